This design comes from an exercise in tuning for a short achievable clock period and few clock cycles per item on the open sky130 flow, not from production work. RTL that was checked went through simulation tests only; none was proved equivalent to the original. The runs stand in the order in which they began. Some may have run side by side, so a run need not build on the results above it, and the first need not be the original design. Not every run is shown, and edits may drop behaviour that the tests do not exercise. Only the layout flow was run in runs 1 and 6; the RTL was not checked for function there. The flow treats the clock pin as an ideal source, which a real chip does not have. Power figures rest on the tool's default switching activity, not on a simulated workload.

File: run.sh
#!/bin/bash
# synth_recipe.tcl (not shown) runs the flow's synth.tcl, then flattens the netlist and writes it again
# the make line also repeats each setting of config.mk as NAME=value (left out here)
make -C /OpenROAD-flow-scripts/flow DESIGN_CONFIG=/design/flow/config.mk WORK_HOME=/design/flow/orfs CLKGATE_MAP_FILE= SYNTH_SCRIPT=/design/flow/synth_recipe.tcl finish
File: config.mk
export PLATFORM = sky130hd
export DESIGN_NAME = se15
export DESIGN_NICKNAME = se15
export VERILOG_FILES = /design/flow/design.v
export SDC_FILE = /design/flow/constraint.sdc
export NUM_CORES = 8
export LEC_CHECK = 0
export CAP_MARGIN = 20
export CORE_MARGIN = 2
export CORE_UTILIZATION = 40
export SLEW_MARGIN = 20
File: constraint.sdc
create_clock -name core_clock -period 5.5 [get_ports {clk}]
set_input_delay 1.1000 -clock core_clock [delete_from_list [all_inputs] [get_ports {clk}]]
set_output_delay 1.1000 -clock core_clock [all_outputs]
set_load 0.01 [all_outputs]
File: design.v
module primary_lfsr_0 #(
parameter POLY_WIDTH = 96,
parameter NUM_OF_STEPS = 15
) 
(
input                       clk,
input                       rst,
input                       enable,
input                       write,
input                [11:0] addr,
input                [31:0] lfsrdin,
output              [9:0] bits_stream,
output   [(POLY_WIDTH-1):0] dout  
);
wire                    lfsr_ld_c;
wire              [9:0] bits_stream_c;
wire [(POLY_WIDTH-1):0] lfsr_ld_data_c;      
wire [(POLY_WIDTH-1):0] lfsr_reg_c;         
wire [(POLY_WIDTH-1):0] temp_c[(NUM_OF_STEPS-1):0],shift;  
reg  [(POLY_WIDTH-1):0] lfsr_reg;            
reg                     enable_d;            
wire load_wrd_0 ,load_wrd_1 ,load_wrd_2;
assign shift = (enable | enable_d) ? lfsr_reg : 'h00000000000;
assign dout = lfsr_reg;
assign load_wrd_0 =  (addr == 12'h6a) & write;
assign load_wrd_1 =  (addr == 12'h6b) & write;
assign load_wrd_2 =  (addr == 12'h6c) & write;
assign lfsr_ld_data_c[   31:0] =  ( load_wrd_0  ) ? lfsrdin : lfsr_reg[   31:0];           
assign lfsr_ld_data_c[  63:32] =  ( load_wrd_1  ) ? lfsrdin : lfsr_reg[  63:32];           
assign lfsr_ld_data_c[  95:64] =  ( load_wrd_2  ) ? lfsrdin : lfsr_reg[  95:64];           
assign bits_stream = {lfsr_reg[86], lfsr_reg[87], lfsr_reg[88], lfsr_reg[89], lfsr_reg[90], 
                                   lfsr_reg[91], lfsr_reg[92], lfsr_reg[93], lfsr_reg[94], lfsr_reg[95]};  
assign lfsr_ld_c = ((load_wrd_0  | load_wrd_1 | load_wrd_2));   
assign temp_c[0] = {shift[(POLY_WIDTH-2):81],
                    shift[(POLY_WIDTH-1)]^shift[80],
                    shift[79:17],
                    shift[(POLY_WIDTH-1)]^shift[16],
                    shift[15],
                    shift[(POLY_WIDTH-1)]^shift[14],
                    shift[13:0],
                    shift[(POLY_WIDTH-1)]};
assign lfsr_reg_c = (enable) ? temp_c[(NUM_OF_STEPS-1)] : (lfsr_ld_c) ? lfsr_ld_data_c : lfsr_reg;
genvar i;
generate
  for (i=1; i<=(NUM_OF_STEPS-1); i=i+1) begin:shifter
   assign temp_c[i] = {temp_c[i-1][(POLY_WIDTH-2):81],
                       temp_c[i-1][(POLY_WIDTH-1)]^temp_c[i-1][80],
                       temp_c[i-1][79:17],
                       temp_c[i-1][(POLY_WIDTH-1)]^temp_c[i-1][16],
                       temp_c[i-1][15],
                       temp_c[i-1][(POLY_WIDTH-1)]^temp_c[i-1][14],
                       temp_c[i-1][13:0],
                       temp_c[i-1][(POLY_WIDTH-1)]};
  end
endgenerate
always @ ( posedge clk or posedge rst )
begin
  if (rst) 
  begin
    lfsr_reg     <= 'h0000000000;
    enable_d     <= 1'b0;
  end
  else
  begin
    enable_d     <= enable;
    lfsr_reg     <= lfsr_reg_c;
  end
end
endmodule
module primary_lfsr_1 #(
parameter POLY_WIDTH = 301,
parameter NUM_OF_STEPS = 15
) 
(
input           clk,
input           rst,
input           enable,
input           write,
input    [11:0] addr,
input    [31:0] lfsrdin,
output   [(POLY_WIDTH-1):0] dout  
);
wire [(POLY_WIDTH-1):0] lfsr_ld_data_c;
wire         lfsr_ld_c;
wire [(POLY_WIDTH-1):0] lfsr_reg_c;   
wire [(POLY_WIDTH-1):0] temp_c[(NUM_OF_STEPS-1):0],shift;
reg  [(POLY_WIDTH-1):0] lfsr_reg;           
reg          enable_d;           
wire load_wrd_0 ,load_wrd_1 ,load_wrd_2 ,load_wrd_3 ,load_wrd_4 ,load_wrd_5 , load_wrd_6 , load_wrd_7 , load_wrd_8 , load_wrd_9;
assign shift = (enable | enable_d) ? lfsr_reg : 'h00000000000;
assign dout = lfsr_reg;
assign load_wrd_0 =  (addr == 12'h071) & write;
assign load_wrd_1 =  (addr == 12'h072) & write;
assign load_wrd_2 =  (addr == 12'h073) & write;
assign load_wrd_3 =  (addr == 12'h074) & write;
assign load_wrd_4 =  (addr == 12'h075) & write;
assign load_wrd_5 =  (addr == 12'h076) & write;
assign load_wrd_6 =  (addr == 12'h077) & write;
assign load_wrd_7 =  (addr == 12'h078) & write;
assign load_wrd_8 =  (addr == 12'h079) & write;
assign load_wrd_9 =  (addr == 12'h07a) & write;
assign lfsr_ld_data_c[              31:0] =  ( load_wrd_0  ) ? lfsrdin : lfsr_reg[   31:0];           
assign lfsr_ld_data_c[             63:32] =  ( load_wrd_1  ) ? lfsrdin : lfsr_reg[  63:32];           
assign lfsr_ld_data_c[             95:64] =  ( load_wrd_2  ) ? lfsrdin : lfsr_reg[  95:64];           
assign lfsr_ld_data_c[            127:96] =  ( load_wrd_3  ) ? lfsrdin : lfsr_reg[ 127:96];           
assign lfsr_ld_data_c[           159:128] =  ( load_wrd_4  ) ? lfsrdin : lfsr_reg[159:128];           
assign lfsr_ld_data_c[           191:160] =  ( load_wrd_5  ) ? lfsrdin : lfsr_reg[191:160];           
assign lfsr_ld_data_c[           223:192] =  ( load_wrd_6  ) ? lfsrdin : lfsr_reg[223:192];           
assign lfsr_ld_data_c[           255:224] =  ( load_wrd_7  ) ? lfsrdin : lfsr_reg[255:224];           
assign lfsr_ld_data_c[           287:256] =  ( load_wrd_8  ) ? lfsrdin : lfsr_reg[287:256];           
assign lfsr_ld_data_c[(POLY_WIDTH-1):288] =  ( load_wrd_9  ) ? lfsrdin : lfsr_reg[(POLY_WIDTH-1):288];           
assign lfsr_ld_c = ((load_wrd_0  | load_wrd_1 | load_wrd_2)
                  | (load_wrd_3  | load_wrd_4  |  load_wrd_5)
                  | (load_wrd_6  | load_wrd_7  |  load_wrd_8 | load_wrd_9 ));
assign temp_c[0] = {shift[(POLY_WIDTH-2):215],
                    shift[(POLY_WIDTH-1)]^shift[214],
                    shift[213:209],
                    shift[(POLY_WIDTH-1)]^shift[208],
                    shift[207:181],
                    shift[(POLY_WIDTH-1)]^shift[180],
                    shift[179:0],
                    shift[(POLY_WIDTH-1)]};
assign lfsr_reg_c = (enable) ? temp_c[(NUM_OF_STEPS-1)] : (lfsr_ld_c) ? lfsr_ld_data_c : lfsr_reg;
genvar i;
generate
  for (i=1; i<=(NUM_OF_STEPS-1); i=i+1) begin:shifter
   assign temp_c[i] = {temp_c[i-1][(POLY_WIDTH-2):215],
                    temp_c[i-1][(POLY_WIDTH-1)]^temp_c[i-1][214],
                    temp_c[i-1][213:209],
                    temp_c[i-1][(POLY_WIDTH-1)]^temp_c[i-1][208],
                    temp_c[i-1][207:181],
                    temp_c[i-1][(POLY_WIDTH-1)]^temp_c[i-1][180],
                    temp_c[i-1][179:0],
                    temp_c[i-1][(POLY_WIDTH-1)]};
  end
endgenerate
always @ ( posedge clk or posedge rst )
begin
  if (rst) 
  begin
    lfsr_reg     <= 'h0000000000;
    enable_d     <= 1'b0;
  end
  else
  begin
    enable_d <= enable;
    lfsr_reg <= lfsr_reg_c;
  end
end
endmodule
module primary_lfsr_2 #(
parameter POLY_WIDTH = 285,
parameter NUM_OF_STEPS = 11
) 
(
input           clk,
input           rst,
input           enable,
input           write,
input    [11:0] addr,
input    [31:0] lfsrdin,
output   [(POLY_WIDTH-1):0] dout  
);
wire [(POLY_WIDTH-1):0] lfsr_ld_data_c; 
wire         lfsr_ld_c;
wire [(POLY_WIDTH-1):0] lfsr_reg_c;    
wire [(POLY_WIDTH-1):0] temp_c[(NUM_OF_STEPS-1):0],shift;  
reg  [(POLY_WIDTH-1):0] lfsr_reg;          
reg          enable_d;           
wire load_wrd_0 ,load_wrd_1 ,load_wrd_2 ,load_wrd_3 ,load_wrd_4 ,load_wrd_5 , load_wrd_6 , load_wrd_7 , load_wrd_8;
assign shift = (enable | enable_d) ? lfsr_reg : 'h00000000000;
assign dout = lfsr_reg;
assign load_wrd_0 =  (addr == 12'h081) & write;
assign load_wrd_1 =  (addr == 12'h082) & write;
assign load_wrd_2 =  (addr == 12'h083) & write;
assign load_wrd_3 =  (addr == 12'h084) & write;
assign load_wrd_4 =  (addr == 12'h085) & write;
assign load_wrd_5 =  (addr == 12'h086) & write;
assign load_wrd_6 =  (addr == 12'h087) & write;
assign load_wrd_7 =  (addr == 12'h088) & write;
assign load_wrd_8 =  (addr == 12'h089) & write;
assign lfsr_ld_data_c[              31:0] =  ( load_wrd_0  ) ? lfsrdin : lfsr_reg[   31:0];           
assign lfsr_ld_data_c[             63:32] =  ( load_wrd_1  ) ? lfsrdin : lfsr_reg[  63:32];           
assign lfsr_ld_data_c[             95:64] =  ( load_wrd_2  ) ? lfsrdin : lfsr_reg[  95:64];           
assign lfsr_ld_data_c[            127:96] =  ( load_wrd_3  ) ? lfsrdin : lfsr_reg[ 127:96];           
assign lfsr_ld_data_c[           159:128] =  ( load_wrd_4  ) ? lfsrdin : lfsr_reg[159:128];           
assign lfsr_ld_data_c[           191:160] =  ( load_wrd_5  ) ? lfsrdin : lfsr_reg[191:160];           
assign lfsr_ld_data_c[           223:192] =  ( load_wrd_6  ) ? lfsrdin : lfsr_reg[223:192];           
assign lfsr_ld_data_c[           255:224] =  ( load_wrd_7  ) ? lfsrdin : lfsr_reg[255:224];           
assign lfsr_ld_data_c[(POLY_WIDTH-1):256] =  ( load_wrd_8  ) ? lfsrdin : lfsr_reg[(POLY_WIDTH-1):256];           
assign lfsr_ld_c = ((load_wrd_0  | load_wrd_1 | load_wrd_2)
                  | (load_wrd_3  | load_wrd_4  |  load_wrd_5)
                  | (load_wrd_6  | load_wrd_7  |  load_wrd_8));
assign temp_c[0] = {shift[(POLY_WIDTH-2):269],
                    shift[(POLY_WIDTH-1)]^shift[268],
                    shift[267:255],
                    shift[(POLY_WIDTH-1)]^shift[254],
                    shift[253:222],
                    shift[(POLY_WIDTH-1)]^shift[221],
                    shift[220:188],
                    shift[(POLY_WIDTH-1)]^shift[187],
                    shift[186:129],
                    shift[(POLY_WIDTH-1)]^shift[128],
                    shift[127:0],
                    shift[(POLY_WIDTH-1)]};
assign lfsr_reg_c = (enable) ? temp_c[(NUM_OF_STEPS-1)] : (lfsr_ld_c) ? lfsr_ld_data_c : lfsr_reg;
genvar i;
generate
  for (i=1; i<=(NUM_OF_STEPS-1); i=i+1) begin:shifter
   assign temp_c[i] = {temp_c[i-1][(POLY_WIDTH-2):269],
                    temp_c[i-1][(POLY_WIDTH-1)]^temp_c[i-1][268],
                    temp_c[i-1][267:255],
                    temp_c[i-1][(POLY_WIDTH-1)]^temp_c[i-1][254],
                    temp_c[i-1][253:222],
                    temp_c[i-1][(POLY_WIDTH-1)]^temp_c[i-1][221],
                    temp_c[i-1][220:188],
                    temp_c[i-1][(POLY_WIDTH-1)]^temp_c[i-1][187],
                    temp_c[i-1][186:129],
                    temp_c[i-1][(POLY_WIDTH-1)]^temp_c[i-1][128],
                    temp_c[i-1][127:0],
                    temp_c[i-1][(POLY_WIDTH-1)]};
  end
endgenerate
always @ ( posedge clk or posedge rst )
begin
  if (rst) 
  begin
    lfsr_reg     <= 'h0000000000;
    enable_d     <= 1'b0;
  end
  else
  begin
    enable_d <= enable;
    lfsr_reg <= lfsr_reg_c;
  end
end
endmodule
module primary_lfsr_3 #(
parameter POLY_WIDTH = 347,
parameter NUM_OF_STEPS = 13
) 
(
input           clk,
input           rst,
input           enable,
input           write,
input    [11:0] addr,
input    [31:0] lfsrdin,
output   [(POLY_WIDTH-1):0] dout  
);
wire [(POLY_WIDTH-1):0] lfsr_ld_data_c; 
wire         lfsr_ld_c;
wire [(POLY_WIDTH-1):0] lfsr_reg_c;    
wire [(POLY_WIDTH-1):0] temp_c[(NUM_OF_STEPS-1):0],shift; 
reg  [(POLY_WIDTH-1):0] lfsr_reg;         
reg          enable_d;          
wire load_wrd_0 ,load_wrd_1 ,load_wrd_2 ,load_wrd_3 ,load_wrd_4 ,load_wrd_5 , load_wrd_6 , load_wrd_7 , load_wrd_8 , load_wrd_9 , load_wrd_10;
assign shift = (enable | enable_d) ? lfsr_reg : 'h00000000000;
assign dout = lfsr_reg;
assign load_wrd_0  =  (addr == 12'h091) & write;
assign load_wrd_1  =  (addr == 12'h092) & write;
assign load_wrd_2  =  (addr == 12'h093) & write;
assign load_wrd_3  =  (addr == 12'h094) & write;
assign load_wrd_4  =  (addr == 12'h095) & write;
assign load_wrd_5  =  (addr == 12'h096) & write;
assign load_wrd_6  =  (addr == 12'h097) & write;
assign load_wrd_7  =  (addr == 12'h098) & write;
assign load_wrd_8  =  (addr == 12'h099) & write;
assign load_wrd_9  =  (addr == 12'h09a) & write;
assign load_wrd_10 =  (addr == 12'h09b) & write;
assign lfsr_ld_data_c[              31:0] =  ( load_wrd_0   ) ? lfsrdin : lfsr_reg[   31:0];           
assign lfsr_ld_data_c[             63:32] =  ( load_wrd_1   ) ? lfsrdin : lfsr_reg[  63:32];           
assign lfsr_ld_data_c[             95:64] =  ( load_wrd_2   ) ? lfsrdin : lfsr_reg[  95:64];           
assign lfsr_ld_data_c[            127:96] =  ( load_wrd_3   ) ? lfsrdin : lfsr_reg[ 127:96];           
assign lfsr_ld_data_c[           159:128] =  ( load_wrd_4   ) ? lfsrdin : lfsr_reg[159:128];           
assign lfsr_ld_data_c[           191:160] =  ( load_wrd_5   ) ? lfsrdin : lfsr_reg[191:160];           
assign lfsr_ld_data_c[           223:192] =  ( load_wrd_6   ) ? lfsrdin : lfsr_reg[223:192];           
assign lfsr_ld_data_c[           255:224] =  ( load_wrd_7   ) ? lfsrdin : lfsr_reg[255:224];           
assign lfsr_ld_data_c[           287:256] =  ( load_wrd_8   ) ? lfsrdin : lfsr_reg[287:256];           
assign lfsr_ld_data_c[           319:288] =  ( load_wrd_9   ) ? lfsrdin : lfsr_reg[319:288];           
assign lfsr_ld_data_c[(POLY_WIDTH-1):320] =  ( load_wrd_10  ) ? lfsrdin : lfsr_reg[(POLY_WIDTH-1):320];           
assign lfsr_ld_c = ((load_wrd_0  | load_wrd_1 | load_wrd_2)
                  | (load_wrd_3  | load_wrd_4  |  load_wrd_5)
                  | (load_wrd_6  | load_wrd_7  |  load_wrd_8)
                  | (load_wrd_9  | load_wrd_10));
assign temp_c[0] = {shift[(POLY_WIDTH-2):236],
                    shift[(POLY_WIDTH-1)]^shift[235],
                    shift[234:209],
                    shift[(POLY_WIDTH-1)]^shift[208],
                    shift[207:162],
                    shift[(POLY_WIDTH-1)]^shift[161],
                    shift[160:64],
                    shift[(POLY_WIDTH-1)]^shift[63],
                    shift[62:31],
                    shift[(POLY_WIDTH-1)]^shift[30],
                    shift[29:0],
                    shift[(POLY_WIDTH-1)]};
assign lfsr_reg_c = (enable) ? temp_c[(NUM_OF_STEPS-1)] : (lfsr_ld_c) ? lfsr_ld_data_c : lfsr_reg;
genvar i;
generate
  for (i=1; i<=(NUM_OF_STEPS-1); i=i+1) begin:shifter
   assign temp_c[i] = {temp_c[i-1][(POLY_WIDTH-2):236],
                    temp_c[i-1][(POLY_WIDTH-1)]^temp_c[i-1][235],
                    temp_c[i-1][234:209],
                    temp_c[i-1][(POLY_WIDTH-1)]^temp_c[i-1][208],
                    temp_c[i-1][207:162],
                    temp_c[i-1][(POLY_WIDTH-1)]^temp_c[i-1][161],
                    temp_c[i-1][160:64],
                    temp_c[i-1][(POLY_WIDTH-1)]^temp_c[i-1][63],
                    temp_c[i-1][62:31],
                    temp_c[i-1][(POLY_WIDTH-1)]^temp_c[i-1][30],
                    temp_c[i-1][29:0],
                    temp_c[i-1][(POLY_WIDTH-1)]};
  end
endgenerate
always @ ( posedge clk or posedge rst )
begin
  if (rst) 
  begin
    lfsr_reg     <= 'h0000000000;
    enable_d     <= 1'b0;
  end
  else
  begin
    enable_d <= enable;
    lfsr_reg <= lfsr_reg_c;
  end
end
endmodule
module primary_lfsr_4 #(
parameter POLY_WIDTH = 34,
parameter NUM_OF_STEPS = 18
) 
(
input           clk,
input           rst,
input           enable,
input           write,
input    [11:0] addr,
input    [31:0] lfsrdin,
output   [(POLY_WIDTH-1):0] dout  
);
wire [(POLY_WIDTH-1):0] lfsr_ld_data_c;      
wire         lfsr_ld_c;
wire [(POLY_WIDTH-1):0] lfsr_reg_c;            
wire [(POLY_WIDTH-1):0] temp_c[(NUM_OF_STEPS-1):0],shift;  
reg  [(POLY_WIDTH-1):0] lfsr_reg;            
reg          enable_d;            
wire load_wrd_0 ,load_wrd_1;
assign shift = (enable | enable_d) ? lfsr_reg : 'h00000000000;
assign dout = lfsr_reg;
assign load_wrd_0  =  (addr == 12'h0a1 ) & write;
assign load_wrd_1  =  (addr == 12'h0a2 ) & write;
assign lfsr_ld_data_c[              31:0] =  ( load_wrd_0   ) ? lfsrdin : lfsr_reg[   31:0];           
assign lfsr_ld_data_c[ (POLY_WIDTH-1):32] =  ( load_wrd_1   ) ? lfsrdin : lfsr_reg[(POLY_WIDTH-1):32];           
assign lfsr_ld_c = ((load_wrd_0  | load_wrd_1 ));
assign temp_c[0] = {shift[(POLY_WIDTH-2):17],
                    shift[(POLY_WIDTH-1)]^shift[16],
                    shift[15:12],
                    shift[(POLY_WIDTH-1)]^shift[11],
                    shift[10:8],
                    shift[(POLY_WIDTH-1)]^shift[7],
                    shift[6:0],
                    shift[(POLY_WIDTH-1)]};
assign lfsr_reg_c = (enable) ? temp_c[(NUM_OF_STEPS-1)] : (lfsr_ld_c) ? lfsr_ld_data_c : lfsr_reg;
genvar i;
generate
  for (i=1; i<=(NUM_OF_STEPS-1); i=i+1) begin:shifter
   assign temp_c[i] = {temp_c[i-1][(POLY_WIDTH-2):17],
                       temp_c[i-1][(POLY_WIDTH-1)]^temp_c[i-1][16],
                       temp_c[i-1][15:12],
                       temp_c[i-1][(POLY_WIDTH-1)]^temp_c[i-1][11],
                       temp_c[i-1][10:8],
                       temp_c[i-1][(POLY_WIDTH-1)]^temp_c[i-1][7],
                       temp_c[i-1][6:0],
                       temp_c[i-1][(POLY_WIDTH-1)]};
  end
endgenerate
always @ ( posedge clk or posedge rst )
begin
  if (rst) 
  begin
    lfsr_reg     <= 'h0000000000;
    enable_d     <= 1'b0;
  end
  else
  begin
    enable_d <= enable;
    lfsr_reg <= lfsr_reg_c;
  end
end
endmodule
module primary_lfsr_5 #(
parameter POLY_WIDTH = 43,
parameter NUM_OF_STEPS = 15
) 
(
input           clk,
input           rst,
input           enable,
input           write,
input    [11:0] addr,
input    [31:0] lfsrdin,
output   [(POLY_WIDTH-1):0] dout  
);
wire [(POLY_WIDTH-1):0] lfsr_ld_data_c;      
wire         lfsr_ld_c;
wire [(POLY_WIDTH-1):0] lfsr_reg_c;            
wire [(POLY_WIDTH-1):0] temp_c[(NUM_OF_STEPS-1):0],shift;  
reg  [(POLY_WIDTH-1):0] lfsr_reg;            
reg          enable_d;            
wire load_wrd_0 ,load_wrd_1;
assign shift = (enable | enable_d) ? lfsr_reg : 'h00000000000;
assign dout = lfsr_reg;
assign load_wrd_0 =  (addr == 12'h0a4) & write;  
assign load_wrd_1 =  (addr == 12'h0a5) & write;
assign lfsr_ld_data_c[   31:0] =  ( load_wrd_0  ) ? lfsrdin : lfsr_reg[   31:0];           
assign lfsr_ld_data_c[(POLY_WIDTH-1):32] =  ( load_wrd_1  ) ? lfsrdin : lfsr_reg[(POLY_WIDTH-1):32];           
assign lfsr_ld_c = ((load_wrd_0  | load_wrd_1 ));   
assign temp_c[0] = {shift[41:35],
                    shift[(POLY_WIDTH-1)]^shift[34],
                    shift[33:32],
                    shift[(POLY_WIDTH-1)]^shift[31],
                    shift[30],
                    shift[(POLY_WIDTH-1)]^shift[29],
                    shift[28:25],
                    shift[(POLY_WIDTH-1)]^shift[24],
                    shift[23:8],
                    shift[(POLY_WIDTH-1)]^shift[7],
                    shift[6:0],
                    shift[(POLY_WIDTH-1)]};
assign lfsr_reg_c = (enable) ? temp_c[14] : (lfsr_ld_c) ? lfsr_ld_data_c : lfsr_reg; 
genvar i;
generate
  for (i=1; i<=(NUM_OF_STEPS-1); i=i+1) begin:shifter
   assign temp_c[i] = {temp_c[i-1][41:35],
                       temp_c[i-1][(POLY_WIDTH-1)]^temp_c[i-1][34],
                       temp_c[i-1][33:32],
                       temp_c[i-1][(POLY_WIDTH-1)]^temp_c[i-1][31],
                       temp_c[i-1][30],
                       temp_c[i-1][(POLY_WIDTH-1)]^temp_c[i-1][29],
                       temp_c[i-1][28:25],
                       temp_c[i-1][(POLY_WIDTH-1)]^temp_c[i-1][24],
                       temp_c[i-1][23:8],
                       temp_c[i-1][(POLY_WIDTH-1)]^temp_c[i-1][7],
                       temp_c[i-1][6:0],
                       temp_c[i-1][(POLY_WIDTH-1)]};
  end
endgenerate
always @ ( posedge clk or posedge rst )
begin
  if (rst) 
  begin
    lfsr_reg     <= 43'h0000000000; 
    enable_d     <= 1'b0;
  end
  else
  begin
    enable_d <= enable;
    lfsr_reg <= lfsr_reg_c;
  end
end
endmodule
module primary_lfsr_6 #(
parameter POLY_WIDTH = 84,
parameter NUM_OF_STEPS = 14
) 
(
input                       clk,
input                       rst,
input                       enable,
input                       write,
input                [11:0] addr,
input                [31:0] lfsrdin,
output   [(POLY_WIDTH-1):0] dout 
);
wire                    lfsr_ld_c;
wire [(POLY_WIDTH-1):0] lfsr_ld_data_c;      
wire [(POLY_WIDTH-1):0] lfsr_reg_c;            
wire [(POLY_WIDTH-1):0] temp_c[(NUM_OF_STEPS-1):0],shift;  
reg  [(POLY_WIDTH-1):0] lfsr_reg;            
reg                      enable_d;            
wire load_wrd_0 ,load_wrd_1 ,load_wrd_2;
assign shift = (enable | enable_d) ? lfsr_reg : 'h00000000000;
assign dout = lfsr_reg;
assign load_wrd_0 =  (addr == 12'h0a9) & write;
assign load_wrd_1 =  (addr == 12'h0aa) & write;
assign load_wrd_2 =  (addr == 12'h0ab) & write;
assign lfsr_ld_data_c[             31:0] =  ( load_wrd_0  ) ? lfsrdin : lfsr_reg[             31:0];           
assign lfsr_ld_data_c[            63:32] =  ( load_wrd_1  ) ? lfsrdin : lfsr_reg[            63:32];           
assign lfsr_ld_data_c[(POLY_WIDTH-1):64] =  ( load_wrd_2  ) ? lfsrdin : lfsr_reg[(POLY_WIDTH-1):64];           
assign lfsr_ld_c = ((load_wrd_0  | load_wrd_1 | load_wrd_2));   
assign temp_c[0] = {shift[(POLY_WIDTH-2):82],
                    shift[(POLY_WIDTH-1)]^shift[81],
                    shift[80:62],
                    shift[(POLY_WIDTH-1)]^shift[61],
                    shift[60:49],
                    shift[(POLY_WIDTH-1)]^shift[48],
                    shift[47:30],
                    shift[(POLY_WIDTH-1)]^shift[29],
                    shift[28:15],
                    shift[(POLY_WIDTH-1)]^shift[14],
                    shift[13:0],
                    shift[(POLY_WIDTH-1)]};
assign lfsr_reg_c = (enable) ? temp_c[(NUM_OF_STEPS-1)] : (lfsr_ld_c) ? lfsr_ld_data_c : lfsr_reg;
genvar i;
generate
  for (i=1; i<=(NUM_OF_STEPS-1); i=i+1) begin:shifter
   assign temp_c[i] = {temp_c[i-1][(POLY_WIDTH-2):82],
                       temp_c[i-1][(POLY_WIDTH-1)]^temp_c[i-1][81],
                       temp_c[i-1][80:62],
                       temp_c[i-1][(POLY_WIDTH-1)]^temp_c[i-1][61],
                       temp_c[i-1][60:49],
                       temp_c[i-1][(POLY_WIDTH-1)]^temp_c[i-1][48],
                       temp_c[i-1][47:30],
                       temp_c[i-1][(POLY_WIDTH-1)]^temp_c[i-1][29],
                       temp_c[i-1][28:15],
                       temp_c[i-1][(POLY_WIDTH-1)]^temp_c[i-1][14],
                       temp_c[i-1][13:0],
                       temp_c[i-1][(POLY_WIDTH-1)]};
  end
endgenerate
always @ ( posedge clk or posedge rst )
begin
  if (rst) 
  begin
    lfsr_reg     <= 'h0000000000;
    enable_d     <= 1'b0;
  end
  else
  begin
    enable_d <= enable;
    lfsr_reg <= lfsr_reg_c;
  end
end
endmodule
module primary_lfsr_7 #(
parameter POLY_WIDTH = 342,
parameter NUM_OF_STEPS = 16
) 
(
input           clk,
input           rst,
input           enable,
input           write,
input    [11:0] addr,
input    [31:0] lfsrdin,
output   [(POLY_WIDTH-1):0] dout  
);
wire [(POLY_WIDTH-1):0] lfsr_ld_data_c;      
wire         lfsr_ld_c;
wire [(POLY_WIDTH-1):0] lfsr_reg_c;            
wire [(POLY_WIDTH-1):0] temp_c[(NUM_OF_STEPS-1):0],shift;  
reg  [(POLY_WIDTH-1):0] lfsr_reg;            
reg          enable_d;            
wire load_wrd_0 ,load_wrd_1 ,load_wrd_2 ,load_wrd_3 ,load_wrd_4 ,load_wrd_5 , load_wrd_6 , load_wrd_7 , load_wrd_8 , load_wrd_9 , load_wrd_10;
assign shift = (enable | enable_d) ? lfsr_reg : 'h00000000000;
assign dout = lfsr_reg;
assign load_wrd_0  =  (addr == 12'h0ac) & write;
assign load_wrd_1  =  (addr == 12'h0ad) & write;
assign load_wrd_2  =  (addr == 12'h0ae) & write;
assign load_wrd_3  =  (addr == 12'h0af) & write;
assign load_wrd_4  =  (addr == 12'h0b0) & write;
assign load_wrd_5  =  (addr == 12'h0b1) & write;
assign load_wrd_6  =  (addr == 12'h0b2) & write;
assign load_wrd_7  =  (addr == 12'h0b3) & write;
assign load_wrd_8  =  (addr == 12'h0b4) & write;
assign load_wrd_9  =  (addr == 12'h0b5) & write;
assign load_wrd_10 =  (addr == 12'h0b6) & write;
assign lfsr_ld_data_c[              31:0] =  ( load_wrd_0   ) ? lfsrdin : lfsr_reg[   31:0];           
assign lfsr_ld_data_c[             63:32] =  ( load_wrd_1   ) ? lfsrdin : lfsr_reg[  63:32];           
assign lfsr_ld_data_c[             95:64] =  ( load_wrd_2   ) ? lfsrdin : lfsr_reg[  95:64];           
assign lfsr_ld_data_c[            127:96] =  ( load_wrd_3   ) ? lfsrdin : lfsr_reg[ 127:96];           
assign lfsr_ld_data_c[           159:128] =  ( load_wrd_4   ) ? lfsrdin : lfsr_reg[159:128];           
assign lfsr_ld_data_c[           191:160] =  ( load_wrd_5   ) ? lfsrdin : lfsr_reg[191:160];           
assign lfsr_ld_data_c[           223:192] =  ( load_wrd_6   ) ? lfsrdin : lfsr_reg[223:192];           
assign lfsr_ld_data_c[           255:224] =  ( load_wrd_7   ) ? lfsrdin : lfsr_reg[255:224];           
assign lfsr_ld_data_c[           287:256] =  ( load_wrd_8   ) ? lfsrdin : lfsr_reg[287:256];           
assign lfsr_ld_data_c[           319:288] =  ( load_wrd_9   ) ? lfsrdin : lfsr_reg[319:288];           
assign lfsr_ld_data_c[(POLY_WIDTH-1):320] =  ( load_wrd_10  ) ? lfsrdin : lfsr_reg[(POLY_WIDTH-1):320];           
assign lfsr_ld_c = ((load_wrd_0  | load_wrd_1 | load_wrd_2)
                  | (load_wrd_3  | load_wrd_4  |  load_wrd_5)
                  | (load_wrd_6  | load_wrd_7  |  load_wrd_8)
                  | (load_wrd_9  | load_wrd_10));
assign temp_c[0] = {shift[(POLY_WIDTH-2):316],
                    shift[(POLY_WIDTH-1)]^shift[315],
                    shift[314:310],
                    shift[(POLY_WIDTH-1)]^shift[309],
                    shift[308:281],
                    shift[(POLY_WIDTH-1)]^shift[280],
                    shift[279:273],
                    shift[(POLY_WIDTH-1)]^shift[272],
                    shift[271:240],
                    shift[(POLY_WIDTH-1)]^shift[239],
                    shift[238:0],
                    shift[(POLY_WIDTH-1)]};
assign lfsr_reg_c = (enable) ? temp_c[(NUM_OF_STEPS-1)] : (lfsr_ld_c) ? lfsr_ld_data_c : lfsr_reg;
genvar i;
generate
  for (i=1; i<=(NUM_OF_STEPS-1); i=i+1) begin:shifter
   assign temp_c[i] = {temp_c[i-1][(POLY_WIDTH-2):316],
                       temp_c[i-1][(POLY_WIDTH-1)]^temp_c[i-1][315],
                       temp_c[i-1][314:310],
                       temp_c[i-1][(POLY_WIDTH-1)]^temp_c[i-1][309],
                       temp_c[i-1][308:281],
                       temp_c[i-1][(POLY_WIDTH-1)]^temp_c[i-1][280],
                       temp_c[i-1][279:273],
                       temp_c[i-1][(POLY_WIDTH-1)]^temp_c[i-1][272],
                       temp_c[i-1][271:240],
                       temp_c[i-1][(POLY_WIDTH-1)]^temp_c[i-1][239],
                       temp_c[i-1][238:0],
                       temp_c[i-1][(POLY_WIDTH-1)]};
  end
endgenerate
always @ ( posedge clk or posedge rst )
begin
  if (rst) 
  begin
    lfsr_reg     <= 'h0000000000;
    enable_d     <= 1'b0;
  end
  else
  begin
    enable_d <= enable;
    lfsr_reg <= lfsr_reg_c;
  end
end
endmodule
module primary_lfsr_8 #(
parameter POLY_WIDTH = 528,
parameter NUM_OF_STEPS = 17
) 
(
input           clk,
input           rst,
input           enable,
input           write,
input    [11:0] addr,
input    [31:0] lfsrdin,
output   [(POLY_WIDTH-1):0] dout  
);
wire [(POLY_WIDTH-1):0] lfsr_ld_data_c;   
wire         lfsr_ld_c;
wire [(POLY_WIDTH-1):0] lfsr_reg_c;            
wire [(POLY_WIDTH-1):0] temp_c[(NUM_OF_STEPS-1):0],shift;  
reg  [(POLY_WIDTH-1):0] lfsr_reg;           
reg          enable_d;            
wire load_wrd_0 ;
wire load_wrd_1 ;
wire load_wrd_2 ;
wire load_wrd_3 ;
wire load_wrd_4 ;
wire load_wrd_5 ;
wire load_wrd_6 ;
wire load_wrd_7 ;
wire load_wrd_8 ;
wire load_wrd_9 ;
wire load_wrd_10;
wire load_wrd_11;
wire load_wrd_12;
wire load_wrd_13;
wire load_wrd_14;
wire load_wrd_15;
wire load_wrd_16;
assign shift = (enable | enable_d) ? lfsr_reg : 0;
assign dout = lfsr_reg;
assign load_wrd_0 =  (addr == 12'h0ba) & write;  
assign load_wrd_1 =  (addr == 12'h0bb) & write;
assign load_wrd_2 =  (addr == 12'h0bc) & write;  
assign load_wrd_3 =  (addr == 12'h0bd) & write;
assign load_wrd_4 =  (addr == 12'h0be) & write;  
assign load_wrd_5 =  (addr == 12'h0bf) & write;
assign load_wrd_6 =  (addr == 12'h0c0) & write;  
assign load_wrd_7 =  (addr == 12'h0c1) & write;
assign load_wrd_8 =  (addr == 12'h0c2) & write;  
assign load_wrd_9 =  (addr == 12'h0c3) & write;
assign load_wrd_10 =  (addr == 12'h0c4) & write;  
assign load_wrd_11 =  (addr == 12'h0c5) & write;
assign load_wrd_12 =  (addr == 12'h0c6) & write;  
assign load_wrd_13 =  (addr == 12'h0c7) & write;
assign load_wrd_14 =  (addr == 12'h0c8) & write;  
assign load_wrd_15 =  (addr == 12'h0c9) & write;
assign load_wrd_16 =  (addr == 12'h0ca) & write;  
assign lfsr_ld_data_c[31:0] =  ( load_wrd_0  ) ? lfsrdin : lfsr_reg[31:0];
assign lfsr_ld_data_c[63:32] =  ( load_wrd_1 ) ? lfsrdin : lfsr_reg[63:32];
assign lfsr_ld_data_c[95:64] =  ( load_wrd_2 ) ? lfsrdin : lfsr_reg[95:64];
assign lfsr_ld_data_c[127:96] =  ( load_wrd_3 ) ? lfsrdin : lfsr_reg[127:96];
assign lfsr_ld_data_c[159:128] =  ( load_wrd_4 ) ? lfsrdin : lfsr_reg[159:128];
assign lfsr_ld_data_c[191:160] =  ( load_wrd_5 ) ? lfsrdin : lfsr_reg[191:160];
assign lfsr_ld_data_c[223:192] =  ( load_wrd_6 ) ? lfsrdin : lfsr_reg[223:192];
assign lfsr_ld_data_c[255:224] =  ( load_wrd_7 ) ? lfsrdin : lfsr_reg[255:224];
assign lfsr_ld_data_c[287:256] =  ( load_wrd_8 ) ? lfsrdin : lfsr_reg[287:256];
assign lfsr_ld_data_c[319:288] =  ( load_wrd_9 ) ? lfsrdin : lfsr_reg[319:288];
assign lfsr_ld_data_c[351:320] =  ( load_wrd_10 ) ? lfsrdin : lfsr_reg[351:320];
assign lfsr_ld_data_c[383:352] =  ( load_wrd_11 ) ? lfsrdin : lfsr_reg[383:352];
assign lfsr_ld_data_c[415:384] =  ( load_wrd_12 ) ? lfsrdin : lfsr_reg[415:384];
assign lfsr_ld_data_c[447:416] =  ( load_wrd_13 ) ? lfsrdin : lfsr_reg[447:416];
assign lfsr_ld_data_c[479:448] =  ( load_wrd_14 ) ? lfsrdin : lfsr_reg[479:448];
assign lfsr_ld_data_c[511:480] =  ( load_wrd_15 ) ? lfsrdin : lfsr_reg[511:480];
assign lfsr_ld_data_c[(POLY_WIDTH-1):512] =  ( load_wrd_16  ) ? lfsrdin : lfsr_reg[(POLY_WIDTH-1):512];           
assign lfsr_ld_c = (load_wrd_0  | load_wrd_1 |
                    load_wrd_2  | load_wrd_3 |
                    load_wrd_4  | load_wrd_5 |
                    load_wrd_6  | load_wrd_7 |
                    load_wrd_8  | load_wrd_9 |
                    load_wrd_10  | load_wrd_11 | 
                    load_wrd_12  | load_wrd_13 |
                    load_wrd_14  | load_wrd_15 |
                    load_wrd_16);
assign temp_c[0] = {shift[526:401],
                    shift[(POLY_WIDTH-1)]^shift[400],
                    shift[399:283],
                    shift[(POLY_WIDTH-1)]^shift[282],
                    shift[281:169],
                    shift[(POLY_WIDTH-1)]^shift[168],
                    shift[167:0],
                    shift[(POLY_WIDTH-1)]};
assign lfsr_reg_c = (enable) ? temp_c[16] : (lfsr_ld_c) ? lfsr_ld_data_c : lfsr_reg; 
genvar i;
generate
  for (i=1; i<=(NUM_OF_STEPS-1); i=i+1) begin:shifter
   assign temp_c[i] = {temp_c[i-1][526:401],
                       temp_c[i-1][(POLY_WIDTH-1)]^temp_c[i-1][400],
                       temp_c[i-1][399:283],
                       temp_c[i-1][(POLY_WIDTH-1)]^temp_c[i-1][282],
                       temp_c[i-1][281:169],
                       temp_c[i-1][(POLY_WIDTH-1)]^temp_c[i-1][168],
                       temp_c[i-1][167:0],
                       temp_c[i-1][(POLY_WIDTH-1)]};
  end
endgenerate
always @ ( posedge clk or posedge rst )
begin
  if (rst) 
  begin
    lfsr_reg     <= 1'b0; 
    enable_d     <= 1'b0;
  end
  else
  begin
    enable_d <= enable;
    lfsr_reg <= lfsr_reg_c;
  end
end
endmodule
module primary_lfsr_9 #(
parameter POLY_WIDTH = 127,
parameter NUM_OF_STEPS = 16
) 
(
input           clk,
input           rst,
input           enable,
input           write,
input    [11:0] addr,
input    [31:0] lfsrdin,
output   [(POLY_WIDTH-1):0] dout  
);
wire [(POLY_WIDTH-1):0] lfsr_ld_data_c;      
wire         lfsr_ld_c;
wire [(POLY_WIDTH-1):0] lfsr_reg_c;          
wire [(POLY_WIDTH-1):0] temp_c[(NUM_OF_STEPS-1):0],shift; 
reg  [(POLY_WIDTH-1):0] lfsr_reg;            
reg          enable_d;            
wire        load_wrd_0;
wire        load_wrd_1;
wire        load_wrd_2;
wire        load_wrd_3;
assign shift = (enable | enable_d) ? lfsr_reg : 0;
assign dout = lfsr_reg;
assign load_wrd_0 =  (addr == 12'h0cc) & write;  
assign load_wrd_1 =  (addr == 12'h0cd) & write;
assign load_wrd_2 =  (addr == 12'h0ce) & write;  
assign load_wrd_3 =  (addr == 12'h0cf) & write;
assign lfsr_ld_data_c[31:0] =  ( load_wrd_0  ) ? lfsrdin : lfsr_reg[31:0];
assign lfsr_ld_data_c[63:32] =  ( load_wrd_1 ) ? lfsrdin : lfsr_reg[63:32];
assign lfsr_ld_data_c[95:64] =  ( load_wrd_2 ) ? lfsrdin : lfsr_reg[95:64];
assign lfsr_ld_data_c[(POLY_WIDTH-1):96] =  ( load_wrd_3  ) ? lfsrdin : lfsr_reg[(POLY_WIDTH-1):96];           
assign lfsr_ld_c = (load_wrd_0  | load_wrd_1 |
                    load_wrd_2  | load_wrd_3 );
assign temp_c[0] = {shift[125:54],
                    shift[(POLY_WIDTH-1)]^shift[53],
                    shift[52:45],
                    shift[(POLY_WIDTH-1)]^shift[44],
                    shift[43:13],
                    shift[(POLY_WIDTH-1)]^shift[12],
                    shift[11:0],
                    shift[(POLY_WIDTH-1)]};
assign lfsr_reg_c = (enable) ? temp_c[15] : (lfsr_ld_c) ? lfsr_ld_data_c : lfsr_reg; 
genvar i;
generate
  for (i=1; i<=(NUM_OF_STEPS-1); i=i+1) begin:shifter
   assign temp_c[i] = {temp_c[i-1][125:54],
                       temp_c[i-1][(POLY_WIDTH-1)]^temp_c[i-1][53],
                       temp_c[i-1][52:45],
                       temp_c[i-1][(POLY_WIDTH-1)]^temp_c[i-1][44],
                       temp_c[i-1][43:13],
                       temp_c[i-1][(POLY_WIDTH-1)]^temp_c[i-1][12],
                       temp_c[i-1][11:0],
                       temp_c[i-1][(POLY_WIDTH-1)]};
  end
endgenerate
always @ ( posedge clk or posedge rst )
begin
  if (rst) 
  begin
    lfsr_reg     <= 1'b0; 
    enable_d     <= 1'b0;
  end
  else
  begin
    enable_d <= enable;
    lfsr_reg <= lfsr_reg_c;
  end
end
endmodule
module primary_lfsr_10 #(
parameter POLY_WIDTH = 86,
parameter NUM_OF_STEPS = 14
) 
(
input           clk,
input           rst,
input           enable,
input           write,
input    [11:0] addr,
input    [31:0] lfsrdin,
output   [(POLY_WIDTH-1):0] dout  
);
wire [(POLY_WIDTH-1):0] lfsr_ld_data_c;   
wire         lfsr_ld_c;
wire [(POLY_WIDTH-1):0] lfsr_reg_c;            
wire [(POLY_WIDTH-1):0] temp_c[(NUM_OF_STEPS-1):0],shift;  
reg  [(POLY_WIDTH-1):0] lfsr_reg;           
reg          enable_d;            
wire        load_wrd_0;
wire        load_wrd_1;
wire        load_wrd_2;
assign shift = (enable | enable_d) ? lfsr_reg : 0;
assign dout = lfsr_reg;
assign load_wrd_0 =  (addr == 12'h0d4) & write;  
assign load_wrd_1 =  (addr == 12'h0d5) & write;
assign load_wrd_2 =  (addr == 12'h0d6) & write;  
assign lfsr_ld_data_c[31:0] =  ( load_wrd_0  ) ? lfsrdin : lfsr_reg[31:0];
assign lfsr_ld_data_c[63:32] =  ( load_wrd_1 ) ? lfsrdin : lfsr_reg[63:32];
assign lfsr_ld_data_c[(POLY_WIDTH-1):64] =  ( load_wrd_2  ) ? lfsrdin : lfsr_reg[(POLY_WIDTH-1):64];           
assign lfsr_ld_c = (load_wrd_0  | load_wrd_1 |
                    load_wrd_2 );
assign temp_c[0] = {shift[84:78],
                    shift[(POLY_WIDTH-1)]^shift[77],
                    shift[76:65],
                    shift[(POLY_WIDTH-1)]^shift[64],
                    shift[63:56],
                    shift[(POLY_WIDTH-1)]^shift[55],
                    shift[54:47],
                    shift[(POLY_WIDTH-1)]^shift[46],
                    shift[45:32],
                    shift[(POLY_WIDTH-1)]^shift[31],
                    shift[30:0],
                    shift[(POLY_WIDTH-1)]};
assign lfsr_reg_c = (enable) ? temp_c[13] : (lfsr_ld_c) ? lfsr_ld_data_c : lfsr_reg; 
genvar i;
generate
  for (i=1; i<=(NUM_OF_STEPS-1); i=i+1) begin:shifter
   assign temp_c[i] = {temp_c[i-1][84:78],
                       temp_c[i-1][(POLY_WIDTH-1)]^temp_c[i-1][77],
                       temp_c[i-1][76:65],
                       temp_c[i-1][(POLY_WIDTH-1)]^temp_c[i-1][64],
                       temp_c[i-1][63:56],
                       temp_c[i-1][(POLY_WIDTH-1)]^temp_c[i-1][55],
                       temp_c[i-1][54:47],
                       temp_c[i-1][(POLY_WIDTH-1)]^temp_c[i-1][46],
                       temp_c[i-1][45:32],
                       temp_c[i-1][(POLY_WIDTH-1)]^temp_c[i-1][31],
                       temp_c[i-1][30:0],
                       temp_c[i-1][(POLY_WIDTH-1)]};
  end
endgenerate
always @ ( posedge clk or posedge rst )
begin
  if (rst) 
  begin
    lfsr_reg     <= 1'b0; 
    enable_d     <= 1'b0;
  end
  else
  begin
    enable_d <= enable;
    lfsr_reg <= lfsr_reg_c;
  end
end
endmodule
module primary_lfsr_11 #(
parameter POLY_WIDTH = 73,
parameter NUM_OF_STEPS = 16
) 
(
input           clk,
input           rst,
input           enable,
input           write,
input    [11:0] addr,
input    [31:0] lfsrdin,
output   [(POLY_WIDTH-1):0] dout  
);
wire [(POLY_WIDTH-1):0] lfsr_ld_data_c;   
wire         lfsr_ld_c;
wire [(POLY_WIDTH-1):0] lfsr_reg_c;            
wire [(POLY_WIDTH-1):0] temp_c[(NUM_OF_STEPS-1):0],shift;  
reg  [(POLY_WIDTH-1):0] lfsr_reg;           
reg          enable_d;            
wire        load_wrd_0;
wire        load_wrd_1;
wire        load_wrd_2;
assign shift = (enable | enable_d) ? lfsr_reg : 0;
assign dout = lfsr_reg;
assign load_wrd_0 =  (addr == 12'h0d7) & write;  
assign load_wrd_1 =  (addr == 12'h0d8) & write;
assign load_wrd_2 =  (addr == 12'h0d9) & write;  
assign lfsr_ld_data_c[31:0] =  ( load_wrd_0  ) ? lfsrdin : lfsr_reg[31:0];
assign lfsr_ld_data_c[63:32] =  ( load_wrd_1 ) ? lfsrdin : lfsr_reg[63:32];
assign lfsr_ld_data_c[(POLY_WIDTH-1):64] =  ( load_wrd_2  ) ? lfsrdin : lfsr_reg[(POLY_WIDTH-1):64];           
assign lfsr_ld_c = (load_wrd_0  | load_wrd_1 |
                    load_wrd_2);
assign temp_c[0] = {shift[71:58],
                    shift[(POLY_WIDTH-1)]^shift[57],
                    shift[56:50],
                    shift[(POLY_WIDTH-1)]^shift[49],
                    shift[48:11],
                    shift[(POLY_WIDTH-1)]^shift[10],
                    shift[9:0],
                    shift[(POLY_WIDTH-1)]};
assign lfsr_reg_c = (enable) ? temp_c[15] : (lfsr_ld_c) ? lfsr_ld_data_c : lfsr_reg; 
genvar i;
generate
  for (i=1; i<=(NUM_OF_STEPS-1); i=i+1) begin:shifter
   assign temp_c[i] = {temp_c[i-1][71:58],
                       temp_c[i-1][(POLY_WIDTH-1)]^temp_c[i-1][57],
                       temp_c[i-1][56:50],
                       temp_c[i-1][(POLY_WIDTH-1)]^temp_c[i-1][49],
                       temp_c[i-1][48:11],
                       temp_c[i-1][(POLY_WIDTH-1)]^temp_c[i-1][10],
                       temp_c[i-1][9:0],
                       temp_c[i-1][(POLY_WIDTH-1)]};
  end
endgenerate
always @ ( posedge clk or posedge rst )
begin
  if (rst) 
  begin
    lfsr_reg     <= 1'b0; 
    enable_d     <= 1'b0;
  end
  else
  begin
    enable_d <= enable;
    lfsr_reg <= lfsr_reg_c;
  end
end
endmodule
module primary_lfsr_12 #(
parameter POLY_WIDTH = 212,
parameter NUM_OF_STEPS = 12
) 
(
input           clk,
input           rst,
input           enable,
input           write,
input    [11:0] addr,
input    [31:0] lfsrdin,
output   [(POLY_WIDTH-1):0] dout  
);
wire [(POLY_WIDTH-1):0] lfsr_ld_data_c;   
wire         lfsr_ld_c;
wire [(POLY_WIDTH-1):0] lfsr_reg_c;            
wire [(POLY_WIDTH-1):0] temp_c[(NUM_OF_STEPS-1):0],shift;  
reg  [(POLY_WIDTH-1):0] lfsr_reg;           
reg          enable_d;            
wire        load_wrd_0;
wire        load_wrd_1;
wire        load_wrd_2;
wire        load_wrd_3;
wire        load_wrd_4;
wire        load_wrd_5;
wire        load_wrd_6;
assign shift = (enable | enable_d) ? lfsr_reg : 0;
assign dout = lfsr_reg;
assign load_wrd_0 =  (addr == 12'h0de) & write;  
assign load_wrd_1 =  (addr == 12'h0df) & write;
assign load_wrd_2 =  (addr == 12'h0e0) & write;  
assign load_wrd_3 =  (addr == 12'h0e1) & write;
assign load_wrd_4 =  (addr == 12'h0e2) & write;  
assign load_wrd_5 =  (addr == 12'h0e3) & write;
assign load_wrd_6 =  (addr == 12'h0e4) & write;
assign lfsr_ld_data_c[31:0] =  ( load_wrd_0  ) ? lfsrdin : lfsr_reg[31:0];
assign lfsr_ld_data_c[63:32] =  ( load_wrd_1 ) ? lfsrdin : lfsr_reg[63:32];
assign lfsr_ld_data_c[95:64] =  ( load_wrd_2 ) ? lfsrdin : lfsr_reg[95:64];
assign lfsr_ld_data_c[127:96] =  ( load_wrd_3 ) ? lfsrdin : lfsr_reg[127:96];
assign lfsr_ld_data_c[159:128] =  ( load_wrd_4 ) ? lfsrdin : lfsr_reg[159:128];
assign lfsr_ld_data_c[191:160] =  ( load_wrd_5 ) ? lfsrdin : lfsr_reg[191:160];
assign lfsr_ld_data_c[(POLY_WIDTH-1):192] =  ( load_wrd_6  ) ? lfsrdin : lfsr_reg[(POLY_WIDTH-1):192];           
assign lfsr_ld_c = (load_wrd_0  | load_wrd_1 |
                    load_wrd_2  | load_wrd_3 |
                    load_wrd_4  | load_wrd_5 |
                    load_wrd_6 );
assign temp_c[0] = {shift[210:181],
                    shift[(POLY_WIDTH-1)]^shift[180],
                    shift[179:158],
                    shift[(POLY_WIDTH-1)]^shift[157],
                    shift[156:127],
                    shift[(POLY_WIDTH-1)]^shift[126],
                    shift[125:92],
                    shift[(POLY_WIDTH-1)]^shift[91],
                    shift[90:83],
                    shift[(POLY_WIDTH-1)]^shift[82],
                    shift[81:0],                    
                    shift[(POLY_WIDTH-1)]};
assign lfsr_reg_c = (enable) ? temp_c[11] : (lfsr_ld_c) ? lfsr_ld_data_c : lfsr_reg; 
genvar i;
generate
  for (i=1; i<=(NUM_OF_STEPS-1); i=i+1) begin:shifter
   assign temp_c[i] = {temp_c[i-1][210:181],
                       temp_c[i-1][(POLY_WIDTH-1)]^temp_c[i-1][180],
                       temp_c[i-1][179:158],
                       temp_c[i-1][(POLY_WIDTH-1)]^temp_c[i-1][157],
                       temp_c[i-1][156:127],
                       temp_c[i-1][(POLY_WIDTH-1)]^temp_c[i-1][126],
                       temp_c[i-1][125:92],
                       temp_c[i-1][(POLY_WIDTH-1)]^temp_c[i-1][91],
                       temp_c[i-1][90:83],
                       temp_c[i-1][(POLY_WIDTH-1)]^temp_c[i-1][82],
                       temp_c[i-1][81:0],
                       temp_c[i-1][(POLY_WIDTH-1)]};
  end
endgenerate
always @ ( posedge clk or posedge rst )
begin
  if (rst) 
  begin
    lfsr_reg     <= 1'b0; 
    enable_d     <= 1'b0;
  end
  else
  begin
    enable_d <= enable;
    lfsr_reg <= lfsr_reg_c;
  end
end
endmodule
module primary_lfsr_13 #(
parameter POLY_WIDTH = 195,
parameter NUM_OF_STEPS = 10
) 
(
input           clk,
input           rst,
input           enable,
input           write,
input    [11:0] addr,
input    [31:0] lfsrdin,
output   [(POLY_WIDTH-1):0] dout  
);
wire [(POLY_WIDTH-1):0] lfsr_ld_data_c;   
wire         lfsr_ld_c;
wire [(POLY_WIDTH-1):0] lfsr_reg_c;            
wire [(POLY_WIDTH-1):0] temp_c[(NUM_OF_STEPS-1):0],shift;  
reg  [(POLY_WIDTH-1):0] lfsr_reg;           
reg          enable_d;            
wire        load_wrd_0;
wire        load_wrd_1;
wire        load_wrd_2;
wire        load_wrd_3;
wire        load_wrd_4;
wire        load_wrd_5;
wire        load_wrd_6;
assign shift = (enable | enable_d) ? lfsr_reg : 0;
assign dout = lfsr_reg;
assign load_wrd_0 =  (addr == 12'h0e8) & write;  
assign load_wrd_1 =  (addr == 12'h0e9) & write;
assign load_wrd_2 =  (addr == 12'h0ea) & write;  
assign load_wrd_3 =  (addr == 12'h0eb) & write;
assign load_wrd_4 =  (addr == 12'h0ec) & write;  
assign load_wrd_5 =  (addr == 12'h0ed) & write;
assign load_wrd_6 =  (addr == 12'h0ee) & write;
assign lfsr_ld_data_c[31:0] =  ( load_wrd_0  ) ? lfsrdin : lfsr_reg[31:0];
assign lfsr_ld_data_c[63:32] =  ( load_wrd_1 ) ? lfsrdin : lfsr_reg[63:32];
assign lfsr_ld_data_c[95:64] =  ( load_wrd_2 ) ? lfsrdin : lfsr_reg[95:64];
assign lfsr_ld_data_c[127:96] =  ( load_wrd_3 ) ? lfsrdin : lfsr_reg[127:96];
assign lfsr_ld_data_c[159:128] =  ( load_wrd_4 ) ? lfsrdin : lfsr_reg[159:128];
assign lfsr_ld_data_c[191:160] =  ( load_wrd_5 ) ? lfsrdin : lfsr_reg[191:160];
assign lfsr_ld_data_c[(POLY_WIDTH-1):192] =  ( load_wrd_6  ) ? lfsrdin : lfsr_reg[(POLY_WIDTH-1):192];           
assign lfsr_ld_c = (load_wrd_0  | load_wrd_1 |
                    load_wrd_2  | load_wrd_3 |
                    load_wrd_4  | load_wrd_5 |
                    load_wrd_6 );
assign temp_c[0] = {shift[193:68],
                    shift[(POLY_WIDTH-1)]^shift[67],
                    shift[66:41],
                    shift[(POLY_WIDTH-1)]^shift[40],
                    shift[39:28],
                    shift[(POLY_WIDTH-1)]^shift[27],
                    shift[26:0],
                    shift[(POLY_WIDTH-1)]};
assign lfsr_reg_c = (enable) ? temp_c[9] : (lfsr_ld_c) ? lfsr_ld_data_c : lfsr_reg; 
genvar i;
generate
  for (i=1; i<=(NUM_OF_STEPS-1); i=i+1) begin:shifter
   assign temp_c[i] = {temp_c[i-1][193:68],
                       temp_c[i-1][(POLY_WIDTH-1)]^temp_c[i-1][67],
                       temp_c[i-1][66:41],
                       temp_c[i-1][(POLY_WIDTH-1)]^temp_c[i-1][40],
                       temp_c[i-1][39:28],
                       temp_c[i-1][(POLY_WIDTH-1)]^temp_c[i-1][27],
                       temp_c[i-1][26:0],
                       temp_c[i-1][(POLY_WIDTH-1)]};
  end
endgenerate
always @ ( posedge clk or posedge rst )
begin
  if (rst) 
  begin
    lfsr_reg     <= 1'b0; 
    enable_d     <= 1'b0;
  end
  else
  begin
    enable_d <= enable;
    lfsr_reg <= lfsr_reg_c;
  end
end
endmodule
module primary_lfsr_14 #(
parameter POLY_WIDTH = 147,
parameter NUM_OF_STEPS = 12
) 
(
input           clk,
input           rst,
input           enable,
input           write,
input    [11:0] addr,
input    [31:0] lfsrdin,
output   [(POLY_WIDTH-1):0] dout  
);
wire [(POLY_WIDTH-1):0] lfsr_ld_data_c;   
wire         lfsr_ld_c;
wire [(POLY_WIDTH-1):0] lfsr_reg_c;            
wire [(POLY_WIDTH-1):0] temp_c[(NUM_OF_STEPS-1):0],shift;  
reg  [(POLY_WIDTH-1):0] lfsr_reg;           
reg          enable_d;            
wire        load_wrd_0;
wire        load_wrd_1;
wire        load_wrd_2;
wire        load_wrd_3;
wire        load_wrd_4;
assign shift = (enable | enable_d) ? lfsr_reg : 0;
assign dout = lfsr_reg;
assign load_wrd_0 =  (addr == 12'h0f0) & write;  
assign load_wrd_1 =  (addr == 12'h0f1) & write;
assign load_wrd_2 =  (addr == 12'h0f2) & write;  
assign load_wrd_3 =  (addr == 12'h0f3) & write;
assign load_wrd_4 =  (addr == 12'h0f4) & write;  
assign lfsr_ld_data_c[31:0] =  ( load_wrd_0  ) ? lfsrdin : lfsr_reg[31:0];
assign lfsr_ld_data_c[63:32] =  ( load_wrd_1 ) ? lfsrdin : lfsr_reg[63:32];
assign lfsr_ld_data_c[95:64] =  ( load_wrd_2 ) ? lfsrdin : lfsr_reg[95:64];
assign lfsr_ld_data_c[127:96] =  ( load_wrd_3 ) ? lfsrdin : lfsr_reg[127:96];
assign lfsr_ld_data_c[(POLY_WIDTH-1):128] =  ( load_wrd_4  ) ? lfsrdin : lfsr_reg[(POLY_WIDTH-1):128];           
assign lfsr_ld_c = (load_wrd_0  | load_wrd_1 |
                    load_wrd_2  | load_wrd_3 |
                    load_wrd_4);
assign temp_c[0] = {shift[145:110],
                    shift[(POLY_WIDTH-1)]^shift[109],
                    shift[108:89],
                    shift[(POLY_WIDTH-1)]^shift[88],
                    shift[87:43],
                    shift[(POLY_WIDTH-1)]^shift[42],
                    shift[41:0],                    
                    shift[(POLY_WIDTH-1)]};
assign lfsr_reg_c = (enable) ? temp_c[11] : (lfsr_ld_c) ? lfsr_ld_data_c : lfsr_reg; 
genvar i;
generate
  for (i=1; i<=(NUM_OF_STEPS-1); i=i+1) begin:shifter
   assign temp_c[i] = {temp_c[i-1][145:110],
                       temp_c[i-1][(POLY_WIDTH-1)]^temp_c[i-1][109],
                       temp_c[i-1][108:89],
                       temp_c[i-1][(POLY_WIDTH-1)]^temp_c[i-1][88],
                       temp_c[i-1][87:43],
                       temp_c[i-1][(POLY_WIDTH-1)]^temp_c[i-1][42],
                       temp_c[i-1][41:0],
                       temp_c[i-1][(POLY_WIDTH-1)]};
  end
endgenerate
always @ ( posedge clk or posedge rst )
begin
  if (rst) 
  begin
    lfsr_reg     <= 1'b0; 
    enable_d     <= 1'b0;
  end
  else
  begin
    enable_d <= enable;
    lfsr_reg <= lfsr_reg_c;
  end
end
endmodule
module primary_lfsr_15 #(
parameter POLY_WIDTH = 64,
parameter NUM_OF_STEPS = 14
) 
(
input           clk,
input           rst,
input           enable,
input           write,
input    [11:0] addr,
input    [31:0] lfsrdin,
output   [(POLY_WIDTH-1):0] dout  
);
wire [(POLY_WIDTH-1):0] lfsr_ld_data_c;   
wire         lfsr_ld_c;
wire [(POLY_WIDTH-1):0] lfsr_reg_c;            
wire [(POLY_WIDTH-1):0] temp_c[(NUM_OF_STEPS-1):0],shift;  
reg  [(POLY_WIDTH-1):0] lfsr_reg;           
reg          enable_d;            
wire        load_wrd_0;
wire        load_wrd_1;
assign shift = (enable | enable_d) ? lfsr_reg : 0;
assign dout = lfsr_reg;
assign load_wrd_0 =  (addr == 12'h0f6) & write;  
assign load_wrd_1 =  (addr == 12'h0f7) & write;
assign lfsr_ld_data_c[31:0] =  ( load_wrd_0  ) ? lfsrdin : lfsr_reg[31:0];
assign lfsr_ld_data_c[(POLY_WIDTH-1):32] =  ( load_wrd_1  ) ? lfsrdin : lfsr_reg[(POLY_WIDTH-1):32];           
assign lfsr_ld_c = (load_wrd_0  | load_wrd_1 );
assign temp_c[0] = {shift[62:61],
                    shift[(POLY_WIDTH-1)]^shift[60],
                    shift[59:34],
                    shift[(POLY_WIDTH-1)]^shift[33],
                    shift[32:9],
                    shift[(POLY_WIDTH-1)]^shift[8],
                    shift[7:0],
                    shift[(POLY_WIDTH-1)]};
assign lfsr_reg_c = (enable) ? temp_c[13] : (lfsr_ld_c) ? lfsr_ld_data_c : lfsr_reg; 
genvar i;
generate
  for (i=1; i<=(NUM_OF_STEPS-1); i=i+1) begin:shifter
   assign temp_c[i] = {temp_c[i-1][62:61],
                       temp_c[i-1][(POLY_WIDTH-1)]^temp_c[i-1][60],
                       temp_c[i-1][59:34],
                       temp_c[i-1][(POLY_WIDTH-1)]^temp_c[i-1][33],
                       temp_c[i-1][32:9],
                       temp_c[i-1][(POLY_WIDTH-1)]^temp_c[i-1][8],
                       temp_c[i-1][7:0],
                       temp_c[i-1][(POLY_WIDTH-1)]};
  end
endgenerate
always @ ( posedge clk or posedge rst )
begin
  if (rst) 
  begin
    lfsr_reg     <= 1'b0; 
    enable_d     <= 1'b0;
  end
  else
  begin
    enable_d <= enable;
    lfsr_reg <= lfsr_reg_c;
  end
end
endmodule
module data_selector(
input           clk,
input           rst,
input           enable,
input           write,
input    [11:0] addr,
input    [31:0] lfsrdin,
input     [9:0] bits_stream,
output   [63:0] dout
);
wire [63:0] lfsr_ld_data_c;
wire         lfsr_ld_c;
wire [63:0] lfsr_reg_c;             
wire [63:0] temp_c[9:0],shift;   
reg  [63:0] lfsr_reg;             
reg          enable_d;             
assign shift = (enable | enable_d) ? lfsr_reg : 64'h00000000;
assign dout = lfsr_reg;
assign load_wrd_0 =  (addr == 12'h068) & write;
assign load_wrd_1 =  (addr == 12'h069) & write;
assign lfsr_ld_data_c[   31:0] =  ( load_wrd_0  ) ? lfsrdin : lfsr_reg[   31:0];           
assign lfsr_ld_data_c[  63:32] =  ( load_wrd_1  ) ? lfsrdin : lfsr_reg[  63:32];           
assign lfsr_ld_c = ((load_wrd_0  | load_wrd_1));
assign temp_c[0] = {shift[62],
                    shift[63]^shift[61],
                    shift[60:57],
                    shift[63]^shift[56],
                    shift[55],
                    shift[63]^shift[54],
                    shift[63]^shift[53],
                    shift[63]^shift[52],
                    shift[63]^shift[51],
                    shift[50:47],
                    shift[63]^shift[46],
                    shift[63]^shift[45],
                    shift[63]^shift[44],
                    shift[43:40],
                    shift[63]^shift[39],
                    shift[63]^shift[38],
                    shift[63]^shift[37],
                    shift[63]^shift[36],
                    shift[35],
                    shift[63]^shift[34],
                    shift[33],
                    shift[63]^shift[32],
                    shift[63]^shift[31],
                    shift[63]^shift[30],
                    shift[29],
                    shift[63]^shift[28],
                    shift[27],
                    shift[63]^shift[26],
                    shift[25:24],
                    shift[63]^shift[23],
                    shift[63]^shift[22],
                    shift[63]^shift[21],
                    shift[63]^shift[20],
                    shift[19],
                    shift[63]^shift[18],
                    shift[17],
                    shift[63]^shift[16],
                    shift[15:13],
                    shift[63]^shift[12],
                    shift[63]^shift[11],
                    shift[10],
                    shift[63]^shift[9],
                    shift[63]^shift[8],
                    shift[7],
                    shift[63]^shift[6],
                    shift[5:4],
                    shift[63]^shift[3],
                    shift[2:1],
                    shift[63]^shift[0],
                    shift[63]^bits_stream[0]};
assign lfsr_reg_c = (enable) ? temp_c[9] : (lfsr_ld_c) ? lfsr_ld_data_c : lfsr_reg;
genvar i;
generate
  for (i=1; i<=9; i=i+1) begin:shifter
   assign temp_c[i] = {temp_c[i-1][62],
                        temp_c[i-1][63]^temp_c[i-1][61],
                        temp_c[i-1][60:57],
                        temp_c[i-1][63]^temp_c[i-1][56],
                        temp_c[i-1][55],
                        temp_c[i-1][63]^temp_c[i-1][54],
                        temp_c[i-1][63]^temp_c[i-1][53],
                        temp_c[i-1][63]^temp_c[i-1][52],
                        temp_c[i-1][63]^temp_c[i-1][51],
                        temp_c[i-1][50:47],
                        temp_c[i-1][63]^temp_c[i-1][46],
                        temp_c[i-1][63]^temp_c[i-1][45],
                        temp_c[i-1][63]^temp_c[i-1][44],
                        temp_c[i-1][43:40],
                        temp_c[i-1][63]^temp_c[i-1][39],
                        temp_c[i-1][63]^temp_c[i-1][38],
                        temp_c[i-1][63]^temp_c[i-1][37],
                        temp_c[i-1][63]^temp_c[i-1][36],
                        temp_c[i-1][35],
                        temp_c[i-1][63]^temp_c[i-1][34],
                        temp_c[i-1][33],
                        temp_c[i-1][63]^temp_c[i-1][32],
                        temp_c[i-1][63]^temp_c[i-1][31],
                        temp_c[i-1][63]^temp_c[i-1][30],
                        temp_c[i-1][29],
                        temp_c[i-1][63]^temp_c[i-1][28],
                        temp_c[i-1][27],
                        temp_c[i-1][63]^temp_c[i-1][26],
                        temp_c[i-1][25:24],
                        temp_c[i-1][63]^temp_c[i-1][23],
                        temp_c[i-1][63]^temp_c[i-1][22],
                        temp_c[i-1][63]^temp_c[i-1][21],
                        temp_c[i-1][63]^temp_c[i-1][20],
                        temp_c[i-1][19],
                        temp_c[i-1][63]^temp_c[i-1][18],
                        temp_c[i-1][17],
                        temp_c[i-1][63]^temp_c[i-1][16],
                        temp_c[i-1][15:13],
                        temp_c[i-1][63]^temp_c[i-1][12],
                        temp_c[i-1][63]^temp_c[i-1][11],
                        temp_c[i-1][10],
                        temp_c[i-1][63]^temp_c[i-1][9],
                        temp_c[i-1][63]^temp_c[i-1][8],
                        temp_c[i-1][7],
                        temp_c[i-1][63]^temp_c[i-1][6],
                        temp_c[i-1][5:4],
                        temp_c[i-1][63]^temp_c[i-1][3],
                        temp_c[i-1][2:1],
                        temp_c[i-1][63]^temp_c[i-1][0],
                        temp_c[i-1][63]^bits_stream[i]};
  end
endgenerate
always @ ( posedge clk or posedge rst )
begin
  if (rst)
  begin
    lfsr_reg     <= 63'h0000000000;
    enable_d     <= 1'b0;
  end
  else
  begin
    enable_d     <= enable;
    lfsr_reg     <= lfsr_reg_c;
  end
end
endmodule
module poly_select_mux(
input   [95:0] p0,
input  [300:0] p1,
input  [284:0] p2,
input  [346:0] p3,
input   [33:0] p4,
input   [42:0] p5,
input   [83:0] p6,
input  [341:0] p7,
input  [527:0] p8,
input  [126:0] p9,
input   [85:0] p10,
input   [72:0] p11,
input  [211:0] p12,
input  [194:0] p13,
input  [146:0] p14,
input   [63:0] p15,
input   [63:0] data_sel_to_poly_mux,
output  [15:0] data_out
);
wire  [4:0] slction_code;
reg  [15:0] poly_sel;
assign slction_code = { data_sel_to_poly_mux[19],
                        data_sel_to_poly_mux[59],
                        data_sel_to_poly_mux[13],
                        data_sel_to_poly_mux[24],
                        data_sel_to_poly_mux[49] };
assign data_out = poly_sel;
always @ (*)
begin
 case (slction_code)
  0 : poly_sel = {p8[0],p2[36],p4[16],p11[13],p5[8],p1[200],p10[58],p3[61],p13[51],p14[96],p9[111],p7[101],p15[12],p6[71],p12[122],p0[58]};
  1 : poly_sel = {p11[61],p6[82],p3[87],p0[14],p5[30],p1[3],p4[20],p13[171],p7[93],p9[15],p8[148],p12[12],p14[75],p2[178],p10[57],p15[38]};
  2 : poly_sel = {p6[36],p5[9],p14[93],p0[48],p4[5],p2[107],p7[118],p1[146],p11[51],p15[30],p10[26],p3[184],p12[182],p13[29],p8[461],p9[92]};
  3 : poly_sel = {p8[456],p13[92],p2[37],p1[88],p12[35],p9[27],p10[17],p15[51],p0[16],p7[121],p5[22],p6[60],p3[239],p14[145],p4[23],p11[27]};
  4 : poly_sel = {p4[26],p9[77],p11[16],p0[65],p5[17],p12[63],p7[298],p8[62],p10[7],p2[184],p14[35],p3[13],p1[252],p6[46],p15[60],p13[145]};
  5 : poly_sel = {p7[9],p2[269],p4[4],p14[64],p1[61],p9[14],p8[375],p15[45],p0[7],p6[30],p10[20],p3[110],p5[26],p11[26],p13[113],p12[16]};
  6 : poly_sel = {p13[67],p10[51],p0[74],p9[1],p5[3],p11[59],p1[147],p12[211],p14[47],p4[17],p3[20],p6[3],p2[202],p15[32],p8[495],p7[274]};
  7 : poly_sel = {p2[95],p9[6],p11[49],p10[40],p4[10],p5[29],p14[95],p0[63],p1[16],p8[319],p15[33],p12[198],p6[83],p7[256],p13[8],p3[66]};
  8 : poly_sel = {p10[31],p1[239],p15[7],p7[56],p12[206],p2[222],p5[41],p9[49],p8[31],p4[21],p6[48],p3[117],p14[74],p11[53],p13[188],p0[50]};
  9 : poly_sel = {p2[231],p15[50],p6[44],p3[55],p7[164],p13[46],p0[44],p14[6],p8[106],p12[104],p11[22],p4[3],p10[9],p9[48],p1[167],p5[10]};
  10: poly_sel = {p9[107],p12[164],p4[12],p0[94],p6[9],p15[54],p14[113],p3[219],p5[11],p1[170],p2[129],p8[76],p7[52],p11[24],p13[87],p10[68]};
  11: poly_sel = {p10[35],p0[82],p2[128],p4[6],p9[31],p11[32],p1[199],p8[513],p12[105],p15[49],p14[126],p3[253],p6[5],p7[193],p13[43],p5[36]};
  12: poly_sel = {p14[25],p15[46],p8[358],p4[28],p1[130],p6[41],p5[18],p13[186],p0[33],p12[201],p9[9],p11[28],p10[30],p7[334],p3[275],p2[116]};
  13: poly_sel = {p7[8],p4[13],p13[70],p1[185],p3[212],p0[54],p6[47],p11[43],p15[19],p8[80],p9[36],p14[73],p10[59],p12[36],p2[181],p5[2]};
  14: poly_sel = {p3[272],p11[52],p10[0],p14[85],p5[1],p12[183],p15[16],p1[194],p2[40],p7[74],p6[37],p8[341],p0[91],p4[11],p9[33],p13[105]};
  15: poly_sel = {p6[14],p14[84],p13[175],p1[293],p3[102],p7[322],p4[15],p9[24],p5[13],p11[47],p12[94],p8[489],p10[70],p2[67],p15[44],p0[51]};
  16: poly_sel = {p5[6],p13[47],p10[66],p3[7],p6[31],p14[140],p7[191],p11[8],p0[40],p15[35],p4[32],p9[53],p1[122],p2[194],p12[24],p8[500]};
  17: poly_sel = {p1[255],p11[10],p13[54],p9[20],p6[16],p2[16],p3[271],p8[175],p7[168],p12[98],p14[112],p0[86],p4[1],p15[29],p10[3],p5[42]};
  18: poly_sel = {p4[25],p9[99],p8[139],p2[0],p15[24],p11[0],p3[151],p5[0],p6[54],p10[65],p1[219],p14[101],p12[142],p0[42],p13[63],p7[126]};
  19: poly_sel = {p3[18],p2[19],p14[9],p1[183],p15[28],p11[9],p6[51],p13[97],p5[14],p4[2],p12[93],p8[301],p9[68],p0[83],p7[317],p10[15]};
  20: poly_sel = {p8[277],p6[0],p13[39],p15[11],p2[154],p12[185],p4[30],p10[82],p0[10],p3[105],p1[139],p11[57],p14[133],p9[79],p5[35],p7[21]};
  21: poly_sel = {p6[53],p11[54],p13[28],p1[220],p15[1],p0[88],p5[37],p3[277],p14[15],p12[0],p10[69],p7[303],p8[369],p2[104],p9[61],p4[31]};
  22: poly_sel = {p3[285],p11[46],p8[120],p10[8],p2[47],p4[27],p15[40],p5[38],p0[90],p9[30],p6[29],p13[5],p12[178],p1[73],p7[100],p14[16]};
  23: poly_sel = {p7[231],p2[244],p4[8],p15[25],p0[34],p1[263],p5[25],p11[31],p12[168],p9[45],p3[335],p8[210],p6[62],p14[12],p10[83],p13[149]};
  24: poly_sel = {p8[110],p9[110],p5[21],p0[57],p1[291],p15[23],p2[103],p13[96],p10[67],p11[3],p6[35],p3[278],p14[8],p12[167],p7[297],p4[14]};
  25: poly_sel = {p3[257],p13[122],p8[131],p2[234],p14[60],p10[4],p1[94],p9[26],p15[61],p5[34],p6[2],p4[33],p0[81],p12[174],p7[300],p11[33]};
  26: poly_sel = {p5[5],p6[58],p13[34],p11[14],p4[18],p9[80],p14[51],p8[404],p12[121],p1[85],p15[0],p3[127],p10[76],p2[199],p7[229],p0[52]};
  27: poly_sel = {p13[111],p12[106],p8[458],p0[66],p1[300],p15[63],p2[211],p11[30],p6[56],p7[210],p4[19],p14[0],p10[53],p3[162],p5[24],p9[104]};
  28: poly_sel = {p0[6],p7[299],p8[484],p11[69],p1[22],p15[53],p12[146],p14[103],p4[7],p13[89],p2[180],p5[28],p9[43],p6[7],p3[136],p10[22]};
  29: poly_sel = {p7[160],p8[520],p3[143],p10[12],p11[67],p9[91],p12[64],p4[0],p13[187],p2[52],p15[13],p6[23],p1[251],p14[131],p0[3],p5[40]};
  30: poly_sel = {p12[43],p9[112],p10[73],p15[34],p0[5],p8[22],p5[31],p14[78],p3[317],p11[19],p4[24],p2[263],p7[166],p13[74],p1[210],p6[13]};
  31: poly_sel = {p6[15],p2[100],p13[117],p11[55],p12[4],p14[118],p9[120],p10[56],p7[331],p4[22],p15[6],p8[256],p5[12],p3[224],p1[187],p0[38]};
 endcase
end
endmodule
module intial_scrmbl_mux(
input [7:0]   data,
input [31:0]  entrophy,
input  [63:0] data_sel_i,
output [31:0] data_pls_entr_o
);
wire  [4:0] slction_code;
reg  [31:0] data_pls_entr;
wire [31:0] e;
assign slction_code = { data_sel_i[55],
                        data_sel_i[33],
                        data_sel_i[54],
                        data_sel_i[35],
                        data_sel_i[45] };
assign e = entrophy;
assign data_pls_entr_o = data_pls_entr;
always @ (*)
begin
 case (slction_code)
  0  : data_pls_entr = {e[17],e[13],e[21],e[26],data[2],e[14],e[11],e[20],e[27],e[25],e[19],e[28],e[1],data[1],e[7],e[18],data[4],data[3],e[22],e[29],e[30],e[15],data[0],e[16],e[3],e[23],data[5],e[31],data[6],e[12],data[7],e[8]};
  1  : data_pls_entr = {e[3],e[1],e[26],e[17],data[4],e[8],data[5],e[14],data[3],e[20],e[27],data[1],data[0],e[12],data[2],e[0],e[18],e[13],e[23],e[4],e[9],e[6],data[6],e[16],e[7],e[15],data[7],e[28],e[22],e[24],e[5],e[31]};
  2  : data_pls_entr = {e[13],e[10],e[11],data[3],data[2],e[23],e[18],e[17],e[15],e[6],data[4],data[6],e[19],e[20],e[5],e[4],e[30],e[28],data[5],e[22],e[9],e[7],e[25],e[2],e[31],data[7],e[24],data[1],data[0],e[8],e[21],e[29]};
  3  : data_pls_entr = {e[23],e[19],e[26],e[16],e[18],e[12],data[6],e[5],data[2],e[29],e[24],data[5],e[3],e[20],e[30],e[28],e[0],e[21],e[9],e[27],data[0],data[3],data[1],data[7],e[14],data[4],e[6],e[22],e[15],e[10],e[11],e[2]};
  4  : data_pls_entr = {e[11],e[20],data[4],e[15],e[0],data[0],e[8],e[7],e[23],data[6],e[17],data[7],data[2],e[24],e[28],e[3],data[5],e[16],e[25],e[21],e[22],e[1],data[1],e[4],e[30],data[3],e[19],e[10],e[26],e[27],e[31],e[6]};
  5  : data_pls_entr = {data[4],data[3],data[0],data[2],e[12],e[5],e[1],e[10],data[6],e[3],e[23],e[18],e[22],e[0],data[1],e[21],e[2],data[7],e[25],e[8],e[24],e[30],e[6],e[27],e[9],e[7],data[5],e[20],e[26],e[11],e[15],e[16]};
  6  : data_pls_entr = {e[15],data[6],data[4],e[4],e[1],e[3],e[30],data[5],data[3],e[7],e[19],e[27],e[16],data[0],data[7],e[25],e[28],e[24],e[26],e[6],e[11],data[2],e[20],e[5],e[17],e[0],e[18],e[31],data[1],e[23],e[14],e[8]};
  7  : data_pls_entr = {e[7],e[28],e[19],e[8],e[29],e[6],e[11],e[21],e[15],e[27],e[2],data[3],e[9],e[16],data[4],e[26],e[17],data[1],data[7],data[6],data[2],e[10],data[5],e[12],e[24],e[14],e[5],e[23],e[3],e[30],data[0],e[25]};
  8  : data_pls_entr = {e[4],e[22],e[15],e[31],e[25],e[27],e[18],e[1],data[7],e[13],data[6],e[21],e[11],data[2],e[0],e[2],e[19],e[12],e[17],e[28],data[0],data[1],e[9],e[24],data[4],e[30],e[26],data[3],e[3],data[5],e[23],e[8]};
  9  : data_pls_entr = {e[7],e[19],data[1],e[14],e[15],e[24],data[0],data[6],data[2],e[9],e[16],e[27],data[5],data[7],e[10],e[20],e[17],e[2],e[12],e[25],e[28],e[13],e[8],e[21],e[31],data[4],e[1],e[6],e[18],data[3],e[3],e[30]};
  10 : data_pls_entr = {e[4],data[0],e[31],e[10],e[24],e[15],data[4],e[0],data[6],e[23],e[11],data[7],e[22],e[9],e[20],e[28],e[21],data[1],data[2],e[12],e[19],data[5],e[5],data[3],e[2],e[1],e[7],e[30],e[3],e[26],e[17],e[14]};
  11 : data_pls_entr = {e[11],e[18],e[0],e[9],data[6],e[6],data[3],data[4],e[5],e[26],e[12],e[17],e[1],e[20],e[22],e[4],e[21],e[7],e[28],data[7],e[31],e[15],data[2],e[8],e[10],e[30],data[1],data[0],data[5],e[27],e[16],e[2]};
  12 : data_pls_entr = {e[18],e[19],data[3],e[12],e[1],e[13],e[8],e[10],e[30],e[5],e[9],data[4],e[6],e[4],e[0],e[31],e[11],data[1],e[24],data[2],e[27],data[7],e[20],e[29],data[6],e[3],data[5],e[21],e[15],data[0],e[28],e[17]};
  13 : data_pls_entr = {e[25],e[9],e[26],data[5],data[6],e[5],e[16],e[24],e[1],e[31],e[8],e[15],data[7],data[0],e[14],e[13],e[10],e[29],e[17],data[2],e[20],e[2],data[4],e[18],data[1],e[11],data[3],e[12],e[28],e[21],e[7],e[19]};
  14 : data_pls_entr = {e[28],e[1],e[19],e[14],data[6],e[24],data[1],e[3],e[11],e[6],e[22],e[10],e[18],data[0],e[16],e[31],e[25],e[9],e[20],e[8],data[2],e[12],data[5],e[29],e[21],e[15],data[7],data[3],e[27],e[26],data[4],e[30]};
  15 : data_pls_entr = {e[2],e[16],e[31],e[8],e[25],e[23],data[1],e[19],data[3],data[6],e[5],e[28],e[7],e[12],e[17],e[10],data[7],e[9],e[24],data[5],e[1],e[30],e[13],e[21],data[2],e[22],data[4],e[26],e[11],data[0],e[6],e[20]};
  16 : data_pls_entr = {data[7],e[15],e[19],e[31],e[12],data[0],e[23],e[17],e[29],e[26],e[20],e[1],e[10],data[1],e[14],e[8],data[6],data[4],e[18],e[22],e[13],data[2],e[3],e[4],e[11],e[27],data[5],data[3],e[9],e[30],e[2],e[5]};
  17 : data_pls_entr = {e[14],e[10],e[13],e[8],e[7],e[27],e[16],e[25],e[3],data[0],data[2],e[1],e[11],e[20],e[24],data[6],e[19],e[28],e[5],data[4],data[7],e[12],e[15],e[4],data[1],e[31],e[30],data[3],e[17],e[22],data[5],e[18]};
  18 : data_pls_entr = {e[30],e[9],data[5],data[7],e[12],e[1],e[22],data[1],e[20],e[3],e[29],data[4],data[6],e[2],data[2],e[10],e[15],data[0],e[25],e[7],e[14],e[18],e[17],e[11],e[6],data[3],e[31],e[24],e[13],e[26],e[27],e[16]};
  19 : data_pls_entr = {data[6],e[22],e[7],data[0],e[11],data[4],data[5],data[7],data[2],e[2],e[21],e[17],e[26],e[19],e[18],e[8],e[0],e[4],e[28],e[14],e[12],data[3],e[24],e[15],e[27],data[1],e[30],e[25],e[1],e[31],e[5],e[20]};
  20 : data_pls_entr = {e[2],e[17],e[27],e[14],data[6],data[7],e[12],e[21],data[2],e[13],e[29],e[10],e[4],e[5],e[7],e[22],e[3],e[24],e[9],e[11],data[0],data[3],data[5],e[8],e[25],data[1],e[28],data[4],e[19],e[1],e[16],e[26]};
  21 : data_pls_entr = {e[28],e[21],data[2],e[10],e[3],e[27],e[17],data[0],e[0],data[3],e[7],data[1],e[5],e[18],data[7],e[31],e[6],e[29],e[24],e[16],data[6],e[22],e[26],e[19],data[5],data[4],e[14],e[12],e[25],e[1],e[15],e[8]};
  22 : data_pls_entr = {e[23],e[22],e[2],data[3],e[13],e[12],e[19],e[15],e[4],e[7],e[27],e[16],data[7],e[24],e[0],e[1],e[5],e[20],e[31],data[4],e[6],data[1],e[21],data[5],data[6],e[25],data[0],e[3],data[2],e[28],e[10],e[29]};
  23 : data_pls_entr = {e[21],e[13],data[3],e[6],data[2],e[26],e[4],e[7],e[19],e[8],data[5],e[14],e[20],e[2],data[1],e[27],e[12],e[3],data[4],e[25],data[7],data[0],e[15],e[10],e[30],e[24],data[6],e[5],e[22],e[17],e[18],e[11]};
  24 : data_pls_entr = {e[19],e[25],e[6],e[3],e[26],e[21],data[6],e[17],e[30],data[5],e[7],e[11],e[8],data[7],e[23],data[2],data[4],e[5],e[24],e[29],e[31],e[4],e[22],data[1],e[14],e[12],e[2],e[13],data[0],e[28],e[1],data[3]};
  25 : data_pls_entr = {data[4],e[7],e[19],data[3],data[2],e[14],e[22],e[12],e[30],e[23],e[3],e[15],e[18],e[8],e[29],e[2],e[6],e[20],data[6],e[11],e[0],data[1],e[5],e[26],data[5],e[25],data[0],e[27],e[31],e[16],e[9],data[7]};
  26 : data_pls_entr = {data[1],e[23],e[24],e[19],data[7],e[18],e[3],e[4],e[15],data[3],e[1],e[13],e[31],e[6],e[11],e[20],e[5],data[0],data[2],e[22],e[25],data[6],e[14],e[16],data[5],e[28],e[26],e[10],e[21],e[30],data[4],e[2]};
  27 : data_pls_entr = {e[8],e[5],data[1],data[7],e[21],e[19],e[25],e[10],e[15],data[0],data[5],e[31],e[4],e[17],e[24],e[6],e[30],e[12],data[3],data[2],e[7],data[6],e[14],e[11],e[0],data[4],e[13],e[29],e[28],e[9],e[22],e[3]};
  28 : data_pls_entr = {e[14],e[20],e[28],e[26],data[3],e[27],e[19],e[9],e[25],e[17],e[12],data[0],e[0],e[8],e[13],e[2],data[6],data[1],e[31],e[5],e[16],e[22],e[3],e[18],data[4],data[5],data[2],data[7],e[21],e[29],e[1],e[30]};
  29 : data_pls_entr = {e[24],e[9],e[1],e[26],data[5],data[3],e[29],e[5],e[6],e[31],e[30],data[1],e[28],e[3],e[11],e[21],data[7],e[0],e[20],e[4],e[27],data[0],e[22],e[7],e[25],data[6],e[15],data[2],e[8],e[2],e[18],data[4]};
  30 : data_pls_entr = {e[22],e[4],e[12],e[17],data[0],e[20],data[2],e[13],e[11],e[7],e[5],e[18],e[3],data[1],e[16],data[6],data[4],e[25],data[3],e[2],data[7],e[28],e[24],e[15],e[26],e[19],data[5],e[1],e[27],e[10],e[8],e[29]};
  31 : data_pls_entr = {e[30],e[3],e[24],e[0],e[8],e[6],e[4],e[1],data[4],e[5],e[7],e[11],e[31],data[2],e[22],e[10],e[28],e[9],e[25],e[26],e[23],data[7],data[3],e[29],data[5],e[2],data[0],data[6],data[1],e[18],e[13],e[27] };
endcase
end
endmodule
module scrambler(
input           clk,
input           rst,
input           enable,
input    [31:0] data_plus_entr,    
input    [15:0] pad_key,
output   [31:0] dout,
output          pushout
);
wire [31:0] lfsr_reg_c;             
wire [31:0] temp_c[15:0],shift;   
reg  [31:0] lfsr_reg;             
reg          enable_d;             
reg          enable_dd;             
assign shift = (enable) ? data_plus_entr : 32'h00000000;
assign dout = lfsr_reg;
assign pushout = enable_d;
assign temp_c[0] = {shift[31]^shift[30],
                    shift[29:25],
                    shift[31]^shift[24],
                    shift[23],
                    shift[31]^shift[22],
                    shift[31]^shift[21],
                    shift[31]^shift[20],
                    shift[31]^shift[19],
                    shift[18],
                    shift[31]^shift[17],
                    shift[31]^shift[16],
                    shift[15:13],
                    shift[31]^shift[12],
                    shift[31]^shift[11],
                    shift[31]^shift[10],
                    shift[9],
                    shift[31]^shift[8],
                    shift[31]^shift[7],
                    shift[6],
                    shift[31]^shift[5],
                    shift[31]^shift[4],
                    shift[31]^shift[3],
                    shift[31]^shift[2],
                    shift[1:0],
                    pad_key[0]};
assign lfsr_reg_c = (enable) ? temp_c[15] : lfsr_reg;
genvar i;
generate
  for (i=1; i<=15; i=i+1) begin:shifter
   assign temp_c[i] = {temp_c[i-1][31]^temp_c[i-1][30],
                    temp_c[i-1][29:25],
                    temp_c[i-1][31]^temp_c[i-1][24],
                    temp_c[i-1][23],
                    temp_c[i-1][31]^temp_c[i-1][22],
                    temp_c[i-1][31]^temp_c[i-1][21],
                    temp_c[i-1][31]^temp_c[i-1][20],
                    temp_c[i-1][31]^temp_c[i-1][19],
                    temp_c[i-1][18],
                    temp_c[i-1][31]^temp_c[i-1][17],
                    temp_c[i-1][31]^temp_c[i-1][16],
                    temp_c[i-1][15:13],
                    temp_c[i-1][31]^temp_c[i-1][12],
                    temp_c[i-1][31]^temp_c[i-1][11],
                    temp_c[i-1][31]^temp_c[i-1][10],
                    temp_c[i-1][9],
                    temp_c[i-1][31]^temp_c[i-1][8],
                    temp_c[i-1][31]^temp_c[i-1][7],
                    temp_c[i-1][6],
                    temp_c[i-1][31]^temp_c[i-1][5],
                    temp_c[i-1][31]^temp_c[i-1][4],
                    temp_c[i-1][31]^temp_c[i-1][3],
                    temp_c[i-1][31]^temp_c[i-1][2],
                    temp_c[i-1][1:0],
                    pad_key[i]};
  end
endgenerate
always @ ( posedge clk or posedge rst )
begin
  if (rst)
  begin
    lfsr_reg     <= 'h00000000;
    enable_d     <= 1'b0;
    enable_dd    <= 1'b0;
  end
  else
  begin
    enable_d  <= enable;
    enable_dd <= enable;
    lfsr_reg  <= lfsr_reg_c;
  end
end
endmodule
module se15(
input           clk,
input           rst,
input           write,
input    [11:0] addr,
input    [31:0] lfsrdin,
input           pushin,
input     [7:0] datain,
input    [31:0] entrophy,
output          pushout,
output   [31:0] dataout
);
wire [95:0]  dout0;
wire [300:0] dout1;
wire [284:0] dout2;
wire [346:0] dout3;
wire [33:0]  dout4;
wire [42:0]  dout5;
wire [83:0]  dout6;
wire [341:0] dout7;
wire [527:0] dout8;
wire [126:0] dout9;
wire [85:0]  dout10;
wire [72:0]  dout11;
wire [211:0] dout12;
wire [194:0] dout13;
wire [146:0] dout14;
wire [63:0]  dout15;
wire [63:0]  dout_data_selector;
wire   [9:0] pad_bits_for_data_selector;
wire  [15:0] pad_bits_for_scrambler;
wire  [31:0] data_plus_entr;
primary_lfsr_0 primary_lfsr_0_dut ( .clk(clk),
                                    .rst(rst),
                                    .enable(pushin),
                                    .write(write),
                                    .lfsrdin(lfsrdin),
                                    .addr(addr),
                                    .bits_stream(pad_bits_for_data_selector),
                                    .dout(dout0) );
primary_lfsr_1 primary_lfsr_1_dut ( .clk(clk),
                                    .rst(rst),
                                    .enable(pushin),
                                    .write(write),
                                    .lfsrdin(lfsrdin),
                                    .addr(addr),
                                    .dout(dout1) );
primary_lfsr_2 primary_lfsr_2_dut ( .clk(clk),
                                    .rst(rst),
                                    .enable(pushin),
                                    .write(write),
                                    .lfsrdin(lfsrdin),
                                    .addr(addr),
                                    .dout(dout2) );
primary_lfsr_3 primary_lfsr_3_dut ( .clk(clk),
                                    .rst(rst),
                                    .enable(pushin),
                                    .write(write),
                                    .lfsrdin(lfsrdin),
                                    .addr(addr),
                                    .dout(dout3) );
primary_lfsr_4 primary_lfsr_4_dut ( .clk(clk),
                                    .rst(rst),
                                    .enable(pushin),
                                    .write(write),
                                    .lfsrdin(lfsrdin),
                                    .addr(addr),
                                    .dout(dout4) );
primary_lfsr_5 primary_lfsr_5_dut ( .clk(clk),
                                    .rst(rst),
                                    .enable(pushin),
                                    .write(write),
                                    .lfsrdin(lfsrdin),
                                    .addr(addr),
                                    .dout(dout5) );
primary_lfsr_6 primary_lfsr_6_dut ( .clk(clk),
                                    .rst(rst),
                                    .enable(pushin),
                                    .write(write),
                                    .lfsrdin(lfsrdin),
                                    .addr(addr),
                                    .dout(dout6) );
primary_lfsr_7 primary_lfsr_7_dut ( .clk(clk),
                                    .rst(rst),
                                    .enable(pushin),
                                    .write(write),
                                    .lfsrdin(lfsrdin),
                                    .addr(addr),
                                    .dout(dout7) );
primary_lfsr_8 primary_lfsr_8_dut ( .clk(clk),
                                    .rst(rst),
                                    .enable(pushin),
                                    .write(write),
                                    .lfsrdin(lfsrdin),
                                    .addr(addr),
                                    .dout(dout8) );
primary_lfsr_9 primary_lfsr_9_dut ( .clk(clk),
                                    .rst(rst),
                                    .enable(pushin),
                                    .write(write),
                                    .lfsrdin(lfsrdin),
                                    .addr(addr),
                                    .dout(dout9) );
primary_lfsr_10 primary_lfsr_10_dut ( .clk(clk),
                                      .rst(rst),
                                      .enable(pushin),
                                      .write(write),
                                      .lfsrdin(lfsrdin),
                                      .addr(addr),
                                      .dout(dout10) );
primary_lfsr_11 primary_lfsr_11_dut ( .clk(clk),
                                      .rst(rst),
                                      .enable(pushin),
                                      .write(write),
                                      .lfsrdin(lfsrdin),
                                      .addr(addr),
                                      .dout(dout11) );
primary_lfsr_12 primary_lfsr_12_dut ( .clk(clk),
                                      .rst(rst),
                                      .enable(pushin),
                                      .write(write),
                                      .lfsrdin(lfsrdin),
                                      .addr(addr),
                                      .dout(dout12) );
primary_lfsr_13 primary_lfsr_13_dut ( .clk(clk),
                                      .rst(rst),
                                      .enable(pushin),
                                      .write(write),
                                      .lfsrdin(lfsrdin),
                                      .addr(addr),
                                      .dout(dout13) );
primary_lfsr_14 primary_lfsr_14_dut ( .clk(clk),
                                      .rst(rst),
                                      .enable(pushin),
                                      .write(write),
                                      .lfsrdin(lfsrdin),
                                      .addr(addr),
                                      .dout(dout14) );
primary_lfsr_15 primary_lfsr_15_dut ( .clk(clk),
                                      .rst(rst),
                                      .enable(pushin),
                                      .write(write),
                                      .lfsrdin(lfsrdin),
                                      .addr(addr),
                                      .dout(dout15) );
data_selector data_selector_dut ( .clk(clk),
                                  .rst(rst),
                                  .enable(pushin),
                                  .write(write),
                                  .lfsrdin(lfsrdin),
                                  .bits_stream(pad_bits_for_data_selector),
                                  .addr(addr),
                                  .dout(dout_data_selector) );
poly_select_mux poly_select_mux_1( .p0  ( dout0),
                                   .p1  ( dout1),
                                   .p2  ( dout2),
                                   .p3  ( dout3),
                                   .p4  ( dout4),
                                   .p5  ( dout5),
                                   .p6  ( dout6),
                                   .p7  ( dout7),
                                   .p8  ( dout8),
                                   .p9  ( dout9),
                                   .p10 (dout10),
                                   .p11 (dout11),
                                   .p12 (dout12),
                                   .p13 (dout13),
                                   .p14 (dout14),
                                   .p15 (dout15),
                                   .data_sel_to_poly_mux(dout_data_selector),
                                   .data_out(pad_bits_for_scrambler));
intial_scrmbl_mux intial_scrmbl_mux_1(.data(datain),
                                      .entrophy(entrophy),
                                      .data_sel_i(dout_data_selector),
                                      .data_pls_entr_o(data_plus_entr));
scrambler scrambler_dut(.clk(clk),
                        .rst(rst),
                        .enable(pushin),
                        .data_plus_entr(data_plus_entr), 
                        .pad_key(pad_bits_for_scrambler),
                        .dout(dataout),
                        .pushout(pushout));
endmodule
==> results.yml, run 1 <==
worst_setup_path:
  max_stage_delay_ns: 1.03
  cp-end-kind: "flop"
  setup_slack_on_the_worst_flop_to_flop_path_ns: 0.21
  critPathKind: "flop to flop"
  start_kind: "flop"
  timing.critical_path.mode_cell: "buf_4"
  worstPathMaxFanout: 32
  worstPathArrival_ns: 6.13
  worstPathCellList: "buf_12 -> nand2b_1 -> nor3_1 -> buf_4 -> a2111oi_1 -> buf_4 -> nand4_1 -> o22a_1 -> xnor2_1 -> xnor2_2 -> buf_4 -> nand2_1 -> xor2_1 -> xnor3_1 -> xnor2_1 -> mux2_2"
  worst_path_max_delay_cell: "a2111oi_1"
  timing.critical_path.required_ns: 6.34
routing:
  ant_nets: 0
  route.detailed.vias_per_inst: 6.22
  drt-pass1-iter-count: 7
  routed-wl-met3_um: 71600
  met1_length_um: 272000
  detail_route.iter0.violations: 18245
  met2RoutedLength_um: 283000
  top_layer: "met5"
  number_of_vias_in_the_routed_layout: 130072
  wire_length_reported_by_the_detailed_router_um: 676000
  wire_per_inst_um: 32.3
  drc_errors: 0
power_and_ir_drop:
  part_of_the_power_in_registers_pct: 31.1
  pwr-share-clk_pct: 24.1
  power.switching_fraction_pct: 38.0
  power_density_nw_per_um2: 584
  share_comb_of_total_power_pct: 44.8
  leakage_nw: 71.3
  netSwitchingPower_mw: 37.7
  p_int_mw: 61.5
  ir_worst_vdd_v: 0.00151
  power.total_mw: 99.2
global_routing:
  global_route.overflow_total: 0
  largest_net_degree_at_the_start_of_global_routing: 138
  grt_use_total_pct: 35.5
  antenna_found_initial: 63
  grt_first_pass_wirelength_um: 953000
  first_global_vias: 120727
sta:
  layout_worst_path_cycle_share_pct: 96.2
  worst_clock_skew_ns: 0.0782
  hold_viol_final: 0
  slew_violations: 0
  setup_viol_count_final: 0
  worst-slew-pin-transition_ns: 1.35
  achievable-frequency_mhz: 189
  worst_hold_slack_after_final_layout_ns: 0.472
  grt_setup_unrepaired: "no"
  slew_headroom_pct: 9.72
  tns_ns: 0
  period_minus_slack_ns: 5.29
layout:
  finish.cell_count_without_fillers: 20920
  num-fill-cells: 34882
  syn2layout_area_growth_pct: 15.1
  drive_above_1_share_pct: 10.9
  largest_reg_flops: 528
  final_nets: 15856
placed_design:
  dp.cells: 20257
  place_congestion: 1.09
  dp.final_hpwl_um: 435000
  port_buffers: 120
floorplan:
  die_x_um: 611
  initial_utilization_pct: 40.1
  die_area_um2: 374000
  rows: 223
  chipHeight_um: 611
  design.core.area_um2: 368000
  top_level_ports: 121
logic_synthesis:
  synth-seq-area-share_pct: 51.9
  synth_edf_count: 0
  syn-cell-area_um2: 148000
  synth.yosys.warnings: 22
  postSynthCellCount: 16126
  yosys_register_bits: 3061
  syn-num-nets: 16214
  synth-async-reset-ratio_pct: 100
  avgSynthCellArea_um2: 9.15
  synth_flop_cell: "dfrtp_1"
  synth.lib_cells_used.distinct: 113
clocking:
  cts_num_sinks: 3061
  cts_buffers: 336
  tritoncts: "done"
  cts_max_level: 5
  cts.root.buffer_cell: "clkbuf_16"
  cts.hold.buffers_added: 0
  cts.path.max_buffers: 4
  post_cts_resized: 0
  cts_post_setup_buffers_inserted: 0
  clock_insertion_delay_worst_skew_ns: 0.98
  clk_pin_slew_ns: 0.06
status:
  run_status: "no timing/DRC/antenna violations"
min_path:
  min-delay-path-class: "flop to flop"
flow_run:
  maxCapViolations: 0
==> final timing paths <==
| check | start | endpoint | cells past startpoint |
|---|---|---|---|
| setup / recovery | data_selector_dut.lfsr_reg[45] | scrambler_dut.lfsr_reg[14] | 16 |
| hold / removal | primary_lfsr_6_dut.lfsr_reg[70] | primary_lfsr_6_dut.lfsr_reg[70] | 1 |
| setup reg to reg | data_selector_dut.lfsr_reg[45] | scrambler_dut.lfsr_reg[14] | 16 |
| hold reg to reg | primary_lfsr_6_dut.lfsr_reg[70] | primary_lfsr_6_dut.lfsr_reg[70] | 1 |
| max in group asynchronous | rst | primary_lfsr_8_dut.lfsr_reg[378] | 4 |
| min in group asynchronous | rst | primary_lfsr_12_dut.lfsr_reg[54] | 2 |
==> stage by stage <==
stage / util [%] / setup WS [ns] / cell area (µm²)
after floorplan: - / -38.20 / 148000
after global routing: 46.1 / 0.0669 / 170000
final: 46.2 / 0.207 / 170000
after detailed placement: 42.9 / -0.178 / 158000
after global placement: 42.9 / -0.277 / 158000
after CTS: 46.1 / 0.299 / 170000
==> worst max-delay path: cells and delay by family (launching register included) <==
kind / cells / cell delay (ns)
and+or+nand+nor: 4 / 0.75
muxes: 1 / 0.26
DFF: 1 / 0.64
buffers and inverters: 4 / 0.85
AOI/OAI and AO/OA: 2 / 1.33
xor gates and xnor gates: 5 / 1.31
==> layout make-up <==
cell class	instances	area (µm²)	area share, %
Sequential cell	3061	76600	45.1
Multi-Input combinational cell	11324	65900	38.8
Clock buffer	499	10000	5.90
Timing Repair Buffer	1003	9590	5.64
Tap cell	4837	6050	3.56
Clock inverter	111	1520	0.896
Inverter	42	161	0.0950
Antenna cell	43	108	0.0633
==> cell families (layout without fill, tap and decap cells) <==
group,count (synthesis),count (layout),share of synthesized area (%)
AOI/OAI and AO/OA,6976,6976,27.2
and+or+nand+nor,3158,3158,8.88
DFF,3061,3061,51.9
buffers and inverters,1741,1655,4.65
xor gates and xnor gates,1151,1151,7.11
muxes,38,38,0.281
adders and majority gates,1,1,0.00678
other,0,43,0
==> layer usage <==
metal	GRT usage [%]	vias to the layer above
li1	-	55859
met1	47.8	64879
met2	50.5	7332
met3	9.40	1954
met4	22.5	48
met5	0	-
==> power by group through the flow <==
| stage | registers [mW] | clock network (mW) | logic (mW) |
|---|---|---|---|
| 2_1_floorplan | 28.8 | 0 | 30.3 |
| 5_1_grt | 31.0 | 25.1 | 47.3 |
| 3_3_place_gp | 30.9 | 0 | 43.9 |
| 6_report | 30.9 | 23.9 | 44.4 |
| 4_1_cts | 30.6 | 24.1 | 44.0 |
| 3_5_place_dp | 31.0 | 0 | 43.8 |
==> synth_stat cells, drive strengths merged, types with 9 or more instances <==
cell type,number,area share [%]
a2111oi,9,0.062
a211oi,631,3.2
a21o,597,3.0
a21oi,2688,9.1
a221oi,129,0.79
a22o,115,0.68
a22oi,170,0.86
a31oi,26,0.11
a32oi,22,0.13
and2,11,0.048
and3,14,0.059
buf,251,0.87
clkbuf,1448,3.7
dfrtp,3061,52
inv,42,0.11
mux2,18,0.14
mux2i,20,0.14
nand2,2423,6.2
nand2b,32,0.14
nand3,73,0.25
nand3b,21,0.11
nand4,90,0.39
nor2,297,0.76
nor2b,55,0.23
nor3,55,0.21
nor4,12,0.051
o211ai,10,0.051
o21ai,2427,8.2
o22a,20,0.12
o22ai,41,0.20
o32ai,25,0.15
or2,9,0.038
xnor2,967,5.9
xnor3,10,0.15
xor2,173,1.1
==> layout by cell type, fill, tap and decap left out, types with 18 or more instances in the layout <==
cell type           n
dfrtp_1          3056
a21oi_1          2590
nand2_1          2418
o21ai_0          2418
xnor2_1           950
buf_4             750
a211oi_1          630
a21o_1            597
clkbuf_16         342
nor2_1            226
a22oi_1           170
xor2_1            165
a221oi_1          126
clkdlybuf4s50_1   119
buf_12            118
a22o_1            115
a21oi_4            93
nand4_1            89
clkbuf_8           88
nand3_1            72
clkbuf_1           69
clkinv_2           54
diode_2            43
inv_1              39
o22ai_1            38
nor2_2             36
nor3_1             36
nor2_4             35
nor2b_4            32
nand2b_1           30
a31oi_1            26
bufinv_16          26
o32ai_1            24
a32oi_1            22
nor2b_1            21
nand3b_1           20
o22a_1             19
mux2i_1            19
nor3_2             18
mux2_2             18
## Run 2: large edit since run 1, in outline
design.v: 1806 -> 3621 lines; modules unchanged: 0
  se15: edited, 183 -> 3621 lines, shown in part
  removed: primary_lfsr_0, primary_lfsr_1, primary_lfsr_2, primary_lfsr_3, primary_lfsr_4, primary_lfsr_5, primary_lfsr_6, primary_lfsr_7, primary_lfsr_8, primary_lfsr_9, primary_lfsr_10, primary_lfsr_11, primary_lfsr_12, primary_lfsr_13, primary_lfsr_14, primary_lfsr_15, data_selector, poly_select_mux, intial_scrmbl_mux, scrambler
==> module se15 as of run 2, first 57 of 3621 lines <==
module se15(
input           clk,
input           rst,
input           write,
input    [11:0] addr,
input    [31:0] lfsrdin,
input           pushin,
input     [7:0] datain,
input    [31:0] entrophy,
output          pushout,
output   [31:0] dataout
);
reg        i_push, i_write;
reg [11:0] i_addr;
reg [31:0] i_din;
reg  [7:0] i_data;
reg [31:0] i_ent;
always @(posedge clk or posedge rst)
  if (rst) begin i_push <= 1'b0; i_write <= 1'b0; end
  else begin i_push <= pushin; i_write <= write; end
always @(posedge clk) begin
  i_addr <= addr; i_din <= lfsrdin; i_data <= datain; i_ent <= entrophy;
end
wire i_ld = i_write & ~i_push;
reg  [100:0] en, ld;
reg         d_push;
reg  [31:0] d_din;
reg   [7:0] d_data;
reg  [31:0] d_ent;
wire [100:0] hit;
assign hit[0] = i_addr == 12'h068;  
assign hit[1] = i_addr == 12'h069;  
assign hit[2] = i_addr == 12'h06a;  
assign hit[3] = i_addr == 12'h06b;  
assign hit[4] = i_addr == 12'h06c;  
assign hit[5] = i_addr == 12'h071;  
assign hit[6] = i_addr == 12'h072;  
assign hit[7] = i_addr == 12'h073;  
assign hit[8] = i_addr == 12'h074;  
assign hit[9] = i_addr == 12'h075;  
assign hit[10] = i_addr == 12'h076;  
assign hit[11] = i_addr == 12'h077;  
assign hit[12] = i_addr == 12'h078;  
assign hit[13] = i_addr == 12'h079;  
assign hit[14] = i_addr == 12'h07a;  
assign hit[15] = i_addr == 12'h081;  
assign hit[16] = i_addr == 12'h082;  
assign hit[17] = i_addr == 12'h083;  
assign hit[18] = i_addr == 12'h084;  
assign hit[19] = i_addr == 12'h085;  
assign hit[20] = i_addr == 12'h086;  
assign hit[21] = i_addr == 12'h087;  
assign hit[22] = i_addr == 12'h088;  
assign hit[23] = i_addr == 12'h089;  
assign hit[24] = i_addr == 12'h091;  
assign hit[25] = i_addr == 12'h092;  
assign hit[26] = i_addr == 12'h093;  
==> run 2 against run 1 <==
  * Clock power grew 29%
  * Die area grew 23%
  * Wire length decreased by 5.2%
  * Maximum frequency increased by 57%
  * Non-clock buffer count shrank 554
  * Largest cell class unchanged
  * Via count rose by 1.4%
  * Critical path depth decreased by 10
  * Still clean
  * Core utilization down 1.5 points
  * Register-to-register slack better by 1.9 ns
==> results.yml, run 2 <==
worst_setup_path:
  worstReg2RegEnd: "en[41]"
  reg2regPathDepth: 6
  critPathKind: "flop to flop"
  crit-reg2reg-launch: "i_push"
  timing.critical_path.to: "en[41]"
  worstPathMaxFanout: 43
  cp-end-kind: "flop"
  setup_slack_on_the_worst_flop_to_flop_path_ns: 2.12
  worstPathArrival_ns: 4.33
  timing.critical_path.required_ns: 6.46
  start_kind: "flop"
  timing.critical_path.from: "i_push"
routing:
  drt-pass1-iter-count: 14
  wire_per_inst_um: 27.7
  wire_length_reported_by_the_detailed_router_um: 641000
  route.detailed.vias_per_inst: 5.71
  drc_errors: 0
  number_of_vias_in_the_routed_layout: 131921
  ant_nets: 0
  detail_route.iter0.violations: 15276
logic_synthesis:
  syn-num-nets: 17784
  most_numerous_cell_in_the_yosys_netlist: "dfrtp_1"
  synth_flop_cell: "dfrtp_1"
  avgSynthCellArea_um2: 10.3
  synth_edf_count: 0
  most_frequent_cells_after_synthesis: "dfrtp_1, nor2_1, a21oi_1, mux2i_1, clkbuf_1"
  synth.lib_cells_used.distinct: 62
  yosys-top-cells-area: "dfrtp_1, mux2i_1, dfxtp_1"
  synth_area_leader_cell: "dfrtp_1"
  synth-async-reset-ratio_pct: 79.2
  yosysTopAreaCellShare_pct: 44.6
  postSynthCellCount: 17696
  syn-cell-area_um2: 182000
  yosys_register_bits: 4088
  synth.yosys.warnings: 1
  synth-seq-area-share_pct: 54.0
sta:
  layout_worst_path_cycle_share_pct: 61.4
  period_minus_slack_ns: 3.38
  slew_violations: 0
  hold_viol_final: 0
  setup_viol_count_final: 0
  worst-slew-pin-transition_ns: 1.30
  worst_clock_skew_ns: 0.101
  grt_setup_unrepaired: "no"
  achievable-frequency_mhz: 296
  slew_headroom_pct: 13.4
  tns_ns: 0
clocking:
  cts_post_setup_buffers_inserted: 0
  cts.hold.buffers_added: 0
  cts.path.max_buffers: 4
  post_cts_resized: 0
  cts_num_sinks: 4088
  clk_pin_slew_ns: 0.06
  cts.root.buffer_cell: "clkbuf_16"
  cts_buffers: 430
  tritoncts: "done"
  clock_insertion_delay_worst_skew_ns: 1.07
  cts_max_level: 5
floorplan:
  die_x_um: 678
  rows: 247
  initial_utilization_pct: 40.2
  top_level_ports: 121
  design.core.area_um2: 452000
  die_area_um2: 460000
  chipHeight_um: 678
layout:
  most-common-layout-cells: "dfrtp_1, nor2_1, a21oi_1"
  syn2layout_area_growth_pct: 11.3
  mostFrequentLayoutCell: "dfrtp_1"
  final_nets: 16838
  largest_reg_flops: 528
  layout.core_utilization_pct: 44.7
  drive_above_1_share_pct: 11.2
power_and_ir_drop:
  power.total_mw: 113
  leakage_nw: 74.4
  power_density_nw_per_um2: 557
  ir_worst_vdd_v: 0.000524
global_routing:
  use_met3_pct: 4.91
  antenna_found_initial: 30
  global_route.overflow_total: 0
  grt_first_pass_wirelength_um: 930000
  top_usage_layer: "met2"
  first_global_vias: 126672
  largest_net_degree_at_the_start_of_global_routing: 110
  global_routing_met1_resource_utilization_pct: 38.0
  grt_use_total_pct: 27.2
  grt_util_met2_pct: 40.7
placed_design:
  port_buffers: 120
  place_congestion: 0.973
  dp.final_hpwl_um: 382000
flow_run:
  maxCapViolations: 0
status:
  run_status: "no timing/DRC/antenna violations"
min_path:
  min-delay-path-class: "flop to flop"
-- run 2: cell types whose count changed after synthesis, moves of 596 or more --
cell | before | now
mux2i_1 | 19 | 2254
o21ai_0 | 2419 | 807
dfxtp_1 | 0 | 852
a21o_1 | 597 | 1
a211oi_1 | 630 | 0
nand2_1 | 2418 | 666
nor2_1 | 292 | 2710
-- run 2: routing by layer --
layer	part of all wire [%]	vias to the layer above	wire length, µm
met5	0.018	-	113
met4	5.7	12	36600
met3	7.9	1578	50500
met1	43	66073	276000
met2	43	5531	278000
li1	-	58727	-
-- run 2: worst min path at each step --
| stage | slack (ns) | depth (start not counted) | endpoint | start |
|---|---|---|---|---|
| global route | 0.33 | 0 | s_ent[9] | d_ent[9] |
| floorplan | 0.31 | 0 | d_data[0] | i_data[0] |
| detailed placement | 0.31 | 0 | d_din[24] | i_din[24] |
| global placement | 0.31 | 0 | d_din[15] | i_din[15] |
| finish | 0.32 | 0 | d_din[27] | i_din[27] |
| CTS | 0.32 | 0 | d_din[5] | i_din[5] |
-- run 2: power by group --
group	total [mW]	internal (mW)	leakage, nW	switching [mW]
sequential	49.9	39.3	42.2	10.5
clock	30.8	17.8	7.30	13.1
combinational	32.0	16.0	25.0	16.0
total	113	73.1	74.4	39.6
-- run 2: stage by stage --
| stage | instance area (µm²) | std cells | worst slack [ns] | hold slack, ns |
|---|---|---|---|---|
| after detailed placement | 187000 | 22292 | 2.23 | 0.312 |
| final | 202000 | 23119 | 2.12 | 0.323 |
| after CTS | 202000 | 23095 | 2.26 | 0.324 |
| after global placement | 187000 | 22289 | 2.02 | 0.310 |
| after global routing | 202000 | 23106 | 2.17 | 0.327 |
| after floorplan | 182000 | 17696 | -40.65 | 0.310 |
-- run 2: cell type report --
cell class | count | area [µm²]
antenna | 22 | 55.1
timing repair buffer | 449 | 4520
fill | 42553 | 250000
clock inverter | 176 | 2400
tap | 5976 | 7480
multi-input combinational | 11732 | 76500
sequential | 4088 | 98500
inverter | 49 | 188
clock buffer | 627 | 12500
-- run 2: logic make-up after synthesis --
group                  after synthesis  synth area share, %
buffers and inverters             1876                 3.92
XOR/XNOR                          1148                 5.86
multiplexers                      2807                 15.9
AND/OR/NAND/NOR                   3801                 8.45
AO/OA/AOI/OAI                     3976                 12.0
flip-flops                        4088                 54.0
-- run 2: worst max-delay path: stages, from the launching register on --
cell	delay (ns)
dfrtp_4	0.68
or4b_4	0.62
nor3_4	0.12
buf_4	0.31
nand4_1	0.96
nor2_1	0.45
or2_2	0.16
Testbench counts for the RTL of run 2, summed over its fixed seeds: cycles 24,600, items 24,000.
==> inputs of run 3 (changes only) <==
--- a/design.v
+++ b/design.v
@@ -12,4 +12,4 @@
 );
-reg        i_push, i_write;
-reg [11:0] i_addr;
+reg        i_push, i_ld;
+reg [15:0] i_ahi, i_alo;
 reg [31:0] i_din;
@@ -18,8 +18,9 @@
 always @(posedge clk or posedge rst)
-  if (rst) begin i_push <= 1'b0; i_write <= 1'b0; end
-  else begin i_push <= pushin; i_write <= write; end
+  if (rst) begin i_push <= 1'b0; i_ld <= 1'b0; end
+  else begin i_push <= pushin; i_ld <= write & ~pushin & (addr[11:8] == 4'h0); end
 always @(posedge clk) begin
-  i_addr <= addr; i_din <= lfsrdin; i_data <= datain; i_ent <= entrophy;
+  i_ahi <= 16'd1 << addr[7:4];
+  i_alo <= 16'd1 << addr[3:0];
+  i_din <= lfsrdin; i_data <= datain; i_ent <= entrophy;
 end
-wire i_ld = i_write & ~i_push;
 reg  [100:0] en, ld;
@@ -30,103 +31,103 @@
 wire [100:0] hit;
-assign hit[0] = i_addr == 12'h068;  
-assign hit[1] = i_addr == 12'h069;  
-assign hit[2] = i_addr == 12'h06a;  
-assign hit[3] = i_addr == 12'h06b;  
-assign hit[4] = i_addr == 12'h06c;  
-assign hit[5] = i_addr == 12'h071;  
-assign hit[6] = i_addr == 12'h072;  
-assign hit[7] = i_addr == 12'h073;  
-assign hit[8] = i_addr == 12'h074;  
-assign hit[9] = i_addr == 12'h075;  
-assign hit[10] = i_addr == 12'h076;  
-assign hit[11] = i_addr == 12'h077;  
-assign hit[12] = i_addr == 12'h078;  
-assign hit[13] = i_addr == 12'h079;  
-assign hit[14] = i_addr == 12'h07a;  
-assign hit[15] = i_addr == 12'h081;  
-assign hit[16] = i_addr == 12'h082;  
-assign hit[17] = i_addr == 12'h083;  
-assign hit[18] = i_addr == 12'h084;  
-assign hit[19] = i_addr == 12'h085;  
-assign hit[20] = i_addr == 12'h086;  
-assign hit[21] = i_addr == 12'h087;  
-assign hit[22] = i_addr == 12'h088;  
-assign hit[23] = i_addr == 12'h089;  
-assign hit[24] = i_addr == 12'h091;  
-assign hit[25] = i_addr == 12'h092;  
-assign hit[26] = i_addr == 12'h093;  
-assign hit[27] = i_addr == 12'h094;  
-assign hit[28] = i_addr == 12'h095;  
-assign hit[29] = i_addr == 12'h096;  
-assign hit[30] = i_addr == 12'h097;  
-assign hit[31] = i_addr == 12'h098;  
-assign hit[32] = i_addr == 12'h099;  
-assign hit[33] = i_addr == 12'h09a;  
-assign hit[34] = i_addr == 12'h09b;  
-assign hit[35] = i_addr == 12'h0a1;  
-assign hit[36] = i_addr == 12'h0a2;  
-assign hit[37] = i_addr == 12'h0a4;  
-assign hit[38] = i_addr == 12'h0a5;  
-assign hit[39] = i_addr == 12'h0a9;  
-assign hit[40] = i_addr == 12'h0aa;  
-assign hit[41] = i_addr == 12'h0ab;  
-assign hit[42] = i_addr == 12'h0ac;  
-assign hit[43] = i_addr == 12'h0ad;  
-assign hit[44] = i_addr == 12'h0ae;  
-assign hit[45] = i_addr == 12'h0af;  
-assign hit[46] = i_addr == 12'h0b0;  
-assign hit[47] = i_addr == 12'h0b1;  
-assign hit[48] = i_addr == 12'h0b2;  
-assign hit[49] = i_addr == 12'h0b3;  
-assign hit[50] = i_addr == 12'h0b4;  
-assign hit[51] = i_addr == 12'h0b5;  
-assign hit[52] = i_addr == 12'h0b6;  
-assign hit[53] = i_addr == 12'h0ba;  
-assign hit[54] = i_addr == 12'h0bb;  
-assign hit[55] = i_addr == 12'h0bc;  
-assign hit[56] = i_addr == 12'h0bd;  
-assign hit[57] = i_addr == 12'h0be;  
-assign hit[58] = i_addr == 12'h0bf;  
-assign hit[59] = i_addr == 12'h0c0;  
-assign hit[60] = i_addr == 12'h0c1;  
-assign hit[61] = i_addr == 12'h0c2;  
-assign hit[62] = i_addr == 12'h0c3;  
-assign hit[63] = i_addr == 12'h0c4;  
-assign hit[64] = i_addr == 12'h0c5;  
-assign hit[65] = i_addr == 12'h0c6;  
-assign hit[66] = i_addr == 12'h0c7;  
-assign hit[67] = i_addr == 12'h0c8;  
-assign hit[68] = i_addr == 12'h0c9;  
-assign hit[69] = i_addr == 12'h0ca;  
-assign hit[70] = i_addr == 12'h0cc;  
-assign hit[71] = i_addr == 12'h0cd;  
-assign hit[72] = i_addr == 12'h0ce;  
-assign hit[73] = i_addr == 12'h0cf;  
-assign hit[74] = i_addr == 12'h0d4;  
-assign hit[75] = i_addr == 12'h0d5;  
-assign hit[76] = i_addr == 12'h0d6;  
-assign hit[77] = i_addr == 12'h0d7;  
-assign hit[78] = i_addr == 12'h0d8;  
-assign hit[79] = i_addr == 12'h0d9;  
-assign hit[80] = i_addr == 12'h0de;  
-assign hit[81] = i_addr == 12'h0df;  
-assign hit[82] = i_addr == 12'h0e0;  
-assign hit[83] = i_addr == 12'h0e1;  
-assign hit[84] = i_addr == 12'h0e2;  
-assign hit[85] = i_addr == 12'h0e3;  
-assign hit[86] = i_addr == 12'h0e4;  
-assign hit[87] = i_addr == 12'h0e8;  
-assign hit[88] = i_addr == 12'h0e9;  
-assign hit[89] = i_addr == 12'h0ea;  
-assign hit[90] = i_addr == 12'h0eb;  
-assign hit[91] = i_addr == 12'h0ec;  
-assign hit[92] = i_addr == 12'h0ed;  
-assign hit[93] = i_addr == 12'h0ee;  
-assign hit[94] = i_addr == 12'h0f0;  
-assign hit[95] = i_addr == 12'h0f1;  
-assign hit[96] = i_addr == 12'h0f2;  
-assign hit[97] = i_addr == 12'h0f3;  
-assign hit[98] = i_addr == 12'h0f4;  
-assign hit[99] = i_addr == 12'h0f6;  
-assign hit[100] = i_addr == 12'h0f7;  
+assign hit[0] = i_ld & i_ahi[6] & i_alo[8];  
+assign hit[1] = i_ld & i_ahi[6] & i_alo[9];  
+assign hit[2] = i_ld & i_ahi[6] & i_alo[10];  
+assign hit[3] = i_ld & i_ahi[6] & i_alo[11];  
+assign hit[4] = i_ld & i_ahi[6] & i_alo[12];  
+assign hit[5] = i_ld & i_ahi[7] & i_alo[1];  
+assign hit[6] = i_ld & i_ahi[7] & i_alo[2];  
+assign hit[7] = i_ld & i_ahi[7] & i_alo[3];  
+assign hit[8] = i_ld & i_ahi[7] & i_alo[4];  
+assign hit[9] = i_ld & i_ahi[7] & i_alo[5];  
+assign hit[10] = i_ld & i_ahi[7] & i_alo[6];  
+assign hit[11] = i_ld & i_ahi[7] & i_alo[7];  
+assign hit[12] = i_ld & i_ahi[7] & i_alo[8];  
+assign hit[13] = i_ld & i_ahi[7] & i_alo[9];  
+assign hit[14] = i_ld & i_ahi[7] & i_alo[10];  
+assign hit[15] = i_ld & i_ahi[8] & i_alo[1];  
+assign hit[16] = i_ld & i_ahi[8] & i_alo[2];  
+assign hit[17] = i_ld & i_ahi[8] & i_alo[3];  
+assign hit[18] = i_ld & i_ahi[8] & i_alo[4];  
+assign hit[19] = i_ld & i_ahi[8] & i_alo[5];  
+assign hit[20] = i_ld & i_ahi[8] & i_alo[6];  
+assign hit[21] = i_ld & i_ahi[8] & i_alo[7];  
+assign hit[22] = i_ld & i_ahi[8] & i_alo[8];  
+assign hit[23] = i_ld & i_ahi[8] & i_alo[9];  
+assign hit[24] = i_ld & i_ahi[9] & i_alo[1];  
+assign hit[25] = i_ld & i_ahi[9] & i_alo[2];  
+assign hit[26] = i_ld & i_ahi[9] & i_alo[3];  
+assign hit[27] = i_ld & i_ahi[9] & i_alo[4];  
+assign hit[28] = i_ld & i_ahi[9] & i_alo[5];  
+assign hit[29] = i_ld & i_ahi[9] & i_alo[6];  
+assign hit[30] = i_ld & i_ahi[9] & i_alo[7];  
+assign hit[31] = i_ld & i_ahi[9] & i_alo[8];  
+assign hit[32] = i_ld & i_ahi[9] & i_alo[9];  
+assign hit[33] = i_ld & i_ahi[9] & i_alo[10];  
+assign hit[34] = i_ld & i_ahi[9] & i_alo[11];  
+assign hit[35] = i_ld & i_ahi[10] & i_alo[1];  
+assign hit[36] = i_ld & i_ahi[10] & i_alo[2];  
+assign hit[37] = i_ld & i_ahi[10] & i_alo[4];  
+assign hit[38] = i_ld & i_ahi[10] & i_alo[5];  
+assign hit[39] = i_ld & i_ahi[10] & i_alo[9];  
+assign hit[40] = i_ld & i_ahi[10] & i_alo[10];  
+assign hit[41] = i_ld & i_ahi[10] & i_alo[11];  
+assign hit[42] = i_ld & i_ahi[10] & i_alo[12];  
+assign hit[43] = i_ld & i_ahi[10] & i_alo[13];  
+assign hit[44] = i_ld & i_ahi[10] & i_alo[14];  
+assign hit[45] = i_ld & i_ahi[10] & i_alo[15];  
+assign hit[46] = i_ld & i_ahi[11] & i_alo[0];  
+assign hit[47] = i_ld & i_ahi[11] & i_alo[1];  
+assign hit[48] = i_ld & i_ahi[11] & i_alo[2];  
+assign hit[49] = i_ld & i_ahi[11] & i_alo[3];  
+assign hit[50] = i_ld & i_ahi[11] & i_alo[4];  
+assign hit[51] = i_ld & i_ahi[11] & i_alo[5];  
+assign hit[52] = i_ld & i_ahi[11] & i_alo[6];  
+assign hit[53] = i_ld & i_ahi[11] & i_alo[10];  
+assign hit[54] = i_ld & i_ahi[11] & i_alo[11];  
+assign hit[55] = i_ld & i_ahi[11] & i_alo[12];  
+assign hit[56] = i_ld & i_ahi[11] & i_alo[13];  
+assign hit[57] = i_ld & i_ahi[11] & i_alo[14];  
+assign hit[58] = i_ld & i_ahi[11] & i_alo[15];  
+assign hit[59] = i_ld & i_ahi[12] & i_alo[0];  
+assign hit[60] = i_ld & i_ahi[12] & i_alo[1];  
+assign hit[61] = i_ld & i_ahi[12] & i_alo[2];  
+assign hit[62] = i_ld & i_ahi[12] & i_alo[3];  
+assign hit[63] = i_ld & i_ahi[12] & i_alo[4];  
+assign hit[64] = i_ld & i_ahi[12] & i_alo[5];  
+assign hit[65] = i_ld & i_ahi[12] & i_alo[6];  
+assign hit[66] = i_ld & i_ahi[12] & i_alo[7];  
+assign hit[67] = i_ld & i_ahi[12] & i_alo[8];  
+assign hit[68] = i_ld & i_ahi[12] & i_alo[9];  
+assign hit[69] = i_ld & i_ahi[12] & i_alo[10];  
+assign hit[70] = i_ld & i_ahi[12] & i_alo[12];  
+assign hit[71] = i_ld & i_ahi[12] & i_alo[13];  
+assign hit[72] = i_ld & i_ahi[12] & i_alo[14];  
+assign hit[73] = i_ld & i_ahi[12] & i_alo[15];  
+assign hit[74] = i_ld & i_ahi[13] & i_alo[4];  
+assign hit[75] = i_ld & i_ahi[13] & i_alo[5];  
+assign hit[76] = i_ld & i_ahi[13] & i_alo[6];  
+assign hit[77] = i_ld & i_ahi[13] & i_alo[7];  
+assign hit[78] = i_ld & i_ahi[13] & i_alo[8];  
+assign hit[79] = i_ld & i_ahi[13] & i_alo[9];  
+assign hit[80] = i_ld & i_ahi[13] & i_alo[14];  
+assign hit[81] = i_ld & i_ahi[13] & i_alo[15];  
+assign hit[82] = i_ld & i_ahi[14] & i_alo[0];  
+assign hit[83] = i_ld & i_ahi[14] & i_alo[1];  
+assign hit[84] = i_ld & i_ahi[14] & i_alo[2];  
+assign hit[85] = i_ld & i_ahi[14] & i_alo[3];  
+assign hit[86] = i_ld & i_ahi[14] & i_alo[4];  
+assign hit[87] = i_ld & i_ahi[14] & i_alo[8];  
+assign hit[88] = i_ld & i_ahi[14] & i_alo[9];  
+assign hit[89] = i_ld & i_ahi[14] & i_alo[10];  
+assign hit[90] = i_ld & i_ahi[14] & i_alo[11];  
+assign hit[91] = i_ld & i_ahi[14] & i_alo[12];  
+assign hit[92] = i_ld & i_ahi[14] & i_alo[13];  
+assign hit[93] = i_ld & i_ahi[14] & i_alo[14];  
+assign hit[94] = i_ld & i_ahi[15] & i_alo[0];  
+assign hit[95] = i_ld & i_ahi[15] & i_alo[1];  
+assign hit[96] = i_ld & i_ahi[15] & i_alo[2];  
+assign hit[97] = i_ld & i_ahi[15] & i_alo[3];  
+assign hit[98] = i_ld & i_ahi[15] & i_alo[4];  
+assign hit[99] = i_ld & i_ahi[15] & i_alo[6];  
+assign hit[100] = i_ld & i_ahi[15] & i_alo[7];  
 always @(posedge clk or posedge rst)
@@ -134,4 +135,4 @@
   else begin
-    en <= {101{i_push}} | ({101{i_ld}} & hit);
-    ld <= {101{i_ld}} & hit;
+    en <= {101{i_push}} | hit;
+    ld <= hit;
     d_push <= i_push;
==> flow/run.sh (new file) <==
#!/bin/bash
# Layout: the standard ORFS flow, with its own clock-tree step (flow/post_cts.tcl):
# the clock tree is built from buf_16 cells, the clock port drives the tree's first
# level directly, and the output flip-flops sit next to their port buffers.
set -euo pipefail
HERE=$(pwd)
bash standard.sh finish \
  SKIP_CTS_REPAIR_TIMING=1 \
  POST_CTS_TCL=$HERE/flow/post_cts.tcl \
  CTS_BUF_LIST=sky130_fd_sc_hd__buf_16 > standard.log 2>&1
==> flow/post_cts.tcl (new file) <==
# Run after CTS (POST_CTS_TCL, with SKIP_CTS_REPAIR_TIMING=1).
# 2. Put each flip-flop that drives an output port's buffer right next to that buffer.
# 3. Then the usual post-CTS timing repair and legalisation.
set blk [ord::get_db_block]
set clknet [[$blk findBTerm clk] getNet]
set its [$clknet getITerms]
if {[llength $its] == 1} {
  set root [[lindex $its 0] getInst]
  set onet ""
  foreach it [$root getITerms] {
    if {[$it isOutputSignal]} { set onet [$it getNet] }
  }
  if {$onet ne "" && [llength [$onet getITerms]] <= 5} {
    puts "post_cts: removing clock root buffer [$root getName]"
    foreach it [$onet getITerms] {
      if {[$it getInst] != $root} { $it disconnect; $it connect $clknet }
    }
    odb::dbInst_destroy $root
    odb::dbNet_destroy $onet
  }
}

foreach bt [$blk getBTerms] {
  if {[$bt getIoType] ne "OUTPUT"} { continue }
  set pnet [$bt getNet]
  set buf ""
  foreach it [$pnet getITerms] { if {[$it isOutputSignal]} { set buf [$it getInst] } }
  if {$buf eq ""} { continue }
  set inet ""
  foreach it [$buf getITerms] { if {[$it isInputSignal]} { set inet [$it getNet] } }
  if {$inet eq ""} { continue }
  set ff ""
  foreach it [$inet getITerms] { if {[$it isOutputSignal]} { set ff [$it getInst] } }
  if {$ff eq "" || ![[$ff getMaster] isSequential]} { continue }
  if {[llength [$inet getITerms]] != 2} { continue }
  lassign [$buf getLocation] bx by
  puts "post_cts: moving [$ff getName] next to [$buf getName] ([$bt getName])"
  $ff setLocation $bx $by
}
detailed_placement
estimate_parasitics -placement
report_clock_latency
repair_timing_helper
detailed_placement
check_placement -verbose
report_clock_latency
==> standard.sh (new file) <==
#!/bin/bash
# synth_recipe.tcl (not shown) runs the flow's synth.tcl, then flattens the netlist and writes it again
# the make line also repeats each setting of config.mk as NAME=value (left out here)
make -C /OpenROAD-flow-scripts/flow DESIGN_CONFIG=/design/flow/config.mk WORK_HOME=/design/flow/orfs CLKGATE_MAP_FILE= SYNTH_SCRIPT=/design/flow/synth_recipe.tcl "${@:-finish}"
--- a/config.mk
+++ b/config.mk
@@ -7,5 +7,8 @@
 export LEC_CHECK = 0
-export CAP_MARGIN = 20
+export CAP_MARGIN = 60
 export CORE_MARGIN = 2
-export CORE_UTILIZATION = 40
-export SLEW_MARGIN = 20
+export CORE_UTILIZATION = 55
+export CTS_CLUSTER_DIAMETER = 60
+export CTS_CLUSTER_SIZE = 20
+export SETUP_SLACK_MARGIN = 3.4
+export SLEW_MARGIN = 60
removed: run.sh
==> run 3 against run 2 <==
  * Sequential power about the same
  * Critical endpoint is now pushout
  * Still clean on timing, DRC and antenna
  * Cell count decreased by 6.6%
  * Wire length shrank 0.58%
==> results.yml, run 3 <==
floorplan:
  design.core.area_um2: 330000
  die_area_um2: 336000
  chipHeight_um: 579
  die_x_um: 579
  top_level_ports: 121
  rows: 211
  initial_utilization_pct: 55.2
worst_setup_path:
  setup_slack_on_the_worst_flop_to_flop_path_ns: 3.37
  timing.critical_path.required_ns: 4.40
  worst_path_max_delay_cell: "dfrtp_1"
  cp_top_family: "flip-flops"
  worstPathCellList: "buf_6"
  start_kind: "flop"
  worstPathMaxFanout: 1
  worstPathArrival_ns: 1.23
  max_stage_delay_ns: 0.40
  crit-reg2reg-launch: "s_oh2[6]"
  critPathKind: "flop to primary output"
  timing.critical_path.to: "pushout"
  timing.critical_path.from: "o_v"
  cp-end-kind: "primary output"
  reg2regPathDepth: 4
  critPathBufInv: 1
  worst-path-stages: 1
  worstReg2RegEnd: "m_pad[15]"
power_and_ir_drop:
  power_density_nw_per_um2: 553
  ir_worst_vdd_v: 0.000368
  leakage_nw: 76.3
clocking:
  cts_num_sinks: 4102
  clk_pin_slew_ns: 0.09
  clock_insertion_delay_worst_skew_ns: 0.71
  tritoncts: "done"
min_path:
  min-delay-path-class: "flop to flop"
  hp-start: "i_din[30]"
sta:
  period_minus_slack_ns: 2.33
  achievable-frequency_mhz: 429
  tns_ns: 0
  grt_setup_unrepaired: "yes"
  slew_headroom_pct: 53.6
  slew_violations: 0
  setup_viol_count_final: 0
  layout_worst_path_cycle_share_pct: 42.4
  hold_viol_final: 0
  worst_clock_skew_ns: 0.0535
  worst-slew-pin-transition_ns: 0.696
placed_design:
  dp.cells: 20882
  dp.final_hpwl_um: 404000
  port_buffers: 120
  place_congestion: 1.01
logic_synthesis:
  most_numerous_cell_in_the_yosys_netlist: "dfrtp_1"
  most_frequent_cells_after_synthesis: "dfrtp_1, nor2_1, a21oi_1, mux2i_1, clkbuf_1"
  synth_flop_cell: "dfrtp_1"
  postSynthCellCount: 17735
  synth.area.mux_share_pct: 15.8
  syn-num-nets: 17823
  synth-async-reset-ratio_pct: 78.9
  synth.lib_cells_used.distinct: 49
  main_combinational_cell_family_by_area_after_synthesis: "multiplexers"
  synth.yosys.warnings: 1
  synth_xor_area_share_pct: 5.82
  yosys-top-cells-area: "dfrtp_1, mux2i_1, dfxtp_1"
  yosys_register_bits: 4102
  synth_area_leader_cell: "dfrtp_1"
  synth_fa_ha_area_share_pct: 0
  synth_edf_count: 0
  avgSynthCellArea_um2: 10.3
  syn-cell-area_um2: 182000
  synth-seq-area-share_pct: 54.0
  synth-compound-area-share_pct: 11.9
  yosysTopAreaCellShare_pct: 44.5
  synth_simple_gate_area_share_pct: 8.55
routing:
  drt-pass1-iter-count: 13
  wire_length_reported_by_the_detailed_router_um: 637000
  route.detailed.vias_per_inst: 6.15
  number_of_vias_in_the_routed_layout: 132786
  detail_route.iter0.violations: 15149
  ant_nets: 0
  wire_per_inst_um: 29.5
  drc_errors: 0
global_routing:
  grt_first_pass_wirelength_um: 924000
  global_route.overflow_total: 0
  grt_use_total_pct: 37.6
  antenna_found_initial: 49
  first_global_vias: 126075
  largest_net_degree_at_the_start_of_global_routing: 97
layout:
  mostFrequentLayoutCell: "dfrtp_1"
  most-common-layout-cells: "dfrtp_1, nor2_1, a21oi_1"
  final_nets: 17003
  num-fill-cells: 27197
  syn2layout_area_growth_pct: 12.4
  largest_reg_flops: 528
  finish.cell_count_without_fillers: 21582
  drive_above_1_share_pct: 12.9
status:
  run_status: "no timing/DRC/antenna violations"
flow_run:
  maxCapViolations: 0
-- run 3: changes by cell type after synthesis, sizes merged, moves of 8 or more --
cell | before | now
a21oi | 2483 | 2475
a31oi | 39 | 47
nor3 | 15 | 26
clkbuf | 1464 | 1485
nand4 | 155 | 147
dfxtp | 852 | 866
mux2i | 2254 | 2241
nand2b | 31 | 41
xnor2 | 918 | 931
and3 | 1 | 101
nor2 | 2710 | 2625
nand2 | 666 | 674
nand3 | 66 | 50
-- run 3: stage by stage --
| step | util, % | hold WS, ns | area [µm²] | setup slack, ns | power, mW |
|---|---|---|---|---|---|
| 2_1_floorplan | - | 0.310 | 182000 | -40.65 | 71.0 |
| 6_report | 62.0 | 0.325 | 205000 | 3.17 | 113 |
| 3_3_place_gp | 56.1 | 0.309 | 185000 | 2.01 | 80.7 |
| 3_5_place_dp | 57.6 | 0.312 | 190000 | 2.33 | 81.7 |
| 5_1_grt | 62.0 | 0.329 | 205000 | 3.13 | 119 |
-- run 3: area by class of cell --
class,instances,area [µm²],share of cell area [%]
flip-flops and latches,4102,99200,48.5
clock inverters,247,2850,1.39
well taps,4366,5460,2.67
inverters,52,199,0.0972
repair buffers,696,10200,4.98
diodes,24,60.1,0.0293
multi-input cells,11737,76800,37.5
clock buffers,358,9850,4.82
-- run 3: cell families after synthesis --
logic type,Yosys count
compound gates,3972
xor+xnor,1151
buf+inv,1896
flops,4102
mux,2799
simple gates,3815
-- run 3: report_power, final --
group / total, mW / leakage [nW] / switching, mW / internal, mW
Combinational: 33.2 / 28.1 / 16.4 / 16.8
Clock: 29.8 / 5.98 / 13.9 / 16.0
Sequential: 50.1 / 42.2 / 10.6 / 39.5
-- run 3: routing by layer --
metal  track usage (%)  vias to the layer above  share of wire, %
met1              53.6                    66232                43
met2              55.2                     5725                43
met4              16.7                       40               5.5
met5             0.199                        -             0.046
li1                  -                    59154                 -
met3              8.37                     1635               9.1
-- run 3: how the worst min path moves through the flow --
stage	endpoint	slack, ns	depth (start not counted)
after floorplan	d_data[0]	0.31	0
after global placement	d_din[30]	0.31	0
after detailed placement	d_din[30]	0.31	0
after global routing	d_din[11]	0.33	0
final	d_din[30]	0.32	0
Testbench counts for the RTL of run 3, summed over its fixed seeds: cycles 24,600, items 24,000.
==> inputs of run 4 (changes only) <==
--- a/config.mk
+++ b/config.mk
@@ -7,8 +7,8 @@
 export LEC_CHECK = 0
-export CAP_MARGIN = 60
+export CAP_MARGIN = 50
 export CORE_MARGIN = 2
-export CORE_UTILIZATION = 55
+export CORE_UTILIZATION = 50
 export CTS_CLUSTER_DIAMETER = 60
-export CTS_CLUSTER_SIZE = 20
+export CTS_CLUSTER_SIZE = 24
 export SETUP_SLACK_MARGIN = 3.4
-export SLEW_MARGIN = 60
+export SLEW_MARGIN = 75
==> run 4 against run 3 <==
  * Highest routed layer unchanged
  * Hold slack lost 0.012 ns
  * Global-route usage shrank 3.3 points
  * Sequential cell count is the same
  * Critical endpoint unchanged
  * Final area grew 4.6%
  * Core utilization shrank 3.0 points
  * Maximum frequency grew 0.12%
  * Sequential share of layout area shrank 2.0 points
  * First-iteration DRC count grew 0.15%
==> results.yml, run 4 <==
status:
  run_status: "no timing/DRC/antenna violations"
worst_setup_path:
  worstPathMaxFanout: 1
  start_kind: "flop"
  worst_path_max_delay_cell: "dfrtp_1"
  cp-end-kind: "primary output"
  critPathBufInv: 1
  setup_slack_on_the_worst_flop_to_flop_path_ns: 3.44
  worstPathCellList: "buf_6"
  timing.critical_path.required_ns: 4.40
  cp_top_family: "flip-flops"
  critPathKind: "flop to primary output"
  worstPathArrival_ns: 1.23
  max_stage_delay_ns: 0.39
logic_synthesis:
  synth-seq-area-share_pct: 54.0
  synth-async-reset-ratio_pct: 78.9
  yosys-top-cells-area: "dfrtp_1, mux2i_1, dfxtp_1"
  yosys_register_bits: 4102
  synth_area_leader_cell: "dfrtp_1"
  synth_edf_count: 0
  avgSynthCellArea_um2: 10.3
  synth.yosys.warnings: 1
  synth_flop_cell: "dfrtp_1"
  synth.lib_cells_used.distinct: 49
  most_numerous_cell_in_the_yosys_netlist: "dfrtp_1"
  yosysTopAreaCellShare_pct: 44.5
  syn-cell-area_um2: 182000
  syn-num-nets: 17823
  most_frequent_cells_after_synthesis: "dfrtp_1, nor2_1, a21oi_1, mux2i_1, clkbuf_1"
  postSynthCellCount: 17735
flow_run:
  maxCapViolations: 0
routing:
  number_of_vias_in_the_routed_layout: 134713
  drt-pass1-iter-count: 13
  drc_errors: 0
  wire_length_reported_by_the_detailed_router_um: 646000
  wire_per_inst_um: 28.8
  route.detailed.vias_per_inst: 6.01
  ant_nets: 0
  detail_route.iter0.violations: 15171
sta:
  slew_headroom_pct: 70.9
  worst_hold_slack_after_final_layout_ns: 0.313
  worst-slew-pin-transition_ns: 0.435
  slew_violations: 0
  achievable-frequency_mhz: 429
  layout_worst_path_cycle_share_pct: 42.4
  grt_setup_unrepaired: "yes"
  tns_ns: 0
  hold_viol_final: 0
  setup_viol_count_final: 0
  fin_ws_ns: 3.17
  worst_clock_skew_ns: 0.0947
  period_minus_slack_ns: 2.33
placed_design:
  port_buffers: 120
  place_ws_ns: 1.71
  dp.final_hpwl_um: 435000
  place_congestion: 0.982
global_routing:
  grt_use_total_pct: 34.3
  grt_first_pass_wirelength_um: 938000
  antenna_found_initial: 38
  largest_net_degree_at_the_start_of_global_routing: 65
  first_global_vias: 128098
  global_route.overflow_total: 0
layout:
  drive_above_1_share_pct: 16.2
  most-common-layout-cells: "dfrtp_1, nor2_1, a21oi_1"
  layout.core_utilization_pct: 59.0
  largest_reg_flops: 528
  syn2layout_area_growth_pct: 17.5
  final_nets: 17402
  mostFrequentLayoutCell: "dfrtp_1"
clocking:
  cts_num_sinks: 4102
  clk_pin_slew_ns: 0.09
  tritoncts: "done"
  clock_insertion_delay_worst_skew_ns: 0.76
power_and_ir_drop:
  power.total_mw: 116
  power_density_nw_per_um2: 543
  ir_worst_vdd_v: 0.000435
  leakage_nw: 80.0
floorplan:
  chipHeight_um: 607
  design.core.area_um2: 363000
  rows: 221
  top_level_ports: 121
  die_area_um2: 369000
  die_x_um: 607
  initial_utilization_pct: 50.2
min_path:
  min-delay-path-class: "flop to flop"
-- run 4: cell families after synthesis --
family	after synthesis	synth area share [%]
XOR/XNOR	1151	5.82
flip-flops	4102	54.0
AO/OA/AOI/OAI	3972	11.9
AND/OR/NAND/NOR	3815	8.55
multiplexers	2799	15.8
buffers and inverters	1896	3.94
-- run 4: where the power goes --
part	switching, mW	internal [mW]
Sequential	10.3	39.6
Combinational	17.2	17.6
Clock	14.9	16.6
Total	42.5	73.8
-- run 4: layer usage --
metal / track usage, % / wire (µm) / vias up
met1: 49.6 / 280000 / 67489
li1: - / - / 60065
met2: 51.4 / 282000 / 5664
met5: 0 / 143 / -
met4: 13.8 / 32100 / 20
met3: 5.79 / 51900 / 1475
-- run 4: final timing paths --
path,endpoint,cells after the start,start
setup reg to reg,m_pad[12],4,s_oh2[4]
min in group asynchronous,k0[11],4,rst
hold / removal,d_din[24],0,i_din[24]
setup / recovery,pushout,1,o_v
max in group asynchronous,k8[380],10,rst
hold reg to reg,d_din[24],0,i_din[24]
-- run 4: layout make-up --
class                           instances  area [µm²]
Antenna cell                           29        72.6
Clock buffer                          368       10100
Clock inverter                        267        3670
Fill cell                           29891      149000
Inverter                               52         203
Multi-Input combinational cell      11737       77500
Sequential cell                      4102       99500
Tap cell                             4794        6000
Timing Repair Buffer                 1081       16900
-- run 4: through the flow --
stage	cells	cell area (µm²)
floorplan	17735	182000
global placement	21109	186000
detailed placement	21647	198000
global route	22407	214000
finish	22430	214000
==> inputs of run 5 (changes only) <==
==> flow/run.sh (replaced) <==
#!/bin/bash
# Layout: the standard ORFS flow (standard.sh), with its own clock-tree step
# (flow/post_cts.tcl, run at the end of ORFS's CTS stage):
#  - the clock tree is built from buf_16 cells and the clock port drives the
#    tree's first level directly (no root buffer);
#  - the port buffers get plain buffer cells and the output flip-flops sit next
#    to their port buffers;
#  - then the usual post-CTS timing repair.
# Each make run's full output goes to its own log here; ORFS's logs are in orfs/logs.
set -uo pipefail
HERE=$(pwd)
ARGS=(SKIP_CTS_REPAIR_TIMING=1 POST_CTS_TCL=$HERE/flow/post_cts.tcl CTS_BUF_LIST=sky130_fd_sc_hd__buf_16)
if bash standard.sh finish "${ARGS[@]}" > standard.log 2>&1; then
  exit 0
fi
# Detailed routing now and then leaves wiring that extraction refuses: lay the
# design out again with a slightly different placement density.
for addon in 0.02 0.04; do
  mv standard.log standard_failed_$addon.log
  bash standard.sh clean_all > clean_$addon.log 2>&1 || true
  if bash standard.sh finish "${ARGS[@]}" PLACE_DENSITY_LB_ADDON=$addon > standard.log 2>&1; then
    exit 0
  fi
done
exit 1
--- a/flow/post_cts.tcl
+++ b/flow/post_cts.tcl
@@ -1,5 +1,7 @@
 # Run after CTS (POST_CTS_TCL, with SKIP_CTS_REPAIR_TIMING=1).
-# 2. Put each flip-flop that drives an output port's buffer right next to that buffer.
-# 3. Then the usual post-CTS timing repair and legalisation.
+# 2. Give the port buffers ordinary buffer cells (buffer_ports picks a delay cell).
+# 3. Put each flip-flop that drives an output port's buffer right next to that buffer.
+# 4. Then the usual post-CTS timing repair and legalisation.
 set blk [ord::get_db_block]
+set db [ord::get_db]
 set clknet [[$blk findBTerm clk] getNet]
@@ -22,8 +24,36 @@
 
+proc port_buffer {bt} {
+  set n [$bt getNet]
+  set want [expr {[$bt getIoType] eq "OUTPUT" ? "isOutputSignal" : "isInputSignal"}]
+  foreach it [$n getITerms] {
+    if {[$it $want]} { return $it }
+  }
+  return ""
+}
+
+set buf_in  [$db findMaster sky130_fd_sc_hd__buf_4]
+set buf_rst [$db findMaster sky130_fd_sc_hd__buf_12]
+set buf_out [$db findMaster sky130_fd_sc_hd__buf_6]
+foreach bt [$blk getBTerms] {
+  set name [$bt getName]
+  if {$name eq "clk"} { continue }
+  set it [port_buffer $bt]
+  if {$it eq ""} { continue }
+  set inst [$it getInst]
+  set m [[$inst getMaster] getName]
+  if {![string match "sky130_fd_sc_hd__clkdlybuf*" $m] && ![string match "sky130_fd_sc_hd__buf_*" $m]} { continue }
+  if {[$bt getIoType] eq "OUTPUT"} {
+    $inst swapMaster $buf_out
+  } elseif {$name eq "rst"} {
+    $inst swapMaster $buf_rst
+  } else {
+    $inst swapMaster $buf_in
+  }
+}
+
 foreach bt [$blk getBTerms] {
   if {[$bt getIoType] ne "OUTPUT"} { continue }
-  set pnet [$bt getNet]
-  set buf ""
-  foreach it [$pnet getITerms] { if {[$it isOutputSignal]} { set buf [$it getInst] } }
-  if {$buf eq ""} { continue }
+  set it [port_buffer $bt]
+  if {$it eq ""} { continue }
+  set buf [$it getInst]
   set inet ""
@@ -37,3 +67,3 @@
   puts "post_cts: moving [$ff getName] next to [$buf getName] ([$bt getName])"
-  $ff setLocation $bx $by
+  $ff setLocation [expr {$bx + [[$buf getMaster] getWidth]}] $by
 }
==> config.mk (replaced) <==
export PLATFORM = sky130hd
export DESIGN_NAME = se15
export DESIGN_NICKNAME = se15
export VERILOG_FILES = /design/flow/design.v
export SDC_FILE = /design/flow/constraint.sdc
export NUM_CORES = 8
export LEC_CHECK = 0
export CAP_MARGIN = 60
export CORE_MARGIN = 2
export CORE_UTILIZATION = 55
export CTS_CLUSTER_DIAMETER = 60
export CTS_CLUSTER_SIZE = 20
export SETUP_SLACK_MARGIN = 3.6
export SLEW_MARGIN = 60
==> run 5 against run 4 <==
  * Highest routed layer unchanged
  * First-iteration DRC count is 3.9% higher
  * Combinational power about the same
  * Still clean on timing, DRC and antenna
  * Register-to-register slack gained 0.06 ns
  * Final area shrank 3.8%
==> results.yml, run 5 <==
sta:
  worst_clock_skew_ns: 0.0532
  fin_ws_ns: 3.17
  slew_violations: 0
  period_minus_slack_ns: 2.33
  setup_viol_count_final: 0
  slew_headroom_pct: 55.1
  tns_ns: 0
  layout_worst_path_cycle_share_pct: 42.4
  worst-slew-pin-transition_ns: 0.673
  achievable-frequency_mhz: 429
  hold_viol_final: 0
  grt_setup_unrepaired: "yes"
worst_setup_path:
  timing.critical_path.from: "o_v"
  worstPathMaxFanout: 1
  worst_path_max_delay_cell: "dfrtp_1"
  max_stage_delay_ns: 0.39
  critPathBufInv: 1
  crit-reg2reg-launch: "s_oh2[30]"
  cp-end-kind: "primary output"
  timing.critical_path.required_ns: 4.40
  worstPathArrival_ns: 1.23
  cp_top_family: "flip-flops"
  critPathKind: "flop to primary output"
  start_kind: "flop"
  worstPathCellList: "buf_6"
logic_synthesis:
  postSynthCellCount: 17735
  synth-async-reset-ratio_pct: 78.9
  synth_area_leader_cell: "dfrtp_1"
  yosysTopAreaCellShare_pct: 44.5
  synth-compound-area-share_pct: 11.9
  most_numerous_cell_in_the_yosys_netlist: "dfrtp_1"
  synth.area.mux_share_pct: 15.8
  synth.lib_cells_used.distinct: 49
  synth_simple_gate_area_share_pct: 8.55
  yosys-top-cells-area: "dfrtp_1, mux2i_1, dfxtp_1"
  avgSynthCellArea_um2: 10.3
  synth_flop_cell: "dfrtp_1"
  synth-seq-area-share_pct: 54.0
  yosys_register_bits: 4102
  main_combinational_cell_family_by_area_after_synthesis: "multiplexers"
  syn-cell-area_um2: 182000
  synth_xor_area_share_pct: 5.82
  synth_edf_count: 0
  synth.yosys.warnings: 1
  syn-num-nets: 17823
  most_frequent_cells_after_synthesis: "dfrtp_1, nor2_1, a21oi_1, mux2i_1, clkbuf_1"
  synth_fa_ha_area_share_pct: 0
min_path:
  min-delay-path-class: "flop to flop"
  hp-start: "i_din[19]"
floorplan:
  chipHeight_um: 579
  initial_utilization_pct: 55.2
  rows: 211
  design.core.area_um2: 330000
  top_level_ports: 121
  die_area_um2: 336000
  die_x_um: 579
clocking:
  tritoncts: "done"
  clock_insertion_delay_worst_skew_ns: 0.72
  cts_num_sinks: 4102
  clk_pin_slew_ns: 0.09
layout:
  num-fill-cells: 27116
  most-common-layout-cells: "dfrtp_1, nor2_1, a21oi_1"
  final-seq-area_um2: 99300
  mostFrequentLayoutCell: "dfrtp_1"
  final_nets: 17073
  layout.core_utilization_pct: 62.4
  area_of_the_multi_input_gates_um2: 77400
  syn2layout_area_growth_pct: 13.0
  drive_above_1_share_pct: 14.3
  largest_reg_flops: 528
routing:
  detail_route.iter0.violations: 15768
  wire_length_reported_by_the_detailed_router_um: 641000
  wire_per_inst_um: 29.6
  drt-pass1-iter-count: 13
  ant_nets: 0
  route.detailed.vias_per_inst: 6.16
  drc_errors: 0
  number_of_vias_in_the_routed_layout: 133482
power_and_ir_drop:
  ir_worst_vdd_v: 0.000367
  power_density_nw_per_um2: 557
  leakage_nw: 76.9
global_routing:
  largest_net_degree_at_the_start_of_global_routing: 97
  global_route.overflow_total: 0
  antenna_found_initial: 49
  grt_first_pass_wirelength_um: 926000
  first_global_vias: 126094
  grt_use_total_pct: 37.7
status:
  run_status: "no timing/DRC/antenna violations"
placed_design:
  place_congestion: 1.01
  dp.final_hpwl_um: 404000
  port_buffers: 120
  place_ws_ns: 2.33
flow_run:
  maxCapViolations: 0
## run 5: where the power goes
part	internal, mW	total, mW	switching (mW)
sequential	39.5	50.1	10.6
combinational	17.6	34.6	16.9
clock	16.0	29.8	13.9
## run 5: worst paths after layout
kind / to / slack [ns] / cells past startpoint
min in group asynchronous: i_push / 0.63 / 4
max: pushout / 3.17 / 1
min reg2reg: d_din[19] / 0.32 / 0
max reg2reg: m_pad[7] / 3.50 / 4
min: d_din[19] / 0.32 / 0
max in group asynchronous: k8[75] / 3.70 / 7
## run 5: kinds of logic (layout without fill, tap and decap cells)
kind of cell              Yosys count  in the layout
DFF                              4102           4102
AOI/OAI and AO/OA                3972           3972
and+or+nand+nor                  3815           3815
muxes                            2799           2799
buffers and inverters            1896           1423
xor gates and xnor gates         1151           1151
other                               0             37
## run 5: metal layers
layer / track usage, % / routed length, µm / vias to the layer above
li1: - / - / 59353
met1: 53.7 / 272000 / 66468
met2: 55.4 / 274000 / 5934
met3: 8.47 / 59800 / 1685
met4: 16.6 / 34400 / 42
met5: 0.0709 / 297 / -
## run 5: cell type report
class / count / share of cell area [%]
Sequential cell: 4102 / 48.2
Multi-Input combinational cell: 11737 / 37.6
Timing Repair Buffer: 766 / 5.18
Clock buffer: 358 / 4.79
Tap cell: 4366 / 2.65
Clock inverter: 247 / 1.39
Inverter: 52 / 0.0985
Antenna cell: 37 / 0.0450
## run 5: per-stage QoR
step	cell area [µm²]	hold slack [ns]	cells	total power, mW
global route	206000	0.329	21635	120
global placement	185000	0.309	20702	80.7
floorplan	182000	0.310	17735	71.0
detailed placement	190000	0.312	20882	81.7
finish	206000	0.320	21665	115
==> inputs of run 6 (changes only) <==
--- a/design.v
+++ b/design.v
@@ -139,4 +139,55 @@
   end
+reg  [31:0] d_din_ksel;
+wire wr_ksel = hit[0] | hit[1];
+always @(posedge clk) d_din_ksel <= i_din[31:0] & {32{wr_ksel}};
+reg  [31:0] d_din_k0;
+wire wr_k0 = hit[2] | hit[3] | hit[4];
+always @(posedge clk) d_din_k0 <= i_din[31:0] & {32{wr_k0}};
+reg  [31:0] d_din_k1;
+wire wr_k1 = hit[5] | hit[6] | hit[7] | hit[8] | hit[9] | hit[10] | hit[11] | hit[12] | hit[13] | hit[14];
+always @(posedge clk) d_din_k1 <= i_din[31:0] & {32{wr_k1}};
+reg  [31:0] d_din_k2;
+wire wr_k2 = hit[15] | hit[16] | hit[17] | hit[18] | hit[19] | hit[20] | hit[21] | hit[22] | hit[23];
+always @(posedge clk) d_din_k2 <= i_din[31:0] & {32{wr_k2}};
+reg  [31:0] d_din_k3;
+wire wr_k3 = hit[24] | hit[25] | hit[26] | hit[27] | hit[28] | hit[29] | hit[30] | hit[31] | hit[32] | hit[33] | hit[34];
+always @(posedge clk) d_din_k3 <= i_din[31:0] & {32{wr_k3}};
+reg  [31:0] d_din_k4;
+wire wr_k4 = hit[35] | hit[36];
+always @(posedge clk) d_din_k4 <= i_din[31:0] & {32{wr_k4}};
+reg  [31:0] d_din_k5;
+wire wr_k5 = hit[37] | hit[38];
+always @(posedge clk) d_din_k5 <= i_din[31:0] & {32{wr_k5}};
+reg  [31:0] d_din_k6;
+wire wr_k6 = hit[39] | hit[40] | hit[41];
+always @(posedge clk) d_din_k6 <= i_din[31:0] & {32{wr_k6}};
+reg  [31:0] d_din_k7;
+wire wr_k7 = hit[42] | hit[43] | hit[44] | hit[45] | hit[46] | hit[47] | hit[48] | hit[49] | hit[50] | hit[51] | hit[52];
+always @(posedge clk) d_din_k7 <= i_din[31:0] & {32{wr_k7}};
+reg  [31:0] d_din_k8;
+wire wr_k8 = hit[53] | hit[54] | hit[55] | hit[56] | hit[57] | hit[58] | hit[59] | hit[60] | hit[61] | hit[62] | hit[63] | hit[64] | hit[65] | hit[66] | hit[67] | hit[68] | hit[69];
+always @(posedge clk) d_din_k8 <= i_din[31:0] & {32{wr_k8}};
+reg  [31:0] d_din_k9;
+wire wr_k9 = hit[70] | hit[71] | hit[72] | hit[73];
+always @(posedge clk) d_din_k9 <= i_din[31:0] & {32{wr_k9}};
+reg  [31:0] d_din_k10;
+wire wr_k10 = hit[74] | hit[75] | hit[76];
+always @(posedge clk) d_din_k10 <= i_din[31:0] & {32{wr_k10}};
+reg  [31:0] d_din_k11;
+wire wr_k11 = hit[77] | hit[78] | hit[79];
+always @(posedge clk) d_din_k11 <= i_din[31:0] & {32{wr_k11}};
+reg  [31:0] d_din_k12;
+wire wr_k12 = hit[80] | hit[81] | hit[82] | hit[83] | hit[84] | hit[85] | hit[86];
+always @(posedge clk) d_din_k12 <= i_din[31:0] & {32{wr_k12}};
+reg  [31:0] d_din_k13;
+wire wr_k13 = hit[87] | hit[88] | hit[89] | hit[90] | hit[91] | hit[92] | hit[93];
+always @(posedge clk) d_din_k13 <= i_din[31:0] & {32{wr_k13}};
+reg  [31:0] d_din_k14;
+wire wr_k14 = hit[94] | hit[95] | hit[96] | hit[97] | hit[98];
+always @(posedge clk) d_din_k14 <= i_din[31:0] & {32{wr_k14}};
+reg  [31:0] d_din_k15;
+wire wr_k15 = hit[99] | hit[100];
+always @(posedge clk) d_din_k15 <= i_din[31:0] & {32{wr_k15}};
 always @(posedge clk) begin
-  d_din <= i_din; d_data <= i_data; d_ent <= i_ent;
+  d_data <= i_data; d_ent <= i_ent;
 end
@@ -3206,305 +3257,305 @@
   if (rst) ksel[31:0] <= 32'd0;
-  else if (en[0]) ksel[31:0] <= ld[0] ? d_din[31:0] : ksel_n[31:0];
+  else if (en[0]) ksel[31:0] <= ld[0] ? d_din_ksel[31:0] : ksel_n[31:0];
 always @(posedge clk or posedge rst)
   if (rst) ksel[63:32] <= 32'd0;
-  else if (en[1]) ksel[63:32] <= ld[1] ? d_din[31:0] : ksel_n[63:32];
+  else if (en[1]) ksel[63:32] <= ld[1] ? d_din_ksel[31:0] : ksel_n[63:32];
 always @(posedge clk or posedge rst)
   if (rst) k0[31:0] <= 32'd0;
-  else if (en[2]) k0[31:0] <= ld[2] ? d_din[31:0] : k0_n[31:0];
+  else if (en[2]) k0[31:0] <= ld[2] ? d_din_k0[31:0] : k0_n[31:0];
 always @(posedge clk or posedge rst)
   if (rst) k0[63:32] <= 32'd0;
-  else if (en[3]) k0[63:32] <= ld[3] ? d_din[31:0] : k0_n[63:32];
+  else if (en[3]) k0[63:32] <= ld[3] ? d_din_k0[31:0] : k0_n[63:32];
 always @(posedge clk or posedge rst)
   if (rst) k0[95:64] <= 32'd0;
-  else if (en[4]) k0[95:64] <= ld[4] ? d_din[31:0] : k0_n[95:64];
+  else if (en[4]) k0[95:64] <= ld[4] ? d_din_k0[31:0] : k0_n[95:64];
 always @(posedge clk or posedge rst)
   if (rst) k1[31:0] <= 32'd0;
-  else if (en[5]) k1[31:0] <= ld[5] ? d_din[31:0] : k1_n[31:0];
+  else if (en[5]) k1[31:0] <= ld[5] ? d_din_k1[31:0] : k1_n[31:0];
 always @(posedge clk or posedge rst)
   if (rst) k1[63:32] <= 32'd0;
-  else if (en[6]) k1[63:32] <= ld[6] ? d_din[31:0] : k1_n[63:32];
+  else if (en[6]) k1[63:32] <= ld[6] ? d_din_k1[31:0] : k1_n[63:32];
 always @(posedge clk or posedge rst)
   if (rst) k1[95:64] <= 32'd0;
-  else if (en[7]) k1[95:64] <= ld[7] ? d_din[31:0] : k1_n[95:64];
+  else if (en[7]) k1[95:64] <= ld[7] ? d_din_k1[31:0] : k1_n[95:64];
 always @(posedge clk or posedge rst)
   if (rst) k1[127:96] <= 32'd0;
-  else if (en[8]) k1[127:96] <= ld[8] ? d_din[31:0] : k1_n[127:96];
+  else if (en[8]) k1[127:96] <= ld[8] ? d_din_k1[31:0] : k1_n[127:96];
 always @(posedge clk or posedge rst)
   if (rst) k1[159:128] <= 32'd0;
-  else if (en[9]) k1[159:128] <= ld[9] ? d_din[31:0] : k1_n[159:128];
+  else if (en[9]) k1[159:128] <= ld[9] ? d_din_k1[31:0] : k1_n[159:128];
 always @(posedge clk or posedge rst)
   if (rst) k1[191:160] <= 32'd0;
-  else if (en[10]) k1[191:160] <= ld[10] ? d_din[31:0] : k1_n[191:160];
+  else if (en[10]) k1[191:160] <= ld[10] ? d_din_k1[31:0] : k1_n[191:160];
 always @(posedge clk or posedge rst)
   if (rst) k1[223:192] <= 32'd0;
-  else if (en[11]) k1[223:192] <= ld[11] ? d_din[31:0] : k1_n[223:192];
+  else if (en[11]) k1[223:192] <= ld[11] ? d_din_k1[31:0] : k1_n[223:192];
 always @(posedge clk or posedge rst)
   if (rst) k1[255:224] <= 32'd0;
-  else if (en[12]) k1[255:224] <= ld[12] ? d_din[31:0] : k1_n[255:224];
+  else if (en[12]) k1[255:224] <= ld[12] ? d_din_k1[31:0] : k1_n[255:224];
 always @(posedge clk or posedge rst)
   if (rst) k1[287:256] <= 32'd0;
-  else if (en[13]) k1[287:256] <= ld[13] ? d_din[31:0] : k1_n[287:256];
+  else if (en[13]) k1[287:256] <= ld[13] ? d_din_k1[31:0] : k1_n[287:256];
 always @(posedge clk or posedge rst)
   if (rst) k1[300:288] <= 13'd0;
-  else if (en[14]) k1[300:288] <= ld[14] ? d_din[12:0] : k1_n[300:288];
+  else if (en[14]) k1[300:288] <= ld[14] ? d_din_k1[12:0] : k1_n[300:288];
 always @(posedge clk or posedge rst)
   if (rst) k2[31:0] <= 32'd0;
-  else if (en[15]) k2[31:0] <= ld[15] ? d_din[31:0] : k2_n[31:0];
+  else if (en[15]) k2[31:0] <= ld[15] ? d_din_k2[31:0] : k2_n[31:0];
 always @(posedge clk or posedge rst)
   if (rst) k2[63:32] <= 32'd0;
-  else if (en[16]) k2[63:32] <= ld[16] ? d_din[31:0] : k2_n[63:32];
+  else if (en[16]) k2[63:32] <= ld[16] ? d_din_k2[31:0] : k2_n[63:32];
 always @(posedge clk or posedge rst)
   if (rst) k2[95:64] <= 32'd0;
-  else if (en[17]) k2[95:64] <= ld[17] ? d_din[31:0] : k2_n[95:64];
+  else if (en[17]) k2[95:64] <= ld[17] ? d_din_k2[31:0] : k2_n[95:64];
 always @(posedge clk or posedge rst)
   if (rst) k2[127:96] <= 32'd0;
-  else if (en[18]) k2[127:96] <= ld[18] ? d_din[31:0] : k2_n[127:96];
+  else if (en[18]) k2[127:96] <= ld[18] ? d_din_k2[31:0] : k2_n[127:96];
 always @(posedge clk or posedge rst)
   if (rst) k2[159:128] <= 32'd0;
-  else if (en[19]) k2[159:128] <= ld[19] ? d_din[31:0] : k2_n[159:128];
+  else if (en[19]) k2[159:128] <= ld[19] ? d_din_k2[31:0] : k2_n[159:128];
 always @(posedge clk or posedge rst)
   if (rst) k2[191:160] <= 32'd0;
-  else if (en[20]) k2[191:160] <= ld[20] ? d_din[31:0] : k2_n[191:160];
+  else if (en[20]) k2[191:160] <= ld[20] ? d_din_k2[31:0] : k2_n[191:160];
 always @(posedge clk or posedge rst)
   if (rst) k2[223:192] <= 32'd0;
-  else if (en[21]) k2[223:192] <= ld[21] ? d_din[31:0] : k2_n[223:192];
+  else if (en[21]) k2[223:192] <= ld[21] ? d_din_k2[31:0] : k2_n[223:192];
 always @(posedge clk or posedge rst)
   if (rst) k2[255:224] <= 32'd0;
-  else if (en[22]) k2[255:224] <= ld[22] ? d_din[31:0] : k2_n[255:224];
+  else if (en[22]) k2[255:224] <= ld[22] ? d_din_k2[31:0] : k2_n[255:224];
 always @(posedge clk or posedge rst)
   if (rst) k2[284:256] <= 29'd0;
-  else if (en[23]) k2[284:256] <= ld[23] ? d_din[28:0] : k2_n[284:256];
+  else if (en[23]) k2[284:256] <= ld[23] ? d_din_k2[28:0] : k2_n[284:256];
 always @(posedge clk or posedge rst)
   if (rst) k3[31:0] <= 32'd0;
-  else if (en[24]) k3[31:0] <= ld[24] ? d_din[31:0] : k3_n[31:0];
+  else if (en[24]) k3[31:0] <= ld[24] ? d_din_k3[31:0] : k3_n[31:0];
 always @(posedge clk or posedge rst)
   if (rst) k3[63:32] <= 32'd0;
-  else if (en[25]) k3[63:32] <= ld[25] ? d_din[31:0] : k3_n[63:32];
+  else if (en[25]) k3[63:32] <= ld[25] ? d_din_k3[31:0] : k3_n[63:32];
 always @(posedge clk or posedge rst)
   if (rst) k3[95:64] <= 32'd0;
-  else if (en[26]) k3[95:64] <= ld[26] ? d_din[31:0] : k3_n[95:64];
+  else if (en[26]) k3[95:64] <= ld[26] ? d_din_k3[31:0] : k3_n[95:64];
 always @(posedge clk or posedge rst)
   if (rst) k3[127:96] <= 32'd0;
-  else if (en[27]) k3[127:96] <= ld[27] ? d_din[31:0] : k3_n[127:96];
+  else if (en[27]) k3[127:96] <= ld[27] ? d_din_k3[31:0] : k3_n[127:96];
 always @(posedge clk or posedge rst)
   if (rst) k3[159:128] <= 32'd0;
-  else if (en[28]) k3[159:128] <= ld[28] ? d_din[31:0] : k3_n[159:128];
+  else if (en[28]) k3[159:128] <= ld[28] ? d_din_k3[31:0] : k3_n[159:128];
 always @(posedge clk or posedge rst)
   if (rst) k3[191:160] <= 32'd0;
-  else if (en[29]) k3[191:160] <= ld[29] ? d_din[31:0] : k3_n[191:160];
+  else if (en[29]) k3[191:160] <= ld[29] ? d_din_k3[31:0] : k3_n[191:160];
 always @(posedge clk or posedge rst)
   if (rst) k3[223:192] <= 32'd0;
-  else if (en[30]) k3[223:192] <= ld[30] ? d_din[31:0] : k3_n[223:192];
+  else if (en[30]) k3[223:192] <= ld[30] ? d_din_k3[31:0] : k3_n[223:192];
 always @(posedge clk or posedge rst)
   if (rst) k3[255:224] <= 32'd0;
-  else if (en[31]) k3[255:224] <= ld[31] ? d_din[31:0] : k3_n[255:224];
+  else if (en[31]) k3[255:224] <= ld[31] ? d_din_k3[31:0] : k3_n[255:224];
 always @(posedge clk or posedge rst)
   if (rst) k3[287:256] <= 32'd0;
-  else if (en[32]) k3[287:256] <= ld[32] ? d_din[31:0] : k3_n[287:256];
+  else if (en[32]) k3[287:256] <= ld[32] ? d_din_k3[31:0] : k3_n[287:256];
 always @(posedge clk or posedge rst)
   if (rst) k3[319:288] <= 32'd0;
-  else if (en[33]) k3[319:288] <= ld[33] ? d_din[31:0] : k3_n[319:288];
+  else if (en[33]) k3[319:288] <= ld[33] ? d_din_k3[31:0] : k3_n[319:288];
 always @(posedge clk or posedge rst)
   if (rst) k3[346:320] <= 27'd0;
-  else if (en[34]) k3[346:320] <= ld[34] ? d_din[26:0] : k3_n[346:320];
+  else if (en[34]) k3[346:320] <= ld[34] ? d_din_k3[26:0] : k3_n[346:320];
 always @(posedge clk or posedge rst)
   if (rst) k4[31:0] <= 32'd0;
-  else if (en[35]) k4[31:0] <= ld[35] ? d_din[31:0] : k4_n[31:0];
+  else if (en[35]) k4[31:0] <= ld[35] ? d_din_k4[31:0] : k4_n[31:0];
 always @(posedge clk or posedge rst)
   if (rst) k4[33:32] <= 2'd0;
-  else if (en[36]) k4[33:32] <= ld[36] ? d_din[1:0] : k4_n[33:32];
+  else if (en[36]) k4[33:32] <= ld[36] ? d_din_k4[1:0] : k4_n[33:32];
 always @(posedge clk or posedge rst)
   if (rst) k5[31:0] <= 32'd0;
-  else if (en[37]) k5[31:0] <= ld[37] ? d_din[31:0] : k5_n[31:0];
+  else if (en[37]) k5[31:0] <= ld[37] ? d_din_k5[31:0] : k5_n[31:0];
 always @(posedge clk or posedge rst)
   if (rst) k5[42:32] <= 11'd0;
-  else if (en[38]) k5[42:32] <= ld[38] ? d_din[10:0] : k5_n[42:32];
+  else if (en[38]) k5[42:32] <= ld[38] ? d_din_k5[10:0] : k5_n[42:32];
 always @(posedge clk or posedge rst)
   if (rst) k6[31:0] <= 32'd0;
-  else if (en[39]) k6[31:0] <= ld[39] ? d_din[31:0] : k6_n[31:0];
+  else if (en[39]) k6[31:0] <= ld[39] ? d_din_k6[31:0] : k6_n[31:0];
 always @(posedge clk or posedge rst)
   if (rst) k6[63:32] <= 32'd0;
-  else if (en[40]) k6[63:32] <= ld[40] ? d_din[31:0] : k6_n[63:32];
+  else if (en[40]) k6[63:32] <= ld[40] ? d_din_k6[31:0] : k6_n[63:32];
 always @(posedge clk or posedge rst)
   if (rst) k6[83:64] <= 20'd0;
-  else if (en[41]) k6[83:64] <= ld[41] ? d_din[19:0] : k6_n[83:64];
+  else if (en[41]) k6[83:64] <= ld[41] ? d_din_k6[19:0] : k6_n[83:64];
 always @(posedge clk or posedge rst)
   if (rst) k7[31:0] <= 32'd0;
-  else if (en[42]) k7[31:0] <= ld[42] ? d_din[31:0] : k7_n[31:0];
+  else if (en[42]) k7[31:0] <= ld[42] ? d_din_k7[31:0] : k7_n[31:0];
 always @(posedge clk or posedge rst)
   if (rst) k7[63:32] <= 32'd0;
-  else if (en[43]) k7[63:32] <= ld[43] ? d_din[31:0] : k7_n[63:32];
+  else if (en[43]) k7[63:32] <= ld[43] ? d_din_k7[31:0] : k7_n[63:32];
 always @(posedge clk or posedge rst)
   if (rst) k7[95:64] <= 32'd0;
-  else if (en[44]) k7[95:64] <= ld[44] ? d_din[31:0] : k7_n[95:64];
+  else if (en[44]) k7[95:64] <= ld[44] ? d_din_k7[31:0] : k7_n[95:64];
 always @(posedge clk or posedge rst)
   if (rst) k7[127:96] <= 32'd0;
-  else if (en[45]) k7[127:96] <= ld[45] ? d_din[31:0] : k7_n[127:96];
+  else if (en[45]) k7[127:96] <= ld[45] ? d_din_k7[31:0] : k7_n[127:96];
 always @(posedge clk or posedge rst)
   if (rst) k7[159:128] <= 32'd0;
-  else if (en[46]) k7[159:128] <= ld[46] ? d_din[31:0] : k7_n[159:128];
+  else if (en[46]) k7[159:128] <= ld[46] ? d_din_k7[31:0] : k7_n[159:128];
 always @(posedge clk or posedge rst)
   if (rst) k7[191:160] <= 32'd0;
-  else if (en[47]) k7[191:160] <= ld[47] ? d_din[31:0] : k7_n[191:160];
+  else if (en[47]) k7[191:160] <= ld[47] ? d_din_k7[31:0] : k7_n[191:160];
 always @(posedge clk or posedge rst)
   if (rst) k7[223:192] <= 32'd0;
-  else if (en[48]) k7[223:192] <= ld[48] ? d_din[31:0] : k7_n[223:192];
+  else if (en[48]) k7[223:192] <= ld[48] ? d_din_k7[31:0] : k7_n[223:192];
 always @(posedge clk or posedge rst)
   if (rst) k7[255:224] <= 32'd0;
-  else if (en[49]) k7[255:224] <= ld[49] ? d_din[31:0] : k7_n[255:224];
+  else if (en[49]) k7[255:224] <= ld[49] ? d_din_k7[31:0] : k7_n[255:224];
 always @(posedge clk or posedge rst)
   if (rst) k7[287:256] <= 32'd0;
-  else if (en[50]) k7[287:256] <= ld[50] ? d_din[31:0] : k7_n[287:256];
+  else if (en[50]) k7[287:256] <= ld[50] ? d_din_k7[31:0] : k7_n[287:256];
 always @(posedge clk or posedge rst)
   if (rst) k7[319:288] <= 32'd0;
-  else if (en[51]) k7[319:288] <= ld[51] ? d_din[31:0] : k7_n[319:288];
+  else if (en[51]) k7[319:288] <= ld[51] ? d_din_k7[31:0] : k7_n[319:288];
 always @(posedge clk or posedge rst)
   if (rst) k7[341:320] <= 22'd0;
-  else if (en[52]) k7[341:320] <= ld[52] ? d_din[21:0] : k7_n[341:320];
+  else if (en[52]) k7[341:320] <= ld[52] ? d_din_k7[21:0] : k7_n[341:320];
 always @(posedge clk or posedge rst)
   if (rst) k8[31:0] <= 32'd0;
-  else if (en[53]) k8[31:0] <= ld[53] ? d_din[31:0] : k8_n[31:0];
+  else if (en[53]) k8[31:0] <= ld[53] ? d_din_k8[31:0] : k8_n[31:0];
 always @(posedge clk or posedge rst)
   if (rst) k8[63:32] <= 32'd0;
-  else if (en[54]) k8[63:32] <= ld[54] ? d_din[31:0] : k8_n[63:32];
+  else if (en[54]) k8[63:32] <= ld[54] ? d_din_k8[31:0] : k8_n[63:32];
 always @(posedge clk or posedge rst)
   if (rst) k8[95:64] <= 32'd0;
-  else if (en[55]) k8[95:64] <= ld[55] ? d_din[31:0] : k8_n[95:64];
+  else if (en[55]) k8[95:64] <= ld[55] ? d_din_k8[31:0] : k8_n[95:64];
 always @(posedge clk or posedge rst)
   if (rst) k8[127:96] <= 32'd0;
-  else if (en[56]) k8[127:96] <= ld[56] ? d_din[31:0] : k8_n[127:96];
+  else if (en[56]) k8[127:96] <= ld[56] ? d_din_k8[31:0] : k8_n[127:96];
 always @(posedge clk or posedge rst)
   if (rst) k8[159:128] <= 32'd0;
-  else if (en[57]) k8[159:128] <= ld[57] ? d_din[31:0] : k8_n[159:128];
+  else if (en[57]) k8[159:128] <= ld[57] ? d_din_k8[31:0] : k8_n[159:128];
 always @(posedge clk or posedge rst)
   if (rst) k8[191:160] <= 32'd0;
-  else if (en[58]) k8[191:160] <= ld[58] ? d_din[31:0] : k8_n[191:160];
+  else if (en[58]) k8[191:160] <= ld[58] ? d_din_k8[31:0] : k8_n[191:160];
 always @(posedge clk or posedge rst)
   if (rst) k8[223:192] <= 32'd0;
-  else if (en[59]) k8[223:192] <= ld[59] ? d_din[31:0] : k8_n[223:192];
+  else if (en[59]) k8[223:192] <= ld[59] ? d_din_k8[31:0] : k8_n[223:192];
 always @(posedge clk or posedge rst)
   if (rst) k8[255:224] <= 32'd0;
-  else if (en[60]) k8[255:224] <= ld[60] ? d_din[31:0] : k8_n[255:224];
+  else if (en[60]) k8[255:224] <= ld[60] ? d_din_k8[31:0] : k8_n[255:224];
 always @(posedge clk or posedge rst)
   if (rst) k8[287:256] <= 32'd0;
-  else if (en[61]) k8[287:256] <= ld[61] ? d_din[31:0] : k8_n[287:256];
+  else if (en[61]) k8[287:256] <= ld[61] ? d_din_k8[31:0] : k8_n[287:256];
 always @(posedge clk or posedge rst)
   if (rst) k8[319:288] <= 32'd0;
-  else if (en[62]) k8[319:288] <= ld[62] ? d_din[31:0] : k8_n[319:288];
+  else if (en[62]) k8[319:288] <= ld[62] ? d_din_k8[31:0] : k8_n[319:288];
 always @(posedge clk or posedge rst)
   if (rst) k8[351:320] <= 32'd0;
-  else if (en[63]) k8[351:320] <= ld[63] ? d_din[31:0] : k8_n[351:320];
+  else if (en[63]) k8[351:320] <= ld[63] ? d_din_k8[31:0] : k8_n[351:320];
 always @(posedge clk or posedge rst)
   if (rst) k8[383:352] <= 32'd0;
-  else if (en[64]) k8[383:352] <= ld[64] ? d_din[31:0] : k8_n[383:352];
+  else if (en[64]) k8[383:352] <= ld[64] ? d_din_k8[31:0] : k8_n[383:352];
 always @(posedge clk or posedge rst)
   if (rst) k8[415:384] <= 32'd0;
-  else if (en[65]) k8[415:384] <= ld[65] ? d_din[31:0] : k8_n[415:384];
+  else if (en[65]) k8[415:384] <= ld[65] ? d_din_k8[31:0] : k8_n[415:384];
 always @(posedge clk or posedge rst)
   if (rst) k8[447:416] <= 32'd0;
-  else if (en[66]) k8[447:416] <= ld[66] ? d_din[31:0] : k8_n[447:416];
+  else if (en[66]) k8[447:416] <= ld[66] ? d_din_k8[31:0] : k8_n[447:416];
 always @(posedge clk or posedge rst)
   if (rst) k8[479:448] <= 32'd0;
-  else if (en[67]) k8[479:448] <= ld[67] ? d_din[31:0] : k8_n[479:448];
+  else if (en[67]) k8[479:448] <= ld[67] ? d_din_k8[31:0] : k8_n[479:448];
 always @(posedge clk or posedge rst)
   if (rst) k8[511:480] <= 32'd0;
-  else if (en[68]) k8[511:480] <= ld[68] ? d_din[31:0] : k8_n[511:480];
+  else if (en[68]) k8[511:480] <= ld[68] ? d_din_k8[31:0] : k8_n[511:480];
 always @(posedge clk or posedge rst)
   if (rst) k8[527:512] <= 16'd0;
-  else if (en[69]) k8[527:512] <= ld[69] ? d_din[15:0] : k8_n[527:512];
+  else if (en[69]) k8[527:512] <= ld[69] ? d_din_k8[15:0] : k8_n[527:512];
 always @(posedge clk or posedge rst)
   if (rst) k9[31:0] <= 32'd0;
-  else if (en[70]) k9[31:0] <= ld[70] ? d_din[31:0] : k9_n[31:0];
+  else if (en[70]) k9[31:0] <= ld[70] ? d_din_k9[31:0] : k9_n[31:0];
 always @(posedge clk or posedge rst)
   if (rst) k9[63:32] <= 32'd0;
-  else if (en[71]) k9[63:32] <= ld[71] ? d_din[31:0] : k9_n[63:32];
+  else if (en[71]) k9[63:32] <= ld[71] ? d_din_k9[31:0] : k9_n[63:32];
 always @(posedge clk or posedge rst)
   if (rst) k9[95:64] <= 32'd0;
-  else if (en[72]) k9[95:64] <= ld[72] ? d_din[31:0] : k9_n[95:64];
+  else if (en[72]) k9[95:64] <= ld[72] ? d_din_k9[31:0] : k9_n[95:64];
 always @(posedge clk or posedge rst)
   if (rst) k9[126:96] <= 31'd0;
-  else if (en[73]) k9[126:96] <= ld[73] ? d_din[30:0] : k9_n[126:96];
+  else if (en[73]) k9[126:96] <= ld[73] ? d_din_k9[30:0] : k9_n[126:96];
 always @(posedge clk or posedge rst)
   if (rst) k10[31:0] <= 32'd0;
-  else if (en[74]) k10[31:0] <= ld[74] ? d_din[31:0] : k10_n[31:0];
+  else if (en[74]) k10[31:0] <= ld[74] ? d_din_k10[31:0] : k10_n[31:0];
 always @(posedge clk or posedge rst)
   if (rst) k10[63:32] <= 32'd0;
-  else if (en[75]) k10[63:32] <= ld[75] ? d_din[31:0] : k10_n[63:32];
+  else if (en[75]) k10[63:32] <= ld[75] ? d_din_k10[31:0] : k10_n[63:32];
 always @(posedge clk or posedge rst)
   if (rst) k10[85:64] <= 22'd0;
-  else if (en[76]) k10[85:64] <= ld[76] ? d_din[21:0] : k10_n[85:64];
+  else if (en[76]) k10[85:64] <= ld[76] ? d_din_k10[21:0] : k10_n[85:64];
 always @(posedge clk or posedge rst)
   if (rst) k11[31:0] <= 32'd0;
-  else if (en[77]) k11[31:0] <= ld[77] ? d_din[31:0] : k11_n[31:0];
+  else if (en[77]) k11[31:0] <= ld[77] ? d_din_k11[31:0] : k11_n[31:0];
 always @(posedge clk or posedge rst)
   if (rst) k11[63:32] <= 32'd0;
-  else if (en[78]) k11[63:32] <= ld[78] ? d_din[31:0] : k11_n[63:32];
+  else if (en[78]) k11[63:32] <= ld[78] ? d_din_k11[31:0] : k11_n[63:32];
 always @(posedge clk or posedge rst)
   if (rst) k11[72:64] <= 9'd0;
-  else if (en[79]) k11[72:64] <= ld[79] ? d_din[8:0] : k11_n[72:64];
+  else if (en[79]) k11[72:64] <= ld[79] ? d_din_k11[8:0] : k11_n[72:64];
 always @(posedge clk or posedge rst)
   if (rst) k12[31:0] <= 32'd0;
-  else if (en[80]) k12[31:0] <= ld[80] ? d_din[31:0] : k12_n[31:0];
+  else if (en[80]) k12[31:0] <= ld[80] ? d_din_k12[31:0] : k12_n[31:0];
 always @(posedge clk or posedge rst)
   if (rst) k12[63:32] <= 32'd0;
-  else if (en[81]) k12[63:32] <= ld[81] ? d_din[31:0] : k12_n[63:32];
+  else if (en[81]) k12[63:32] <= ld[81] ? d_din_k12[31:0] : k12_n[63:32];
 always @(posedge clk or posedge rst)
   if (rst) k12[95:64] <= 32'd0;
-  else if (en[82]) k12[95:64] <= ld[82] ? d_din[31:0] : k12_n[95:64];
+  else if (en[82]) k12[95:64] <= ld[82] ? d_din_k12[31:0] : k12_n[95:64];
 always @(posedge clk or posedge rst)
   if (rst) k12[127:96] <= 32'd0;
-  else if (en[83]) k12[127:96] <= ld[83] ? d_din[31:0] : k12_n[127:96];
+  else if (en[83]) k12[127:96] <= ld[83] ? d_din_k12[31:0] : k12_n[127:96];
 always @(posedge clk or posedge rst)
   if (rst) k12[159:128] <= 32'd0;
-  else if (en[84]) k12[159:128] <= ld[84] ? d_din[31:0] : k12_n[159:128];
+  else if (en[84]) k12[159:128] <= ld[84] ? d_din_k12[31:0] : k12_n[159:128];
 always @(posedge clk or posedge rst)
   if (rst) k12[191:160] <= 32'd0;
-  else if (en[85]) k12[191:160] <= ld[85] ? d_din[31:0] : k12_n[191:160];
+  else if (en[85]) k12[191:160] <= ld[85] ? d_din_k12[31:0] : k12_n[191:160];
 always @(posedge clk or posedge rst)
   if (rst) k12[211:192] <= 20'd0;
-  else if (en[86]) k12[211:192] <= ld[86] ? d_din[19:0] : k12_n[211:192];
+  else if (en[86]) k12[211:192] <= ld[86] ? d_din_k12[19:0] : k12_n[211:192];
 always @(posedge clk or posedge rst)
   if (rst) k13[31:0] <= 32'd0;
-  else if (en[87]) k13[31:0] <= ld[87] ? d_din[31:0] : k13_n[31:0];
+  else if (en[87]) k13[31:0] <= ld[87] ? d_din_k13[31:0] : k13_n[31:0];
 always @(posedge clk or posedge rst)
   if (rst) k13[63:32] <= 32'd0;
-  else if (en[88]) k13[63:32] <= ld[88] ? d_din[31:0] : k13_n[63:32];
+  else if (en[88]) k13[63:32] <= ld[88] ? d_din_k13[31:0] : k13_n[63:32];
 always @(posedge clk or posedge rst)
   if (rst) k13[95:64] <= 32'd0;
-  else if (en[89]) k13[95:64] <= ld[89] ? d_din[31:0] : k13_n[95:64];
+  else if (en[89]) k13[95:64] <= ld[89] ? d_din_k13[31:0] : k13_n[95:64];
 always @(posedge clk or posedge rst)
   if (rst) k13[127:96] <= 32'd0;
-  else if (en[90]) k13[127:96] <= ld[90] ? d_din[31:0] : k13_n[127:96];
+  else if (en[90]) k13[127:96] <= ld[90] ? d_din_k13[31:0] : k13_n[127:96];
 always @(posedge clk or posedge rst)
   if (rst) k13[159:128] <= 32'd0;
-  else if (en[91]) k13[159:128] <= ld[91] ? d_din[31:0] : k13_n[159:128];
+  else if (en[91]) k13[159:128] <= ld[91] ? d_din_k13[31:0] : k13_n[159:128];
 always @(posedge clk or posedge rst)
   if (rst) k13[191:160] <= 32'd0;
-  else if (en[92]) k13[191:160] <= ld[92] ? d_din[31:0] : k13_n[191:160];
+  else if (en[92]) k13[191:160] <= ld[92] ? d_din_k13[31:0] : k13_n[191:160];
 always @(posedge clk or posedge rst)
   if (rst) k13[194:192] <= 3'd0;
-  else if (en[93]) k13[194:192] <= ld[93] ? d_din[2:0] : k13_n[194:192];
+  else if (en[93]) k13[194:192] <= ld[93] ? d_din_k13[2:0] : k13_n[194:192];
 always @(posedge clk or posedge rst)
   if (rst) k14[31:0] <= 32'd0;
-  else if (en[94]) k14[31:0] <= ld[94] ? d_din[31:0] : k14_n[31:0];
+  else if (en[94]) k14[31:0] <= ld[94] ? d_din_k14[31:0] : k14_n[31:0];
 always @(posedge clk or posedge rst)
   if (rst) k14[63:32] <= 32'd0;
-  else if (en[95]) k14[63:32] <= ld[95] ? d_din[31:0] : k14_n[63:32];
+  else if (en[95]) k14[63:32] <= ld[95] ? d_din_k14[31:0] : k14_n[63:32];
 always @(posedge clk or posedge rst)
   if (rst) k14[95:64] <= 32'd0;
-  else if (en[96]) k14[95:64] <= ld[96] ? d_din[31:0] : k14_n[95:64];
+  else if (en[96]) k14[95:64] <= ld[96] ? d_din_k14[31:0] : k14_n[95:64];
 always @(posedge clk or posedge rst)
   if (rst) k14[127:96] <= 32'd0;
-  else if (en[97]) k14[127:96] <= ld[97] ? d_din[31:0] : k14_n[127:96];
+  else if (en[97]) k14[127:96] <= ld[97] ? d_din_k14[31:0] : k14_n[127:96];
 always @(posedge clk or posedge rst)
   if (rst) k14[146:128] <= 19'd0;
-  else if (en[98]) k14[146:128] <= ld[98] ? d_din[18:0] : k14_n[146:128];
+  else if (en[98]) k14[146:128] <= ld[98] ? d_din_k14[18:0] : k14_n[146:128];
 always @(posedge clk or posedge rst)
   if (rst) k15[31:0] <= 32'd0;
-  else if (en[99]) k15[31:0] <= ld[99] ? d_din[31:0] : k15_n[31:0];
+  else if (en[99]) k15[31:0] <= ld[99] ? d_din_k15[31:0] : k15_n[31:0];
 always @(posedge clk or posedge rst)
   if (rst) k15[63:32] <= 32'd0;
-  else if (en[100]) k15[63:32] <= ld[100] ? d_din[31:0] : k15_n[63:32];
-reg [511:0] s_cand;
-reg [31:0] s_oh1, s_oh2;
+  else if (en[100]) k15[63:32] <= ld[100] ? d_din_k15[31:0] : k15_n[63:32];
+reg [511:0] s_pc;  
+reg [31:0] s_oh1;
 reg  [7:0] s_data;
@@ -3514,3 +3565,3 @@
 wire [4:0] code2 = {ksel[19], ksel[59], ksel[13], ksel[24], ksel[49]};
-wire [511:0] cand = {k15[63], k15[61], k15[60], k15[54], k15[53], k15[51], k15[50], k15[49], k15[46], k15[45], k15[44], k15[40], k15[38], k15[35], k15[34], k15[33], k15[32], k15[30], k15[29], k15[28], k15[25], k15[24], k15[23], k15[19], k15[16], k15[13], k15[12], k15[11], k15[7], k15[6], k15[1], k15[0], k14[145], k14[140], k14[133], k14[131], k14[126], k14[118], k14[113], k14[112], k14[103], k14[101], k14[96], k14[95], k14[93], k14[85], k14[84], k14[78], k14[75], k14[74], k14[73], k14[64], k14[60], k14[51], k14[47], k14[35], k14[25], k14[16], k14[15], k14[12], k14[9], k14[8], k14[6], k14[0], k13[188], k13[187], k13[186], k13[175], k13[171], k13[149], k13[145], k13[122], k13[117], k13[113], k13[111], k13[105], k13[97], k13[96], k13[92], k13[89], k13[87], k13[74], k13[70], k13[67], k13[63], k13[54], k13[51], k13[47], k13[46], k13[43], k13[39], k13[34], k13[29], k13[28], k13[8], k13[5], k12[211], k12[206], k12[201], k12[198], k12[185], k12[183], k12[182], k12[178], k12[174], k12[168], k12[167], k12[164], k12[146], k12[142], k12[122], k12[121], k12[106], k12[105], k12[104], k12[98], k12[94], k12[93], k12[64], k12[63], k12[43], k12[36], k12[35], k12[24], k12[16], k12[12], k12[4], k12[0], k11[69], k11[67], k11[61], k11[59], k11[57], k11[55], k11[54], k11[53], k11[52], k11[51], k11[49], k11[47], k11[46], k11[43], k11[33], k11[32], k11[31], k11[30], k11[28], k11[27], k11[26], k11[24], k11[22], k11[19], k11[16], k11[14], k11[13], k11[10], k11[9], k11[8], k11[3], k11[0], k10[83], k10[82], k10[76], k10[73], k10[70], k10[69], k10[68], k10[67], k10[66], k10[65], k10[59], k10[58], k10[57], k10[56], k10[53], k10[51], k10[40], k10[35], k10[31], k10[30], k10[26], k10[22], k10[20], k10[17], k10[15], k10[12], k10[9], k10[8], k10[7], k10[4], k10[3], k10[0], k9[120], k9[112], k9[111], k9[110], k9[107], k9[104], k9[99], k9[92], k9[91], k9[80], k9[79], k9[77], k9[68], k9[61], k9[53], k9[49], k9[48], k9[45], k9[43], k9[36], k9[33], k9[31], k9[30], k9[27], k9[26], k9[24], k9[20], k9[15], k9[14], k9[9], k9[6], k9[1], k8[520], k8[513], k8[500], k8[495], k8[489], k8[484], k8[461], k8[458], k8[456], k8[404], k8[375], k8[369], k8[358], k8[341], k8[319], k8[301], k8[277], k8[256], k8[210], k8[175], k8[148], k8[139], k8[131], k8[120], k8[110], k8[106], k8[80], k8[76], k8[62], k8[31], k8[22], k8[0], k7[334], k7[331], k7[322], k7[317], k7[303], k7[300], k7[299], k7[298], k7[297], k7[274], k7[256], k7[231], k7[229], k7[210], k7[193], k7[191], k7[168], k7[166], k7[164], k7[160], k7[126], k7[121], k7[118], k7[101], k7[100], k7[93], k7[74], k7[56], k7[52], k7[21], k7[9], k7[8], k6[83], k6[82], k6[71], k6[62], k6[60], k6[58], k6[56], k6[54], k6[53], k6[51], k6[48], k6[47], k6[46], k6[44], k6[41], k6[37], k6[36], k6[35], k6[31], k6[30], k6[29], k6[23], k6[16], k6[15], k6[14], k6[13], k6[9], k6[7], k6[5], k6[3], k6[2], k6[0], k5[42], k5[41], k5[40], k5[38], k5[37], k5[36], k5[35], k5[34], k5[31], k5[30], k5[29], k5[28], k5[26], k5[25], k5[24], k5[22], k5[21], k5[18], k5[17], k5[14], k5[13], k5[12], k5[11], k5[10], k5[9], k5[8], k5[6], k5[5], k5[3], k5[2], k5[1], k5[0], k4[33], k4[32], k4[31], k4[30], k4[28], k4[27], k4[26], k4[25], k4[24], k4[23], k4[22], k4[21], k4[20], k4[19], k4[18], k4[17], k4[16], k4[15], k4[14], k4[13], k4[12], k4[11], k4[10], k4[8], k4[7], k4[6], k4[5], k4[4], k4[3], k4[2], k4[1], k4[0], k3[335], k3[317], k3[285], k3[278], k3[277], k3[275], k3[272], k3[271], k3[257], k3[253], k3[239], k3[224], k3[219], k3[212], k3[184], k3[162], k3[151], k3[143], k3[136], k3[127], k3[117], k3[110], k3[105], k3[102], k3[87], k3[66], k3[61], k3[55], k3[20], k3[18], k3[13], k3[7], k2[269], k2[263], k2[244], k2[234], k2[231], k2[222], k2[211], k2[202], k2[199], k2[194], k2[184], k2[181], k2[180], k2[178], k2[154], k2[129], k2[128], k2[116], k2[107], k2[104], k2[103], k2[100], k2[95], k2[67], k2[52], k2[47], k2[40], k2[37], k2[36], k2[19], k2[16], k2[0], k1[300], k1[293], k1[291], k1[263], k1[255], k1[252], k1[251], k1[239], k1[220], k1[219], k1[210], k1[200], k1[199], k1[194], k1[187], k1[185], k1[183], k1[170], k1[167], k1[147], k1[146], k1[139], k1[130], k1[122], k1[94], k1[88], k1[85], k1[73], k1[61], k1[22], k1[16], k1[3], k0[94], k0[91], k0[90], k0[88], k0[86], k0[83], k0[82], k0[81], k0[74], k0[66], k0[65], k0[63], k0[58], k0[57], k0[54], k0[52], k0[51], k0[50], k0[48], k0[44], k0[42], k0[40], k0[38], k0[34], k0[33], k0[16], k0[14], k0[10], k0[7], k0[6], k0[5], k0[3]};
+wire [31:0] dec2 = 32'd1 << code2;
 always @(posedge clk or posedge rst)
@@ -3518,5 +3569,4 @@
 always @(posedge clk) begin
-  s_cand <= cand;
+  s_pc <= {k6[15] & dec2[31], k2[100] & dec2[31], k13[117] & dec2[31], k11[55] & dec2[31], k12[4] & dec2[31], k14[118] & dec2[31], k9[120] & dec2[31], k10[56] & dec2[31], k7[331] & dec2[31], k4[22] & dec2[31], k15[6] & dec2[31], k8[256] & dec2[31], k5[12] & dec2[31], k3[224] & dec2[31], k1[187] & dec2[31], k0[38] & dec2[31], k12[43] & dec2[30], k9[112] & dec2[30], k10[73] & dec2[30], k15[34] & dec2[30], k0[5] & dec2[30], k8[22] & dec2[30], k5[31] & dec2[30], k14[78] & dec2[30], k3[317] & dec2[30], k11[19] & dec2[30], k4[24] & dec2[30], k2[263] & dec2[30], k7[166] & dec2[30], k13[74] & dec2[30], k1[210] & dec2[30], k6[13] & dec2[30], k7[160] & dec2[29], k8[520] & dec2[29], k3[143] & dec2[29], k10[12] & dec2[29], k11[67] & dec2[29], k9[91] & dec2[29], k12[64] & dec2[29], k4[0] & dec2[29], k13[187] & dec2[29], k2[52] & dec2[29], k15[13] & dec2[29], k6[23] & dec2[29], k1[251] & dec2[29], k14[131] & dec2[29], k0[3] & dec2[29], k5[40] & dec2[29], k0[6] & dec2[28], k7[299] & dec2[28], k8[484] & dec2[28], k11[69] & dec2[28], k1[22] & dec2[28], k15[53] & dec2[28], k12[146] & dec2[28], k14[103] & dec2[28], k4[7] & dec2[28], k13[89] & dec2[28], k2[180] & dec2[28], k5[28] & dec2[28], k9[43] & dec2[28], k6[7] & dec2[28], k3[136] & dec2[28], k10[22] & dec2[28], k13[111] & dec2[27], k12[106] & dec2[27], k8[458] & dec2[27], k0[66] & dec2[27], k1[300] & dec2[27], k15[63] & dec2[27], k2[211] & dec2[27], k11[30] & dec2[27], k6[56] & dec2[27], k7[210] & dec2[27], k4[19] & dec2[27], k14[0] & dec2[27], k10[53] & dec2[27], k3[162] & dec2[27], k5[24] & dec2[27], k9[104] & dec2[27], k5[5] & dec2[26], k6[58] & dec2[26], k13[34] & dec2[26], k11[14] & dec2[26], k4[18] & dec2[26], k9[80] & dec2[26], k14[51] & dec2[26], k8[404] & dec2[26], k12[121] & dec2[26], k1[85] & dec2[26], k15[0] & dec2[26], k3[127] & dec2[26], k10[76] & dec2[26], k2[199] & dec2[26], k7[229] & dec2[26], k0[52] & dec2[26], k3[257] & dec2[25], k13[122] & dec2[25], k8[131] & dec2[25], k2[234] & dec2[25], k14[60] & dec2[25], k10[4] & dec2[25], k1[94] & dec2[25], k9[26] & dec2[25], k15[61] & dec2[25], k5[34] & dec2[25], k6[2] & dec2[25], k4[33] & dec2[25], k0[81] & dec2[25], k12[174] & dec2[25], k7[300] & dec2[25], k11[33] & dec2[25], k8[110] & dec2[24], k9[110] & dec2[24], k5[21] & dec2[24], k0[57] & dec2[24], k1[291] & dec2[24], k15[23] & dec2[24], k2[103] & dec2[24], k13[96] & dec2[24], k10[67] & dec2[24], k11[3] & dec2[24], k6[35] & dec2[24], k3[278] & dec2[24], k14[8] & dec2[24], k12[167] & dec2[24], k7[297] & dec2[24], k4[14] & dec2[24], k7[231] & dec2[23], k2[244] & dec2[23], k4[8] & dec2[23], k15[25] & dec2[23], k0[34] & dec2[23], k1[263] & dec2[23], k5[25] & dec2[23], k11[31] & dec2[23], k12[168] & dec2[23], k9[45] & dec2[23], k3[335] & dec2[23], k8[210] & dec2[23], k6[62] & dec2[23], k14[12] & dec2[23], k10[83] & dec2[23], k13[149] & dec2[23], k3[285] & dec2[22], k11[46] & dec2[22], k8[120] & dec2[22], k10[8] & dec2[22], k2[47] & dec2[22], k4[27] & dec2[22], k15[40] & dec2[22], k5[38] & dec2[22], k0[90] & dec2[22], k9[30] & dec2[22], k6[29] & dec2[22], k13[5] & dec2[22], k12[178] & dec2[22], k1[73] & dec2[22], k7[100] & dec2[22], k14[16] & dec2[22], k6[53] & dec2[21], k11[54] & dec2[21], k13[28] & dec2[21], k1[220] & dec2[21], k15[1] & dec2[21], k0[88] & dec2[21], k5[37] & dec2[21], k3[277] & dec2[21], k14[15] & dec2[21], k12[0] & dec2[21], k10[69] & dec2[21], k7[303] & dec2[21], k8[369] & dec2[21], k2[104] & dec2[21], k9[61] & dec2[21], k4[31] & dec2[21], k8[277] & dec2[20], k6[0] & dec2[20], k13[39] & dec2[20], k15[11] & dec2[20], k2[154] & dec2[20], k12[185] & dec2[20], k4[30] & dec2[20], k10[82] & dec2[20], k0[10] & dec2[20], k3[105] & dec2[20], k1[139] & dec2[20], k11[57] & dec2[20], k14[133] & dec2[20], k9[79] & dec2[20], k5[35] & dec2[20], k7[21] & dec2[20], k3[18] & dec2[19], k2[19] & dec2[19], k14[9] & dec2[19], k1[183] & dec2[19], k15[28] & dec2[19], k11[9] & dec2[19], k6[51] & dec2[19], k13[97] & dec2[19], k5[14] & dec2[19], k4[2] & dec2[19], k12[93] & dec2[19], k8[301] & dec2[19], k9[68] & dec2[19], k0[83] & dec2[19], k7[317] & dec2[19], k10[15] & dec2[19], k4[25] & dec2[18], k9[99] & dec2[18], k8[139] & dec2[18], k2[0] & dec2[18], k15[24] & dec2[18], k11[0] & dec2[18], k3[151] & dec2[18], k5[0] & dec2[18], k6[54] & dec2[18], k10[65] & dec2[18], k1[219] & dec2[18], k14[101] & dec2[18], k12[142] & dec2[18], k0[42] & dec2[18], k13[63] & dec2[18], k7[126] & dec2[18], k1[255] & dec2[17], k11[10] & dec2[17], k13[54] & dec2[17], k9[20] & dec2[17], k6[16] & dec2[17], k2[16] & dec2[17], k3[271] & dec2[17], k8[175] & dec2[17], k7[168] & dec2[17], k12[98] & dec2[17], k14[112] & dec2[17], k0[86] & dec2[17], k4[1] & dec2[17], k15[29] & dec2[17], k10[3] & dec2[17], k5[42] & dec2[17], k5[6] & dec2[16], k13[47] & dec2[16], k10[66] & dec2[16], k3[7] & dec2[16], k6[31] & dec2[16], k14[140] & dec2[16], k7[191] & dec2[16], k11[8] & dec2[16], k0[40] & dec2[16], k15[35] & dec2[16], k4[32] & dec2[16], k9[53] & dec2[16], k1[122] & dec2[16], k2[194] & dec2[16], k12[24] & dec2[16], k8[500] & dec2[16], k6[14] & dec2[15], k14[84] & dec2[15], k13[175] & dec2[15], k1[293] & dec2[15], k3[102] & dec2[15], k7[322] & dec2[15], k4[15] & dec2[15], k9[24] & dec2[15], k5[13] & dec2[15], k11[47] & dec2[15], k12[94] & dec2[15], k8[489] & dec2[15], k10[70] & dec2[15], k2[67] & dec2[15], k15[44] & dec2[15], k0[51] & dec2[15], k3[272] & dec2[14], k11[52] & dec2[14], k10[0] & dec2[14], k14[85] & dec2[14], k5[1] & dec2[14], k12[183] & dec2[14], k15[16] & dec2[14], k1[194] & dec2[14], k2[40] & dec2[14], k7[74] & dec2[14], k6[37] & dec2[14], k8[341] & dec2[14], k0[91] & dec2[14], k4[11] & dec2[14], k9[33] & dec2[14], k13[105] & dec2[14], k7[8] & dec2[13], k4[13] & dec2[13], k13[70] & dec2[13], k1[185] & dec2[13], k3[212] & dec2[13], k0[54] & dec2[13], k6[47] & dec2[13], k11[43] & dec2[13], k15[19] & dec2[13], k8[80] & dec2[13], k9[36] & dec2[13], k14[73] & dec2[13], k10[59] & dec2[13], k12[36] & dec2[13], k2[181] & dec2[13], k5[2] & dec2[13], k14[25] & dec2[12], k15[46] & dec2[12], k8[358] & dec2[12], k4[28] & dec2[12], k1[130] & dec2[12], k6[41] & dec2[12], k5[18] & dec2[12], k13[186] & dec2[12], k0[33] & dec2[12], k12[201] & dec2[12], k9[9] & dec2[12], k11[28] & dec2[12], k10[30] & dec2[12], k7[334] & dec2[12], k3[275] & dec2[12], k2[116] & dec2[12], k10[35] & dec2[11], k0[82] & dec2[11], k2[128] & dec2[11], k4[6] & dec2[11], k9[31] & dec2[11], k11[32] & dec2[11], k1[199] & dec2[11], k8[513] & dec2[11], k12[105] & dec2[11], k15[49] & dec2[11], k14[126] & dec2[11], k3[253] & dec2[11], k6[5] & dec2[11], k7[193] & dec2[11], k13[43] & dec2[11], k5[36] & dec2[11], k9[107] & dec2[10], k12[164] & dec2[10], k4[12] & dec2[10], k0[94] & dec2[10], k6[9] & dec2[10], k15[54] & dec2[10], k14[113] & dec2[10], k3[219] & dec2[10], k5[11] & dec2[10], k1[170] & dec2[10], k2[129] & dec2[10], k8[76] & dec2[10], k7[52] & dec2[10], k11[24] & dec2[10], k13[87] & dec2[10], k10[68] & dec2[10], k2[231] & dec2[9], k15[50] & dec2[9], k6[44] & dec2[9], k3[55] & dec2[9], k7[164] & dec2[9], k13[46] & dec2[9], k0[44] & dec2[9], k14[6] & dec2[9], k8[106] & dec2[9], k12[104] & dec2[9], k11[22] & dec2[9], k4[3] & dec2[9], k10[9] & dec2[9], k9[48] & dec2[9], k1[167] & dec2[9], k5[10] & dec2[9], k10[31] & dec2[8], k1[239] & dec2[8], k15[7] & dec2[8], k7[56] & dec2[8], k12[206] & dec2[8], k2[222] & dec2[8], k5[41] & dec2[8], k9[49] & dec2[8], k8[31] & dec2[8], k4[21] & dec2[8], k6[48] & dec2[8], k3[117] & dec2[8], k14[74] & dec2[8], k11[53] & dec2[8], k13[188] & dec2[8], k0[50] & dec2[8], k2[95] & dec2[7], k9[6] & dec2[7], k11[49] & dec2[7], k10[40] & dec2[7], k4[10] & dec2[7], k5[29] & dec2[7], k14[95] & dec2[7], k0[63] & dec2[7], k1[16] & dec2[7], k8[319] & dec2[7], k15[33] & dec2[7], k12[198] & dec2[7], k6[83] & dec2[7], k7[256] & dec2[7], k13[8] & dec2[7], k3[66] & dec2[7], k13[67] & dec2[6], k10[51] & dec2[6], k0[74] & dec2[6], k9[1] & dec2[6], k5[3] & dec2[6], k11[59] & dec2[6], k1[147] & dec2[6], k12[211] & dec2[6], k14[47] & dec2[6], k4[17] & dec2[6], k3[20] & dec2[6], k6[3] & dec2[6], k2[202] & dec2[6], k15[32] & dec2[6], k8[495] & dec2[6], k7[274] & dec2[6], k7[9] & dec2[5], k2[269] & dec2[5], k4[4] & dec2[5], k14[64] & dec2[5], k1[61] & dec2[5], k9[14] & dec2[5], k8[375] & dec2[5], k15[45] & dec2[5], k0[7] & dec2[5], k6[30] & dec2[5], k10[20] & dec2[5], k3[110] & dec2[5], k5[26] & dec2[5], k11[26] & dec2[5], k13[113] & dec2[5], k12[16] & dec2[5], k4[26] & dec2[4], k9[77] & dec2[4], k11[16] & dec2[4], k0[65] & dec2[4], k5[17] & dec2[4], k12[63] & dec2[4], k7[298] & dec2[4], k8[62] & dec2[4], k10[7] & dec2[4], k2[184] & dec2[4], k14[35] & dec2[4], k3[13] & dec2[4], k1[252] & dec2[4], k6[46] & dec2[4], k15[60] & dec2[4], k13[145] & dec2[4], k8[456] & dec2[3], k13[92] & dec2[3], k2[37] & dec2[3], k1[88] & dec2[3], k12[35] & dec2[3], k9[27] & dec2[3], k10[17] & dec2[3], k15[51] & dec2[3], k0[16] & dec2[3], k7[121] & dec2[3], k5[22] & dec2[3], k6[60] & dec2[3], k3[239] & dec2[3], k14[145] & dec2[3], k4[23] & dec2[3], k11[27] & dec2[3], k6[36] & dec2[2], k5[9] & dec2[2], k14[93] & dec2[2], k0[48] & dec2[2], k4[5] & dec2[2], k2[107] & dec2[2], k7[118] & dec2[2], k1[146] & dec2[2], k11[51] & dec2[2], k15[30] & dec2[2], k10[26] & dec2[2], k3[184] & dec2[2], k12[182] & dec2[2], k13[29] & dec2[2], k8[461] & dec2[2], k9[92] & dec2[2], k11[61] & dec2[1], k6[82] & dec2[1], k3[87] & dec2[1], k0[14] & dec2[1], k5[30] & dec2[1], k1[3] & dec2[1], k4[20] & dec2[1], k13[171] & dec2[1], k7[93] & dec2[1], k9[15] & dec2[1], k8[148] & dec2[1], k12[12] & dec2[1], k14[75] & dec2[1], k2[178] & dec2[1], k10[57] & dec2[1], k15[38] & dec2[1], k8[0] & dec2[0], k2[36] & dec2[0], k4[16] & dec2[0], k11[13] & dec2[0], k5[8] & dec2[0], k1[200] & dec2[0], k10[58] & dec2[0], k3[61] & dec2[0], k13[51] & dec2[0], k14[96] & dec2[0], k9[111] & dec2[0], k7[101] & dec2[0], k15[12] & dec2[0], k6[71] & dec2[0], k12[122] & dec2[0], k0[58] & dec2[0]};
   s_oh1 <= 32'd1 << code1;
-  s_oh2 <= 32'd1 << code2;
   s_data <= d_data; s_ent <= d_ent;
@@ -3560,18 +3610,18 @@
 assign dpe[31] = (s_oh1[0] & s_ent[17]) | (s_oh1[1] & s_ent[3]) | (s_oh1[2] & s_ent[13]) | (s_oh1[3] & s_ent[23]) | (s_oh1[4] & s_ent[11]) | (s_oh1[5] & s_data[4]) | (s_oh1[6] & s_ent[15]) | (s_oh1[7] & s_ent[7]) | (s_oh1[8] & s_ent[4]) | (s_oh1[9] & s_ent[7]) | (s_oh1[10] & s_ent[4]) | (s_oh1[11] & s_ent[11]) | (s_oh1[12] & s_ent[18]) | (s_oh1[13] & s_ent[25]) | (s_oh1[14] & s_ent[28]) | (s_oh1[15] & s_ent[2]) | (s_oh1[16] & s_data[7]) | (s_oh1[17] & s_ent[14]) | (s_oh1[18] & s_ent[30]) | (s_oh1[19] & s_data[6]) | (s_oh1[20] & s_ent[2]) | (s_oh1[21] & s_ent[28]) | (s_oh1[22] & s_ent[23]) | (s_oh1[23] & s_ent[21]) | (s_oh1[24] & s_ent[19]) | (s_oh1[25] & s_data[4]) | (s_oh1[26] & s_data[1]) | (s_oh1[27] & s_ent[8]) | (s_oh1[28] & s_ent[14]) | (s_oh1[29] & s_ent[24]) | (s_oh1[30] & s_ent[22]) | (s_oh1[31] & s_ent[30]);
-assign pad[0] = (s_oh2[0] & s_cand[19]) | (s_oh2[1] & s_cand[499]) | (s_oh2[2] & s_cand[312]) | (s_oh2[3] & s_cand[364]) | (s_oh2[4] & s_cand[441]) | (s_oh2[5] & s_cand[387]) | (s_oh2[6] & s_cand[246]) | (s_oh2[7] & s_cand[102]) | (s_oh2[8] & s_cand[14]) | (s_oh2[9] & s_cand[168]) | (s_oh2[10] & s_cand[345]) | (s_oh2[11] & s_cand[186]) | (s_oh2[12] & s_cand[78]) | (s_oh2[13] & s_cand[162]) | (s_oh2[14] & s_cand[436]) | (s_oh2[15] & s_cand[15]) | (s_oh2[16] & s_cand[285]) | (s_oh2[17] & s_cand[191]) | (s_oh2[18] & s_cand[235]) | (s_oh2[19] & s_cand[327]) | (s_oh2[20] & s_cand[226]) | (s_oh2[21] & s_cand[157]) | (s_oh2[22] & s_cand[454]) | (s_oh2[23] & s_cand[442]) | (s_oh2[24] & s_cand[141]) | (s_oh2[25] & s_cand[369]) | (s_oh2[26] & s_cand[16]) | (s_oh2[27] & s_cand[314]) | (s_oh2[28] & s_cand[330]) | (s_oh2[29] & s_cand[189]) | (s_oh2[30] & s_cand[198]) | (s_oh2[31] & s_cand[9]);
-assign pad[1] = (s_oh2[0] & s_cand[401]) | (s_oh2[1] & s_cand[339]) | (s_oh2[2] & s_cand[281]) | (s_oh2[3] & s_cand[150]) | (s_oh2[4] & s_cand[509]) | (s_oh2[5] & s_cand[438]) | (s_oh2[6] & s_cand[284]) | (s_oh2[7] & s_cand[417]) | (s_oh2[8] & s_cand[447]) | (s_oh2[9] & s_cand[45]) | (s_oh2[10] & s_cand[431]) | (s_oh2[11] & s_cand[422]) | (s_oh2[12] & s_cand[122]) | (s_oh2[13] & s_cand[84]) | (s_oh2[14] & s_cand[299]) | (s_oh2[15] & s_cand[501]) | (s_oh2[16] & s_cand[388]) | (s_oh2[17] & s_cand[321]) | (s_oh2[18] & s_cand[427]) | (s_oh2[19] & s_cand[252]) | (s_oh2[20] & s_cand[185]) | (s_oh2[21] & s_cand[306]) | (s_oh2[22] & s_cand[231]) | (s_oh2[23] & s_cand[351]) | (s_oh2[24] & s_cand[247]) | (s_oh2[25] & s_cand[250]) | (s_oh2[26] & s_cand[243]) | (s_oh2[27] & s_cand[177]) | (s_oh2[28] & s_cand[109]) | (s_oh2[29] & s_cand[0]) | (s_oh2[30] & s_cand[53]) | (s_oh2[31] & s_cand[49]);
-assign pad[2] = (s_oh2[0] & s_cand[221]) | (s_oh2[1] & s_cand[82]) | (s_oh2[2] & s_cand[419]) | (s_oh2[3] & s_cand[479]) | (s_oh2[4] & s_cand[211]) | (s_oh2[5] & s_cand[363]) | (s_oh2[6] & s_cand[495]) | (s_oh2[7] & s_cand[245]) | (s_oh2[8] & s_cand[376]) | (s_oh2[9] & s_cand[303]) | (s_oh2[10] & s_cand[362]) | (s_oh2[11] & s_cand[241]) | (s_oh2[12] & s_cand[255]) | (s_oh2[13] & s_cand[390]) | (s_oh2[14] & s_cand[138]) | (s_oh2[15] & s_cand[72]) | (s_oh2[16] & s_cand[86]) | (s_oh2[17] & s_cand[493]) | (s_oh2[18] & s_cand[11]) | (s_oh2[19] & s_cand[26]) | (s_oh2[20] & s_cand[309]) | (s_oh2[21] & s_cand[76]) | (s_oh2[22] & s_cand[36]) | (s_oh2[23] & s_cand[452]) | (s_oh2[24] & s_cand[405]) | (s_oh2[25] & s_cand[407]) | (s_oh2[26] & s_cand[87]) | (s_oh2[27] & s_cand[112]) | (s_oh2[28] & s_cand[196]) | (s_oh2[29] & s_cand[476]) | (s_oh2[30] & s_cand[430]) | (s_oh2[31] & s_cand[116]);
-assign pad[3] = (s_oh2[0] & s_cand[485]) | (s_oh2[1] & s_cand[463]) | (s_oh2[2] & s_cand[409]) | (s_oh2[3] & s_cand[117]) | (s_oh2[4] & s_cand[58]) | (s_oh2[5] & s_cand[179]) | (s_oh2[6] & s_cand[88]) | (s_oh2[7] & s_cand[223]) | (s_oh2[8] & s_cand[462]) | (s_oh2[9] & s_cand[325]) | (s_oh2[10] & s_cand[227]) | (s_oh2[11] & s_cand[195]) | (s_oh2[12] & s_cand[332]) | (s_oh2[13] & s_cand[341]) | (s_oh2[14] & s_cand[30]) | (s_oh2[15] & s_cand[347]) | (s_oh2[16] & s_cand[40]) | (s_oh2[17] & s_cand[129]) | (s_oh2[18] & s_cand[402]) | (s_oh2[19] & s_cand[307]) | (s_oh2[20] & s_cand[477]) | (s_oh2[21] & s_cand[276]) | (s_oh2[22] & s_cand[408]) | (s_oh2[23] & s_cand[220]) | (s_oh2[24] & s_cand[450]) | (s_oh2[25] & s_cand[24]) | (s_oh2[26] & s_cand[349]) | (s_oh2[27] & s_cand[337]) | (s_oh2[28] & s_cand[301]) | (s_oh2[29] & s_cand[57]) | (s_oh2[30] & s_cand[238]) | (s_oh2[31] & s_cand[170]);
-assign pad[4] = (s_oh2[0] & s_cand[232]) | (s_oh2[1] & s_cand[386]) | (s_oh2[2] & s_cand[113]) | (s_oh2[3] & s_cand[219]) | (s_oh2[4] & s_cand[97]) | (s_oh2[5] & s_cand[106]) | (s_oh2[6] & s_cand[194]) | (s_oh2[7] & s_cand[412]) | (s_oh2[8] & s_cand[107]) | (s_oh2[9] & s_cand[131]) | (s_oh2[10] & s_cand[260]) | (s_oh2[11] & s_cand[118]) | (s_oh2[12] & s_cand[365]) | (s_oh2[13] & s_cand[461]) | (s_oh2[14] & s_cand[274]) | (s_oh2[15] & s_cand[283]) | (s_oh2[16] & s_cand[305]) | (s_oh2[17] & s_cand[27]) | (s_oh2[18] & s_cand[470]) | (s_oh2[19] & s_cand[272]) | (s_oh2[20] & s_cand[379]) | (s_oh2[21] & s_cand[251]) | (s_oh2[22] & s_cand[416]) | (s_oh2[23] & s_cand[269]) | (s_oh2[24] & s_cand[124]) | (s_oh2[25] & s_cand[159]) | (s_oh2[26] & s_cand[108]) | (s_oh2[27] & s_cand[448]) | (s_oh2[28] & s_cand[180]) | (s_oh2[29] & s_cand[202]) | (s_oh2[30] & s_cand[94]) | (s_oh2[31] & s_cand[270]);
-assign pad[5] = (s_oh2[0] & s_cand[317]) | (s_oh2[1] & s_cand[267]) | (s_oh2[2] & s_cand[331]) | (s_oh2[3] & s_cand[176]) | (s_oh2[4] & s_cand[456]) | (s_oh2[5] & s_cand[329]) | (s_oh2[6] & s_cand[99]) | (s_oh2[7] & s_cand[496]) | (s_oh2[8] & s_cand[213]) | (s_oh2[9] & s_cand[361]) | (s_oh2[10] & s_cand[80]) | (s_oh2[11] & s_cand[475]) | (s_oh2[12] & s_cand[290]) | (s_oh2[13] & s_cand[300]) | (s_oh2[14] & s_cand[208]) | (s_oh2[15] & s_cand[395]) | (s_oh2[16] & s_cand[158]) | (s_oh2[17] & s_cand[472]) | (s_oh2[18] & s_cand[54]) | (s_oh2[19] & s_cand[394]) | (s_oh2[20] & s_cand[42]) | (s_oh2[21] & s_cand[346]) | (s_oh2[22] & s_cand[203]) | (s_oh2[23] & s_cand[127]) | (s_oh2[24] & s_cand[206]) | (s_oh2[25] & s_cand[193]) | (s_oh2[26] & s_cand[480]) | (s_oh2[27] & s_cand[146]) | (s_oh2[28] & s_cand[83]) | (s_oh2[29] & s_cand[486]) | (s_oh2[30] & s_cand[151]) | (s_oh2[31] & s_cand[482]);
-assign pad[6] = (s_oh2[0] & s_cand[469]) | (s_oh2[1] & s_cand[292]) | (s_oh2[2] & s_cand[494]) | (s_oh2[3] & s_cand[234]) | (s_oh2[4] & s_cand[85]) | (s_oh2[5] & s_cand[204]) | (s_oh2[6] & s_cand[144]) | (s_oh2[7] & s_cand[273]) | (s_oh2[8] & s_cand[148]) | (s_oh2[9] & s_cand[397]) | (s_oh2[10] & s_cand[46]) | (s_oh2[11] & s_cand[504]) | (s_oh2[12] & s_cand[413]) | (s_oh2[13] & s_cand[261]) | (s_oh2[14] & s_cand[229]) | (s_oh2[15] & s_cand[372]) | (s_oh2[16] & s_cand[498]) | (s_oh2[17] & s_cand[396]) | (s_oh2[18] & s_cand[342]) | (s_oh2[19] & s_cand[130]) | (s_oh2[20] & s_cand[105]) | (s_oh2[21] & s_cand[384]) | (s_oh2[22] & s_cand[297]) | (s_oh2[23] & s_cand[302]) | (s_oh2[24] & s_cand[353]) | (s_oh2[25] & s_cand[184]) | (s_oh2[26] & s_cand[37]) | (s_oh2[27] & s_cand[242]) | (s_oh2[28] & s_cand[432]) | (s_oh2[29] & s_cand[71]) | (s_oh2[30] & s_cand[360]) | (s_oh2[31] & s_cand[149]);
-assign pad[7] = (s_oh2[0] & s_cand[425]) | (s_oh2[1] & s_cand[230]) | (s_oh2[2] & s_cand[374]) | (s_oh2[3] & s_cand[6]) | (s_oh2[4] & s_cand[323]) | (s_oh2[5] & s_cand[3]) | (s_oh2[6] & s_cand[457]) | (s_oh2[7] & s_cand[33]) | (s_oh2[8] & s_cand[258]) | (s_oh2[9] & s_cand[262]) | (s_oh2[10] & s_cand[169]) | (s_oh2[11] & s_cand[398]) | (s_oh2[12] & s_cand[7]) | (s_oh2[13] & s_cand[488]) | (s_oh2[14] & s_cand[69]) | (s_oh2[15] & s_cand[171]) | (s_oh2[16] & s_cand[10]) | (s_oh2[17] & s_cand[239]) | (s_oh2[18] & s_cand[216]) | (s_oh2[19] & s_cand[172]) | (s_oh2[20] & s_cand[4]) | (s_oh2[21] & s_cand[453]) | (s_oh2[22] & s_cand[29]) | (s_oh2[23] & s_cand[406]) | (s_oh2[24] & s_cand[344]) | (s_oh2[25] & s_cand[510]) | (s_oh2[26] & s_cand[400]) | (s_oh2[27] & s_cand[217]) | (s_oh2[28] & s_cand[135]) | (s_oh2[29] & s_cand[446]) | (s_oh2[30] & s_cand[126]) | (s_oh2[31] & s_cand[254]);
-assign pad[8] = (s_oh2[0] & s_cand[101]) | (s_oh2[1] & s_cand[443]) | (s_oh2[2] & s_cand[43]) | (s_oh2[3] & s_cand[506]) | (s_oh2[4] & s_cand[259]) | (s_oh2[5] & s_cand[502]) | (s_oh2[6] & s_cand[415]) | (s_oh2[7] & s_cand[20]) | (s_oh2[8] & s_cand[304]) | (s_oh2[9] & s_cand[449]) | (s_oh2[10] & s_cand[115]) | (s_oh2[11] & s_cand[286]) | (s_oh2[12] & s_cand[445]) | (s_oh2[13] & s_cand[370]) | (s_oh2[14] & s_cand[50]) | (s_oh2[15] & s_cand[294]) | (s_oh2[16] & s_cand[354]) | (s_oh2[17] & s_cand[268]) | (s_oh2[18] & s_cand[160]) | (s_oh2[19] & s_cand[435]) | (s_oh2[20] & s_cand[350]) | (s_oh2[21] & s_cand[123]) | (s_oh2[22] & s_cand[188]) | (s_oh2[23] & s_cand[367]) | (s_oh2[24] & s_cand[434]) | (s_oh2[25] & s_cand[295]) | (s_oh2[26] & s_cand[278]) | (s_oh2[27] & s_cand[366]) | (s_oh2[28] & s_cand[471]) | (s_oh2[29] & s_cand[128]) | (s_oh2[30] & s_cand[464]) | (s_oh2[31] & s_cand[338]);
-assign pad[9] = (s_oh2[0] & s_cand[340]) | (s_oh2[1] & s_cand[147]) | (s_oh2[2] & s_cand[233]) | (s_oh2[3] & s_cand[328]) | (s_oh2[4] & s_cand[248]) | (s_oh2[5] & s_cand[277]) | (s_oh2[6] & s_cand[44]) | (s_oh2[7] & s_cand[468]) | (s_oh2[8] & s_cand[190]) | (s_oh2[9] & s_cand[12]) | (s_oh2[10] & s_cand[473]) | (s_oh2[11] & s_cand[51]) | (s_oh2[12] & s_cand[174]) | (s_oh2[13] & s_cand[212]) | (s_oh2[14] & s_cand[487]) | (s_oh2[15] & s_cand[142]) | (s_oh2[16] & s_cand[240]) | (s_oh2[17] & s_cand[120]) | (s_oh2[18] & s_cand[111]) | (s_oh2[19] & s_cand[214]) | (s_oh2[20] & s_cand[156]) | (s_oh2[21] & s_cand[187]) | (s_oh2[22] & s_cand[500]) | (s_oh2[23] & s_cand[178]) | (s_oh2[24] & s_cand[75]) | (s_oh2[25] & s_cand[39]) | (s_oh2[26] & s_cand[458]) | (s_oh2[27] & s_cand[89]) | (s_oh2[28] & s_cand[403]) | (s_oh2[29] & s_cand[393]) | (s_oh2[30] & s_cand[183]) | (s_oh2[31] & s_cand[319]);
-assign pad[10] = (s_oh2[0] & s_cand[52]) | (s_oh2[1] & s_cand[32]) | (s_oh2[2] & s_cand[77]) | (s_oh2[3] & s_cand[296]) | (s_oh2[4] & s_cand[392]) | (s_oh2[5] & s_cand[291]) | (s_oh2[6] & s_cand[380]) | (s_oh2[7] & s_cand[181]) | (s_oh2[8] & s_cand[90]) | (s_oh2[9] & s_cand[423]) | (s_oh2[10] & s_cand[508]) | (s_oh2[11] & s_cand[368]) | (s_oh2[12] & s_cand[209]) | (s_oh2[13] & s_cand[17]) | (s_oh2[14] & s_cand[410]) | (s_oh2[15] & s_cand[253]) | (s_oh2[16] & s_cand[478]) | (s_oh2[17] & s_cand[65]) | (s_oh2[18] & s_cand[352]) | (s_oh2[19] & s_cand[355]) | (s_oh2[20] & s_cand[411]) | (s_oh2[21] & s_cand[28]) | (s_oh2[22] & s_cand[154]) | (s_oh2[23] & s_cand[60]) | (s_oh2[24] & s_cand[489]) | (s_oh2[25] & s_cand[322]) | (s_oh2[26] & s_cand[310]) | (s_oh2[27] & s_cand[511]) | (s_oh2[28] & s_cand[507]) | (s_oh2[29] & s_cand[311]) | (s_oh2[30] & s_cand[257]) | (s_oh2[31] & s_cand[474]);
-assign pad[11] = (s_oh2[0] & s_cand[166]) | (s_oh2[1] & s_cand[182]) | (s_oh2[2] & s_cand[133]) | (s_oh2[3] & s_cand[389]) | (s_oh2[4] & s_cand[173]) | (s_oh2[5] & s_cand[35]) | (s_oh2[6] & s_cand[163]) | (s_oh2[7] & s_cand[137]) | (s_oh2[8] & s_cand[414]) | (s_oh2[9] & s_cand[237]) | (s_oh2[10] & s_cand[197]) | (s_oh2[11] & s_cand[298]) | (s_oh2[12] & s_cand[41]) | (s_oh2[13] & s_cand[114]) | (s_oh2[14] & s_cand[161]) | (s_oh2[15] & s_cand[104]) | (s_oh2[16] & s_cand[205]) | (s_oh2[17] & s_cand[201]) | (s_oh2[18] & s_cand[490]) | (s_oh2[19] & s_cand[492]) | (s_oh2[20] & s_cand[81]) | (s_oh2[21] & s_cand[481]) | (s_oh2[22] & s_cand[70]) | (s_oh2[23] & s_cand[8]) | (s_oh2[24] & s_cand[61]) | (s_oh2[25] & s_cand[459]) | (s_oh2[26] & s_cand[145]) | (s_oh2[27] & s_cand[63]) | (s_oh2[28] & s_cand[34]) | (s_oh2[29] & s_cand[382]) | (s_oh2[30] & s_cand[1]) | (s_oh2[31] & s_cand[385]);
-assign pad[12] = (s_oh2[0] & s_cand[357]) | (s_oh2[1] & s_cand[5]) | (s_oh2[2] & s_cand[13]) | (s_oh2[3] & s_cand[38]) | (s_oh2[4] & s_cand[21]) | (s_oh2[5] & s_cand[460]) | (s_oh2[6] & s_cand[288]) | (s_oh2[7] & s_cand[335]) | (s_oh2[8] & s_cand[228]) | (s_oh2[9] & s_cand[100]) | (s_oh2[10] & s_cand[31]) | (s_oh2[11] & s_cand[134]) | (s_oh2[12] & s_cand[155]) | (s_oh2[13] & s_cand[48]) | (s_oh2[14] & s_cand[466]) | (s_oh2[15] & s_cand[62]) | (s_oh2[16] & s_cand[96]) | (s_oh2[17] & s_cand[293]) | (s_oh2[18] & s_cand[64]) | (s_oh2[19] & s_cand[47]) | (s_oh2[20] & s_cand[484]) | (s_oh2[21] & s_cand[55]) | (s_oh2[22] & s_cand[324]) | (s_oh2[23] & s_cand[491]) | (s_oh2[24] & s_cand[18]) | (s_oh2[25] & s_cand[92]) | (s_oh2[26] & s_cand[358]) | (s_oh2[27] & s_cand[22]) | (s_oh2[28] & s_cand[383]) | (s_oh2[29] & s_cand[326]) | (s_oh2[30] & s_cand[497]) | (s_oh2[31] & s_cand[378]);
-assign pad[13] = (s_oh2[0] & s_cand[143]) | (s_oh2[1] & s_cand[103]) | (s_oh2[2] & s_cand[467]) | (s_oh2[3] & s_cand[68]) | (s_oh2[4] & s_cand[359]) | (s_oh2[5] & s_cand[132]) | (s_oh2[6] & s_cand[23]) | (s_oh2[7] & s_cand[373]) | (s_oh2[8] & s_cand[483]) | (s_oh2[9] & s_cand[210]) | (s_oh2[10] & s_cand[139]) | (s_oh2[11] & s_cand[79]) | (s_oh2[12] & s_cand[275]) | (s_oh2[13] & s_cand[429]) | (s_oh2[14] & s_cand[320]) | (s_oh2[15] & s_cand[444]) | (s_oh2[16] & s_cand[343]) | (s_oh2[17] & s_cand[426]) | (s_oh2[18] & s_cand[266]) | (s_oh2[19] & s_cand[451]) | (s_oh2[20] & s_cand[421]) | (s_oh2[21] & s_cand[418]) | (s_oh2[22] & s_cand[264]) | (s_oh2[23] & s_cand[136]) | (s_oh2[24] & s_cand[175]) | (s_oh2[25] & s_cand[265]) | (s_oh2[26] & s_cand[420]) | (s_oh2[27] & s_cand[280]) | (s_oh2[28] & s_cand[282]) | (s_oh2[29] & s_cand[110]) | (s_oh2[30] & s_cand[348]) | (s_oh2[31] & s_cand[439]);
-assign pad[14] = (s_oh2[0] & s_cand[67]) | (s_oh2[1] & s_cand[222]) | (s_oh2[2] & s_cand[167]) | (s_oh2[3] & s_cand[433]) | (s_oh2[4] & s_cand[308]) | (s_oh2[5] & s_cand[95]) | (s_oh2[6] & s_cand[336]) | (s_oh2[7] & s_cand[289]) | (s_oh2[8] & s_cand[56]) | (s_oh2[9] & s_cand[505]) | (s_oh2[10] & s_cand[404]) | (s_oh2[11] & s_cand[25]) | (s_oh2[12] & s_cand[503]) | (s_oh2[13] & s_cand[140]) | (s_oh2[14] & s_cand[375]) | (s_oh2[15] & s_cand[465]) | (s_oh2[16] & s_cand[424]) | (s_oh2[17] & s_cand[356]) | (s_oh2[18] & s_cand[313]) | (s_oh2[19] & s_cand[66]) | (s_oh2[20] & s_cand[192]) | (s_oh2[21] & s_cand[377]) | (s_oh2[22] & s_cand[371]) | (s_oh2[23] & s_cand[93]) | (s_oh2[24] & s_cand[316]) | (s_oh2[25] & s_cand[440]) | (s_oh2[26] & s_cand[218]) | (s_oh2[27] & s_cand[399]) | (s_oh2[28] & s_cand[249]) | (s_oh2[29] & s_cand[287]) | (s_oh2[30] & s_cand[318]) | (s_oh2[31] & s_cand[74]);
-assign pad[15] = (s_oh2[0] & s_cand[256]) | (s_oh2[1] & s_cand[381]) | (s_oh2[2] & s_cand[207]) | (s_oh2[3] & s_cand[279]) | (s_oh2[4] & s_cand[153]) | (s_oh2[5] & s_cand[225]) | (s_oh2[6] & s_cand[428]) | (s_oh2[7] & s_cand[73]) | (s_oh2[8] & s_cand[333]) | (s_oh2[9] & s_cand[91]) | (s_oh2[10] & s_cand[315]) | (s_oh2[11] & s_cand[334]) | (s_oh2[12] & s_cand[455]) | (s_oh2[13] & s_cand[224]) | (s_oh2[14] & s_cand[121]) | (s_oh2[15] & s_cand[199]) | (s_oh2[16] & s_cand[165]) | (s_oh2[17] & s_cand[59]) | (s_oh2[18] & s_cand[152]) | (s_oh2[19] & s_cand[98]) | (s_oh2[20] & s_cand[271]) | (s_oh2[21] & s_cand[215]) | (s_oh2[22] & s_cand[125]) | (s_oh2[23] & s_cand[244]) | (s_oh2[24] & s_cand[263]) | (s_oh2[25] & s_cand[119]) | (s_oh2[26] & s_cand[164]) | (s_oh2[27] & s_cand[437]) | (s_oh2[28] & s_cand[2]) | (s_oh2[29] & s_cand[236]) | (s_oh2[30] & s_cand[391]) | (s_oh2[31] & s_cand[200]);
+assign pad[0] = s_pc[0] | s_pc[16] | s_pc[32] | s_pc[48] | s_pc[64] | s_pc[80] | s_pc[96] | s_pc[112] | s_pc[128] | s_pc[144] | s_pc[160] | s_pc[176] | s_pc[192] | s_pc[208] | s_pc[224] | s_pc[240] | s_pc[256] | s_pc[272] | s_pc[288] | s_pc[304] | s_pc[320] | s_pc[336] | s_pc[352] | s_pc[368] | s_pc[384] | s_pc[400] | s_pc[416] | s_pc[432] | s_pc[448] | s_pc[464] | s_pc[480] | s_pc[496];
+assign pad[1] = s_pc[1] | s_pc[17] | s_pc[33] | s_pc[49] | s_pc[65] | s_pc[81] | s_pc[97] | s_pc[113] | s_pc[129] | s_pc[145] | s_pc[161] | s_pc[177] | s_pc[193] | s_pc[209] | s_pc[225] | s_pc[241] | s_pc[257] | s_pc[273] | s_pc[289] | s_pc[305] | s_pc[321] | s_pc[337] | s_pc[353] | s_pc[369] | s_pc[385] | s_pc[401] | s_pc[417] | s_pc[433] | s_pc[449] | s_pc[465] | s_pc[481] | s_pc[497];
+assign pad[2] = s_pc[2] | s_pc[18] | s_pc[34] | s_pc[50] | s_pc[66] | s_pc[82] | s_pc[98] | s_pc[114] | s_pc[130] | s_pc[146] | s_pc[162] | s_pc[178] | s_pc[194] | s_pc[210] | s_pc[226] | s_pc[242] | s_pc[258] | s_pc[274] | s_pc[290] | s_pc[306] | s_pc[322] | s_pc[338] | s_pc[354] | s_pc[370] | s_pc[386] | s_pc[402] | s_pc[418] | s_pc[434] | s_pc[450] | s_pc[466] | s_pc[482] | s_pc[498];
+assign pad[3] = s_pc[3] | s_pc[19] | s_pc[35] | s_pc[51] | s_pc[67] | s_pc[83] | s_pc[99] | s_pc[115] | s_pc[131] | s_pc[147] | s_pc[163] | s_pc[179] | s_pc[195] | s_pc[211] | s_pc[227] | s_pc[243] | s_pc[259] | s_pc[275] | s_pc[291] | s_pc[307] | s_pc[323] | s_pc[339] | s_pc[355] | s_pc[371] | s_pc[387] | s_pc[403] | s_pc[419] | s_pc[435] | s_pc[451] | s_pc[467] | s_pc[483] | s_pc[499];
+assign pad[4] = s_pc[4] | s_pc[20] | s_pc[36] | s_pc[52] | s_pc[68] | s_pc[84] | s_pc[100] | s_pc[116] | s_pc[132] | s_pc[148] | s_pc[164] | s_pc[180] | s_pc[196] | s_pc[212] | s_pc[228] | s_pc[244] | s_pc[260] | s_pc[276] | s_pc[292] | s_pc[308] | s_pc[324] | s_pc[340] | s_pc[356] | s_pc[372] | s_pc[388] | s_pc[404] | s_pc[420] | s_pc[436] | s_pc[452] | s_pc[468] | s_pc[484] | s_pc[500];
+assign pad[5] = s_pc[5] | s_pc[21] | s_pc[37] | s_pc[53] | s_pc[69] | s_pc[85] | s_pc[101] | s_pc[117] | s_pc[133] | s_pc[149] | s_pc[165] | s_pc[181] | s_pc[197] | s_pc[213] | s_pc[229] | s_pc[245] | s_pc[261] | s_pc[277] | s_pc[293] | s_pc[309] | s_pc[325] | s_pc[341] | s_pc[357] | s_pc[373] | s_pc[389] | s_pc[405] | s_pc[421] | s_pc[437] | s_pc[453] | s_pc[469] | s_pc[485] | s_pc[501];
+assign pad[6] = s_pc[6] | s_pc[22] | s_pc[38] | s_pc[54] | s_pc[70] | s_pc[86] | s_pc[102] | s_pc[118] | s_pc[134] | s_pc[150] | s_pc[166] | s_pc[182] | s_pc[198] | s_pc[214] | s_pc[230] | s_pc[246] | s_pc[262] | s_pc[278] | s_pc[294] | s_pc[310] | s_pc[326] | s_pc[342] | s_pc[358] | s_pc[374] | s_pc[390] | s_pc[406] | s_pc[422] | s_pc[438] | s_pc[454] | s_pc[470] | s_pc[486] | s_pc[502];
+assign pad[7] = s_pc[7] | s_pc[23] | s_pc[39] | s_pc[55] | s_pc[71] | s_pc[87] | s_pc[103] | s_pc[119] | s_pc[135] | s_pc[151] | s_pc[167] | s_pc[183] | s_pc[199] | s_pc[215] | s_pc[231] | s_pc[247] | s_pc[263] | s_pc[279] | s_pc[295] | s_pc[311] | s_pc[327] | s_pc[343] | s_pc[359] | s_pc[375] | s_pc[391] | s_pc[407] | s_pc[423] | s_pc[439] | s_pc[455] | s_pc[471] | s_pc[487] | s_pc[503];
+assign pad[8] = s_pc[8] | s_pc[24] | s_pc[40] | s_pc[56] | s_pc[72] | s_pc[88] | s_pc[104] | s_pc[120] | s_pc[136] | s_pc[152] | s_pc[168] | s_pc[184] | s_pc[200] | s_pc[216] | s_pc[232] | s_pc[248] | s_pc[264] | s_pc[280] | s_pc[296] | s_pc[312] | s_pc[328] | s_pc[344] | s_pc[360] | s_pc[376] | s_pc[392] | s_pc[408] | s_pc[424] | s_pc[440] | s_pc[456] | s_pc[472] | s_pc[488] | s_pc[504];
+assign pad[9] = s_pc[9] | s_pc[25] | s_pc[41] | s_pc[57] | s_pc[73] | s_pc[89] | s_pc[105] | s_pc[121] | s_pc[137] | s_pc[153] | s_pc[169] | s_pc[185] | s_pc[201] | s_pc[217] | s_pc[233] | s_pc[249] | s_pc[265] | s_pc[281] | s_pc[297] | s_pc[313] | s_pc[329] | s_pc[345] | s_pc[361] | s_pc[377] | s_pc[393] | s_pc[409] | s_pc[425] | s_pc[441] | s_pc[457] | s_pc[473] | s_pc[489] | s_pc[505];
+assign pad[10] = s_pc[10] | s_pc[26] | s_pc[42] | s_pc[58] | s_pc[74] | s_pc[90] | s_pc[106] | s_pc[122] | s_pc[138] | s_pc[154] | s_pc[170] | s_pc[186] | s_pc[202] | s_pc[218] | s_pc[234] | s_pc[250] | s_pc[266] | s_pc[282] | s_pc[298] | s_pc[314] | s_pc[330] | s_pc[346] | s_pc[362] | s_pc[378] | s_pc[394] | s_pc[410] | s_pc[426] | s_pc[442] | s_pc[458] | s_pc[474] | s_pc[490] | s_pc[506];
+assign pad[11] = s_pc[11] | s_pc[27] | s_pc[43] | s_pc[59] | s_pc[75] | s_pc[91] | s_pc[107] | s_pc[123] | s_pc[139] | s_pc[155] | s_pc[171] | s_pc[187] | s_pc[203] | s_pc[219] | s_pc[235] | s_pc[251] | s_pc[267] | s_pc[283] | s_pc[299] | s_pc[315] | s_pc[331] | s_pc[347] | s_pc[363] | s_pc[379] | s_pc[395] | s_pc[411] | s_pc[427] | s_pc[443] | s_pc[459] | s_pc[475] | s_pc[491] | s_pc[507];
+assign pad[12] = s_pc[12] | s_pc[28] | s_pc[44] | s_pc[60] | s_pc[76] | s_pc[92] | s_pc[108] | s_pc[124] | s_pc[140] | s_pc[156] | s_pc[172] | s_pc[188] | s_pc[204] | s_pc[220] | s_pc[236] | s_pc[252] | s_pc[268] | s_pc[284] | s_pc[300] | s_pc[316] | s_pc[332] | s_pc[348] | s_pc[364] | s_pc[380] | s_pc[396] | s_pc[412] | s_pc[428] | s_pc[444] | s_pc[460] | s_pc[476] | s_pc[492] | s_pc[508];
+assign pad[13] = s_pc[13] | s_pc[29] | s_pc[45] | s_pc[61] | s_pc[77] | s_pc[93] | s_pc[109] | s_pc[125] | s_pc[141] | s_pc[157] | s_pc[173] | s_pc[189] | s_pc[205] | s_pc[221] | s_pc[237] | s_pc[253] | s_pc[269] | s_pc[285] | s_pc[301] | s_pc[317] | s_pc[333] | s_pc[349] | s_pc[365] | s_pc[381] | s_pc[397] | s_pc[413] | s_pc[429] | s_pc[445] | s_pc[461] | s_pc[477] | s_pc[493] | s_pc[509];
+assign pad[14] = s_pc[14] | s_pc[30] | s_pc[46] | s_pc[62] | s_pc[78] | s_pc[94] | s_pc[110] | s_pc[126] | s_pc[142] | s_pc[158] | s_pc[174] | s_pc[190] | s_pc[206] | s_pc[222] | s_pc[238] | s_pc[254] | s_pc[270] | s_pc[286] | s_pc[302] | s_pc[318] | s_pc[334] | s_pc[350] | s_pc[366] | s_pc[382] | s_pc[398] | s_pc[414] | s_pc[430] | s_pc[446] | s_pc[462] | s_pc[478] | s_pc[494] | s_pc[510];
+assign pad[15] = s_pc[15] | s_pc[31] | s_pc[47] | s_pc[63] | s_pc[79] | s_pc[95] | s_pc[111] | s_pc[127] | s_pc[143] | s_pc[159] | s_pc[175] | s_pc[191] | s_pc[207] | s_pc[223] | s_pc[239] | s_pc[255] | s_pc[271] | s_pc[287] | s_pc[303] | s_pc[319] | s_pc[335] | s_pc[351] | s_pc[367] | s_pc[383] | s_pc[399] | s_pc[415] | s_pc[431] | s_pc[447] | s_pc[463] | s_pc[479] | s_pc[495] | s_pc[511];
 always @(posedge clk or posedge rst)
==> run 6 against run 5 <==
  * The layout now fails its checks (antenna violations)
  * Sequential power rose by 3%
  * Core utilization is 0.55 points higher
  * Final area is 8.8% higher
  * Synthesized cell count grew 7.4%
  * First-iteration DRC count up 11%
  * Cell count grew 10%
  * Area after synthesis up 8.0%
  * Clock skew grew 0.0060 ns
  * Critical path type unchanged
  * Largest power group unchanged
==> results.yml, run 6 <==
status:
  run_status: "complete, but fails checks"
  layout.failed_checks: "antenna violations"
logic_synthesis:
  yosysTopAreaCellShare_pct: 41.2
  synth.yosys.warnings: 1
  most_frequent_cells_after_synthesis: "dfrtp_1, nor2_1, a21oi_1, mux2i_1, clkbuf_1"
  synth_edf_count: 0
  synth-async-reset-ratio_pct: 70.6
  avgSynthCellArea_um2: 10.3
  synth.lib_cells_used.distinct: 56
  synth_area_leader_cell: "dfrtp_1"
  syn-cell-area_um2: 197000
  postSynthCellCount: 19053
  synth_flop_cell: "dfrtp_1"
  synth-seq-area-share_pct: 54.9
  syn-num-nets: 19141
  yosys_register_bits: 4582
  yosys-top-cells-area: "dfrtp_1, dfxtp_1, mux2i_1"
  most_numerous_cell_in_the_yosys_netlist: "dfrtp_1"
routing:
  detail_route.iter0.violations: 17449
  drt-pass1-iter-count: 17
  drc_errors: 0
  number_of_vias_in_the_routed_layout: 143656
  route.detailed.vias_per_inst: 6.03
  ant_nets: 3
  wire_length_reported_by_the_detailed_router_um: 683000
  wire_per_inst_um: 28.6
sta:
  setup_viol_count_final: 0
  tns_ns: 0
  slew_violations: 0
  period_minus_slack_ns: 2.32
  hold_viol_final: 0
  achievable-frequency_mhz: 431
  worst_clock_skew_ns: 0.0591
  grt_setup_unrepaired: "yes"
  worst-slew-pin-transition_ns: 0.776
  layout_worst_path_cycle_share_pct: 42.1
  slew_headroom_pct: 48.3
floorplan:
  initial_utilization_pct: 55.2
  die_area_um2: 362000
  rows: 219
  chipHeight_um: 602
  design.core.area_um2: 356000
  die_x_um: 602
  top_level_ports: 121
power_and_ir_drop:
  part_of_the_power_in_registers_pct: 42.3
  power.switching_fraction_pct: 35.9
  leakage_nw: 84.8
  pwr-share-clk_pct: 28.4
  ir_worst_vdd_v: 0.000444
  share_comb_of_total_power_pct: 29.3
  netSwitchingPower_mw: 43.9
  power_density_nw_per_um2: 547
  p_int_mw: 78.5
worst_setup_path:
  start_kind: "flop"
  cp_top_family: "flip-flops"
  worstPathMaxFanout: 1
  worstPathArrival_ns: 1.22
  critPathBufInv: 1
  max_stage_delay_ns: 0.38
  worst_path_max_delay_cell: "dfrtp_1"
  critPathKind: "flop to primary output"
  setup_slack_on_the_worst_flop_to_flop_path_ns: 3.39
  cp-end-kind: "primary output"
  timing.critical_path.required_ns: 4.40
  worstPathCellList: "buf_6"
global_routing:
  first_global_vias: 134170
  global_route.overflow_total: 0
  grt_use_total_pct: 37.0
  antenna_found_initial: 108
  largest_net_degree_at_the_start_of_global_routing: 88
  grt_first_pass_wirelength_um: 983000
placed_design:
  dp.final_hpwl_um: 436000
  port_buffers: 120
  dp.cells: 22621
  place_congestion: 0.986
clocking:
  tritoncts: "done"
  clock_insertion_delay_worst_skew_ns: 0.76
  clk_pin_slew_ns: 0.08
  cts_num_sinks: 4582
layout:
  layout.core_utilization_pct: 62.9
  mostFrequentLayoutCell: "dfrtp_1"
  final_nets: 18546
  final-seq-area_um2: 109000
  largest_reg_flops: 528
  drive_above_1_share_pct: 14.5
  finish.cell_count_without_fillers: 23837
  syn2layout_area_growth_pct: 13.9
  num-fill-cells: 29056
  most-common-layout-cells: "dfrtp_1, nor2_1, a21oi_1"
  area_of_the_multi_input_gates_um2: 83600
flow_run:
  maxCapViolations: 0
min_path:
  min-delay-path-class: "flop to flop"
[run 6: cell types whose count changed after synthesis, moves of 20 or more]
cell      before   now
a22oi_1      428   167
and2_1         2   986
and3_1       101   124
clkbuf_1    1485  1396
dfxtp_1      866  1346
nand2_1      674   654
nand4_1      147   105
nor2b_1        9    42
nor4_1         1   130
o21ai_0      810   787
[run 6: power by group through the flow]
stage	Sequential, mW	Clock [mW]	Combinational (mW)
2_1_floorplan	46.6	0	26.4
3_3_place_gp	51.9	0	31.5
3_5_place_dp	52.0	0	32.4
5_1_grt	52.2	36.6	39.2
6_report	51.8	34.7	35.9
[run 6: routing by layer]
metal	vias up	routed length, µm	GRT usage, %
met5	-	245	0.0661
met4	34	33200	16.5
met3	1701	61700	7.12
met2	6872	304000	55.8
met1	71092	283000	52.1
li1	63957	-	-
[run 6: path summary, 6_finish.rpt]
| check | depth (start not counted) | endpoint | start |
|---|---|---|---|
| min in group asynchronous | 3 | k14[131] | rst |
| worst max register to register | 7 | ksel[37] | ksel[62] |
| worst min register to register | 0 | s_ent[6] | d_ent[6] |
| worst max-delay path | 1 | pushout | o_v |
| worst min-delay path | 0 | s_ent[6] | d_ent[6] |
| max in group asynchronous | 8 | k12[5] | rst |
[run 6: layout make-up]
type	instances	share of cell area, %
diodes	300	0.335
clock inverters	295	1.60
repair buffers	770	4.30
inverters	56	0.0967
well taps	4751	2.65
flip-flops and latches	4582	48.5
multi-input cells	12666	37.3
clock buffers	417	5.13
[run 6: metrics by stage]
step | hold slack (ns) | power, mW | instance area [µm²] | worst slack [ns]
final | 0.322 | 122 | 224000 | 3.18
after global routing | 0.325 | 128 | 223000 | 3.15
after detailed placement | 0.312 | 84.4 | 204000 | 2.20
after global placement | 0.310 | 83.4 | 200000 | 2.13
after floorplan | 0.310 | 72.9 | 197000 | -40.65
[run 6: cell families (layout without fill, tap and decap cells)]
kind of cell              count (synthesis)  after routing  synth area share (%)
DFF                                    4582           4582                  54.9
xor gates and xnor gates               1146           1147                  5.25
other                                     0            300                     0
muxes                                  2812           2812                  14.7
and+or+nand+nor                        4981           4981                  11.6
buffers and inverters                  1807           1538                  3.46
AOI/OAI and AO/OA                      3725           3726                  10.1
==> inputs of run 7 (changes only) <==
==> design.v: back to that of run 3 <==
==> run.sh (new file) <==
#!/bin/bash
# synth_recipe.tcl (not shown) runs the flow's synth.tcl, then flattens the netlist and writes it again
# the make line also repeats each setting of config.mk as NAME=value (left out here)
make -C /OpenROAD-flow-scripts/flow DESIGN_CONFIG=/design/flow/config.mk WORK_HOME=/design/flow/orfs CLKGATE_MAP_FILE= SYNTH_SCRIPT=/design/flow/synth_recipe.tcl finish
--- a/config.mk
+++ b/config.mk
@@ -12,3 +12,3 @@
 export CTS_CLUSTER_SIZE = 20
-export SETUP_SLACK_MARGIN = 3.6
+export SETUP_SLACK_MARGIN = 3.2
 export SLEW_MARGIN = 60
removed: flow/run.sh
removed: flow/post_cts.tcl
removed: standard.sh
==> run 7 against run 6 <==
  * The run now finishes clean
  * Hold slack worse by 0.019 ns
  * Register-to-register slack worse by 0.23 ns
  * Core utilization is 1.5 points lower
  * Maximum frequency is 11% lower
  * Clock power is 26% lower
  * Sequential power is 3% lower
  * Critical endpoint unchanged
==> results.yml, run 7 <==
global_routing:
  first_global_vias: 125353
  antenna_found_initial: 48
  global_route.overflow_total: 0
  grt_first_pass_wirelength_um: 921000
  grt_use_total_pct: 37.6
  largest_net_degree_at_the_start_of_global_routing: 97
clocking:
  clk_pin_slew_ns: 0.08
  tritoncts: "done"
  cts_max_level: 5
  cts.root.buffer_cell: "clkbuf_16"
  cts.path.max_buffers: 4
  cts_num_sinks: 4102
  clock_insertion_delay_worst_skew_ns: 0.99
  cts.hold.buffers_added: 0
  cts_buffers: 327
sta:
  fin_ws_ns: 2.90
  period_minus_slack_ns: 2.60
  layout_worst_path_cycle_share_pct: 47.2
  slew_violations: 0
  setup_viol_count_final: 0
  worst-slew-pin-transition_ns: 0.686
  achievable-frequency_mhz: 385
  hold_viol_final: 0
  tns_ns: 0
  slew_headroom_pct: 54.3
  grt_setup_unrepaired: "yes"
  worst_clock_skew_ns: 0.0507
routing:
  drt-pass1-iter-count: 13
  ant_nets: 0
  route.detailed.vias_per_inst: 6.15
  number_of_vias_in_the_routed_layout: 132477
  detail_route.iter0.violations: 16258
  drc_errors: 0
  wire_per_inst_um: 29.4
  wire_length_reported_by_the_detailed_router_um: 634000
min_path:
  min-delay-path-class: "flop to flop"
  hold_depth: 0
  hold_path_end: "d_din[19]"
  hp-start: "i_din[19]"
layout:
  drive_above_1_share_pct: 12.7
  stdcell_area_um2: 203000
  mostFrequentLayoutCell: "dfrtp_1"
  final_nets: 16971
  most-common-layout-cells: "dfrtp_1, nor2_1, a21oi_1"
  layout.core_utilization_pct: 61.4
  syn2layout_area_growth_pct: 11.3
  largest_reg_flops: 528
  num-fill-cells: 27467
  finish.cell_count_without_fillers: 21555
flow_run:
  maxCapViolations: 0
logic_synthesis:
  syn-cell-area_um2: 182000
  yosys-top-cells-area: "dfrtp_1, mux2i_1, dfxtp_1"
  postSynthCellCount: 17735
  synth_edf_count: 0
  syn-num-nets: 17823
  most_frequent_cells_after_synthesis: "dfrtp_1, nor2_1, a21oi_1, mux2i_1, clkbuf_1"
  synth_flop_cell: "dfrtp_1"
  synth_area_leader_cell: "dfrtp_1"
  synth-seq-area-share_pct: 54.0
  avgSynthCellArea_um2: 10.3
  synth-async-reset-ratio_pct: 78.9
  synth.lib_cells_used.distinct: 49
  yosysTopAreaCellShare_pct: 44.5
  most_numerous_cell_in_the_yosys_netlist: "dfrtp_1"
  yosys_register_bits: 4102
  synth.yosys.warnings: 1
floorplan:
  top_level_ports: 121
  die_area_um2: 336000
  die_x_um: 579
  design.core.area_um2: 330000
  initial_utilization_pct: 55.2
  chipHeight_um: 579
  rows: 211
worst_setup_path:
  timing.critical_path.required_ns: 4.40
  worstPathCellList: "buf_6"
  cp-end-kind: "primary output"
  reg2regPathDepth: 4
  worstPathMaxFanout: 1
  worstReg2RegEnd: "m_pad[2]"
  critPathBufInv: 1
  max_stage_delay_ns: 0.40
  crit-reg2reg-launch: "s_oh2[2]"
  worst_path_max_delay_cell: "dfrtp_1"
  worstPathArrival_ns: 1.50
  start_kind: "flop"
  critPathKind: "flop to primary output"
  cp_top_family: "flip-flops"
  setup_slack_on_the_worst_flop_to_flop_path_ns: 3.16
placed_design:
  port_buffers: 120
  place_congestion: 1.01
  dp.cells: 20882
  post_dp_cell_area_um2: 190000
  place_ws_ns: 2.33
  dp.final_hpwl_um: 404000
power_and_ir_drop:
  ir_worst_vdd_v: 0.000436
  leakage_nw: 75.5
  power_density_nw_per_um2: 534
status:
  run_status: "no timing/DRC/antenna violations"
==> run 7: cell count changes after synthesis, moves of 42 or more <==
cell	change
nor4_1	-129
and2_1	-984
a22oi_1	+261
nand4_1	+42
clkbuf_1	+89
dfxtp_1	-480
==> run 7: power breakdown <==
group | internal [mW] | switching, mW
Sequential | 39.4 | 10.6
Clock | 13.0 | 12.7
Combinational | 16.4 | 16.1
Total | 68.8 | 39.4
==> run 7: cells by family (layout without fill, tap and decap cells) <==
kind of cell              after synthesis  count (layout)  share of synthesized area (%)
xor gates and xnor gates             1151            1151                           5.82
muxes                                2799            2799                           15.8
DFF                                  4102            4102                           54.0
and+or+nand+nor                      3815            3815                           8.55
other                                   0              29                              0
AOI/OAI and AO/OA                    3972            3972                           11.9
buffers and inverters                1896            1321                           3.94
==> run 7: metal layers <==
| layer | part of all wire, % | GRT usage [%] | wire length, µm |
|---|---|---|---|
| met1 | 43 | 53.7 | 272000 |
| met2 | 43 | 55.2 | 271000 |
| met3 | 9.0 | 7.95 | 56800 |
| met4 | 5.4 | 16.5 | 34300 |
| met5 | 0.030 | 0.156 | 193 |
==> run 7: layout make-up <==
cell class              instances  area [µm²]  area share, %
flip-flops and latches       4102       99200           48.9
multi-input cells           11737       76700           37.9
repair buffers                663        9530           4.70
clock buffers                 400        8930           4.41
well taps                    4366        5460           2.70
clock inverters               206        2560           1.26
inverters                      52         199         0.0982
diodes                         29        72.6         0.0358
==> run 7: worst max path at each step <==
stage | start | end | slack [ns] | cells after the start
finish | o_v | pushout | 2.90 | 1
global route | o_v | pushout | 2.86 | 1
detailed placement | rst | k8[465] | 2.33 | 8
CTS | o_v | pushout | 2.82 | 1
floorplan | rst | d_push | -40.65 | 1
global placement | rst | k14[5] | 2.01 | 4
==> run 7: timing repair <==
action,CTS,global route
setup buffers,0,6
hold endpoints to repair,0,0
resized for setup,154,26
endpoints found under the setup margin,42,47
pin swaps,1,1
==> run 7: through the flow <==
step | hold slack, ns | total power [mW]
6_report | 0.303 | 108
5_1_grt | 0.319 | 114
4_1_cts | 0.314 | 107
3_5_place_dp | 0.312 | 81.7
3_3_place_gp | 0.309 | 80.7
2_1_floorplan | 0.310 | 71.0
Testbench counts for the RTL of run 7, summed over its fixed seeds: cycles 24,600, items 24,000.

==> re-timing with driven ports <==
The results above use ideal ports. As a check the final layouts listed here were re-extracted and re-timed, cells and wires unchanged.
Step 1: set_driving_cell puts a clkbuf_16 on clk and a buf_2 on each other input, an assumption about the parent block.
Step 2 times the ports against the registers' clock, not the clock port: input delays grow and output delays shrink by t, the midpoint of the rising clock arrivals with the driver on.
Slacks: ideal / step 1 / step 2; pairs: ideal / step 1.
run	t, ns	setup WS [ns]	worst setup path after step 2	latest minus earliest clock arrival (ns)	slew at the worst register clock pin (ns)
run 1	1.058	0.207 / 0.207 / -0.274	input to register	0.093 / 0.094	0.07 / 0.07
run 2	1.147	2.123 / 2.123 / 2.123	register to register	0.104 / 0.104	0.07 / 0.07
run 3	0.920	3.167 / 2.934 / 2.704	input, reset recovery	0.061 / 0.061	0.09 / 0.09
run 4	0.951	3.170 / 2.925 / 2.696	input, reset recovery	0.103 / 0.103	0.10 / 0.10
run 5	0.923	3.168 / 2.935 / 2.959	input, reset recovery	0.062 / 0.063	0.09 / 0.09
run 6	0.956	3.182 / 2.947 / 2.889	input, reset recovery	0.083 / 0.083	0.09 / 0.09
run 7	1.091	2.902 / 2.777 / 2.354	input, reset recovery	0.061 / 0.061	0.09 / 0.09
With both steps, setup timing fails in run 1, where it was met with ideal ports. For run 7, which loses most, drivers alone change the setup slack by -0.125 ns; drivers and shift together by -0.548 ns. Setup slack includes reset recovery checks.
